This design comes from an exercise in tuning for small area on the open sky130 flow, not from production work. At most, simulation tests tie the RTL to the original design; equivalence was not proved. The runs stand in the order in which they began. Some may have run side by side, so a run need not build on the results above it, and the first need not be the original design. Not every run is shown, and edits may drop behaviour that the tests do not exercise. The RTL of run 1 was laid out without a check of its function. Power and IR drop assume default switching activity.

==> design.v <==
module MUX #(
    parameter N=1
) (
    output wire o,
    input  wire i,
    input  wire [N-1:0] s,
    input  wire [N-1:0] d);
    assign o = (|s) ? &(d|(~s)) : i;
endmodule
module LOGIC (
    input  [1725-1:0] i,
    output [1725-1:0] o);
assign o[674] = i[192]|i[256];
assign o[928] = i[1077]|i[829];
assign o[522] = i[197]|i[403];
assign o[1117] = i[1134]|i[717];
assign o[876] = i[276]|i[697];
assign o[1448] = ~i[636]|i[660];
assign o[996] = ~i[310]|~i[119];
assign o[1018] = i[893]|i[68];
assign o[1688] = i[787]|i[673];
assign o[1309] = i[1077]|i[1669];
assign o[1228] = i[303]|i[1504];
assign o[125] = i[1410]|i[809]|i[540];
assign o[1081] = i[1055]|i[1337]|i[1355];
assign o[925] = ~i[1675]|i[541]|~i[1609];
assign o[544] = i[1609]|i[1675]|~i[541]|i[119];
assign o[630] = i[0]|i[1210]|i[461]|i[677];
assign o[664] = i[1620]|~i[310]|i[1050]|~i[1300];
assign o[837] = i[310]|i[1675]|i[1536]|~i[541]|~i[1609];
assign o[636] = ~i[1620]|~i[1575]|~i[1300]|i[927]|i[996];
assign o[218] = i[309]|i[528]|i[932]|i[1589]|i[446]|i[1430];
assign o[847] = i[1382]|i[712]|~i[1107]|i[1259]|i[857]|i[342];
assign o[980] = i[1620]|i[1675]|~i[927]|~i[541]|i[1300]|~i[678]|i[996];
assign o[1065] = i[1620]|i[1675]|i[1536]|~i[1300]|~i[541]|i[927]|i[996];
assign o[889] = i[1620]|~i[1675]|i[1536]|~i[1300]|~i[541]|i[927]|i[996];
assign o[1379] = i[1609]|~i[1675]|i[1536]|~i[927]|~i[541]|i[1300]|i[996];
assign o[774] = i[1620]|i[1675]|i[1536]|~i[1300]|i[541]|i[927]|i[996];
assign o[340] = i[1620]|i[1609]|~i[1675]|~i[1300]|i[541]|i[927]|i[996];
assign o[1268] = i[1503]|i[493]|i[1473]|i[1108]|i[991]|i[1302]|i[892]|i[833];
assign o[1586] = i[1620]|i[1609]|~i[1675]|i[1536]|~i[1300]|i[541]|i[119]|i[927];
assign o[1219] = ~i[1620]|i[1609]|~i[378]|~i[1675]|~i[927]|~i[1300]|~i[541]|i[996];
assign o[979] = ~i[24]&i[546];
assign o[19] = ~(~i[660]|~i[559]);
assign o[36] = ~(~i[1341]|i[393]);
assign o[46] = ~(i[197]|~i[595]);
assign o[53] = ~(i[1675]|i[119]);
assign o[65] = ~(~i[1425]|i[308]);
assign o[80] = ~(i[1130]|i[267]);
assign o[160] = ~(i[781]|~i[366]);
assign o[169] = ~(i[1624]|i[366]);
assign o[174] = ~(~i[427]|i[1459]);
assign o[176] = ~(i[10]|i[660]);
assign o[180] = ~(i[197]|i[1716]);
assign o[188] = ~(i[1606]|~i[223]);
assign o[193] = ~(~i[1122]|i[701]);
assign o[200] = ~(~i[292]|i[919]);
assign o[204] = ~(~i[1620]|~i[1575]);
assign o[251] = ~(i[1035]|~i[1579]);
assign o[260] = ~(i[1205]|~i[1001]);
assign o[261] = ~(i[447]|i[461]);
assign o[264] = ~(i[1312]|i[1149]);
assign o[269] = ~(i[1241]|~i[336]);
assign o[275] = ~(i[773]|~i[664]);
assign o[295] = ~(i[425]|~i[1285]);
assign o[327] = ~(i[1226]|i[1569]);
assign o[334] = ~(i[1382]|i[1553]);
assign o[335] = ~(i[347]|i[925]);
assign o[378] = ~(~i[223]|i[18]);
assign o[385] = ~(i[604]|~i[857]);
assign o[410] = ~(i[1184]|~i[900]);
assign o[412] = ~(i[164]|i[560]);
assign o[425] = ~(i[155]|~i[841]);
assign o[467] = ~(i[134]|i[17]);
assign o[479] = ~(i[739]|~i[1336]);
assign o[506] = ~(i[192]|i[660]);
assign o[516] = ~(i[1691]|~i[681]);
assign o[540] = ~(i[1077]|i[369]);
assign o[550] = ~(i[384]|i[1228]);
assign o[553] = ~(i[781]|~i[1124]);
assign o[555] = ~(i[1525]|~i[590]);
assign o[595] = ~(i[354]|i[1168]);
assign o[637] = ~(i[1318]|i[1314]);
assign o[640] = ~(i[649]|~i[350]);
assign o[678] = ~(~i[223]|i[644]);
assign o[717] = ~(i[1132]|i[1036]);
assign o[720] = ~(i[197]|i[56]);
assign o[735] = ~(~i[1150]|i[36]);
assign o[743] = ~(i[523]|~i[49]);
assign o[753] = ~(i[1257]|i[811]);
assign o[773] = ~(~i[17]|i[273]);
assign o[781] = ~(i[197]|i[199]);
assign o[790] = ~(i[53]|i[691]);
assign o[809] = ~(i[1077]|i[361]);
assign o[810] = ~(~i[584]|i[293]);
assign o[811] = ~(~i[412]|~i[581]);
assign o[812] = ~(~i[17]|~i[24]);
assign o[813] = ~(i[653]|~i[24]);
assign o[817] = ~(i[1220]|~i[142]);
assign o[819] = ~(i[449]|i[596]);
assign o[824] = ~(i[487]|i[579]);
assign o[827] = ~(~i[717]|i[1350]);
assign o[860] = ~(~i[1023]|i[640]);
assign o[877] = ~(i[506]|i[933]);
assign o[879] = ~(i[197]|~i[1011]);
assign o[882] = ~(i[597]|i[1252]);
assign o[917] = ~(i[197]|~i[712]);
assign o[930] = ~(i[134]|i[1276]);
assign o[944] = ~(i[89]|i[759]);
assign o[959] = ~(i[430]|i[294]);
assign o[964] = ~(i[554]|i[1533]);
assign o[1044] = ~(~i[32]|i[812]);
assign o[1055] = ~(~i[660]|i[756]);
assign o[1069] = ~(~i[94]|i[1274]);
assign o[1087] = ~(i[1382]|i[717]);
assign o[1090] = ~(~i[1225]|i[157]);
assign o[1097] = ~(i[345]|~i[1188]);
assign o[1109] = ~(i[1464]|i[902]);
assign o[1115] = ~(i[1609]|i[620]);
assign o[1134] = ~(i[1465]|~i[698]);
assign o[1154] = ~(i[197]|i[959]);
assign o[1159] = ~(i[613]|~i[1287]);
assign o[1170] = ~(i[781]|~i[443]);
assign o[1179] = ~(~i[1425]|~i[599]);
assign o[1180] = ~(i[197]|i[554]);
assign o[1213] = ~(~i[205]|i[609]);
assign o[1217] = ~(i[1241]|~i[1314]);
assign o[1220] = ~(i[1632]|~i[477]);
assign o[1225] = ~(i[285]|i[1524]);
assign o[1241] = ~(~i[1318]|i[1398]);
assign o[1253] = ~(~i[655]|i[1542]);
assign o[1257] = ~(i[412]|~i[1565]);
assign o[1286] = ~(i[17]|i[930]);
assign o[1312] = ~(i[1693]|i[1291]);
assign o[1316] = ~(i[344]|~i[377]);
assign o[1342] = ~(i[310]|i[1536]);
assign o[1343] = ~(i[197]|i[152]);
assign o[1345] = ~(i[379]|~i[1139]);
assign o[1350] = ~(i[1382]|i[760]);
assign o[1374] = ~(i[562]|i[882]);
assign o[1380] = ~(i[819]|i[1154]);
assign o[1382] = ~(i[197]|~i[1452]);
assign o[1391] = ~(i[352]|i[750]);
assign o[1410] = ~(i[1077]|i[1690]);
assign o[1457] = ~(i[781]|~i[974]);
assign o[1465] = ~(i[197]|~i[370]);
assign o[1517] = ~(~i[1176]|i[559]);
assign o[1575] = ~(~i[223]|i[1360]);
assign o[1587] = ~(i[1077]|i[894]);
assign o[1610] = ~(i[640]|~i[681]);
assign o[1619] = ~(i[1448]|i[182]);
assign o[1622] = ~(i[1077]|i[758]);
assign o[1629] = ~(~i[166]|i[753]);
assign o[1671] = ~(i[1077]|i[955]);
assign o[1705] = ~(i[467]|i[630]);
assign o[10] = ~(i[467]|i[1721]|i[1211]);
assign o[14] = ~(~i[1395]|i[323]|i[671]);
assign o[58] = ~(i[927]|i[1620]|~i[678]);
assign o[134] = ~(i[1557]|i[259]|i[1052]);
assign o[187] = ~(i[197]|~i[717]|i[1131]);
assign o[191] = ~(i[347]|i[197]|i[790]);
assign o[258] = ~(i[1300]|~i[1575]|i[927]);
assign o[267] = ~(i[544]|i[785]|~i[1447]);
assign o[273] = ~(~i[1575]|i[1620]|i[791]);
assign o[279] = ~(~i[1104]|~i[338]|~i[1049]);
assign o[281] = ~(i[927]|i[1620]|~i[188]);
assign o[285] = ~(~i[1575]|~i[1620]|i[1300]);
assign o[307] = ~(i[541]|~i[32]|~i[1675]);
assign o[354] = ~(i[927]|i[1620]|~i[188]);
assign o[447] = ~(i[927]|i[1620]|~i[678]);
assign o[501] = ~(i[819]|~i[1395]|i[180]);
assign o[510] = ~(i[347]|i[1052]|~i[790]);
assign o[513] = ~(i[1646]|~i[338]|~i[384]);
assign o[546] = ~(~i[1675]|~i[541]|i[119]);
assign o[616] = ~(i[1482]|i[286]|i[665]);
assign o[677] = ~(i[791]|i[1620]|~i[678]);
assign o[691] = ~(~i[1675]|~i[541]|i[119]);
assign o[844] = ~(i[786]|i[985]|i[1664]);
assign o[1019] = ~(i[1622]|~i[1587]|i[1671]);
assign o[1215] = ~(i[1382]|i[1185]|~i[1713]);
assign o[1243] = ~(~i[541]|i[310]|~i[1533]);
assign o[1246] = ~(~i[541]|i[1675]|i[119]);
assign o[1275] = ~(i[832]|i[197]|i[1019]);
assign o[1293] = ~(i[541]|i[1675]|~i[627]);
assign o[1358] = ~(i[917]|i[1109]|i[245]);
assign o[1368] = ~(i[1374]|~i[1431]|~i[1032]);
assign o[1371] = ~(~i[69]|~i[541]|~i[1675]);
assign o[1433] = ~(~i[541]|i[1675]|~i[1625]);
assign o[1562] = ~(~i[1675]|i[541]|i[119]);
assign o[1614] = ~(i[1177]|i[1111]|i[1436]);
assign o[1712] = ~(i[1134]|i[264]|~i[717]);
assign o[145] = ~(~i[1675]|i[541]|i[310]|~i[1609]);
assign o[152] = ~(~i[272]|i[630]|~i[1219]|i[1575]);
assign o[219] = ~(~i[1575]|~i[927]|~i[1620]|i[1300]);
assign o[302] = ~(~i[1622]|~i[1587]|i[1671]|i[540]);
assign o[324] = ~(i[1675]|i[541]|i[1609]|i[119]);
assign o[384] = ~(i[946]|i[1228]|i[653]|~i[1455]);
assign o[388] = ~(i[425]|i[623]|i[516]|~i[841]);
assign o[570] = ~(~i[477]|i[1220]|i[142]|~i[1459]);
assign o[575] = ~(i[310]|i[1675]|i[1609]|i[1536]);
assign o[607] = ~(~i[927]|i[1300]|i[1620]|~i[678]);
assign o[620] = ~(i[307]|i[1433]|i[1371]|i[1293]);
assign o[822] = ~(i[310]|i[1675]|i[1609]|~i[1533]);
assign o[904] = ~(i[1300]|i[927]|~i[1620]|~i[678]);
assign o[1031] = ~(~i[927]|~i[541]|~i[678]|i[996]);
assign o[1057] = ~(~i[1575]|~i[927]|i[1620]|i[1300]);
assign o[1155] = ~(i[310]|i[1675]|i[1609]|~i[1533]);
assign o[1178] = ~(i[960]|i[614]|i[848]|i[1652]);
assign o[1185] = ~(i[729]|i[916]|i[197]|i[1137]);
assign o[1196] = ~(i[522]|i[1228]|~i[837]|~i[366]);
assign o[1385] = ~(~i[1620]|i[310]|~i[378]|~i[1300]);
assign o[1466] = ~(~i[1675]|~i[541]|i[1609]|i[119]);
assign o[1524] = ~(~i[1575]|i[310]|~i[1620]|~i[1300]);
assign o[1540] = ~(~i[1675]|i[541]|i[119]|~i[1609]);
assign o[1716] = ~(i[510]|i[653]|i[218]|i[660]);
assign o[60] = ~(i[310]|~i[1620]|i[927]|~i[1300]|~i[678]);
assign o[84] = ~(i[310]|~i[1575]|~i[927]|~i[1620]|~i[1300]);
assign o[104] = ~(~i[636]|~i[24]|i[1589]|i[275]|i[847]);
assign o[157] = ~(~i[927]|~i[1575]|~i[541]|~i[1300]|i[996]);
assign o[301] = ~(~i[1533]|i[310]|i[541]|i[1675]|~i[1609]);
assign o[342] = ~(i[310]|~i[1620]|i[927]|~i[1300]|~i[678]);
assign o[347] = ~(i[281]|i[219]|i[1385]|i[607]|i[904]);
assign o[403] = ~(i[1536]|~i[1675]|~i[541]|i[310]|~i[1609]);
assign o[461] = ~(i[310]|~i[1620]|i[927]|~i[1300]|~i[188]);
assign o[492] = ~(i[310]|~i[1620]|i[927]|~i[1300]|~i[188]);
assign o[660] = ~(i[927]|~i[1620]|~i[678]|~i[1300]|i[996]);
assign o[787] = ~(i[310]|i[1675]|i[1536]|i[1609]|i[541]);
assign o[791] = ~(~i[927]|i[1620]|~i[541]|~i[1300]|i[996]);
assign o[985] = ~(i[1536]|~i[1675]|i[541]|i[1609]|i[119]);
assign o[1050] = ~(~i[927]|i[1620]|~i[541]|~i[1300]|i[996]);
assign o[1130] = ~(~i[1219]|i[192]|i[1109]|i[653]|~i[666]);
assign o[1168] = ~(i[310]|~i[1620]|~i[378]|~i[1300]|i[927]);
assign o[1204] = ~(~i[1575]|~i[1620]|i[310]|~i[1300]|i[927]);
assign o[1210] = ~(i[310]|~i[1620]|~i[927]|~i[378]|~i[1300]);
assign o[1211] = ~(~i[636]|i[273]|~i[666]|~i[1219]|i[1286]);
assign o[1259] = ~(i[310]|~i[1620]|~i[927]|~i[1300]|~i[188]);
assign o[1294] = ~(i[1587]|i[1622]|i[1671]|~i[1410]|i[540]);
assign o[1334] = ~(~i[292]|~i[1670]|~i[1704]|~i[584]|~i[502]);
assign o[1337] = ~(i[1536]|~i[927]|i[541]|i[1675]|i[996]);
assign o[1355] = ~(i[1536]|i[310]|i[541]|i[1675]|~i[1609]);
assign o[1420] = ~(~i[1675]|i[310]|i[1536]|i[1609]|i[541]);
assign o[1428] = ~(i[310]|~i[1620]|~i[927]|~i[1300]|~i[678]);
assign o[1504] = ~(~i[1675]|i[310]|i[1536]|i[1609]|~i[541]);
assign o[1512] = ~(~i[1575]|i[1620]|i[310]|~i[1300]|i[927]);
assign o[1582] = ~(~i[927]|~i[1575]|~i[541]|~i[1300]|i[996]);
assign o[1601] = ~(~i[1675]|i[1300]|i[541]|~i[1609]|i[996]);
assign o[272] = ~(~i[17]|i[273]|~i[636]|i[660]|i[0]|~i[666]);
assign o[286] = ~(~i[1675]|i[1536]|~i[927]|i[541]|i[1609]|i[996]);
assign o[665] = ~(~i[1675]|i[1536]|i[1300]|i[541]|i[1609]|i[996]);
assign o[764] = ~(~i[927]|~i[541]|i[1675]|i[1300]|i[1620]|i[996]);
assign o[857] = ~(i[1675]|~i[927]|~i[1620]|~i[541]|~i[1300]|i[996]);
assign o[1052] = ~(~i[927]|~i[541]|i[1675]|i[1300]|i[1620]|i[996]);
assign o[1233] = ~(i[1536]|~i[927]|i[1675]|i[541]|~i[1609]|i[996]);
assign o[1324] = ~(~i[927]|~i[541]|i[1620]|~i[1533]|~i[1300]|i[119]);
assign o[1347] = ~(~i[636]|i[1396]|i[979]|i[550]|~i[666]|i[782]);
assign o[1352] = ~(i[653]|~i[24]|i[335]|i[352]|i[1642]|i[932]);
assign o[1396] = ~(i[1536]|~i[927]|i[1620]|~i[541]|~i[1300]|i[119]);
assign o[1464] = ~(i[370]|i[784]|i[271]|i[552]|i[1612]|i[1487]);
assign o[1520] = ~(i[1620]|~i[927]|i[1609]|~i[541]|~i[1300]|i[996]);
assign o[1557] = ~(~i[927]|~i[541]|~i[1620]|~i[1609]|~i[1300]|i[996]);
assign o[1658] = ~(i[1536]|~i[927]|i[1675]|i[541]|i[1609]|i[996]);
assign o[1710] = ~(~i[927]|~i[1533]|i[1675]|i[541]|~i[1620]|i[996]);
assign o[1721] = ~(i[1536]|i[927]|~i[1620]|~i[47]|~i[1300]|i[996]);
assign o[256] = ~(i[784]|i[0]|i[1478]|i[594]|i[188]|i[1210]|i[678]);
assign o[259] = ~(~i[1675]|~i[1620]|~i[927]|i[1609]|~i[541]|~i[1300]|i[996]);
assign o[303] = ~(i[1536]|~i[1675]|~i[927]|~i[541]|i[1300]|i[1609]|i[996]);
assign o[382] = ~(i[1536]|~i[927]|i[541]|i[1620]|~i[1609]|~i[1300]|i[996]);
assign o[446] = ~(i[1675]|~i[1620]|~i[927]|~i[378]|~i[541]|~i[1300]|i[996]);
assign o[552] = ~(i[1536]|~i[927]|~i[541]|i[1620]|~i[1609]|~i[1300]|i[996]);
assign o[594] = ~(i[1536]|~i[927]|~i[541]|i[1675]|i[1300]|i[1620]|i[996]);
assign o[804] = ~(~i[1675]|~i[927]|~i[541]|~i[1620]|~i[188]|~i[1300]|i[996]);
assign o[932] = ~(~i[927]|~i[1575]|~i[541]|i[1620]|~i[1609]|~i[1300]|i[996]);
assign o[950] = ~(~i[927]|~i[1533]|i[1300]|i[1675]|i[541]|i[1620]|i[996]);
assign o[1074] = ~(i[1536]|i[1675]|~i[927]|i[1620]|~i[541]|~i[1300]|i[119]);
assign o[1430] = ~(~i[927]|i[1620]|~i[541]|i[1609]|~i[678]|~i[1300]|i[996]);
assign o[1455] = ~(i[1420]|i[179]|i[131]|i[1324]|i[1243]|i[257]|i[822]);
assign o[1478] = ~(i[1536]|~i[927]|~i[541]|~i[1620]|~i[1609]|~i[1300]|i[996]);
assign o[1482] = ~(~i[927]|~i[1533]|i[541]|i[1620]|~i[1609]|~i[1300]|i[996]);
assign o[1487] = ~(~i[927]|i[1620]|~i[541]|i[1609]|~i[678]|~i[1300]|i[996]);
assign o[1589] = ~(~i[927]|~i[541]|i[1300]|i[1675]|~i[188]|i[1620]|i[996]);
assign o[1646] = ~(~i[1675]|~i[927]|~i[541]|~i[1533]|i[1300]|i[1609]|i[996]);
assign o[1665] = ~(~i[1675]|~i[927]|~i[541]|i[1620]|~i[1533]|~i[1300]|i[119]);
assign o[0] = ~(~i[1620]|i[1675]|~i[378]|~i[927]|i[1609]|~i[541]|~i[1300]|i[996]);
assign o[4] = ~(~i[1675]|i[1536]|i[1620]|~i[927]|i[1609]|i[541]|~i[1300]|i[996]);
assign o[76] = ~(i[1536]|~i[927]|i[1675]|i[541]|i[1620]|i[119]|~i[1300]|~i[1609]);
assign o[131] = ~(i[1675]|i[1536]|i[1620]|~i[927]|i[1609]|~i[541]|~i[1300]|i[996]);
assign o[167] = ~(~i[1675]|i[1536]|i[1620]|~i[927]|i[1609]|i[541]|~i[1300]|i[119]);
assign o[179] = ~(~i[1675]|i[1536]|~i[927]|i[541]|i[1620]|i[119]|~i[1300]|~i[1609]);
assign o[245] = ~(~i[1675]|i[1536]|i[541]|i[119]|i[1620]|i[927]|~i[1300]|~i[1609]);
assign o[257] = ~(~i[1675]|i[1536]|i[541]|i[927]|i[1620]|~i[1609]|~i[1300]|i[996]);
assign o[271] = ~(~i[1675]|i[1536]|~i[1620]|~i[927]|i[1609]|~i[541]|~i[1300]|i[996]);
assign o[309] = ~(~i[1575]|~i[927]|i[1675]|~i[541]|i[1620]|i[1300]|~i[1609]|i[996]);
assign o[352] = ~(~i[1675]|~i[927]|~i[1620]|~i[541]|~i[1609]|~i[188]|~i[1300]|i[996]);
assign o[370] = ~(~i[1675]|~i[927]|~i[1620]|~i[541]|~i[378]|~i[1609]|~i[1300]|i[996]);
assign o[487] = ~(~i[1675]|~i[927]|~i[1575]|~i[541]|~i[1620]|~i[1609]|~i[1300]|i[996]);
assign o[528] = ~(~i[1620]|~i[1675]|~i[378]|~i[927]|i[1609]|~i[541]|~i[1300]|i[996]);
assign o[579] = ~(~i[1675]|~i[927]|~i[1620]|~i[541]|i[1609]|~i[678]|~i[1300]|i[996]);
assign o[712] = ~(~i[1575]|~i[1675]|~i[1620]|~i[927]|i[1609]|~i[541]|~i[1300]|i[996]);
assign o[750] = ~(~i[1675]|~i[927]|~i[1575]|~i[541]|i[1620]|~i[1609]|~i[1300]|i[996]);
assign o[784] = ~(i[1675]|~i[927]|~i[1620]|~i[541]|~i[378]|~i[1609]|~i[1300]|i[996]);
assign o[786] = ~(~i[927]|~i[1533]|i[1675]|i[541]|i[1620]|i[119]|~i[1300]|~i[1609]);
assign o[1086] = ~(~i[1575]|~i[927]|i[1675]|~i[541]|i[1620]|~i[1609]|~i[1300]|i[996]);
assign o[1173] = ~(~i[1675]|i[1536]|i[541]|i[927]|i[1620]|~i[1609]|~i[1300]|i[996]);
assign o[1226] = ~(~i[1675]|i[1536]|i[1620]|~i[927]|i[1609]|~i[541]|~i[1300]|i[996]);
assign o[1311] = ~(~i[927]|i[1675]|~i[1620]|~i[541]|~i[1609]|~i[188]|~i[1300]|i[996]);
assign o[1543] = ~(~i[1675]|i[1536]|~i[927]|i[541]|i[1620]|i[119]|~i[1300]|~i[1609]);
assign o[1569] = ~(i[1675]|~i[927]|~i[1620]|~i[541]|~i[1609]|~i[188]|~i[1300]|i[996]);
assign o[1612] = ~(i[1675]|~i[927]|~i[1620]|~i[541]|i[1609]|~i[188]|~i[1300]|i[996]);
assign o[1664] = ~(i[1675]|~i[927]|i[1620]|~i[1533]|i[1609]|i[541]|~i[1300]|i[996]);
assign o[1649] = ~(i[764]|i[197]|i[1109]|i[1382]|i[1057]|~i[1107]|i[1259]|i[712]|i[857]);
assign o[1704] = ~(~i[655]|i[379]|~i[1611]|~i[1359]|~i[377]|~i[622]|~i[1139]|~i[1022]|~i[900]);
assign o[919] = ~(i[1704]&i[1670]);
assign o[1137] = ~(i[790]&i[925]);
assign o[1386] = ~(i[1316]&i[1611]);
assign o[1101] = ~(i[813]&i[46]);
assign o[1077] = ~(i[879]&i[827]);
assign o[757] = ~(i[142]&~i[477]);
assign o[1594] = ~(i[779]&i[604]);
assign o[523] = ~(i[948]&i[1334]);
assign o[473] = ~(i[980]&i[1408]);
assign o[1642] = ~(i[824]&~i[1338]);
assign o[29] = ~(i[787]&i[348]);
assign o[293] = ~(i[200]&i[502]);
assign o[986] = ~(i[276]&i[697]);
assign o[782] = ~(i[1303]&~i[712]);
assign o[673] = ~(i[575]&i[348]);
assign o[504] = ~(~i[24]&~i[197]);
assign o[319] = ~(i[623]&~i[841]);
assign o[701] = ~(~i[1691]&i[681]);
assign o[1525] = ~(~i[143]&i[1628]);
assign o[308] = ~(i[1063]&~i[404]);
assign o[946] = ~(i[844]&i[616]);
assign o[1184] = ~(i[1253]&i[1359]);
assign o[933] = ~(~i[1679]&~i[1176]);
assign o[233] = ~(i[893]&i[68]);
assign o[192] = ~(~i[1721]&i[595]);
assign o[609] = ~(i[743]&i[1551]);
assign o[1459] = ~(i[336]&~i[1084]);
assign o[695] = ~(~i[1425]&i[1450]);
assign o[1542] = ~(i[1345]&i[1022]);
assign o[344] = ~(i[410]&i[622]);
assign o[1111] = ~(i[215]&i[199]);
assign o[651] = ~(~i[1425]&i[308]|i[65]);
assign o[274] = ~(~i[1023]&i[640]|i[860]);
assign o[515] = ~(i[1542]&~i[655]|i[1253]);
assign o[1209] = ~(i[609]&~i[205]|i[1213]);
assign o[1500] = ~(i[379]&~i[1139]|i[1345]);
assign o[263] = ~(i[753]&~i[166]|i[1629]);
assign o[371] = ~(~i[590]&i[1525]|i[555]);
assign o[486] = ~(~i[142]&i[1220]|i[817]);
assign o[1314] = ~(i[427]&i[336]|i[1084]);
assign o[366] = ~(~i[24]&i[1246]|i[1074]);
assign o[1285] = ~(i[1628]&i[590]|i[143]);
assign o[754] = ~(i[443]&i[199]|i[1673]);
assign o[207] = ~(i[293]&~i[584]|i[810]);
assign o[916] = ~(i[412]&i[559]|i[1517]);
assign o[22] = ~(~i[1122]&i[701]|i[193]);
assign o[427] = ~(i[142]&~i[1632]|~i[477]);
assign o[1486] = ~(i[919]&~i[292]|i[200]);
assign o[586] = ~(i[1544]&~i[636]|i[1619]);
assign o[142] = ~(i[1425]&i[1063]|i[404]);
assign o[532] = ~(~i[1314]&i[1241]|i[1217]);
assign o[1475] = ~(i[345]&~i[1188]|i[1097]);
assign o[1308] = ~(i[1314]&i[1398]|i[637]);
assign o[965] = ~(~i[1285]&i[425]|i[295]);
assign o[1039] = ~(i[197]&i[151]|i[456]);
assign o[1327] = ~(i[1314]&~i[1398]|~i[1318]);
assign o[1023] = ~(i[681]&i[1122]|i[1691]);
assign o[732] = ~(i[792]&i[1528]|i[1161]);
assign o[1009] = ~(i[36]&~i[1150]|i[735]);
assign o[1494] = ~(i[1205]&~i[1001]|i[260]);
assign o[450] = ~(i[613]&~i[1287]|i[1159]);
assign o[623] = ~(i[1628]&i[590]|i[143]);
assign o[20] = ~(i[344]&~i[377]|i[1316]);
assign o[1544] = ~(i[1609]&i[620]|i[1115]);
assign o[1290] = ~(i[197]&~i[698]|i[1126]);
assign o[875] = ~(i[523]&~i[49]|i[743]);
assign o[1197] = ~(~i[427]&i[1459]|i[174]);
assign o[632] = ~(~i[902]&i[271]|i[1582]);
assign o[1122] = ~(i[1285]&~i[155]|~i[841]);
assign o[679] = ~(i[739]&~i[1336]|i[479]);
assign o[1037] = ~(i[145]&i[335]|i[1086]);
assign o[474] = ~(i[1184]&~i[900]|i[410]);
assign o[1425] = ~(i[1023]&~i[649]|i[1372]|~i[350]);
assign o[851] = ~(i[1019]&i[125]|i[1294]|i[302]);
assign o[182] = ~(i[660]&~i[1679]|i[0]|~i[17]|~i[1211]);
assign o[11] = ~(~i[1420]&i[1342]|i[4]|i[167]|i[1396]|i[1228]);
assign o[1107] = ~(i[324]&~i[24]|i[1520]|i[1428]|i[1204]|i[492]|i[58]);
assign o[252] = ~(i[691]&i[653]|i[1710]|i[1665]|i[1155]|i[950]|i[301]);
assign o[604] = ~(i[1536]&i[204]|i[197]|i[1582]|i[804]|i[1311]|i[1031]|i[1428]);
assign o[472] = ~(~i[197]&i[706]|i[197]&i[1373]);
assign o[428] = ~(~i[197]&i[40]|i[197]&i[706]);
assign o[613] = ~(~i[697]&i[393]|~i[1341]&i[697]);
assign o[262] = ~(~i[1008]&i[685]|~i[1321]&i[1008]);
assign o[468] = ~(~i[197]&i[1373]|i[197]&i[940]);
assign o[1091] = ~(~i[197]&i[537]|i[197]&i[40]);
assign o[626] = ~(~i[493]&i[1269]|~i[1269]&i[1530]);
assign o[345] = ~(i[986]&~i[1341]|i[393]&i[876]);
assign o[1181] = ~(i[754]&~i[493]|~i[754]&i[1442]);
assign o[739] = ~(~i[893]&i[811]|i[893]&i[1257]);
assign o[1205] = ~(i[811]&i[1018]|i[233]&i[1257]);
assign o[1106] = ~(i[258]&~i[1562]|i[335]&i[1540]|i[76]|i[1543]|i[1658]|i[245]|i[84]);
assign o[1717] = ~(i[258]&i[1562]|i[335]&i[1601]|i[1173]|i[1233]|i[60]|i[382]|i[1512]);
assign o[1495] = ~(~i[1302]&i[781]|i[1457]&i[99]|i[1609]&~i[974]);
assign o[566] = ~(i[1170]&i[1607]|~i[991]&i[781]|~i[443]&i[1268]);
assign o[845] = ~(~i[1473]&i[781]|~i[1124]&i[1609]|i[553]&i[1078]);
assign o[299] = ~(i[408]&i[1436]|i[1614]&i[44]|~i[833]&i[1111]|~i[1283]);
assign o[1082] = ~(~i[1049]&~i[1108]|i[412]&~i[338]|i[1051]&i[279]|i[1609]&~i[1104]);
wire sb_local_1287 = i[801]|i[1263]|~i[621]|~i[512]|i[1698];
wire idb_local_1473 = i[1331]|~i[398]|~i[878]|i[710]&~i[1221]|~i[1577];
wire adh_local_1651 = ~i[1683]|~i[598]|i[710]&~i[1020];
wire db2sb_1287 = idb_local_1473 & ~i[1527];
wire sb2db_1473 = sb_local_1287 & ~i[1527];
wire adh2sb_1287 = adh_local_1651 & ~i[1602];
wire sb2adh_1651 = sb_local_1287 & ~i[1602];
MUX #(8) mux_sb_1287 (.o(o[1287]), .i(i[1287]), .s({i[943],i[801],i[1263],~i[621],~i[512],i[1698],db2sb_1287,adh2sb_1287}), .d({i[657],i[573],i[1],~i[752],~i[276],i[978],i[1473],i[1651]}));
MUX #(7) mux_idb_1473 (.o(o[1473]), .i(i[1473]), .s({i[943],i[1331],~i[398],~i[878],i[710]&~i[1221],sb2db_1473,~i[1577]}), .d({i[657],i[978],~i[114],i[1411],~i[1485],i[1287],~i[334]}));
MUX #(6) mux_adl_1242 (.o(o[1242]), .i(i[1242]), .s({i[943],~i[339],~i[745],~i[897],i[710]&~i[1121],i[45]}), .d({i[657],~i[752],~i[276],i[1411],~i[1485],i[558]}));
MUX #(5) mux_adh_1651 (.o(o[1651]), .i(i[1651]), .s({i[943],~i[1683],~i[598],i[710]&~i[1020], sb2adh_1651}), .d({i[657],i[558],~i[114],~i[1485],i[1287]}));
MUX #(2) mux_pcl_655 (.o(o[655]), .i(i[655]), .s({i[898],i[414]}), .d({i[1411],i[1242]}));
MUX #(2) mux_pch_502 (.o(o[502]), .i(i[502]), .s({i[48],i[741]}), .d({i[1651],~i[114]}));
wire sb_local_54 = i[801]|i[1263]|~i[621]|~i[512]|i[1698];
wire idb_local_1108 = i[1331]|~i[398]|~i[878]|i[710]&~i[1221]|~i[1577];
wire adh_local_407 = ~i[683]|~i[598]|i[710]&~i[1020];
wire db2sb_54 = idb_local_1108 & ~i[1527];
wire sb2db_1108 = sb_local_54 & ~i[1527];
wire adh2sb_54 = adh_local_407 & ~i[1602];
wire sb2adh_407 = sb_local_54 & ~i[1602];
MUX #(8) mux_sb_54 (.o(o[54]), .i(i[54]), .s({i[943],i[801],i[1263],~i[621],~i[512],i[1698],db2sb_54,adh2sb_54}), .d({i[657],i[64],i[1216],~i[418],~i[394],i[737],i[1108],i[407]}));
MUX #(7) mux_idb_1108 (.o(o[1108]), .i(i[1108]), .s({i[943],i[1331],~i[398],~i[878],i[710]&~i[1221],sb2db_1108,~i[1577]}), .d({i[657],i[737],~i[780],i[526],~i[116],i[54],i[32]}));
MUX #(6) mux_adl_413 (.o(o[413]), .i(i[413]), .s({i[943],~i[339],~i[745],~i[897],i[710]&~i[1121],~i[357]}), .d({i[657],~i[418],~i[394],i[526],~i[116],i[558]}));
MUX #(5) mux_adh_407 (.o(o[407]), .i(i[407]), .s({i[943],~i[683],~i[598],i[710]&~i[1020], sb2adh_407}), .d({i[657],i[558],~i[780],~i[116],i[54]}));
MUX #(2) mux_pcl_1139 (.o(o[1139]), .i(i[1139]), .s({i[898],i[414]}), .d({i[526],i[413]}));
MUX #(2) mux_pch_1670 (.o(o[1670]), .i(i[1670]), .s({i[48],i[741]}), .d({i[407],~i[780]}));
wire sb_local_1150 = i[801]|i[1263]|~i[621]|~i[512]|i[1698];
wire idb_local_991 = i[1331]|~i[398]|~i[878]|i[710]&~i[1221]|~i[1577];
wire adh_local_52 = ~i[1683]|~i[598]|i[710]&~i[1020];
wire db2sb_1150 = idb_local_991 & ~i[1527];
wire sb2db_991 = sb_local_1150 & ~i[1527];
wire adh2sb_1150 = adh_local_52 & ~i[1602];
wire sb2adh_52 = sb_local_1150 & ~i[1602];
MUX #(8) mux_sb_1150 (.o(o[1150]), .i(i[1150]), .s({i[943],i[801],i[1263],~i[621],~i[512],i[1698],db2sb_1150,adh2sb_1150}), .d({i[657],i[1148],i[98],~i[1064],~i[697],i[1234],i[991],i[52]}));
MUX #(7) mux_idb_991 (.o(o[991]), .i(i[991]), .s({i[943],i[1331],~i[398],~i[878],i[710]&~i[1221],sb2db_991,~i[1577]}), .d({i[657],i[1234],i[126],~i[1102],~i[576],i[1150],i[627]}));
MUX #(6) mux_adl_1282 (.o(o[1282]), .i(i[1282]), .s({i[943],~i[339],~i[745],~i[897],i[710]&~i[1121],~i[170]}), .d({i[657],~i[1064],~i[697],~i[1102],~i[576],i[558]}));
MUX #(5) mux_adh_52 (.o(o[52]), .i(i[52]), .s({i[943],~i[1683],~i[598],i[710]&~i[1020], sb2adh_52}), .d({i[657],i[558],i[126],~i[576],i[1150]}));
MUX #(2) mux_pcl_1022 (.o(o[1022]), .i(i[1022]), .s({i[898],i[414]}), .d({~i[1102],i[1282]}));
MUX #(2) mux_pch_292 (.o(o[292]), .i(i[292]), .s({i[48],i[741]}), .d({i[52],i[126]}));
wire sb_local_1188 = i[801]|i[1263]|~i[621]|~i[512]|i[1698];
wire idb_local_1302 = i[1331]|~i[398]|~i[878]|i[710]&~i[1221]|~i[1577];
wire adh_local_315 = ~i[1683]|~i[598]|i[710]&~i[1020];
wire db2sb_1188 = idb_local_1302 & ~i[1527];
wire sb2db_1302 = sb_local_1188 & ~i[1527];
wire adh2sb_1188 = adh_local_315 & ~i[1602];
wire sb2adh_315 = sb_local_1188 & ~i[1602];
MUX #(8) mux_sb_1188 (.o(o[1188]), .i(i[1188]), .s({i[943],i[801],i[1263],~i[621],~i[512],i[1698],db2sb_1188,adh2sb_1188}), .d({i[657],i[305],i[1648],~i[828],~i[495],i[162],i[1302],i[315]}));
MUX #(7) mux_idb_1302 (.o(o[1302]), .i(i[1302]), .s({i[943],i[1331],~i[398],~i[878],i[710]&~i[1221],sb2db_1302,~i[1577]}), .d({i[657],i[162],i[1061],~i[868],~i[1284],i[1188],i[348]}));
MUX #(6) mux_adl_684 (.o(o[684]), .i(i[684]), .s({i[943],~i[339],~i[745],~i[897],i[710]&~i[1121],i[558]}), .d({i[657],~i[828],~i[495],~i[868],~i[1284],i[558]}));
MUX #(5) mux_adh_315 (.o(o[315]), .i(i[315]), .s({i[943],~i[1683],~i[598],i[710]&~i[1020], sb2adh_315}), .d({i[657],i[558],i[1061],~i[1284],i[1188]}));
MUX #(2) mux_pcl_1359 (.o(o[1359]), .i(i[1359]), .s({i[898],i[414]}), .d({~i[868],i[684]}));
MUX #(2) mux_pch_584 (.o(o[584]), .i(i[584]), .s({i[48],i[741]}), .d({i[315],i[1061]}));
wire sb_local_1405 = i[801]|i[1263]|~i[621]|~i[512]|i[1698];
wire idb_local_892 = i[1331]|~i[398]|~i[878]|i[710]&~i[1221]|~i[1577];
wire adh_local_1160 = ~i[1683]|~i[598]|i[710]&~i[1020];
wire db2sb_1405 = idb_local_892 & ~i[1527];
wire sb2db_892 = sb_local_1405 & ~i[1527];
wire adh2sb_1405 = adh_local_1160 & ~i[1602];
wire sb2adh_1160 = sb_local_1405 & ~i[1602];
MUX #(8) mux_sb_1405 (.o(o[1405]), .i(i[1405]), .s({i[943],i[801],i[1263],~i[621],~i[512],i[1698],db2sb_1405,adh2sb_1405}), .d({i[657],i[989],i[85],~i[1603],~i[1490],i[727],i[892],i[1160]}));
MUX #(7) mux_idb_892 (.o(o[892]), .i(i[892]), .s({i[943],i[1331],~i[398],~i[878],i[710]&~i[1221],sb2db_892,~i[1577]}), .d({i[657],i[727],~i[820],i[15],~i[1516],i[1405],i[827]}));
MUX #(6) mux_adl_1437 (.o(o[1437]), .i(i[1437]), .s({i[943],~i[339],~i[745],~i[897],i[710]&~i[1121],i[558]}), .d({i[657],~i[1603],~i[1490],i[15],~i[1516],i[558]}));
MUX #(5) mux_adh_1160 (.o(o[1160]), .i(i[1160]), .s({i[943],~i[1683],~i[598],i[710]&~i[1020], sb2adh_1160}), .d({i[657],i[558],~i[820],~i[1516],i[1405]}));
MUX #(2) mux_pcl_900 (.o(o[900]), .i(i[900]), .s({i[898],i[414]}), .d({i[15],i[1437]}));
MUX #(2) mux_pch_948 (.o(o[948]), .i(i[948]), .s({i[48],i[741]}), .d({i[1160],~i[820]}));
wire sb_local_166 = i[801]|i[1263]|~i[621]|~i[512]|i[1698];
wire idb_local_1503 = i[1331]|~i[398]|~i[878]|i[710]&~i[1221]|i[558];
wire adh_local_483 = ~i[1683]|~i[598]|i[710]&~i[1020];
wire db2sb_166 = idb_local_1503 & ~i[1527];
wire sb2db_1503 = sb_local_166 & ~i[1527];
wire adh2sb_166 = adh_local_483 & ~i[1602];
wire sb2adh_483 = sb_local_166 & ~i[1602];
MUX #(8) mux_sb_166 (.o(o[166]), .i(i[166]), .s({i[943],i[801],i[1263],~i[621],~i[512],i[1698],db2sb_166,adh2sb_166}), .d({i[657],i[615],i[589],~i[601],~i[893],i[858],i[1503],i[483]}));
MUX #(7) mux_idb_1503 (.o(o[1503]), .i(i[1503]), .s({i[943],i[1331],~i[398],~i[878],i[710]&~i[1221],sb2db_1503,i[558]}), .d({i[657],i[858],i[469],~i[1326],~i[498],i[166],i[558]}));
MUX #(6) mux_adl_1630 (.o(o[1630]), .i(i[1630]), .s({i[943],~i[339],~i[745],~i[897],i[710]&~i[1121],i[558]}), .d({i[657],~i[601],~i[893],~i[1326],~i[498],i[558]}));
MUX #(5) mux_adh_483 (.o(o[483]), .i(i[483]), .s({i[943],~i[1683],~i[598],i[710]&~i[1020], sb2adh_483}), .d({i[657],i[558],i[469],~i[498],i[166]}));
MUX #(2) mux_pcl_622 (.o(o[622]), .i(i[622]), .s({i[898],i[414]}), .d({~i[1326],i[1630]}));
MUX #(2) mux_pch_49 (.o(o[49]), .i(i[49]), .s({i[48],i[741]}), .d({i[483],i[469]}));
wire sb_local_1336 = i[801]|i[1263]|~i[621]|~i[512]|i[1698];
wire idb_local_833 = i[1331]|~i[398]|~i[878]|i[710]&~i[1221]|~i[1577];
wire adh_local_13 = ~i[1683]|~i[598]|i[710]&~i[1020];
wire db2sb_1336 = idb_local_833 & ~i[1527];
wire sb2db_833 = sb_local_1336 & ~i[1527];
wire adh2sb_1336 = adh_local_13 & ~i[1602];
wire sb2adh_13 = sb_local_1336 & ~i[1602];
MUX #(8) mux_sb_1336 (.o(o[1336]), .i(i[1336]), .s({i[943],i[801],i[1263],~i[621],~i[512],i[1698],db2sb_1336,adh2sb_1336}), .d({i[657],i[115],i[448],~i[1029],~i[68],i[1136],i[833],i[13]}));
MUX #(7) mux_idb_833 (.o(o[833]), .i(i[833]), .s({i[943],i[1331],~i[398],~i[878],i[710]&~i[1221],sb2db_833,~i[1577]}), .d({i[657],i[1136],~i[751],i[993],~i[1537],i[1336],i[1625]}));
MUX #(6) mux_adl_121 (.o(o[121]), .i(i[121]), .s({i[943],~i[339],~i[745],~i[897],i[710]&~i[1121],i[558]}), .d({i[657],~i[1029],~i[68],i[993],~i[1537],i[558]}));
MUX #(5) mux_adh_13 (.o(o[13]), .i(i[13]), .s({i[943],~i[1683],~i[598],i[710]&~i[1020], sb2adh_13}), .d({i[657],i[558],~i[751],~i[1537],i[1336]}));
MUX #(2) mux_pcl_377 (.o(o[377]), .i(i[377]), .s({i[898],i[414]}), .d({i[993],i[121]}));
MUX #(2) mux_pch_1551 (.o(o[1551]), .i(i[1551]), .s({i[48],i[741]}), .d({i[13],~i[751]}));
wire sb_local_1001 = i[801]|i[1263]|~i[621]|i[1333]|i[1698];
wire idb_local_493 = i[1331]|~i[398]|~i[878]|i[710]&~i[1221]|~i[1577];
wire adh_local_1539 = ~i[1683]|~i[598]|i[710]&~i[1020];
wire db2sb_1001 = idb_local_493 & ~i[1527];
wire sb2db_493 = sb_local_1001 & ~i[1527];
wire adh2sb_1001 = adh_local_1539 & ~i[1602];
wire sb2adh_1539 = sb_local_1001 & ~i[1602];
MUX #(8) mux_sb_1001 (.o(o[1001]), .i(i[1001]), .s({i[943],i[801],i[1263],~i[621],i[1333],i[1698],db2sb_1001,adh2sb_1001}), .d({i[657],i[843],i[777],~i[181],~i[1123],i[1653],i[493],i[1539]}));
MUX #(7) mux_idb_493 (.o(o[493]), .i(i[493]), .s({i[943],i[1331],~i[398],~i[878],i[710]&~i[1221],sb2db_493,~i[1577]}), .d({i[657],i[1653],i[663],~i[536],~i[529],i[1001],i[69]}));
MUX #(6) mux_adl_1299 (.o(o[1299]), .i(i[1299]), .s({i[943],~i[339],~i[745],~i[897],i[710]&~i[1121],i[558]}), .d({i[657],~i[181],~i[1123],~i[536],~i[529],i[558]}));
MUX #(5) mux_adh_1539 (.o(o[1539]), .i(i[1539]), .s({i[943],~i[1683],~i[598],i[710]&~i[1020], sb2adh_1539}), .d({i[657],i[558],i[663],~i[529],i[1001]}));
MUX #(2) mux_pcl_1611 (.o(o[1611]), .i(i[1611]), .s({i[898],i[414]}), .d({~i[536],i[1299]}));
MUX #(2) mux_pch_205 (.o(o[205]), .i(i[205]), .s({i[48],i[741]}), .d({i[1539],i[663]}));
assign o[430] = (i[756]^i[412]) & i[899];
assign o[1536] = ~(i[964]|i[732]);
assign o[17] = ~(i[964]|i[732]);
assign o[779] = ~((i[787]|i[1081]|~i[1219])&~i[197]);
assign o[1035] = ~(i[943]|i[943]);
assign o[1085] = ~(~i[197]&(~i[17]|~i[636]&i[1544])|~i[666]&i[197]);
assign o[379] = ~((i[1581]|i[1570])&i[1472]);
assign o[480] = ~((~i[334]|~i[675])&i[264]);
assign o[1229] = ~((i[1670]|i[1704])&i[919]);
assign o[484] = ~((i[1611]|i[1316])&i[1386]);
assign o[1408] = ~((i[575]|i[1466])&i[1044]);
assign o[1657] = ~((i[1334]|i[948])&i[523]);
assign o[1402] = ~((i[502]|i[200])&i[293]);
assign o[1631] = ~((i[1359]|i[1253])&i[1184]);
assign o[1192] = ~((i[1551]|i[743])&i[609]);
assign o[1073] = ~((i[410]|i[622])&i[344]);
assign o[1099] = ~((i[1345]|i[1022])&i[1542]);
assign o[629] = ~((~i[636]|~i[17])&i[480]|i[50]);
assign o[696] = ~((i[1343]|i[877])&~i[660]|~i[357]);
assign o[1372] = ~((i[1691]|i[319])&(i[1610]|i[388])|~i[1450]);
assign o[333] = ~((i[757]|i[1459])&(i[570]|i[269])|~i[1450]);
assign o[1303] = ~((i[1601]|i[1540])&i[335]);
assign o[1393] = ~i[873];
assign o[945] = ~i[1288];
assign o[1591] = ~i[1418];
assign o[650] = ~i[823];
assign o[175] = ~i[1266];
assign o[82] = ~i[527];
assign o[1005] = ~i[222];
assign o[1349] = ~i[158];
assign o[1331] = ~i[266]&i[710]&~i[943];
assign o[1698] = ~i[55]&i[710]&~i[943];
assign o[1263] = ~i[1404]&i[710]&~i[943];
assign o[801] = ~i[1113]&i[710]&~i[943];
assign o[414] = ~i[265]&i[710]&~i[943];
assign o[654] = ~i[796]&i[710]&~i[943];
assign o[859] = ~i[688]&i[710]&~i[943];
assign o[325] = ~i[460]&i[710]&~i[943];
assign o[984] = ~i[1027]&i[710]&~i[943];
assign o[549] = ~i[360]&i[710]&~i[943];
assign o[1068] = ~i[805]&i[710]&~i[943];
assign o[437] = ~i[1477]&i[710]&~i[943];
assign o[1186] = ~i[459]&i[710]&~i[943];
assign o[48] = ~i[1162]&i[710]&~i[943];
assign o[741] = ~i[1509]&i[710]&~i[943];
assign o[534] = ~i[1505]&i[710]&~i[943];
assign o[898] = ~i[509]&i[710]&~i[943];
assign o[874] = ~i[521]&i[710]&~i[943];
assign o[710] = ~i[1171];
assign o[943] =  i[1171];
assign o[297] = ~(i[1032]|~i[1297]&i[943]);
assign o[1032] = ~(i[297]|i[1297]&i[943]);
assign o[854] = ~(i[975]|~i[159]&i[943]);
assign o[330] = ~(i[807]|i[103]&i[943]);
assign o[807] = ~(i[330]|~i[103]&i[943]);
assign o[975] = ~(i[854]|i[159]&i[943]);
assign o[539] = ~i[666];
assign o[1156] = ~i[402];
assign o[736] = i[710]&~i[190]? i[1630] : i[736];
assign o[148] = i[710]&~i[610]? i[52] : i[148];
assign o[451] = i[710]&~i[190]? i[1282] : i[451];
assign o[1340] = i[710]&~i[190]? i[1242] : i[1340];
assign o[211] = i[710]&~i[190]? i[684] : i[211];
assign o[1493] = i[710]&~i[190]? i[1299] : i[1493];
assign o[1443] = i[710]&~i[610]? i[1651] : i[1443];
assign o[195] = i[710]&~i[610]? i[1539] : i[195];
assign o[887] = i[710]&~i[190]? i[121] : i[887];
assign o[230] = i[710]&~i[610]? i[407] : i[230];
assign o[399] = i[710]&~i[610]? i[315] : i[399];
assign o[349] = i[710]&~i[610]? i[483] : i[349];
assign o[672] = i[710]&~i[610]? i[13] : i[672];
assign o[268] = i[710]&~i[190]? i[413] : i[268];
assign o[435] = i[710]&~i[190]? i[1437] : i[435];
assign o[1237] = i[710]&~i[610]? i[1160] : i[1237];
assign o[1532] = i[874]? i[1188] : i[654]? ~i[828] : i[1532];
assign o[828] = i[943]? ~i[1532] : i[828];
assign o[1098] = i[874]? i[166] : i[654]? ~i[601] : i[1098];
assign o[601] = i[943]? ~i[1098] : i[601];
assign o[1435] = i[874]? i[1001] : i[654]? ~i[181] : i[1435];
assign o[181] = i[943]? ~i[1435] : i[181];
assign o[1702] = i[874]? i[1405] : i[654]? ~i[1603] : i[1702];
assign o[1603] = i[943]? ~i[1702] : i[1603];
assign o[1403] = i[874]? i[54] : i[654]? ~i[418] : i[1403];
assign o[418] = i[943]? ~i[1403] : i[418];
assign o[1212] = i[874]? i[1336] : i[654]? ~i[1029] : i[1212];
assign o[1029] = i[943]? ~i[1212] : i[1029];
assign o[81] = i[874]? i[1287] : i[654]? ~i[752] : i[81];
assign o[752] = i[943]? ~i[81] : i[752];
assign o[183] = i[874]? i[1150] : i[654]? ~i[1064] : i[183];
assign o[1064] = i[943]? ~i[183] : i[1064];
assign o[737] = i[534]? i[54] : i[737];
assign o[1653] = i[534]? i[1494] : i[1653];
assign o[305] = i[325]? i[1188] : i[305];
assign o[978] = i[534]? i[450] : i[978];
assign o[85] = i[1186]? i[1405] : i[85];
assign o[727] = i[534]? i[1405] : i[727];
assign o[989] = i[325]? i[1405] : i[989];
assign o[448] = i[1186]? i[1336] : i[448];
assign o[1] = i[1186]? i[1287] : i[1];
assign o[162] = i[534]? i[1475] : i[162];
assign o[615] = i[325]? i[166] : i[615];
assign o[1216] = i[1186]? i[54] : i[1216];
assign o[589] = i[1186]? i[166] : i[589];
assign o[64] = i[325]? i[54] : i[64];
assign o[1148] = i[325]? i[1150] : i[1148];
assign o[1136] = i[534]? i[679] : i[1136];
assign o[98] = i[1186]? i[1150] : i[98];
assign o[115] = i[325]? i[1336] : i[115];
assign o[573] = i[325]? i[1287] : i[573];
assign o[1648] = i[1186]? i[1188] : i[1648];
assign o[1234] = i[534]? i[1009] : i[1234];
assign o[777] = i[1186]? i[1001] : i[777];
assign o[843] = i[325]? i[1001] : i[843];
assign o[858] = i[534]? i[263] : i[858];
assign o[1609] = i[710]&i[879]? i[928] : i[1609];
assign o[1675] = i[710]&i[879]? i[1309] : i[1675];
assign o[1620] = i[710]&i[879]? ~i[1587] : i[1620];
assign o[541] = i[710]&i[879]? ~i[1410] : i[541];
assign o[1300] = i[710]&i[879]? ~i[1671] : i[1300];
assign o[119] = i[710]&i[879]? ~i[809] : i[119];
assign o[310] = i[710]&i[879]? ~i[1622] : i[310];
assign o[927] = i[710]&i[879]? ~i[540] : i[927];
MUX #(5) mux_alu_out_68 (.o(o[68]), .i(i[68]), .s({~i[226]&i[943],~i[1674]&i[943],~i[95]&i[943],~i[101]&i[943],~i[1529]&i[943]}), .d({i[1318],i[1197],i[1084],i[1459],i[336]}));
MUX #(5) mux_alu_out_276 (.o(o[276]), .i(i[276]), .s({~i[1674]&i[943],~i[95]&i[943],~i[101]&i[943],~i[1529]&i[943],~i[226]&i[943]}), .d({i[22],i[1691],i[701],i[681],i[350]}));
MUX #(5) mux_alu_out_495 (.o(o[495]), .i(i[495]), .s({~i[1674]&i[943],~i[95]&i[943],~i[101]&i[943],~i[226]&i[943],~i[1529]&i[943]}), .d({i[274],i[649],~i[640],i[1063],i[350]}));
MUX #(5) mux_alu_out_893 (.o(o[893]), .i(i[893]), .s({~i[1674]&i[943],~i[226]&i[943],~i[95]&i[943],~i[101]&i[943],~i[1529]&i[943]}), .d({i[486],i[336],i[1632],~i[1220],i[477]}));
MUX #(5) mux_alu_out_394 (.o(o[394]), .i(i[394]), .s({~i[1674]&i[943],~i[1529]&i[943],~i[95]&i[943],~i[101]&i[943],~i[226]&i[943]}), .d({i[371],i[1628],i[143],i[1525],i[841]}));
MUX #(5) mux_alu_out_697 (.o(o[697]), .i(i[697]), .s({~i[95]&i[943],~i[101]&i[943],~i[1674]&i[943],~i[226]&i[943],~i[1529]&i[943]}), .d({i[155],~i[425],i[965],i[681],i[841]}));
MUX #(5) mux_alu_out_1490 (.o(o[1490]), .i(i[1490]), .s({~i[226]&i[943],~i[1674]&i[943],~i[101]&i[943],~i[1529]&i[943],~i[95]&i[943]}), .d({i[477],i[651],i[308],i[1063],i[404]}));
MUX #(5) mux_alu_out_1123 (.o(o[1123]), .i(i[1123]), .s({~i[1529]&i[943],~i[101]&i[943],~i[95]&i[943],~i[1674]&i[943],~i[226]&i[943]}), .d({i[1318],~i[1241],i[1398],i[532],i[657]}));
MUX #(2) mux_alua_1627 (.o(o[1627]), .i(i[1627]), .s({i[549],i[984]}), .d({i[1336],i[558]}));
MUX #(3) mux_alub_235 (.o(o[235]), .i(i[235]), .s({ i[1068],i[859],i[437]}), .d({~i[833],i[833],i[121]}));
assign o[1084] = ~(i[235]|i[1627]);
assign o[336] = ~(i[235]&i[1627]);
MUX #(2) mux_alua_1522 (.o(o[1522]), .i(i[1522]), .s({i[549],i[984]}), .d({i[1001],i[558]}));
MUX #(3) mux_alub_1535 (.o(o[1535]), .i(i[1535]), .s({ i[1068],i[859],i[437]}), .d({~i[493],i[493],i[1299]}));
assign o[1398] = ~(i[1535]|i[1522]);
assign o[1318] = ~(i[1535]&i[1522]);
MUX #(2) mux_alua_1332 (.o(o[1332]), .i(i[1332]), .s({i[549],i[984]}), .d({i[1287],i[558]}));
MUX #(3) mux_alub_704 (.o(o[704]), .i(i[704]), .s({ i[1068],i[859],i[437]}), .d({~i[1473],i[1473],i[1242]}));
assign o[1691] = ~(i[704]|i[1332]);
assign o[681] = ~(i[704]&i[1332]);
MUX #(2) mux_alua_1142 (.o(o[1142]), .i(i[1142]), .s({i[549],i[984]}), .d({i[1405],i[558]}));
MUX #(3) mux_alub_1645 (.o(o[1645]), .i(i[1645]), .s({ i[1068],i[859],i[437]}), .d({~i[892],i[892],i[1437]}));
assign o[404] = ~(i[1645]|i[1142]);
assign o[1063] = ~(i[1645]&i[1142]);
MUX #(2) mux_alua_1248 (.o(o[1248]), .i(i[1248]), .s({i[549],i[984]}), .d({i[1150],i[558]}));
MUX #(3) mux_alub_1432 (.o(o[1432]), .i(i[1432]), .s({ i[1068],i[859],i[437]}), .d({~i[991],i[991],i[1282]}));
assign o[155] = ~(i[1432]|i[1248]);
assign o[841] = ~(i[1432]&i[1248]);
MUX #(2) mux_alua_1167 (.o(o[1167]), .i(i[1167]), .s({i[549],i[984]}), .d({i[54],i[558]}));
MUX #(3) mux_alub_977 (.o(o[977]), .i(i[977]), .s({ i[1068],i[859],i[437]}), .d({~i[1108],i[1108],i[413]}));
assign o[143] = ~(i[977]|i[1167]);
assign o[1628] = ~(i[977]&i[1167]);
MUX #(2) mux_alua_530 (.o(o[530]), .i(i[530]), .s({i[549],i[984]}), .d({i[166],i[558]}));
MUX #(3) mux_alub_1678 (.o(o[1678]), .i(i[1678]), .s({ i[1068],i[859],i[437]}), .d({~i[1503],i[1503],i[1630]}));
assign o[1632] = ~(i[1678]|i[530]);
assign o[477] = ~(i[1678]&i[530]);
MUX #(2) mux_alua_1680 (.o(o[1680]), .i(i[1680]), .s({i[549],i[984]}), .d({i[1188],i[558]}));
MUX #(3) mux_alub_96 (.o(o[96]), .i(i[96]), .s({ i[1068],i[859],i[437]}), .d({~i[1302],i[1302],i[684]}));
assign o[649] = ~(i[96]|i[1680]);
assign o[350] = ~(i[96]&i[1680]);
assign o[758] = i[943] ? ~i[1005] : i[758];
assign o[361] = i[943] ? ~i[82] : i[361];
assign o[688] = i[943] ? i[1594] : i[688];
assign o[1565] = i[943] ? i[1450] : i[1565];
assign o[1027] = i[943] ? i[1649] : i[1027];
assign o[760] = i[943] ? i[629] : i[760];
assign o[610] = i[943] ? i[696] : i[610];
assign o[1436] = i[943] ? i[1155] : i[1436];
assign o[1078] = i[943] ? i[334] : i[1078];
assign o[1341] = i[943] ? i[695] : i[1341];
assign o[56] = i[943] ? i[824] : i[56];
assign o[1485] = i[943] ? ~i[945] : i[1485];
assign o[1338] = i[710] ? i[720] : i[1338];
assign o[449] = i[943] ? ~i[1395] : i[449];
assign o[45] = i[943] ? i[1712] : i[45];
assign o[1252] = i[943] ? i[1374] : i[1252];
assign o[899] = i[943] ? i[19] : i[899];
assign o[1126] = i[943] ? i[1465] : i[1126];
assign o[680] = i[943] ? i[1688] : i[680];
assign o[415] = i[943] ? i[1196] : i[415];
assign o[968] = i[943] ? ~i[366] : i[968];
assign o[974] = i[943] ? i[774] : i[974];
assign o[1404] = i[943] ? i[1106] : i[1404];
assign o[1577] = i[943] ? i[1391] : i[1577];
assign o[339] = i[943] ? i[632] : i[339];
assign o[685] = i[943] ? ~i[1447] : i[685];
assign o[596] = i[943] ? i[1085] : i[596];
assign o[1291] = i[710] ? i[1382] : i[1291];
assign o[527] = i[710] ? ~i[991] : i[527];
assign o[666] = i[710] ? i[1380] : i[666];
assign o[47] = i[710] ? ~i[865] : i[47];
assign o[1221] = i[943] ? i[104] : i[1221];
assign o[215] = i[943] ? i[1379] : i[215];
assign o[759] = i[710] ? i[187] : i[759];
assign o[1693] = i[943] ? i[264] : i[1693];
assign o[799] = i[943] ? i[264] : i[799];
assign o[40] = i[943] ? i[1575] : i[40];
assign o[1602] = i[943] ? i[506] : i[1602];
assign o[94] = i[710] ? ~i[1672] : i[94];
assign o[456] = i[943] ? i[191] : i[456];
assign o[1121] = i[943] ? i[1225] : i[1121];
assign o[1530] = i[943] ? ~i[756] : i[1530];
assign o[780] = i[943] ? i[1229] : i[780];
assign o[554] = i[943] ? i[17] : i[554];
assign o[581] = i[943] ? i[599] : i[581];
assign o[627] = i[710] ? i[566] : i[627];
assign o[1579] = i[710] ? i[187] : i[1579];
assign o[338] = i[943] ? i[252] : i[338];
assign o[199] = i[943] ? i[327] : i[199];
assign o[1269] = i[943] ? ~i[636] : i[1269];
assign o[158] = i[710] ? ~i[493] : i[158];
assign o[537] = i[943] ? ~i[666] : i[537];
assign o[576] = i[943] ? ~i[82] : i[576];
assign o[18] = i[710] ? i[468] : i[18];
assign o[1699] = i[943] ? ~i[94] : i[1699];
assign o[706] = i[943] ? i[678] : i[706];
assign o[536] = i[943] ? i[484] : i[536];
assign o[940] = i[943] ? i[378] : i[940];
assign o[126] = i[943] ? i[1486] : i[126];
assign o[1411] = i[943] ? i[515] : i[1411];
assign o[751] = i[943] ? i[1192] : i[751];
assign o[590] = i[710] ? i[1178] : i[590];
assign o[868] = i[943] ? i[1631] : i[868];
assign o[360] = i[943] ? ~i[1649] : i[360];
assign o[1505] = i[943] ? i[1455] : i[1505];
assign o[460] = i[943] ? i[616] : i[460];
assign o[151] = i[943] ? ~i[24] : i[151];
assign o[526] = i[943] ? i[1500] : i[526];
assign o[1533] = i[710] ? i[1180] : i[1533];
assign o[529] = i[943] ? ~i[1349] : i[529];
assign o[1509] = i[943] ? ~i[272] : i[1509];
assign o[1266] = i[710] ? ~i[1503] : i[1266];
assign o[1176] = i[943] ? ~i[1409] : i[1176];
assign o[671] = i[710] ? ~i[197] : i[671];
assign o[99] = i[943] ? ~i[348] : i[99];
assign o[1652] = i[943] ? i[385] : i[1652];
assign o[357] = i[943] ? ~i[1465] : i[357];
assign o[1442] = i[943] ? ~i[69] : i[1442];
assign o[1177] = i[943] ? i[1069] : i[1177];
assign o[993] = i[943] ? i[20] : i[993];
assign o[190] = i[943] ? i[1101] : i[190];
assign o[24] = i[710] ? i[1039] : i[24];
assign o[1333] = i[943] ? i[80] : i[1333];
assign o[1409] = i[710] ? i[916] : i[1409];
assign o[1020] = i[943] ? i[1705] : i[1020];
assign o[1274] = i[710] ? ~i[1699] : i[1274];
assign o[55] = i[943] ? i[11] : i[55];
assign o[644] = i[710] ? i[428] : i[644];
assign o[521] = i[943] ? i[1358] : i[521];
assign o[1326] = i[943] ? i[1073] : i[1326];
assign o[69] = i[710] ? i[1181] : i[69];
assign o[663] = i[943] ? i[1209] : i[663];
assign o[398] = i[943] ? i[824] : i[398];
assign o[1124] = i[943] ? i[1065] : i[1124];
assign o[1272] = i[710] ? i[197] : i[1272];
assign o[1574] = i[943] ? i[1228] : i[1574];
assign o[1438] = i[943] ? i[504] : i[1438];
assign o[1360] = i[710] ? i[1091] : i[1360];
assign o[1713] = i[943] ? i[501] : i[1713];
assign o[1276] = i[710] ? i[197] : i[1276];
assign o[1049] = i[943] ? i[160] : i[1049];
assign o[73] = i[943] ? ~i[366] : i[73];
assign o[1102] = i[943] ? i[1099] : i[1102];
assign o[512] = i[943] ? i[1130] : i[512];
assign o[745] = i[943] ? i[674] : i[745];
assign o[114] = i[943] ? i[1402] : i[114];
assign o[897] = i[943] ? i[1211] : i[897];
assign o[265] = i[943] ? i[182] : i[265];
assign o[1161] = i[710] ? ~i[1380] : i[1161];
assign o[1528] = i[710] ? i[1215] : i[1528];
assign o[50] = i[710] ? i[1350] : i[50];
assign o[1581] = i[710] ? i[1275] : i[1581];
assign o[1472] = i[710] ? i[827] : i[1472];
assign o[226] = i[710] ? ~i[968] : i[226];
assign o[621] = i[943] ? i[1586] : i[621];
assign o[266] = i[943] ? i[1037] : i[266];
assign o[1149] = i[710] ? i[1368] : i[1149];
assign o[1051] = i[943] ? ~i[32] : i[1051];
assign o[1321] = i[943] ? i[32] : i[1321];
assign o[1284] = i[943] ? ~i[650] : i[1284];
assign o[560] = i[943] ? ~i[1327] : i[560];
assign o[1452] = i[943] ? ~i[698] : i[1452];
assign o[469] = i[943] ? i[875] : i[469];
assign o[559] = i[943] ? ~i[1272] : i[559];
assign o[44] = i[943] ? ~i[1625] : i[44];
assign o[1606] = i[710] ? i[472] : i[1606];
assign o[1624] = i[710] ? i[197] : i[1624];
assign o[88] = i[943] ? i[522] : i[88];
assign o[982] = i[943] ? ~i[837] : i[982];
assign o[865] = i[943] ? ~i[89] : i[865];
assign o[1431] = i[943] ? i[1134] : i[1431];
assign o[832] = i[943] ? i[586] : i[832];
assign o[294] = i[943] ? i[14] : i[294];
assign o[675] = i[710] ? i[330] : i[675];
assign o[599] = i[710] ? ~i[561] : i[599];
assign o[1669] = i[943] ? ~i[1591] : i[1669];
assign o[1690] = i[943] ? ~i[1349] : i[1690];
assign o[955] = i[943] ? ~i[945] : i[955];
assign o[698] = i[710] ? i[1290] : i[698];
assign o[796] = i[943] ? ~i[1358] : i[796];
assign o[1104] = i[943] ? i[889] : i[1104];
assign o[1283] = i[943] ? i[340] : i[1283];
assign o[1008] = i[943] ? i[169] : i[1008];
assign o[1625] = i[710] ? i[299] : i[1625];
assign o[222] = i[710] ? ~i[1108] : i[222];
assign o[1011] = i[943] ? ~i[666] : i[1011];
assign o[1036] = i[943] ? ~i[1395] : i[1036];
assign o[598] = i[943] ? i[176] : i[598];
assign o[820] = i[943] ? i[1657] : i[820];
assign o[1529] = i[710] ? ~i[1574] : i[1529];
assign o[95] = i[710] ? ~i[88] : i[95];
assign o[1131] = i[943] ? i[1352] : i[1131];
assign o[1418] = i[710] ? ~i[833] : i[1418];
assign o[197] = i[943] ? i[944] : i[197];
assign o[562] = i[710] ? ~i[1032] : i[562];
assign o[509] = i[943] ? ~i[182] : i[509];
assign o[597] = i[710] ? ~i[799] : i[597];
assign o[1288] = i[710] ? ~i[1473] : i[1288];
assign o[792] = i[710] ? i[851] : i[792];
assign o[1447] = i[710] ? i[262] : i[1447];
assign o[1537] = i[943] ? ~i[1591] : i[1537];
assign o[369] = i[943] ? ~i[1393] : i[369];
assign o[894] = i[943] ? ~i[650] : i[894];
assign o[829] = i[943] ? ~i[175] : i[829];
assign o[902] = i[710] ? i[197] : i[902];
assign o[823] = i[710] ? ~i[1302] : i[823];
assign o[756] = i[710] ? i[626] : i[756];
assign o[683] = i[943] ? i[1225] : i[683];
assign o[1373] = i[943] ? i[188] : i[1373];
assign o[1132] = i[710] ? i[1087] : i[1132];
assign o[1607] = i[943] ? ~i[627] : i[1607];
assign o[1395] = i[710] ? i[854] : i[1395];
assign o[960] = i[943] ? i[1081] : i[960];
assign o[614] = i[943] ? ~i[1107] : i[614];
assign o[848] = i[943] ? i[473] : i[848];
assign o[223] = i[710] ? i[1215] : i[223];
assign o[1679] = i[710] ? i[197] : i[1679];
assign o[116] = i[943] ? ~i[1005] : i[116];
assign o[459] = i[943] ? i[844] : i[459];
assign o[164] = i[943] ? i[333] : i[164];
assign o[1061] = i[943] ? i[207] : i[1061];
assign o[498] = i[943] ? ~i[175] : i[498];
assign o[1113] = i[943] ? i[1717] : i[1113];
assign o[402] = i[710] ? i[187] : i[402];
assign o[15] = i[943] ? i[474] : i[15];
assign o[1683] = i[943] ? i[1090] : i[1683];
assign o[878] = i[943] ? ~i[1338] : i[878];
assign o[1553] = i[710] ? i[845] : i[1553];
assign o[323] = i[710] ? i[959] : i[323];
assign o[729] = i[943] ? i[261] : i[729];
assign o[1477] = i[943] ? i[604] : i[1477];
assign o[1450] = i[710] ? ~i[680] : i[1450];
assign o[1674] = i[710] ? ~i[415] : i[1674];
assign o[873] = i[710] ? ~i[892] : i[873];
assign o[170] = i[943] ? i[1117] : i[170];
assign o[561] = i[943] ? i[29] : i[561];
assign o[408] = i[943] ? i[1308] : i[408];
assign o[101] = i[710] ? ~i[982] : i[101];
assign o[805] = i[943] ? i[779] : i[805];
assign o[393] = i[943] ? i[1179] : i[393];
assign o[1570] = i[710] ? i[430] : i[1570];
assign o[653] = i[710] ? ~i[1438] : i[653];
assign o[1516] = i[943] ? ~i[1393] : i[1516];
assign o[1673] = i[943] ? i[1646] : i[1673];
assign o[443] = i[943] ? i[513] : i[443];
assign o[785] = i[710] ? ~i[73] : i[785];
assign o[1527] = i[943] ? i[1347] : i[1527];
assign o[348] = i[710] ? i[1495] : i[348];
assign o[1162] = i[943] ? i[272] : i[1162];
assign o[32] = i[710] ? i[1082] : i[32];
endmodule
module chip_6502 (
    input           clk,     
    input           clr,     
    input           phi,     
    input           res,
    input           so,
    input           rdy,
    input           nmi,
    input           irq,
    input     [7:0] dbi,
    output    [7:0] dbo,
    output          rw,
    output          sync,
    output   [15:0] ab,
    output   [15:0] pc);
    wire [1725-1:0] no;
    reg  [1725-1:0] ni;
    reg  [1725-1:0] q;
    LOGIC logic_00 (.i(ni), .o(no));
    always @ (posedge clk)
        if (clr) q <= 0;
        else q <= no;
    always @* begin
        ni = q;
        ni[657 ]  = 1'b1;
        ni[558 ]  = 1'b0;
        ni[159 ]  = res;
        ni[1171]  = phi;
        ni[1672  ]  = so;
        ni[89 ]  = rdy;
        ni[1297 ]  = nmi;
        ni[103 ]  = irq;
       {ni[1349],ni[1591],ni[175],ni[1393],
        ni[650],ni[945],ni[82],ni[1005]} = dbi[7:0];
    end
    assign dbo[7:0] = {
        no[1349],no[1591],no[175],no[1393],
        no[650],no[945],no[82],no[1005]
    };
    assign ab[15:0] = {
        no[195], no[672], no[349], no[1237],
        no[399], no[1443], no[148],  no[230],
        no[1493],  no[887],  no[736],  no[435],
        no[211],  no[1340],  no[451],  no[268]
    };
    assign pc[15:0] = {
        no[205], no[1551], no[49], no[948],
        no[584], no[502], no[292], no[1670],
        no[1611], no[377], no[622], no[900],
        no[1359], no[655], no[1022], no[1139]
    };
    assign rw   = no[1156];
    assign sync = no[539];
endmodule
`default_nettype none
module tia #(
  parameter DATA_WIDTH = 8,
  parameter ADDR_WIDTH = 6
) (
  input                           clk_i,
  input                           rst_i,
  input                           enable_i,
  input                           cpu_enable_i,
  input                           cpu_tick_i,
  input                           stb_i,
  input                           we_i,
  input [ADDR_WIDTH-1:0]          adr_i,
  input [DATA_WIDTH-1:0]          dat_i,
  output reg [DATA_WIDTH-1:0]     dat_o,
  input [6:0]                     buttons,
  input [7:0]                     pot,
  input                           pal,
  output [3:0]                    audio_left,
  output [3:0]                    audio_right,
  output reg                      stall_cpu,
  output reg [6:0]                vid_out,
  output [15:0]                   vid_addr,
  output reg                      vid_wr
);
    localparam UP = 3, RIGHT = 6, LEFT = 5, DOWN = 4, SELECT = 2, RESET = 0, FIRE = 1;
  reg [6:0]        colubk, colup0, colup1, colupf;
  reg              vsync, vblank, enam0, enam1, enabl, vdelbl, vdelp0, vdelp1;
  reg              refp0, refp1, refpf, scorepf, pf_priority;
  reg [7:0]        grp0, grp1, old_grp0, old_grp1;
  reg [7:0]        x_p0, x_p1, x_m0, x_m1, x_bl;
  reg [19:0]       pf;
  reg signed [7:0] hmp0, hmp1, hmm0, hmm1, hmbl;
  reg [14:0]       cx;
  reg              cx_clr;
  reg [3:0]        audc0, audc1, audv0, audv1;
  reg [4:0]        audf0, audf1;
  reg              m0_locked, m1_locked;
  reg [3:0]        ball_w, m0_w, m1_w;
  reg [5:0]        p0_w, p1_w;
  reg [1:0]        p0_scale, p1_scale;
  reg [1:0]        p0_copies, p1_copies;
  reg [6:0]        p0_spacing, p1_spacing;
  reg              latch_ports, dump_ports;
  reg [7:0]        xpos;
  reg [8:0]        ypos;
  wire [8:0] depth = pal ? 312 : 262;
  wire [8:0] start = pal ? 36 : 22;
  wire [8:0] hblank_area = pal ? 48 : 38;
  assign vid_addr = (ypos - start) * 160 + xpos;
  wire       valid_cmd = stb_i;
  wire       valid_write_cmd = valid_cmd && we_i;
  wire       valid_read_cmd = valid_cmd && !we_i;
  wire [31:0] pf_idx  = xpos < 80 ? (xpos >> 2) : ((!refpf ? xpos - 80 : 159 - xpos) >> 2);
  wire [31:0] p0_idx  = refp0 ? (xpos - x_p0) >> p0_scale  : 7 - ((xpos - x_p0) >> p0_scale);
  wire [31:0] p1_idx  = refp1 ? (xpos - x_p1) >> p1_scale  : 7 - ((xpos - x_p1) >> p1_scale);
  wire       pf_bit   = pf_idx < 20 ? pf[pf_idx[4:0]] : 1'b0;
  wire       p0_bit   = (xpos >= x_p0 && xpos < x_p0 + p0_w ||
                        (p0_copies > 0 && ((xpos - p0_spacing) >= x_p0 &&
                        (xpos - p0_spacing) < x_p0 + p0_w)) ||
                        (p0_copies > 1 && ((xpos - (p0_spacing << 1)) >= x_p0 &&
                        (xpos - (p0_spacing << 1)) < x_p0 + p0_w))) &&
                         (p0_idx < 8) && (vdelp0 ? old_grp0[p0_idx[2:0]] : grp0[p0_idx[2:0]]);
  wire       p1_bit   = (xpos >= x_p1 && xpos < x_p1 + p1_w ||
                        (p1_copies > 0 && ((xpos - p1_spacing) >= x_p1 &&
                        (xpos - p1_spacing) < x_p1 + p1_w)) ||
                        (p1_copies > 1 && ((xpos - (p1_spacing << 1)) >= x_p1 &&
                        (xpos - (p1_spacing << 1)) < x_p1 + p1_w))) &&
                         (p1_idx < 8) && (vdelp1 ? old_grp1[p1_idx[2:0]] : grp1[p1_idx[2:0]]);
  wire       bl_bit   = enabl && xpos >= x_bl && xpos < x_bl + ball_w;
  wire       m0_bit   = enam0 && xpos >= x_m0 && xpos < x_m0 + m0_w;
  wire       m1_bit   = enam1 && xpos >= x_m1 && xpos < x_m1 + m1_w;
  wire [6:0] pf_color = (scorepf ? (xpos < 160 ? colup0 : colup1) :  colupf);
  wire [15:0] audio_div0 = 38 * (audf0 + 1) *
   (audc0 == 2 ? 15 :
    audc0 == 4 || audc0 == 5 ? 2 :
    audc0 == 6 || audc0 == 10 ? 31 :
    audc0 == 12 || audc0 == 13 || audc0 == 15 ? 6 :
    audc0 == 14 ? 93 : 1) ;
  wire [15:0] audio_div1 = 38 * (audf1 + 1) *
   (audc1 == 2 ? 15 :
    audc1 == 4 || audc1 == 5 ? 2 :
    audc1 == 6 || audc1 == 10 ? 31 :
    audc1 == 12 || audc1 == 13 || audc1 == 15 ? 6 :
    audc1 == 14 ? 93 : 1) ;
  reg [15:0] audio_left_counter, audio_right_counter;
  integer i;
  always @(posedge clk_i) begin
      if (rst_i) dat_o <= 0;
      else if (cpu_tick_i && valid_read_cmd) begin
        dat_o <= 0;
        case (adr_i[3:0])
          'h0: dat_o <= cx[14:13] << 6;          
          'h1: dat_o <= cx[12:11] << 6;          
          'h2: dat_o <= cx[10:9] << 6;           
          'h3: dat_o <= cx[8:7] << 6;            
          'h4: dat_o <= cx[6:5] << 6;            
          'h5: dat_o <= cx[4:3] << 6;            
          'h6: dat_o <= cx[2] << 7;              
          'h7: dat_o <= cx[1:0] << 6;            
          'h8: dat_o <= ypos > pot ? 8'h80 : 8'h00;                      
          'h9: dat_o <= 0;                       
          'ha: dat_o <= 0;                       
          'hb: dat_o <= 0;                       
          'hc: dat_o <= {buttons[FIRE], 7'b0};   
          'hd: dat_o <= {buttons[FIRE], 7'b0};   
        endcase
      end
  end
  always @(posedge clk_i) begin
    if (rst_i) begin
      colubk <= 0;
      colupf <= 0;
      colup0 <= 0;
      colup1 <= 0;
      vsync <= 0;
      vblank <= 0;
      enam0 <= 0;
      enam1 <= 0;
      enabl <= 0;
      vdelbl <= 0;
      vdelp0 <= 0;
      vdelp1 <= 0;
      refp0 <= 0;
      refp1 <= 0;
      refpf <= 0;
      scorepf <= 0;
      pf_priority <= 0;
      grp0 <= 0;
      grp1 <= 0;
      x_p0 <= 0;
      x_p1 <= 0;
      x_m0 <= 0;
      x_m1 <= 0;
      x_bl <= 0;
      pf <= 0;
      hmp0 <= 0;
      hmp1 <= 0;
      hmm0 <= 0;
      hmm1 <= 0;
      hmbl <= 0;
      cx <= 0;
      cx_clr <= 0;
      m0_locked <= 0;
      m1_locked <= 0;
      ball_w <= 0;
      m0_w <= 0;
      m1_w <= 0;
      p0_w <= 0;
      p1_w <= 0;
      p0_scale <= 0;
      p1_scale <= 0;
      p0_copies <= 0;
      p1_copies <= 0;
      p0_spacing <= 0;
      p1_spacing <= 0;
      audv0 <= 0;
      audv1 <= 0;
      audc0 <= 0;
      audc1 <= 0;
      audf0 <= 0;
      audf1 <= 0;
      xpos <= 0;
      ypos <= 0;
      old_grp0 <= 0;
      old_grp1 <= 0;
      latch_ports <= 0;
      dump_ports <= 0;
      vid_out <= 0;
      stall_cpu <= 0;
      vid_wr <= 0;
    end else if (cpu_enable_i) begin
      cx_clr <= 0;
      if (valid_write_cmd) begin
        case (adr_i) 
          'h00: begin                      
                  vsync <= dat_i[1];
                  if (vsync == 0 && dat_i[1] == 1) begin
                    xpos <= 0;
                    ypos <= 0;
                  end
                end
          'h01: begin                      
                  vblank <= dat_i[1];
                  latch_ports <= dat_i[6];
                  dump_ports <= dat_i[7];
                end
          'h02: stall_cpu <= 1;            
          'h03: ;                          
          'h04: begin                      
                  m0_w <= (1 << dat_i[5:4]);
                  p0_scale <= 0;
                  case (dat_i[2:0])
                    0: begin p0_w <= 8; p0_copies <= 0; end
                    1: begin p0_w <= 8; p0_copies <= 1; p0_spacing <= 16; end
                    2: begin p0_w <= 8; p0_copies <= 1; p0_spacing <= 32; end
                    3: begin p0_w <= 8; p0_copies <= 2; p0_spacing <= 16; end
                    4: begin p0_w <= 8; p0_copies <= 1; p0_spacing <= 64; end
                    5: begin p0_w <= 16; p0_scale <= 1; p0_copies <= 0; end
                    6: begin p0_w <= 8; p0_copies <= 2; p0_spacing <= 32; end
                    7: begin p0_w <=32; p0_scale <= 2; p0_copies <= 0; end
                  endcase
                end
          'h05: begin                      
                  m1_w <= (1 << dat_i[5:4]);
                  p1_scale <= 0;
                  case (dat_i[2:0])
                    0: begin p1_w <= 8; p1_copies <= 0; end
                    1: begin p1_w <= 8; p1_copies <= 1; p1_spacing <= 16; end
                    2: begin p1_w <= 8; p1_copies <= 1; p1_spacing <= 32; end
                    3: begin p1_w <= 8; p1_copies <= 2; p1_spacing <= 16; end
                    4: begin p1_w <= 8; p1_copies <= 1; p1_spacing <= 64; end
                    5: begin p1_w <= 16; p1_scale <= 1; p1_copies <= 0; end
                    6: begin p1_w <= 8; p1_copies <= 2; p1_spacing <= 32; end
                    7: begin p1_w <=32; p1_scale <= 2; p1_copies <= 0; end
                  endcase
                end
          'h06: colup0 <= dat_i[7:1];      
          'h07: colup1 <= dat_i[7:1];      
          'h08: colupf <= dat_i[7:1];      
          'h09: colubk <= dat_i[7:1];      
          'h0a: begin                      
                  ball_w <= (1 << dat_i[5:4]); 
                  refpf <= dat_i[0];
                  scorepf <= dat_i[1];
                  pf_priority <= dat_i[2];
                end
          'h0b: refp0 <= dat_i[3];         
          'h0c: refp1 <= dat_i[3];         
          'h0d: for(i = 0; i<4; i = i + 1) pf[i] <= dat_i[4+i];    
          'h0e: for(i = 0; i<8; i = i + 1) pf[4+i] <= dat_i[7-i];  
          'h0f: for(i = 0; i<8; i = i + 1) pf[12+i] <= dat_i[i];   
          'h10: x_p0 <= xpos >= 160 ? 0 : xpos + 5;         
          'h11: x_p1 <= xpos >= 160 ? 0 : xpos + 5;         
          'h12: x_m0 <= xpos >= 160 ? 0 : xpos + 5;         
          'h13: x_m1 <= xpos >= 160 ? 0 : xpos + 5;         
          'h14: x_bl <= xpos >= 160 ? 0 : xpos + 5;         
          'h15: audc0 <= dat_i[3:0];       
          'h16: audc1 <= dat_i[3:0];       
          'h17: audf0 <= dat_i[4:0];       
          'h18: audf1 <= dat_i[4:0];       
          'h19: audv0 <= dat_i[3:0];       
          'h1a: audv1 <= dat_i[3:0];       
	  'h1b: begin grp0 <= dat_i; old_grp1 <= grp1; end             
	  'h1c: begin grp1 <= dat_i; old_grp0 <= grp0; end             
          'h1d: enam0 <= dat_i[1];         
          'h1e: enam1 <= dat_i[1];         
          'h1f: enabl <= dat_i[1];         
          'h20: hmp0 <= $signed(dat_i[7:4]);        
          'h21: hmp1 <= $signed(dat_i[7:4]);        
          'h22: hmm0 <= $signed(dat_i[7:4]);        
          'h23: hmm1 <= $signed(dat_i[7:4]);        
          'h24: hmbl <= $signed(dat_i[7:4]);        
          'h25: vdelp0 <= dat_i[0];        
          'h26: vdelp1 <= dat_i[0];        
          'h27: vdelbl <= dat_i[0];        
          'h28: begin x_m0 <= x_p0 + (p0_w >> 1); m0_locked <= dat_i[1]; end  
          'h29: begin x_m1 <= x_p1 + (p1_w >> 1); m1_locked <= dat_i[1]; end  
          'h2a: begin                      
                  x_p0 <= x_p0 - hmp0;
                  x_p1 <= x_p1 - hmp1;
                  x_m0 <= x_m0 - hmm0;
                  x_m1 <= x_m1 - hmm1;
                  x_bl <= x_bl - hmbl;
                end
          'h2b: begin
                  hmp0 <= 0;               
                  hmp1 <= 0;
                  hmm0 <= 0;  
                  hmm1 <= 0;  
                  hmbl <= 0; 
                end
          'h2c: cx_clr <= 1;               
        endcase
      end
    end
    if (xpos == 160) stall_cpu <= 0;
    if (!rst_i && enable_i) begin
      if (cx_clr) cx <= 0;
      vid_wr <= 0;
      if (ypos < depth - 1) begin  
        if (xpos < 227)  begin  
           xpos <= xpos + 1;
        end else begin
           xpos <= 0;
           ypos <= ypos + 1;
        end
        if (m0_bit) begin
          if (p1_bit) cx[14] <= 1;
          if (p0_bit) cx[13] <= 1;
        end
        if (m1_bit) begin
          if (p0_bit) cx[12] <= 1;  
          if (p1_bit) cx[11] <= 1;
        end
        if (p0_bit) begin
          if (pf_bit) cx[10] <= 1;
          if (bl_bit) cx[9] <= 1;
        end
        if (p1_bit) begin
          if (pf_bit) cx[8] <= 1;
          if (bl_bit) cx[7] <= 1;
        end
        if (m0_bit) begin
          if (pf_bit) cx[6] <= 1;
          if (bl_bit) cx[5] <= 1;
        end
        if (m1_bit) begin
          if (pf_bit) cx[4] <= 1;
          if (bl_bit) cx[3] <= 1;
        end
        if (bl_bit && pf_bit) cx[2] <= 1;
        if (p0_bit && p1_bit) cx[1] <= 1;
        if (m0_bit && m1_bit) cx[0] <= 1;
        if ( ypos >= start && xpos < 160) begin  
	  if (ypos >= hblank_area)
            vid_out <=
               bl_bit ? colupf :
               m0_bit ? colup0 :
               m1_bit ? colup1 :
               pf_priority && pf_bit ? pf_color :
               p0_bit ? colup0 :
               p1_bit ? colup1 :
               pf_bit ? pf_color : colubk;
          else vid_out <= 8'b0;
          vid_wr <= 1;
        end
      end else begin
         ypos <= 0;
      end
    end
  end
  reg audio_l, audio_r;
  wire p4_l, p5_l, p9_l, p4_r, p5_r, p9_r;
  poly4 poly4_l (
    .clk(clk_i),
    .ena(audio_left_counter == audio_div0),
    .reset(rst_i),
    .q(p4_l)
  );
  poly5 poly5_l (
    .clk(clk_i),
    .ena(audio_left_counter == audio_div0),
    .reset(rst_i),
    .q(p5_l)
  );
  poly9 poly9_l (
    .clk(clk_i),
    .ena(audio_left_counter == audio_div0),
    .reset(rst_i),
    .q(p9_l)
  );
  poly4 poly4_r (
    .clk(clk_i),
    .ena(audio_right_counter == audio_div0),
    .reset(rst_i),
    .q(p4_r)
  );
  poly5 poly5_r (
    .clk(clk_i),
    .ena(audio_right_counter == audio_div0),
    .reset(rst_i),
    .q(p5_r)
  );
  poly9 poly9_r (
    .clk(clk_i),
    .ena(audio_right_counter == audio_div0),
    .reset(rst_i),
    .q(p9_r)
  );
  always @(posedge clk_i) begin
   if (rst_i) begin
    audio_left_counter <= 0;
    audio_right_counter <= 0;
    audio_l <= 0;
    audio_r <= 0;
   end else if (cpu_tick_i) begin
    audio_left_counter <= audio_left_counter + 1;
    audio_right_counter <= audio_right_counter + 1;
    if (audc0 != 4'h0 && audc0 != 4'hb) begin
      if (audio_left_counter >= audio_div0) begin
        if (audc0 == 1) audio_l <= p4_l;
	else if (audc0 == 8) audio_l <= p9_l;
	else if (audc0 == 9 || audc0 == 7) audio_l <= p5_l;
	else audio_l <= !audio_l;
        audio_left_counter <= 0;
      end
    end else audio_l <= 1;
    if (audc1 != 4'h0 && audc1 != 4'hb) begin
      if (audio_right_counter >= audio_div1) begin
        if (audc1 == 1) audio_r <= p4_r;
	else if (audc1 == 8) audio_r <= p9_r;
	else if (audc1 == 9 || audc1 == 7) audio_r <= p5_r;
	else audio_r <= !audio_r;
        audio_right_counter <= 0;
      end
    end else audio_r <= 1;
   end
  end
  assign audio_left = audio_l * audv0;
  assign audio_right = audio_r * audv1;
endmodule
module poly4 (
  input clk,
  input ena,
  input reset,
  output q
);
reg [3:0] x;
always @(posedge clk) begin
  if (reset) x <= 4'b1111;
  else if (ena) x <= {x[1] ^ x[0], x[3:1]};
end
assign q = x[0];
endmodule
module poly5 (
  input clk,
  input ena,
  input reset,
  output q
);
reg [4:0] x;
always @(posedge clk) begin
  if (reset) x <= 5'b11111;
  else if (ena) x <= {x[2] ^ x[0], x[4:1]};
end
assign q = x[0];
endmodule
module poly9 (
  input clk,
  input ena,
  input reset,
  output q
);
reg [8:0] x;
always @(posedge clk) begin
  if (reset) x <= 5'b11111;
  else if (ena) x <= {x[4] ^ x[0], x[8:1]};
end
assign q = x[0];
endmodule
`default_nettype none
module pia (
  input                           clk_i,
  input                           cpu_tick_i,
  input                           rst_i,
  input                           stb_i,
  input                           we_i,
  input [6:0]                     adr_i,
  input [7:0]                     dat_i,
  output reg [7:0]                dat_o,
  input [6:0]                     buttons,
  input [3:0]                     sw
);
  localparam UP = 3, RIGHT = 6, LEFT = 5, DOWN = 4, SELECT = 2, RESET = 0, FIRE = 1;
  wire valid_cmd = !rst_i && stb_i;
  wire valid_write_cmd = valid_cmd && we_i;
  wire valid_read_cmd = valid_cmd && !we_i;
  reg [7:0]  intim;
  reg [1:0]  instat;
  reg        underflow;
  reg [23:0] time_counter;
  reg [7:0]  reset_timer;
  reg [10:0] interval;
  reg [7:0]  swa_dir, swb_dir;
  always @(posedge clk_i) begin
    if (rst_i) begin
      interval <= sw[3];
      time_counter <= 0;
      intim <= 0;
      underflow <= 0;
      instat <= 0;
      reset_timer <= 0;
      dat_o <= 0;
      swa_dir <= 0;
      swb_dir <= 0;
    end else if (cpu_tick_i) begin
      reset_timer <= 0;
      if (valid_read_cmd) begin
        case (adr_i) 
          7'h00: begin dat_o <= {buttons[6:3], buttons[6:3]}; end 
          7'h01: dat_o <= swa_dir;  
          7'h02: dat_o <= {~sw[0], ~sw[1], 2'b11, sw[2], 1'b1, buttons[SELECT], buttons[RESET]};  
          7'h03: dat_o <= {2'b0, swb_dir[5:4], 1'b0, swb_dir[2], 2'b0};  
	  7'h04: begin; dat_o <= intim; underflow <= 0; end  
	  7'h05: begin dat_o <= {instat, 6'b0}; instat[0] <= 0; end 
        endcase
      end
      if (valid_write_cmd) begin
        case (adr_i)
          7'h01: swa_dir <= dat_i;
          7'h03: swb_dir <= dat_i; 
          7'h14: begin interval <= 1; reset_timer <= dat_i; underflow <= 0; end  
          7'h15: begin interval <= 8; reset_timer <= dat_i; underflow <= 0; end   
          7'h16: begin interval <= 64; reset_timer <= dat_i; underflow <= 0; end  
          7'h17: begin interval <= 1024; reset_timer <= dat_i; underflow <= 0; end  
        endcase
      end
      if (reset_timer > 0) begin
        time_counter <= 0;
        intim <= reset_timer;
	instat <= 2'b0;
      end else begin
        time_counter <= time_counter + 1;
      end
      if (time_counter == (underflow ? 11'b1 : interval) - 1) begin
        if (intim == 0) begin
	  underflow <= 1;
	  instat <= 2'b11;
        end
        intim <= intim - 1;
        time_counter <= 0;
      end
    end
  end
endmodule
module ram #(
  parameter DATA_WIDTH = 8,
  parameter DEPTH = 128,
  parameter ADDRESS_WIDTH = $clog2(DEPTH)
) (
  input                       clk,
  input                       rst,
  input                       we,
  input [ADDRESS_WIDTH-1:0]   addr,
  input [DATA_WIDTH-1:0]      din,
  output reg [DATA_WIDTH-1:0] dout
);
  reg [DATA_WIDTH*DEPTH-1:0] mem;
  always @(posedge clk) begin
    if (rst) begin
      mem <= 0;
      dout <= 0;
    end else begin
      if (we)
        mem[addr*DATA_WIDTH +: DATA_WIDTH] <= din;
      dout <= mem[addr*DATA_WIDTH +: DATA_WIDTH];
    end
  end
endmodule
`default_nettype none
module atari_core (
  input         clk,
  input         rst,           
  input  [6:0]  btn,
  input  [3:0]  sw,
  input  [7:0]  pot,
  input         pal,
  input  [2:0]  rom_size,
  input         e0_detect,
  input         fe_detect,
  output [14:0] rom_addr,
  input  [7:0]  rom_data,
  output [15:0] cpu_addr,
  output [7:0]  cpu_dout,
  output        cpu_rw,
  output [6:0]  vid_out,
  output [15:0] vid_addr,
  output        vid_wr,
  output [3:0]  audio_l,
  output [3:0]  audio_r
);
  localparam c_speed = 3;
  reg [6:0] r_btn;
  always @(posedge clk)
    if (rst) r_btn <= 0;
    else r_btn <= btn;
  reg [c_speed:0] clk_counter;
  wire            cpu_enable = clk_counter == 0;
  wire            tia_enable = clk_counter >= 5 && clk_counter <= 7;
  wire            clk_cpu = clk_counter[c_speed];
  wire            cpu_tick = clk_counter == 8;
  always @(posedge clk) begin
    if (rst) clk_counter <= 0;
    else clk_counter <= clk_counter + 1;
  end
  reg [7:0] res_counter;
  wire      reset = rst;
  wire      cpu_res_n = res_counter[7];
  always @(posedge clk) begin
    if (rst) res_counter <= 0;
    else if (!res_counter[7]) res_counter <= res_counter + 1;
  end
  wire [7:0]  ram_out;
  wire [7:0]  pia_dat_o;
  wire [7:0]  tia_dat_o;
  wire [7:0]  cpu_din;
  wire [15:0] cpu_address;
  wire [15:0] pc;
  wire        rnw;
  wire        stall_cpu;
  assign cpu_addr = cpu_address;
  assign cpu_rw = rnw;
  wire ram_cs = cpu_address[12] == 0 && cpu_address[9] == 0 && cpu_address[7] == 1;
  wire tia_cs = cpu_address[12] == 0 && cpu_address[7] == 0;
  wire pia_cs = cpu_address[12] == 0 && cpu_address[9] == 1 && cpu_address[7] == 1;
  wire rom_cs = cpu_address[12] == 1;
  chip_6502 aholme_cpu (
    .clk(clk),
    .clr(rst),
    .phi(clk_cpu),
    .res(cpu_res_n),
    .so(1'b1),
    .rdy(!stall_cpu),
    .nmi(1'b1),
    .irq(1'b1),
    .rw(rnw),
    .dbi(cpu_din),
    .dbo(cpu_dout),
    .ab(cpu_address),
    .sync(),
    .pc(pc)
  );
  reg [2:0] bank;
  reg [2:0] bank0;
  reg [2:0] bank1;
  reg [2:0] bank2;
  wire f8 = rom_size == 3'b001;
  wire e0 = rom_size == 3'b001 && e0_detect;
  wire fe = rom_size == 3'b001 && fe_detect;
  wire f6 = rom_size == 3'b011;
  wire f4 = rom_size == 3'b111;
  always @(posedge clk) begin
    if (reset) begin
      bank <= 0;
      bank0 <= 0;
      bank1 <= 0;
      bank2 <= 0;
    end begin
      if (clk_counter == 15) begin
        if (e0) begin  
          if (cpu_address[12:0] == 13'h1fe0) bank0 <= 0;
          if (cpu_address[12:0] == 13'h1fe1) bank0 <= 1;
          if (cpu_address[12:0] == 13'h1fe2) bank0 <= 2;
          if (cpu_address[12:0] == 13'h1fe3) bank0 <= 3;
          if (cpu_address[12:0] == 13'h1fe4) bank0 <= 4;
          if (cpu_address[12:0] == 13'h1fe5) bank0 <= 5;
          if (cpu_address[12:0] == 13'h1fe6) bank0 <= 6;
          if (cpu_address[12:0] == 13'h1fe7) bank0 <= 7;
          if (cpu_address[12:0] == 13'h1fe8) bank1 <= 0;
          if (cpu_address[12:0] == 13'h1fe9) bank1 <= 1;
          if (cpu_address[12:0] == 13'h1fea) bank1 <= 2;
          if (cpu_address[12:0] == 13'h1feb) bank1 <= 3;
          if (cpu_address[12:0] == 13'h1fec) bank1 <= 4;
          if (cpu_address[12:0] == 13'h1fed) bank1 <= 5;
          if (cpu_address[12:0] == 13'h1fee) bank1 <= 6;
          if (cpu_address[12:0] == 13'h1fef) bank1 <= 7;
          if (cpu_address[12:0] == 13'h1ff0) bank2 <= 0;
          if (cpu_address[12:0] == 13'h1ff1) bank2 <= 1;
          if (cpu_address[12:0] == 13'h1ff2) bank2 <= 2;
          if (cpu_address[12:0] == 13'h1ff3) bank2 <= 3;
          if (cpu_address[12:0] == 13'h1ff4) bank2 <= 4;
          if (cpu_address[12:0] == 13'h1ff5) bank2 <= 5;
          if (cpu_address[12:0] == 13'h1ff6) bank2 <= 6;
          if (cpu_address[12:0] == 13'h1ff7) bank2 <= 7;
        end else if (fe) begin  
          if (cpu_address[12:0] == 13'h01fe) bank <= 0;
          if (cpu_address[12:0] == 13'h11fe) bank <= 1;
        end else if (f8) begin  
          if (cpu_address[12:0] == 13'h1ff8) bank <= 0;
          if (cpu_address[12:0] == 13'h1ff9)  bank <= 1;
        end else if (f6) begin  
          if (cpu_address[12:0] == 13'h1ff6) bank <= 0;
          if (cpu_address[12:0] == 13'h1ff7) bank <= 1;
          if (cpu_address[12:0] == 13'h1ff8) bank <= 2;
          if (cpu_address[12:0] == 13'h1ff9) bank <= 3;
        end else if (f4) begin  
          if (cpu_address[12:0] == 13'h1ff4) bank <= 0;
          if (cpu_address[12:0] == 13'h1ff5) bank <= 1;
          if (cpu_address[12:0] == 13'h1ff6) bank <= 2;
          if (cpu_address[12:0] == 13'h1ff7) bank <= 3;
          if (cpu_address[12:0] == 13'h1ff8) bank <= 4;
          if (cpu_address[12:0] == 13'h1ff9) bank <= 5;
          if (cpu_address[12:0] == 13'h1ffa) bank <= 6;
          if (cpu_address[12:0] == 13'h1ffb) bank <= 7;
        end
      end
    end
  end
  assign cpu_din = tia_cs ? tia_dat_o :
                   pia_cs ? pia_dat_o :
                   ram_cs ? ram_out :
                   rom_cs ? rom_data : 8'h00;
  tia tia_ram (
    .clk_i(clk),
    .rst_i(reset),
    .stb_i(tia_cs),
    .we_i(!rnw),
    .adr_i(cpu_address[5:0]),
    .dat_i(cpu_dout),
    .dat_o(tia_dat_o),
    .buttons({~r_btn[6:1], r_btn[0]}),
    .pot(pot),
    .audio_left(audio_l),
    .audio_right(audio_r),
    .stall_cpu(stall_cpu),
    .enable_i(tia_enable),
    .cpu_enable_i(cpu_enable),
    .cpu_tick_i(cpu_tick),
    .vid_out(vid_out),
    .vid_addr(vid_addr),
    .vid_wr(vid_wr),
    .pal(pal)
  );
  pia pia (
    .clk_i(clk),
    .cpu_tick_i(cpu_tick),
    .rst_i(reset),
    .stb_i(pia_cs),
    .we_i(!rnw),
    .adr_i(cpu_address[6:0]),
    .dat_i(cpu_dout),
    .dat_o(pia_dat_o),
    .buttons({~r_btn[6:1], r_btn[0]}),
    .sw(sw)
  );
  reg [14:0] rom_address;
  always @* begin
    if (e0) begin
      case(cpu_address[11:10])
        0: rom_address = {bank0, cpu_address[9:0]};
        1: rom_address = {bank1, cpu_address[9:0]};
        2: rom_address = {bank2, cpu_address[9:0]};
        3: rom_address = {3'b111, cpu_address[9:0]};
      endcase
    end else rom_address = {bank, cpu_address[11:0]};
  end
  assign rom_addr = rom_address;
  ram #(
    .DATA_WIDTH(8),
    .DEPTH(128)
  ) ram (
    .clk(clk),
    .rst(reset),
    .addr(cpu_address[6:0]),
    .dout(ram_out),
    .din(cpu_dout),
    .we(!rnw && ram_cs)
  );
endmodule
==> run.sh <==
#!/bin/bash
# synth_recipe.tcl (not shown) runs the flow's synth.tcl, then flattens the netlist and writes it again
# the make line also repeats each setting of config.mk as NAME=value (left out here)
make -C /OpenROAD-flow-scripts/flow DESIGN_CONFIG=/design/flow/config.mk WORK_HOME=/design/flow/orfs CLKGATE_MAP_FILE= SYNTH_SCRIPT=/design/flow/synth_recipe.tcl finish
==> config.mk <==
export PLATFORM = sky130hd
export DESIGN_NAME = atari_core
export DESIGN_NICKNAME = atari_core
export VERILOG_FILES = /design/flow/design.v
export SDC_FILE = /design/flow/constraint.sdc
export NUM_CORES = 4
export LEC_CHECK = 0
export CAP_MARGIN = 20
export CORE_MARGIN = 2
export CORE_UTILIZATION = 40
export SLEW_MARGIN = 20
==> constraint.sdc <==
create_clock -name core_clock -period 12.0 [get_ports {clk}]
set_input_delay 2.4000 -clock core_clock [delete_from_list [all_inputs] [get_ports {clk}]]
set_output_delay 2.4000 -clock core_clock [all_outputs]
set_load 0.01 [all_outputs]
==> impl_metrics.env, run 1 <==
export IMPL_via_per_inst=5.67
export IMPL_maxCapViolCount=0
export IMPL_cellPowerDensity_nw_per_um2=136
export IMPL_worstMarginPinSlew_ns=1.17
export IMPL_post_place_ws_ns=2.17
export IMPL_syn2layout_area_growth_pct=10.6
export IMPL_ys_flop_type="dfxtp_1"
export IMPL_slew_headroom_pct=21.8
export IMPL_tritoncts="yes"
export IMPL_vias=89200
export IMPL_row_count=186
export IMPL_place_area_sq_um=106000
export IMPL_yosysTopAreaCell="dfxtp_1"
export IMPL_reg2reg_to="tia_ram.audio_left_counter[11]"
export IMPL_insertion_delay_ns=0.91
export IMPL_multi_input_area_sq_um=53900
export IMPL_finalHoldViolCount=0
export IMPL_h_tree_depth=4
export IMPL_finClkSkew_ns=0.0675
export IMPL_final_core_util_pct=44.5
export IMPL_die_y_microns=513
export IMPL_slew_viol_final=0
export IMPL_dr_pass1_iters=6
export IMPL_cts_root_buf="clkbuf_16"
export IMPL_path_class="flip-flop to flip-flop"
export IMPL_synth_seq_cells=2212
export IMPL_synthMostInstantiatedCell="nor2_1"
export IMPL_fin_crit_ns=9.84
export IMPL_setup_viol=0
export IMPL_startpoint_type="flip-flop"
export IMPL_rr_worst_depth=36
export IMPL_gr_usage_all_layers_pct=24.0
export IMPL_post_route_cell_area_sq_um=115000
export IMPL_cts_hold_buf=0
export IMPL_grt_max_degree=227
export IMPL_clock_sinks=2212
export IMPL_ir_drop_mv=0.158
export IMPL_final_antenna_net_count=0
export IMPL_critPathCaptureType="flip-flop"
export IMPL_critPathLaunch="tia_ram.audf0[0]"
export IMPL_slowest_stage="dfxtp_1"
export IMPL_tns_ns=0
export IMPL_hpwl_microns=216000
export IMPL_power_leakage_nw=40.6
export IMPL_die_x_microns=513
export IMPL_io_pins=107
export IMPL_start_util_pct=40.3
export IMPL_numPortBuffers=106
export IMPL_max_freq_mhz=102
export IMPL_crit_path_end="tia_ram.audio_left_counter[11]"
export IMPL_setup_ws_ns=2.16
export IMPL_antenna_found_initial=6
export IMPL_r2r_start="tia_ram.audf0[0]"
export IMPL_synth_common_cells="nor2_1, dfxtp_1, nand2_1"
export IMPL_core_sq_um=257000
export IMPL_post_drt_wl_per_cell_microns=20.7
export IMPL_clkTransAtPathRegs_ns=0.07
export IMPL_num_fill_cells=25000
export IMPL_drtIter0Drc=8266
export IMPL_grt_overflow=0
export IMPL_layout_drive_gt1_share_pct=5.79
export IMPL_synth_top_area_share_pct=42.7
export IMPL_grt_pass1_wl_microns=505000
export IMPL_regArea_sq_um=44300
export IMPL_postSynthAreaPerCell_sq_um=8.18
export IMPL_async_reset_ff_share_pct=0
export IMPL_ys_top_cells_by_area="dfxtp_1, nor2_1, a211oi_1"
export IMPL_fin_crit_sh_pct=82.0
export IMPL_ff2ff_setup_slack_ns=2.16
export IMPL_synth_edff_count=2
export IMPL_status="complete, no violations"
export IMPL_drc=0
export IMPL_place_gp_congestion=0.890
export IMPL_die_area_sq_um=263000
export IMPL_netlist_area_sq_um=104000
export IMPL_synth_seq_area_share_pct=42.8
export IMPL_worstPathMaxFanout=18
export IMPL_cts_buffers=226
export IMPL_hold_ws_ns=0.369
export IMPL_yosysWarnings=917
export IMPL_routed_wl_microns=326000
export IMPL_crit_top_cell="ha_1"
export IMPL_rsz0062_at_grt="false"
export IMPL_required_ns=12.78
export IMPL_synth_cell_types=107
export IMPL_synth_nets=13200
export IMPL_syn_inst=12700
export IMPL_cts_setup_buffers=0
export IMPL_grt_pass1_vias=84900
export IMPL_cts_resized_gates=0
export IMPL_worst_path_largest_cell_delay_ns=0.65
export IMPL_clk_path_buf_depth=3
export IMPL_worstPathArrival_ns=10.62
export IMPL_fin_nets=12700
export IMPL_hold_path_class="flip-flop to flip-flop"
cells in the final DEF (no fill, tap or decap), drive strengths merged, types with 55 or more instances in the layout:
cell           count
a21o              55
nor2b             86
a21oi            483
buf              156
clkbuf           321
mux2i            263
ha               412
o22ai             65
nor3             228
clkinv            58
dfxtp           2210
a311oi           148
fa                88
nand2           1476
nor4              55
xnor2            158
nor2            2352
a211oi          1162
clkdlybuf4s50    105
o21ai            241
a31oi             73
inv              448
and3             151
nand2b            73
nand3            634
xor2              96
registers in the layout, indices dropped and copies added (netlist names), 9 cells and up:
| register | count |
|---|---|
| tia_ram.audio_right_counter | 16 |
| tia_ram.audio_left_counter | 16 |
| tia_ram.poly9_r.x | 9 |
| pia.time_counter | 24 |
| tia_ram.ypos | 9 |
| aholme_cpu.q | 762 |
| tia_ram.poly9_l.x | 9 |
| tia_ram.pf | 20 |
| ram.mem | 1024 |
| tia_ram.cx | 15 |
where the power goes:
part | internal (mW) | switching, mW | total (mW) | leakage [nW]
Clock | 4.29 | 3.12 | 7.40 | 3.86
Sequential | 7.43 | 0.0982 | 7.53 | 17.9
Combinational | 0.150 | 0.445 | 0.595 | 18.8
Total | 11.9 | 3.66 | 15.5 | 40.6
worst max-delay path: cells and delay by family, from the launching register on:
family | cells | cell delay, ns
xor gates and xnor gates | 3 | 0.86
buffers and inverters | 5 | 0.65
DFF | 1 | 0.65
AOI/OAI and AO/OA | 8 | 1.53
and+or+nand+nor | 8 | 1.30
adders and majority gates | 12 | 4.74
stage by stage:
stage          std cells  total power [mW]
2_1_floorplan      12700              8.02
3_3_place_gp       15300              8.27
3_5_place_dp       15300              8.27
4_1_cts            15700              15.6
5_1_grt            15700              16.0
6_report           15700              15.5
layout make-up:
cell class              count  share of cell area (%)
diodes                      3                 0.00656
clock buffers             321                    5.75
clock inverters            93                    1.16
inverters                 446                    1.48
multi-input cells        9006                    47.1
flip-flops and latches   2212                    38.7
well taps                3384                    3.70
repair buffers            261                    2.11
routing by layer:
metal  track usage, %  vias to the layer above  part of all wire, %
met3             3.34                      555                  6.1
met2             39.1                     2854                   46
met4             8.38                        0                  3.4
li1                 -                    43000                    -
met5                0                        -                    0
met1             32.3                    42800                   45
cell families after synthesis:
| kind of cell | count (synthesis) | synth area share, % |
|---|---|---|
| flops | 2212 | 42.8 |
| fa+ha+maj | 500 | 6.68 |
| compound gates | 2650 | 17.9 |
| buf+inv | 1438 | 5.42 |
| simple gates | 5304 | 22.0 |
| mux | 297 | 3.03 |
| xor+xnor | 255 | 2.20 |
worst min path at each step:
| stage | end | cells after the start | from | slack [ns] |
|---|---|---|---|---|
| finish | aholme_cpu.q[790] | 1 | aholme_cpu.q[53] | 0.37 |
| CTS | aholme_cpu.q[790] | 1 | aholme_cpu.q[53] | 0.38 |
| floorplan | aholme_cpu.q[1032] | 1 | aholme_cpu.q[297] | 0.37 |
| global route | aholme_cpu.q[1286] | 1 | aholme_cpu.q[930] | 0.39 |
| detailed placement | aholme_cpu.q[790] | 1 | aholme_cpu.q[53] | 0.37 |
| global placement | aholme_cpu.q[1286] | 1 | aholme_cpu.q[930] | 0.37 |
==> run 2: changes to the inputs <==
--- a/design.v
+++ b/design.v
@@ -964,5 +964,5 @@
 );
-    localparam UP = 3, RIGHT = 6, LEFT = 5, DOWN = 4, SELECT = 2, RESET = 0, FIRE = 1;
+  localparam FIRE = 1;
   reg [6:0]        colubk, colup0, colup1, colupf;
-  reg              vsync, vblank, enam0, enam1, enabl, vdelbl, vdelp0, vdelp1;
+  reg              vsync, enam0, enam1, enabl, vdelp0, vdelp1;
   reg              refp0, refp1, refpf, scorepf, pf_priority;
@@ -971,3 +971,3 @@
   reg [19:0]       pf;
-  reg signed [7:0] hmp0, hmp1, hmm0, hmm1, hmbl;
+  reg [3:0]        hmp0, hmp1, hmm0, hmm1, hmbl;    
   reg [14:0]       cx;
@@ -976,52 +976,81 @@
   reg [4:0]        audf0, audf1;
-  reg              m0_locked, m1_locked;
-  reg [3:0]        ball_w, m0_w, m1_w;
-  reg [5:0]        p0_w, p1_w;
-  reg [1:0]        p0_scale, p1_scale;
-  reg [1:0]        p0_copies, p1_copies;
-  reg [6:0]        p0_spacing, p1_spacing;
-  reg              latch_ports, dump_ports;
+  reg [3:0]        ball_w, m0_w, m1_w;               
+  reg [1:0]        p0_sz, p1_sz;                     
   reg [7:0]        xpos;
   reg [8:0]        ypos;
-  wire [8:0] depth = pal ? 312 : 262;
-  wire [8:0] start = pal ? 36 : 22;
-  wire [8:0] hblank_area = pal ? 48 : 38;
-  assign vid_addr = (ypos - start) * 160 + xpos;
-  wire       valid_cmd = stb_i;
-  wire       valid_write_cmd = valid_cmd && we_i;
-  wire       valid_read_cmd = valid_cmd && !we_i;
-  wire [31:0] pf_idx  = xpos < 80 ? (xpos >> 2) : ((!refpf ? xpos - 80 : 159 - xpos) >> 2);
-  wire [31:0] p0_idx  = refp0 ? (xpos - x_p0) >> p0_scale  : 7 - ((xpos - x_p0) >> p0_scale);
-  wire [31:0] p1_idx  = refp1 ? (xpos - x_p1) >> p1_scale  : 7 - ((xpos - x_p1) >> p1_scale);
-  wire       pf_bit   = pf_idx < 20 ? pf[pf_idx[4:0]] : 1'b0;
-  wire       p0_bit   = (xpos >= x_p0 && xpos < x_p0 + p0_w ||
-                        (p0_copies > 0 && ((xpos - p0_spacing) >= x_p0 &&
-                        (xpos - p0_spacing) < x_p0 + p0_w)) ||
-                        (p0_copies > 1 && ((xpos - (p0_spacing << 1)) >= x_p0 &&
-                        (xpos - (p0_spacing << 1)) < x_p0 + p0_w))) &&
-                         (p0_idx < 8) && (vdelp0 ? old_grp0[p0_idx[2:0]] : grp0[p0_idx[2:0]]);
-  wire       p1_bit   = (xpos >= x_p1 && xpos < x_p1 + p1_w ||
-                        (p1_copies > 0 && ((xpos - p1_spacing) >= x_p1 &&
-                        (xpos - p1_spacing) < x_p1 + p1_w)) ||
-                        (p1_copies > 1 && ((xpos - (p1_spacing << 1)) >= x_p1 &&
-                        (xpos - (p1_spacing << 1)) < x_p1 + p1_w))) &&
-                         (p1_idx < 8) && (vdelp1 ? old_grp1[p1_idx[2:0]] : grp1[p1_idx[2:0]]);
-  wire       bl_bit   = enabl && xpos >= x_bl && xpos < x_bl + ball_w;
-  wire       m0_bit   = enam0 && xpos >= x_m0 && xpos < x_m0 + m0_w;
-  wire       m1_bit   = enam1 && xpos >= x_m1 && xpos < x_m1 + m1_w;
-  wire [6:0] pf_color = (scorepf ? (xpos < 160 ? colup0 : colup1) :  colupf);
-  wire [15:0] audio_div0 = 38 * (audf0 + 1) *
-   (audc0 == 2 ? 15 :
-    audc0 == 4 || audc0 == 5 ? 2 :
-    audc0 == 6 || audc0 == 10 ? 31 :
-    audc0 == 12 || audc0 == 13 || audc0 == 15 ? 6 :
-    audc0 == 14 ? 93 : 1) ;
-  wire [15:0] audio_div1 = 38 * (audf1 + 1) *
-   (audc1 == 2 ? 15 :
-    audc1 == 4 || audc1 == 5 ? 2 :
-    audc1 == 6 || audc1 == 10 ? 31 :
-    audc1 == 12 || audc1 == 13 || audc1 == 15 ? 6 :
-    audc1 == 14 ? 93 : 1) ;
+  wire [8:0] depth_m1    = pal ? 9'd311 : 9'd261;
+  wire [8:0] start       = pal ? 9'd36 : 9'd22;
+  wire [8:0] hblank_area = pal ? 9'd48 : 9'd38;
+  wire [10:0] va_hi = {ypos, 2'b00} + {2'b00, ypos} + {8'd0, xpos[7:5]} - (pal ? 11'd180 : 11'd110);
+  assign vid_addr = {va_hi, xpos[4:0]};
+  wire valid_write_cmd = stb_i && we_i;
+  wire valid_read_cmd  = stb_i && !we_i;
+  wire [5:0] xq = xpos[7:2];
+  wire [4:0] pf_j = xq - 6'd20;
+  reg        pf_bit;
+  always @* begin
+    if (xq < 20) pf_bit = pf[xq[4:0]];
+    else if (xq < 40) pf_bit = refpf ? pf[5'd19 - pf_j] : pf[pf_j];
+    else pf_bit = 1'b0;
+  end
+  function player_bit;
+    input [7:0] xp;
+    input [7:0] x;
+    input [1:0] sz;
+    input       refl;
+    input [7:0] g;
+    reg   [8:0] d;
+    reg         in;
+    reg   [2:0] idx;
+    begin
+      d = {1'b0, xp} - {1'b0, x};
+      case (sz)
+        2'd1: begin in = d[7:3] == 0 && x[7:3] != 5'h1f; idx = d[2:0]; end
+        2'd2: begin in = d[7:4] == 0 && x[7:4] != 4'hf;  idx = d[3:1]; end
+        2'd3: begin in = d[7:5] == 0 && x[7:5] != 3'h7;  idx = d[4:2]; end
+        default: begin in = 1'b0; idx = d[2:0]; end
+      endcase
+      if (!refl) idx = ~idx;
+      player_bit = !d[8] && in && g[idx];
+    end
+  endfunction
+  function object_bit;
+    input [7:0] xp;
+    input [7:0] x;
+    input [3:0] w;
+    reg   [8:0] d;
+    begin
+      d = {1'b0, xp} - {1'b0, x};
+      object_bit = !d[8] &&
+        ((w[0] && d[7:0] == 0 && x[7:0] != 8'hff) ||
+         (w[1] && d[7:1] == 0 && x[7:1] != 7'h7f) ||
+         (w[2] && d[7:2] == 0 && x[7:2] != 6'h3f) ||
+         (w[3] && d[7:3] == 0 && x[7:3] != 5'h1f));
+    end
+  endfunction
+  wire p0_bit = player_bit(xpos, x_p0, p0_sz, refp0, vdelp0 ? old_grp0 : grp0);
+  wire p1_bit = player_bit(xpos, x_p1, p1_sz, refp1, vdelp1 ? old_grp1 : grp1);
+  wire bl_bit = enabl && object_bit(xpos, x_bl, ball_w);
+  wire m0_bit = enam0 && object_bit(xpos, x_m0, m0_w);
+  wire m1_bit = enam1 && object_bit(xpos, x_m1, m1_w);
+  wire [6:0] pf_color = scorepf ? colup0 : colupf;
+  function [15:0] audio_div;
+    input [3:0] c;
+    input [4:0] f;
+    reg  [11:0] m;
+    begin
+      case (c)
+        4'd2:                 m = 12'd570;    
+        4'd4, 4'd5:           m = 12'd76;     
+        4'd6, 4'd10:          m = 12'd1178;   
+        4'd12, 4'd13, 4'd15:  m = 12'd228;    
+        4'd14:                m = 12'd3534;   
+        default:              m = 12'd38;
+      endcase
+      audio_div = m * ({1'b0, f} + 6'd1);
+    end
+  endfunction
+  wire [15:0] audio_div0 = audio_div(audc0, audf0);
+  wire [15:0] audio_div1 = audio_div(audc1, audf1);
   reg [15:0] audio_left_counter, audio_right_counter;
-  integer i;
   always @(posedge clk_i) begin
@@ -1031,16 +1060,14 @@
         case (adr_i[3:0])
-          'h0: dat_o <= cx[14:13] << 6;          
-          'h1: dat_o <= cx[12:11] << 6;          
-          'h2: dat_o <= cx[10:9] << 6;           
-          'h3: dat_o <= cx[8:7] << 6;            
-          'h4: dat_o <= cx[6:5] << 6;            
-          'h5: dat_o <= cx[4:3] << 6;            
-          'h6: dat_o <= cx[2] << 7;              
-          'h7: dat_o <= cx[1:0] << 6;            
-          'h8: dat_o <= ypos > pot ? 8'h80 : 8'h00;                      
-          'h9: dat_o <= 0;                       
-          'ha: dat_o <= 0;                       
-          'hb: dat_o <= 0;                       
-          'hc: dat_o <= {buttons[FIRE], 7'b0};   
-          'hd: dat_o <= {buttons[FIRE], 7'b0};   
+          'h0: dat_o[7:6] <= cx[14:13];            
+          'h1: dat_o[7:6] <= cx[12:11];            
+          'h2: dat_o[7:6] <= cx[10:9];             
+          'h3: dat_o[7:6] <= cx[8:7];              
+          'h4: dat_o[7:6] <= cx[6:5];              
+          'h5: dat_o[7:6] <= cx[4:3];              
+          'h6: dat_o[7] <= cx[2];                  
+          'h7: dat_o[7:6] <= cx[1:0];              
+          'h8: dat_o[7] <= ypos > pot;             
+          'hc: dat_o[7] <= buttons[FIRE];          
+          'hd: dat_o[7] <= buttons[FIRE];          
+          default: ;
         endcase
@@ -1055,3 +1082,2 @@
       vsync <= 0;
-      vblank <= 0;
       enam0 <= 0;
@@ -1059,3 +1085,2 @@
       enabl <= 0;
-      vdelbl <= 0;
       vdelp0 <= 0;
@@ -1082,4 +1107,2 @@
       cx_clr <= 0;
-      m0_locked <= 0;
-      m1_locked <= 0;
       ball_w <= 0;
@@ -1087,10 +1110,4 @@
       m1_w <= 0;
-      p0_w <= 0;
-      p1_w <= 0;
-      p0_scale <= 0;
-      p1_scale <= 0;
-      p0_copies <= 0;
-      p1_copies <= 0;
-      p0_spacing <= 0;
-      p1_spacing <= 0;
+      p0_sz <= 0;
+      p1_sz <= 0;
       audv0 <= 0;
@@ -1105,4 +1122,2 @@
       old_grp1 <= 0;
-      latch_ports <= 0;
-      dump_ports <= 0;
       vid_out <= 0;
@@ -1113,3 +1128,3 @@
       if (valid_write_cmd) begin
-        case (adr_i) 
+        case (adr_i)
           'h00: begin                      
@@ -1121,36 +1136,10 @@
                 end
-          'h01: begin                      
-                  vblank <= dat_i[1];
-                  latch_ports <= dat_i[6];
-                  dump_ports <= dat_i[7];
-                end
           'h02: stall_cpu <= 1;            
-          'h03: ;                          
           'h04: begin                      
-                  m0_w <= (1 << dat_i[5:4]);
-                  p0_scale <= 0;
-                  case (dat_i[2:0])
-                    0: begin p0_w <= 8; p0_copies <= 0; end
-                    1: begin p0_w <= 8; p0_copies <= 1; p0_spacing <= 16; end
-                    2: begin p0_w <= 8; p0_copies <= 1; p0_spacing <= 32; end
-                    3: begin p0_w <= 8; p0_copies <= 2; p0_spacing <= 16; end
-                    4: begin p0_w <= 8; p0_copies <= 1; p0_spacing <= 64; end
-                    5: begin p0_w <= 16; p0_scale <= 1; p0_copies <= 0; end
-                    6: begin p0_w <= 8; p0_copies <= 2; p0_spacing <= 32; end
-                    7: begin p0_w <=32; p0_scale <= 2; p0_copies <= 0; end
-                  endcase
+                  m0_w <= 4'b0001 << dat_i[5:4];
+                  p0_sz <= dat_i[2:0] == 5 ? 2'd2 : dat_i[2:0] == 7 ? 2'd3 : 2'd1;
                 end
           'h05: begin                      
-                  m1_w <= (1 << dat_i[5:4]);
-                  p1_scale <= 0;
-                  case (dat_i[2:0])
-                    0: begin p1_w <= 8; p1_copies <= 0; end
-                    1: begin p1_w <= 8; p1_copies <= 1; p1_spacing <= 16; end
-                    2: begin p1_w <= 8; p1_copies <= 1; p1_spacing <= 32; end
-                    3: begin p1_w <= 8; p1_copies <= 2; p1_spacing <= 16; end
-                    4: begin p1_w <= 8; p1_copies <= 1; p1_spacing <= 64; end
-                    5: begin p1_w <= 16; p1_scale <= 1; p1_copies <= 0; end
-                    6: begin p1_w <= 8; p1_copies <= 2; p1_spacing <= 32; end
-                    7: begin p1_w <=32; p1_scale <= 2; p1_copies <= 0; end
-                  endcase
+                  m1_w <= 4'b0001 << dat_i[5:4];
+                  p1_sz <= dat_i[2:0] == 5 ? 2'd2 : dat_i[2:0] == 7 ? 2'd3 : 2'd1;
                 end
@@ -1161,3 +1150,3 @@
           'h0a: begin                      
-                  ball_w <= (1 << dat_i[5:4]); 
+                  ball_w <= 4'b0001 << dat_i[5:4];
                   refpf <= dat_i[0];
@@ -1168,10 +1157,11 @@
           'h0c: refp1 <= dat_i[3];         
-          'h0d: for(i = 0; i<4; i = i + 1) pf[i] <= dat_i[4+i];    
-          'h0e: for(i = 0; i<8; i = i + 1) pf[4+i] <= dat_i[7-i];  
-          'h0f: for(i = 0; i<8; i = i + 1) pf[12+i] <= dat_i[i];   
-          'h10: x_p0 <= xpos >= 160 ? 0 : xpos + 5;         
-          'h11: x_p1 <= xpos >= 160 ? 0 : xpos + 5;         
-          'h12: x_m0 <= xpos >= 160 ? 0 : xpos + 5;         
-          'h13: x_m1 <= xpos >= 160 ? 0 : xpos + 5;         
-          'h14: x_bl <= xpos >= 160 ? 0 : xpos + 5;         
+          'h0d: pf[3:0] <= dat_i[7:4];     
+          'h0e: pf[11:4] <= {dat_i[0], dat_i[1], dat_i[2], dat_i[3],
+                             dat_i[4], dat_i[5], dat_i[6], dat_i[7]};  
+          'h0f: pf[19:12] <= dat_i;        
+          'h10: x_p0 <= xpos >= 160 ? 8'd0 : xpos + 8'd5;         
+          'h11: x_p1 <= xpos >= 160 ? 8'd0 : xpos + 8'd5;         
+          'h12: x_m0 <= xpos >= 160 ? 8'd0 : xpos + 8'd5;         
+          'h13: x_m1 <= xpos >= 160 ? 8'd0 : xpos + 8'd5;         
+          'h14: x_bl <= xpos >= 160 ? 8'd0 : xpos + 8'd5;         
           'h15: audc0 <= dat_i[3:0];       
@@ -1182,4 +1172,4 @@
           'h1a: audv1 <= dat_i[3:0];       
-	  'h1b: begin grp0 <= dat_i; old_grp1 <= grp1; end             
-	  'h1c: begin grp1 <= dat_i; old_grp0 <= grp0; end             
+          'h1b: begin grp0 <= dat_i; old_grp1 <= grp1; end             
+          'h1c: begin grp1 <= dat_i; old_grp0 <= grp0; end             
           'h1d: enam0 <= dat_i[1];         
@@ -1187,18 +1177,17 @@
           'h1f: enabl <= dat_i[1];         
-          'h20: hmp0 <= $signed(dat_i[7:4]);        
-          'h21: hmp1 <= $signed(dat_i[7:4]);        
-          'h22: hmm0 <= $signed(dat_i[7:4]);        
-          'h23: hmm1 <= $signed(dat_i[7:4]);        
-          'h24: hmbl <= $signed(dat_i[7:4]);        
+          'h20: hmp0 <= dat_i[7:4];        
+          'h21: hmp1 <= dat_i[7:4];        
+          'h22: hmm0 <= dat_i[7:4];        
+          'h23: hmm1 <= dat_i[7:4];        
+          'h24: hmbl <= dat_i[7:4];        
           'h25: vdelp0 <= dat_i[0];        
           'h26: vdelp1 <= dat_i[0];        
-          'h27: vdelbl <= dat_i[0];        
-          'h28: begin x_m0 <= x_p0 + (p0_w >> 1); m0_locked <= dat_i[1]; end  
-          'h29: begin x_m1 <= x_p1 + (p1_w >> 1); m1_locked <= dat_i[1]; end  
+          'h28: x_m0 <= x_p0 + {2'b00, p0_sz == 3, p0_sz == 2, p0_sz == 1, 2'b00};  
+          'h29: x_m1 <= x_p1 + {2'b00, p1_sz == 3, p1_sz == 2, p1_sz == 1, 2'b00};  
           'h2a: begin                      
-                  x_p0 <= x_p0 - hmp0;
-                  x_p1 <= x_p1 - hmp1;
-                  x_m0 <= x_m0 - hmm0;
-                  x_m1 <= x_m1 - hmm1;
-                  x_bl <= x_bl - hmbl;
+                  x_p0 <= x_p0 - {{4{hmp0[3]}}, hmp0};
+                  x_p1 <= x_p1 - {{4{hmp1[3]}}, hmp1};
+                  x_m0 <= x_m0 - {{4{hmm0[3]}}, hmm0};
+                  x_m1 <= x_m1 - {{4{hmm1[3]}}, hmm1};
+                  x_bl <= x_bl - {{4{hmbl[3]}}, hmbl};
                 end
@@ -1207,7 +1196,8 @@
                   hmp1 <= 0;
-                  hmm0 <= 0;  
-                  hmm1 <= 0;  
-                  hmbl <= 0; 
+                  hmm0 <= 0;
+                  hmm1 <= 0;
+                  hmbl <= 0;
                 end
           'h2c: cx_clr <= 1;               
+          default: ;
         endcase
@@ -1219,3 +1209,3 @@
       vid_wr <= 0;
-      if (ypos < depth - 1) begin  
+      if (ypos < depth_m1) begin  
         if (xpos < 227)  begin  
@@ -1253,4 +1243,4 @@
         if (m0_bit && m1_bit) cx[0] <= 1;
-        if ( ypos >= start && xpos < 160) begin  
-	  if (ypos >= hblank_area)
+        if (ypos >= start && xpos < 160) begin  
+          if (ypos >= hblank_area)
             vid_out <=
@@ -1263,3 +1253,3 @@
                pf_bit ? pf_color : colubk;
-          else vid_out <= 8'b0;
+          else vid_out <= 7'b0;
           vid_wr <= 1;
@@ -1273,38 +1263,10 @@
   wire p4_l, p5_l, p9_l, p4_r, p5_r, p9_r;
-  poly4 poly4_l (
-    .clk(clk_i),
-    .ena(audio_left_counter == audio_div0),
-    .reset(rst_i),
-    .q(p4_l)
-  );
-  poly5 poly5_l (
-    .clk(clk_i),
-    .ena(audio_left_counter == audio_div0),
-    .reset(rst_i),
-    .q(p5_l)
-  );
-  poly9 poly9_l (
-    .clk(clk_i),
-    .ena(audio_left_counter == audio_div0),
-    .reset(rst_i),
-    .q(p9_l)
-  );
-  poly4 poly4_r (
-    .clk(clk_i),
-    .ena(audio_right_counter == audio_div0),
-    .reset(rst_i),
-    .q(p4_r)
-  );
-  poly5 poly5_r (
-    .clk(clk_i),
-    .ena(audio_right_counter == audio_div0),
-    .reset(rst_i),
-    .q(p5_r)
-  );
-  poly9 poly9_r (
-    .clk(clk_i),
-    .ena(audio_right_counter == audio_div0),
-    .reset(rst_i),
-    .q(p9_r)
-  );
+  wire ena_l = audio_left_counter == audio_div0;
+  wire ena_r = audio_right_counter == audio_div0;
+  poly4 poly4_l (.clk(clk_i), .ena(ena_l), .reset(rst_i), .q(p4_l));
+  poly5 poly5_l (.clk(clk_i), .ena(ena_l), .reset(rst_i), .q(p5_l));
+  poly9 poly9_l (.clk(clk_i), .ena(ena_l), .reset(rst_i), .q(p9_l));
+  poly4 poly4_r (.clk(clk_i), .ena(ena_r), .reset(rst_i), .q(p4_r));
+  poly5 poly5_r (.clk(clk_i), .ena(ena_r), .reset(rst_i), .q(p5_r));
+  poly9 poly9_r (.clk(clk_i), .ena(ena_r), .reset(rst_i), .q(p9_r));
   always @(posedge clk_i) begin
@@ -1321,5 +1283,5 @@
         if (audc0 == 1) audio_l <= p4_l;
-	else if (audc0 == 8) audio_l <= p9_l;
-	else if (audc0 == 9 || audc0 == 7) audio_l <= p5_l;
-	else audio_l <= !audio_l;
+        else if (audc0 == 8) audio_l <= p9_l;
+        else if (audc0 == 9 || audc0 == 7) audio_l <= p5_l;
+        else audio_l <= !audio_l;
         audio_left_counter <= 0;
@@ -1330,5 +1292,5 @@
         if (audc1 == 1) audio_r <= p4_r;
-	else if (audc1 == 8) audio_r <= p9_r;
-	else if (audc1 == 9 || audc1 == 7) audio_r <= p5_r;
-	else audio_r <= !audio_r;
+        else if (audc1 == 8) audio_r <= p9_r;
+        else if (audc1 == 9 || audc1 == 7) audio_r <= p5_r;
+        else audio_r <= !audio_r;
         audio_right_counter <= 0;
@@ -1338,4 +1300,4 @@
   end
-  assign audio_left = audio_l * audv0;
-  assign audio_right = audio_r * audv1;
+  assign audio_left = audio_l ? audv0 : 4'd0;
+  assign audio_right = audio_r ? audv1 : 4'd0;
 endmodule
@@ -1375,3 +1337,3 @@
 always @(posedge clk) begin
-  if (reset) x <= 5'b11111;
+  if (reset) x <= 9'h01f;
   else if (ena) x <= {x[4] ^ x[0], x[8:1]};
@@ -1467,13 +1429,15 @@
 );
-  reg [DATA_WIDTH*DEPTH-1:0] mem;
-  always @(posedge clk) begin
-    if (rst) begin
-      mem <= 0;
-      dout <= 0;
-    end else begin
-      if (we)
-        mem[addr*DATA_WIDTH +: DATA_WIDTH] <= din;
-      dout <= mem[addr*DATA_WIDTH +: DATA_WIDTH];
+  wire [DATA_WIDTH-1:0] wdata = rst ? {DATA_WIDTH{1'b0}} : din;
+  reg [DATA_WIDTH-1:0] mem [0:DEPTH-1];
+  genvar k;
+  generate
+    for (k = 0; k < DEPTH; k = k + 1) begin : word
+      wire wen = rst | (we && addr == k);
+      always @(posedge clk)
+        if (wen) mem[k] <= wdata;
     end
-  end
+  endgenerate
+  always @(posedge clk)
+    if (rst) dout <= 0;
+    else dout <= mem[addr];
 endmodule
==> run 2 against run 1 <==
Compared with the run above: cell area is 8.2% lower; largest power group unchanged; sequential share of layout area grew 13 points; critical endpoint is now vid_addr[15]; core utilization rose by 1.2 points; via count shrank 22%; wire length rose by 4.0%; clock skew grew 0.056 ns; worst setup slack better by 0.92 ns; die area shrank 11%; first-iteration DRC count rose by 6.9%; fmax up 10%; synthesized area down 11%; clock power decreased by 1%.
==> impl_metrics.env, run 2 <==
export IMPL_status="complete, no violations"
export IMPL_power_leakage_nw=37.8
export IMPL_start_util_pct=40.2
export IMPL_vias=70000
export IMPL_synth_cell_types=105
export IMPL_power_internal_mw=12.6
export IMPL_p_sw_share_pct=23.1
export IMPL_synth_nets=8663
export IMPL_hpwl_microns=232000
export IMPL_max_freq_mhz=112
export IMPL_ys_top_cells_by_area="edfxtp_1, dfxtp_1, nor2_1"
export IMPL_worstPathArrival_ns=6.52
export IMPL_clkPwrFrac_pct=44.5
export IMPL_largest_reg_flops=1024
export IMPL_cts_resized_gates=0
export IMPL_synth_top_area_share_pct=33.3
export IMPL_grt_pass1_vias=65800
export IMPL_synth_edff_count=1026
export IMPL_synthMostInstantiatedCell="dfxtp_1"
export IMPL_clock_sinks=2218
export IMPL_final_common_cell="dfxtp_1"
export IMPL_grt_overflow=0
export IMPL_worstPathMaxFanout=8
export IMPL_cts_setup_buffers=0
export IMPL_slowest_stage="clkdlybuf4s50_1"
export IMPL_finClkSkew_ns=0.124
export IMPL_worstMarginPinSlew_ns=1.32
export IMPL_fin_nets=8775
export IMPL_place_area_sq_um=97300
export IMPL_layout_drive_gt1_share_pct=8.53
export IMPL_slew_viol_final=0
export IMPL_post_drt_wl_per_cell_microns=29.1
export IMPL_cts_hold_buf=0
export IMPL_clk_path_buf_depth=3
export IMPL_io_pins=107
export IMPL_path_class="input pin to primary output"
export IMPL_rsz0062_at_grt="false"
export IMPL_top_regs="ram.mem (1024), aholme_cpu.q (762), pia.time_counter (24)"
export IMPL_cts_buffers=225
export IMPL_place_gp_congestion=1.00
export IMPL_row_count=176
export IMPL_drtIter0Drc=8839
export IMPL_async_reset_ff_share_pct=0
export IMPL_maxCapViolCount=0
export IMPL_postSynthAreaPerCell_sq_um=11.1
export IMPL_combPwrFrac_pct=4.0
export IMPL_cellPowerDensity_nw_per_um2=156
export IMPL_fin_crit_ns=8.92
export IMPL_cts_root_buf="clkbuf_16"
export IMPL_syn2layout_area_growth_pct=13.8
export IMPL_grt_max_degree=137
export IMPL_setup_viol=0
export IMPL_die_x_microns=485
export IMPL_crit_buf_inv=2
export IMPL_post_route_cell_area_sq_um=105000
export IMPL_synth_common_cells="dfxtp_1, nor2_1, edfxtp_1"
export IMPL_tns_ns=0
export IMPL_die_area_sq_um=235000
export IMPL_startpoint_type="input pin"
export IMPL_netlist_area_sq_um=92400
export IMPL_worst_path_largest_cell_delay_ns=0.68
export IMPL_antenna_found_initial=11
export IMPL_die_y_microns=485
export IMPL_via_per_inst=6.00
export IMPL_gr_usage_all_layers_pct=28.0
export IMPL_slew_headroom_pct=12.2
export IMPL_dr_pass1_iters=8
export IMPL_yosysWarnings=918
export IMPL_drc=0
export IMPL_finalHoldViolCount=0
export IMPL_synth_seq_cells=2218
export IMPL_synth_seq_area_share_pct=59.1
export IMPL_ys_flop_type="dfxtp_1"
export IMPL_path_cells="clkdlybuf4s50_1, fa_1, fa_1, ha_1, a21o_1, a21oi_1, o21bai_1, a21oi_1, nor2b_1, o21a_1, o21ai_0, nand2b_1, a21oi_1, xnor2_1, clkdlybuf4s50_1"
export IMPL_critPathTopFamily="adder cells"
export IMPL_tritoncts="yes"
export IMPL_grt_pass1_wl_microns=479000
export IMPL_core_sq_um=230000
export IMPL_syn_inst=8327
export IMPL_required_ns=9.60
export IMPL_ir_drop_mv=0.142
export IMPL_h_tree_depth=4
export IMPL_largest_register="ram.mem"
export IMPL_crit_top_cell="a21oi_1"
export IMPL_p_sw_mw=3.79
export IMPL_numPortBuffers=106
export IMPL_yosysTopAreaCell="edfxtp_1"
export IMPL_routed_wl_microns=339000
export IMPL_clkTransAtPathRegs_ns=0.06
export IMPL_final_antenna_net_count=0
export IMPL_insertion_delay_ns=0.94
export IMPL_critPathCaptureType="primary output"
export IMPL_final_cell_mix="dfxtp_1, edfxtp_1, nor2_1, nand2_1, inv_1"
export IMPL_fin_crit_sh_pct=74.4
export IMPL_p_seq_share_pct=51.4
export IMPL_hold_path_class="flip-flop to flip-flop"
run 2: changes by cell type in the layout (fill, tap and decap cells not counted), moves of 512 or more:
cell / delta
dfxtp_1: -1011
a211oi_1: -932
nand3_1: -512
nor2_1: -1275
nand2_1: -788
edfxtp_1: +1024
run 2: final cells by class:
class,count,area (sq um)
Multi-Input combinational cell,5286,34700
Antenna cell,11,27.5
Sequential cell,2218,54700
Tap cell,3026,3790
Clock inverter,118,1480
Clock buffer,298,6250
Fill cell,21100,125000
Timing Repair Buffer,315,2720
Inverter,393,1480
run 2: final timing paths:
check	slack (ns)	start	depth (start not counted)	endpoint
worst min-delay path	0.37	aholme_cpu.q[487]	1	aholme_cpu.q[824]
worst min register to register	0.37	aholme_cpu.q[487]	1	aholme_cpu.q[824]
worst max register to register	4.81	tia_ram.audf0[0]	25	tia_ram.audio_left_counter[3]
worst max-delay path	3.08	pal	15	vid_addr[15]
run 2: cells by family after synthesis:
| family | after synthesis | share of synthesized area [%] |
|---|---|---|
| xor gates and xnor gates | 178 | 1.72 |
| DFF | 2218 | 59.1 |
| and+or+nand+nor | 2712 | 13.5 |
| muxes | 307 | 3.57 |
| buffers and inverters | 823 | 3.59 |
| AOI/OAI and AO/OA | 1788 | 13.6 |
| adders and majority gates | 301 | 4.81 |
run 2: worst register-to-register path: stages (launching register included):
cell	delay (ns)
dfxtp_1	0.58
ha_1	0.26
nand3_1	0.11
xnor2_1	0.72
nand2_1	0.19
fa_1	0.52
fa_1	0.55
inv_1	0.05
fa_1	0.47
ha_1	0.34
nor2b_1	0.14
o21ai_0	0.23
a21oi_1	0.12
o21ai_0	0.28
nand2b_1	0.17
xnor2_1	0.16
ha_1	0.31
a21o_1	0.16
a21o_1	0.16
a21o_1	0.16
a21o_1	0.16
a21o_1	0.17
a211oi_1	0.34
a21boi_0	0.21
a21o_1	0.39
nor2_1	0.16
run 2: power by group through the flow:
stage	sequential, mW	combinational [mW]	clock, mW
6_report	8.44	0.662	7.31
2_1_floorplan	8.53	0.343	0
3_5_place_dp	8.60	0.638	0
4_1_cts	8.43	0.639	7.37
5_1_grt	8.46	0.681	7.67
3_3_place_gp	8.58	0.631	0
run 2: metal layers:
layer / GRT usage [%] / wire, microns
met5: 0 / 25
met4: 15.7 / 21700
met3: 6.95 / 37400
met2: 42.5 / 148000
met1: 36.4 / 132000
run 2: per-stage QoR:
stage	std cells	hold WS, ns	power, mW	setup WS (ns)	utilization [%]
after global placement	11200	0.372	9.22	2.91	42.3
after CTS	11700	0.371	16.4	3.01	45.7
after global routing	11700	0.383	16.8	2.70	45.7
after floorplan	8327	0.367	8.88	4.61	-
final	11700	0.370	16.4	3.08	45.7
after detailed placement	11200	0.375	9.23	3.05	42.3
==> run 3: changes to the inputs <==
--- a/config.mk
+++ b/config.mk
@@ -7,5 +7,7 @@
 export LEC_CHECK = 0
-export CAP_MARGIN = 20
+export CAP_MARGIN = 0
 export CORE_MARGIN = 2
 export CORE_UTILIZATION = 40
-export SLEW_MARGIN = 20
+export CTS_BUF_LIST = sky130_fd_sc_hd__clkbuf_4 sky130_fd_sc_hd__clkbuf_8
+export CTS_CLUSTER_SIZE = 30
+export SLEW_MARGIN = 0
==> run 3 against run 2 <==
Compared with the run above: highest routed layer unchanged; synthesized area did not move; via count rose by 1.0%; core utilization fell by 0.089 points; global-route usage rose by 0.26 points; largest power group unchanged; largest cell class unchanged; combinational power barely moved; fmax fell by 0.65%; power fell by 1.9%; sequential share of layout area rose by 0.10 points; synthesized cell count did not move.
==> impl_metrics.env, run 3 <==
export IMPL_post_drt_wl_per_cell_microns=28.7
export IMPL_cts_buffers=380
export IMPL_numPortBuffers=106
export IMPL_top_regs="ram.mem (1024), aholme_cpu.q (762), pia.time_counter (24)"
export IMPL_finClkSkew_ns=0.118
export IMPL_synth_nets=8663
export IMPL_yosysTopAreaCell="edfxtp_1"
export IMPL_synthMostInstantiatedCell="dfxtp_1"
export IMPL_worstPathMaxFanout=8
export IMPL_h_tree_depth=5
export IMPL_async_reset_ff_share_pct=0
export IMPL_dr_pass1_iters=9
export IMPL_startpoint_type="input pin"
export IMPL_synth_edff_count=1026
export IMPL_fin_crit_sh_pct=74.8
export IMPL_die_area_sq_um=235000
export IMPL_required_ns=9.60
export IMPL_via_per_inst=5.94
export IMPL_slew_viol_final=0
export IMPL_power_leakage_nw=38.1
export IMPL_grt_pass1_wl_microns=484000
export IMPL_largest_register="ram.mem"
export IMPL_die_x_microns=485
export IMPL_largest_reg_flops=1024
export IMPL_clock_sinks=2218
export IMPL_synth_seq_area_share_pct=59.1
export IMPL_synth_top_area_share_pct=33.3
export IMPL_cts_resized_gates=0
export IMPL_ff2ff_setup_slack_ns=4.75
export IMPL_final_antenna_net_count=0
export IMPL_gr_usage_all_layers_pct=28.2
export IMPL_clk_path_buf_depth=4
export IMPL_hold_ws_ns=0.380
export IMPL_setup_viol=0
export IMPL_drtIter0Drc=9558
export IMPL_rsz0062_at_grt="false"
export IMPL_grt_overflow=0
export IMPL_drc=0
export IMPL_cts_root_buf="clkbuf_8"
export IMPL_yosysWarnings=918
export IMPL_routed_wl_microns=341000
export IMPL_postSynthAreaPerCell_sq_um=11.1
export IMPL_status="complete, no violations"
export IMPL_cts_hold_buf=0
export IMPL_grt_max_degree=137
export IMPL_final_core_util_pct=45.7
export IMPL_ys_top_cells_by_area="edfxtp_1, dfxtp_1, nor2_1"
export IMPL_layout_cells_non_filler=11900
export IMPL_synth_common_cells="dfxtp_1, nor2_1, edfxtp_1"
export IMPL_max_freq_mhz=111
export IMPL_fin_crit_ns=8.98
export IMPL_hold_path_class="flip-flop to flip-flop"
export IMPL_die_y_microns=485
export IMPL_slew_headroom_pct=4.57
export IMPL_layout_drive_gt1_share_pct=11.1
export IMPL_netlist_area_sq_um=92400
export IMPL_final_cell_mix="dfxtp_1, edfxtp_1, nor2_1, nand2_1, clkbuf_8"
export IMPL_syn_inst=8327
export IMPL_finalHoldViolCount=0
export IMPL_fin_nets=8926
export IMPL_final_common_cell="dfxtp_1"
export IMPL_grt_pass1_vias=67000
export IMPL_tns_ns=0
export IMPL_maxCapViolCount=0
export IMPL_hpwl_microns=232000
export IMPL_syn2layout_area_growth_pct=13.5
export IMPL_synth_cell_types=105
export IMPL_tritoncts="yes"
export IMPL_cellPowerDensity_nw_per_um2=153
export IMPL_clkTransAtPathRegs_ns=0.06
export IMPL_antenna_found_initial=13
export IMPL_start_util_pct=40.2
export IMPL_placed_cells=11200
export IMPL_ir_drop_mv=0.113
export IMPL_ys_flop_type="dfxtp_1"
export IMPL_critPathCaptureType="primary output"
export IMPL_synth_seq_cells=2218
export IMPL_core_sq_um=230000
export IMPL_row_count=176
export IMPL_insertion_delay_ns=1.08
export IMPL_worstMarginPinSlew_ns=1.43
export IMPL_io_pins=107
export IMPL_cts_setup_buffers=0
export IMPL_path_class="input pin to primary output"
export IMPL_vias=70700
export IMPL_place_gp_congestion=1.00
export IMPL_worstPathArrival_ns=6.58
## run 3: final timing paths
kind                                     to         startpoint  depth (start not counted)
max reg2reg  tia_ram.audio_left_counter[14]   tia_ram.audf0[0]                         25
min                       aholme_cpu.q[678]  aholme_cpu.q[644]                          1
min reg2reg               aholme_cpu.q[678]  aholme_cpu.q[644]                          1
max                            vid_addr[15]                pal                         15
## run 3: area by class of cell
cell class                 count  area [sq um]
multi-input combinational   5286         34700
timing repair buffer         311          2660
fill                       21300        125000
clock inverter                91           638
antenna                        8          20.0
inverter                     393          1480
tap                         3026          3790
sequential                  2218         54700
clock buffer                 564          7010
## run 3: kinds of logic after synthesis
logic type / share of synthesized area (%)
mux: 3.57
xor+xnor: 1.72
flops: 59.1
simple gates: 13.5
fa+ha+maj: 4.81
compound gates: 13.6
buf+inv: 3.59
## run 3: per-layer routing
layer	track usage (%)	up-vias	wire, microns
met2	42.8	4142	149000
met1	36.7	34700	132000
met5	0	-	60
li1	-	31000	-
met4	16.0	8	22500
met3	7.09	925	37700
## run 3: power breakdown
part           total (mW)  leakage (nW)  switching, mW  internal [mW]
Sequential           8.44          20.1          0.148           8.29
Clock                7.00          4.06           3.12           3.88
Combinational       0.660          14.0          0.522          0.138
## run 3: per-stage QoR
stage                     setup slack (ns)  cell area [sq um]  total power, mW
final                                 3.02             105000             16.1
after global routing                  2.66             105000             16.5
after floorplan                       4.61              92400             8.88
after global placement                2.91              97300             9.22
after CTS                             2.95             105000             16.1
after detailed placement              2.98              97300             9.23
## run 3: worst max-delay path, cell delays in order
cell and delay (ns):
clkdlybuf4s50_1 0.69, fa_1 0.56, fa_1 0.51, ha_1 0.30
a21o_1 0.18, a21oi_1 0.25, o21bai_1 0.10, a21oi_1 0.23
nor2b_1 0.07, o21a_1 0.18, o21ai_0 0.16, nand2b_1 0.08
a21oi_1 0.17, xnor2_1 0.14, clkdlybuf4s50_1 0.56
==> run 4: changes to the inputs <==
--- a/design.v
+++ b/design.v
@@ -949,2 +949,3 @@
   input                           cpu_tick_i,
+  input [3:0]                     cc_i,           
   input                           stb_i,
@@ -1052,4 +1053,6 @@
   endfunction
-  wire [15:0] audio_div0 = audio_div(audc0, audf0);
-  wire [15:0] audio_div1 = audio_div(audc1, audf1);
+  wire        div_right = cc_i == 4'd8;
+  wire [15:0] audio_div_x = audio_div(div_right ? audc1 : audc0, div_right ? audf1 : audf0);
+  wire        cmp_phase = cc_i == 4'd1 || cc_i == 4'd9;
+  reg         ena_l_q, ena_r_q, ge_l_q;
   reg [15:0] audio_left_counter, audio_right_counter;
@@ -1263,4 +1266,17 @@
   wire p4_l, p5_l, p9_l, p4_r, p5_r, p9_r;
-  wire ena_l = audio_left_counter == audio_div0;
-  wire ena_r = audio_right_counter == audio_div0;
+  wire ena_l = cmp_phase ? audio_left_counter == audio_div_x : ena_l_q;
+  wire ena_r = cmp_phase ? audio_right_counter == audio_div_x : ena_r_q;
+  wire ge_l  = cc_i == 4'd1 ? audio_left_counter >= audio_div_x : ge_l_q;
+  wire ge_r  = audio_right_counter >= audio_div_x;
+  always @(posedge clk_i) begin
+    if (rst_i) begin
+      ena_l_q <= 0;
+      ena_r_q <= 0;
+      ge_l_q <= 0;
+    end else begin
+      ena_l_q <= ena_l;
+      ena_r_q <= ena_r;
+      ge_l_q <= ge_l;
+    end
+  end
   poly4 poly4_l (.clk(clk_i), .ena(ena_l), .reset(rst_i), .q(p4_l));
@@ -1281,3 +1297,3 @@
     if (audc0 != 4'h0 && audc0 != 4'hb) begin
-      if (audio_left_counter >= audio_div0) begin
+      if (ge_l) begin
         if (audc0 == 1) audio_l <= p4_l;
@@ -1290,3 +1306,3 @@
     if (audc1 != 4'h0 && audc1 != 4'hb) begin
-      if (audio_right_counter >= audio_div1) begin
+      if (ge_r) begin
         if (audc1 == 1) audio_r <= p4_r;
@@ -1602,2 +1618,3 @@
     .cpu_tick_i(cpu_tick),
+    .cc_i(clk_counter),
     .vid_out(vid_out),
==> flow/run.sh (new file) <==
#!/bin/bash
# Layout flow: the standard flow (standard.sh) with two changes.
# 1. Synthesis maps the combinational logic with an area-oriented ABC script
#    (flow/abc_speed.script, delay relaxed, no buffering or upsizing) in place
#    of ORFS's delay-oriented one; the clock period leaves ample slack. The
#    rest of synthesis, and so every register it infers, is the standard one.
# 2. Clock tree synthesis clusters up to 25 sinks within 100 um per
#    clkbuf_16 leaf buffer and inserts no dummy loads.
# Each tool's output goes to ORFS's logs under orfs/logs; make's to
# standard_flow.log here.
set -euo pipefail
here=$(pwd)
rm -rf "$here/orfs_scripts"
cp -r "$FLOW_HOME/scripts" "$here/orfs_scripts"
cp "$here/flow/abc_speed.script" "$here/orfs_scripts/abc_speed.script"
export SCRIPTS_DIR="$here/orfs_scripts"
export CTS_ARGS="-sink_clustering_enable -repair_clock_nets -dont_use_dummy_load -sink_clustering_size 25 -sink_clustering_max_diameter 100 -buf_list sky130_fd_sc_hd__clkbuf_16"
bash standard.sh > "$here/standard_flow.log" 2>&1
==> flow/abc_speed.script (new file) <==
&get -n
&st
&synch2
&dch -f
&nf -R 1000 -p -E 100 -F 8 -A 4
&put
topo
dnsize -c
==> standard.sh (new file) <==
#!/bin/bash
# synth_recipe.tcl (not shown) runs the flow's synth.tcl, then flattens the netlist and writes it again
# the make line also repeats each setting of config.mk as NAME=value (left out here)
make -C /OpenROAD-flow-scripts/flow DESIGN_CONFIG=/design/flow/config.mk WORK_HOME=/design/flow/orfs CLKGATE_MAP_FILE= SYNTH_SCRIPT=/design/flow/synth_recipe.tcl "${@:-finish}"
==> config.mk (replaced) <==
export PLATFORM = sky130hd
export DESIGN_NAME = atari_core
export DESIGN_NICKNAME = atari_core
export VERILOG_FILES = /design/flow/design.v
export SDC_FILE = /design/flow/constraint.sdc
export NUM_CORES = 4
export LEC_CHECK = 0
export CAP_MARGIN = 20
export CORE_MARGIN = 2
export CORE_UTILIZATION = 50
export SLEW_MARGIN = 20
removed: run.sh
==> run 4 against run 3 <==
Compared with the run above: largest cell class unchanged; first-iteration DRC count down 25%; still clean on timing, DRC and antenna; sequential cell count down 17; non-clock buffer count down 86; power down 21%; global-route usage up 0.19 points; critical path depth up 20.
==> impl_metrics.env, run 4 <==
export IMPL_status="complete, no violations"
export IMPL_post_drt_wl_per_cell_microns=25.7
export IMPL_start_util_pct=50.4
export IMPL_cts_root_buf="clkbuf_16"
export IMPL_final_core_util_pct=54.6
export IMPL_synthMuxAreaShare_pct=1.16
export IMPL_grt_max_degree=107
export IMPL_tns_ns=0
export IMPL_cts_setup_buffers=0
export IMPL_slew_headroom_pct=22.1
export IMPL_worst_path_largest_cell_delay_ns=0.79
export IMPL_hpwl_microns=171000
export IMPL_clkPwrFrac_pct=29.3
export IMPL_layout_cells_non_filler=9861
export IMPL_worstPathArrival_ns=9.85
export IMPL_max_freq_mhz=108
export IMPL_gr_usage_all_layers_pct=28.4
export IMPL_grt_overflow=0
export IMPL_p_sw_share_pct=22.6
export IMPL_hold_path_class="flip-flop to flip-flop"
export IMPL_top_regs="ram.mem (1024), aholme_cpu.q (762), pia.time_counter (24)"
export IMPL_clkTransAtPathRegs_ns=0.10
export IMPL_clk_path_buf_depth=3
export IMPL_power_internal_mw=9.86
export IMPL_crit_top_cell="a21oi_1"
export IMPL_synth_xor_area_share_pct=1.42
export IMPL_core_sq_um=170000
export IMPL_synthAdderAreaFrac_pct=4.04
export IMPL_grt_pass1_wl_microns=376000
export IMPL_h_tree_depth=3
export IMPL_insertion_delay_ns=0.77
export IMPL_finClkSkew_ns=0.0844
export IMPL_routed_wl_microns=253000
export IMPL_fin_nets=7920
export IMPL_ir_drop_mv=0.156
export IMPL_netlist_area_sq_um=85500
export IMPL_syn2layout_area_growth_pct=8.37
export IMPL_required_ns=12.63
export IMPL_regArea_sq_um=54300
export IMPL_synth_seq_cells=2201
export IMPL_fin_crit_ns=9.22
export IMPL_antenna_found_initial=4
export IMPL_ys_flop_type="dfxtp_1"
export IMPL_finalHoldViolCount=0
export IMPL_slew_viol_final=0
export IMPL_die_area_sq_um=174000
export IMPL_final_cell_mix="dfxtp_1, edfxtp_1, nand2_1, nor2_1, a21oi_1"
export IMPL_fin_crit_sh_pct=76.8
export IMPL_worstMarginPinSlew_ns=1.17
export IMPL_r2r_start="clk_counter[0]"
export IMPL_synthMostInstantiatedCell="dfxtp_1"
export IMPL_multi_input_area_sq_um=29900
export IMPL_maxCapViolCount=0
export IMPL_p_seq_share_pct=65.8
export IMPL_num_fill_cells=14700
export IMPL_power_leakage_nw=32.8
export IMPL_final_common_cell="dfxtp_1"
export IMPL_die_x_microns=418
export IMPL_drc=0
export IMPL_setup_viol=0
export IMPL_place_gp_congestion=0.912
export IMPL_path_class="flip-flop to flip-flop"
export IMPL_yosysWarnings=918
export IMPL_synthSimpleGateAreaFrac_pct=12.2
export IMPL_largest_register="ram.mem"
export IMPL_cellPowerDensity_nw_per_um2=137
export IMPL_drtIter0Drc=7209
export IMPL_ys_top_cells_by_area="edfxtp_1, dfxtp_1, nand2_1"
export IMPL_grt_pass1_vias=58100
export IMPL_synth_common_cells="dfxtp_1, edfxtp_1, nand2_1"
export IMPL_cts_hold_buf=0
export IMPL_vias=61200
export IMPL_syn_inst=7357
export IMPL_cts_buffers=99
export IMPL_startpoint_type="flip-flop"
export IMPL_min_delay_start="aholme_cpu.q[807]"
export IMPL_dr_pass1_iters=9
export IMPL_slowest_stage="a21oi_1"
export IMPL_combPwrFrac_pct=4.9
export IMPL_row_count=151
export IMPL_synth_cell_types=73
export IMPL_synth_edff_count=1026
export IMPL_critPathCaptureType="flip-flop"
export IMPL_synth_top_area_share_pct=36.0
export IMPL_clock_sinks=2201
export IMPL_rsz0062_at_grt="false"
export IMPL_synth_top_family_by_area="compound AO/OA/AOI/OAI gates"
export IMPL_worstPathMaxFanout=15
export IMPL_via_per_inst=6.20
export IMPL_synth_nets=7633
export IMPL_layout_drive_gt1_share_pct=3.42
export IMPL_placed_cells=9760
export IMPL_synth_seq_area_share_pct=63.5
export IMPL_hold_ws_ns=0.352
export IMPL_largest_reg_flops=1024
export IMPL_yosysTopAreaCell="edfxtp_1"
export IMPL_tritoncts="yes"
export IMPL_die_y_microns=418
export IMPL_cts_resized_gates=0
export IMPL_crit_buf_inv=3
export IMPL_p_sw_mw=2.87
export IMPL_postSynthAreaPerCell_sq_um=11.6
export IMPL_async_reset_ff_share_pct=0
export IMPL_critPathLaunch="clk_counter[0]"
export IMPL_io_pins=107
export IMPL_critPathTopFamily="compound AO/OA/AOI/OAI gates"
export IMPL_final_antenna_net_count=0
export IMPL_numPortBuffers=106
export IMPL_synth_compound_area_share_pct=15.9
-- run 4: cell count changes in the layout (fill, tap and decap cells not counted), moves of 192 or more --
cell / change
a21oi_1: +225
clkbuf_8: -443
clkinv_1: +285
inv_1: -389
nor2_1: -289
o21ai_0: +192
-- run 4: final cells by class --
cell class,instances,share of cell area (%)
Inverter,329,1.34
Multi-Input combinational cell,4788,32.2
Sequential cell,2201,58.6
Antenna cell,1,0.00270
Tap cell,2218,2.99
Timing Repair Buffer,225,2.15
Clock buffer,99,2.67
-- run 4: kinds of logic after synthesis --
logic type / after synthesis
AND/OR/NAND/NOR: 2323
flip-flops: 2201
AO/OA/AOI/OAI: 1997
buffers and inverters: 368
adder cells (fa/ha/maj): 244
XOR/XNOR: 139
multiplexers: 85
-- run 4: metal layers --
metal / vias up / wire length, microns / GRT usage (%)
li1: 28300 / - / -
met1: 30300 / 107000 / 38.9
met2: 2149 / 120000 / 46.9
met3: 369 / 15800 / 3.19
met4: 2 / 9940 / 10.2
met5: - / 13 / 0
-- run 4: worst paths after layout --
check,endpoint,slack [ns],cells past startpoint
max,tia_ram.audio_right_counter[7],2.78,35
min,aholme_cpu.q[330],0.35,1
max reg2reg,tia_ram.audio_right_counter[7],2.78,35
min reg2reg,aholme_cpu.q[330],0.35,1
-- run 4: per-stage QoR --
| step | power [mW] | instance area (sq um) | worst slack, ns |
|---|---|---|---|
| after global routing | 13.1 | 92700 | 1.85 |
| after CTS | 12.8 | 92700 | 2.74 |
| after detailed placement | 9.17 | 90200 | 2.80 |
| after global placement | 9.16 | 90200 | 3.01 |
| final | 12.7 | 92700 | 2.78 |
| after floorplan | 8.84 | 85600 | 1.66 |
-- run 4: power by group through the flow --
stage	clock network, mW	logic [mW]	registers (mW)
after CTS	3.79	0.625	8.38
after detailed placement	0	0.624	8.55
after floorplan	0	0.325	8.52
after global placement	0	0.615	8.54
final	3.73	0.626	8.38
after global routing	4.02	0.674	8.41
-- run 4: worst register-to-register path: cells and delay by family, from the launching register on --
family	cells	cell delay, ns
and+or+nand+nor	12	2.37
AOI/OAI and AO/OA	12	3.36
DFF	1	0.37
adders and majority gates	6	2.33
buffers and inverters	3	0.36
xor gates and xnor gates	2	0.34
==> run 5: changes to the inputs <==
==> run.sh (new file) <==
#!/bin/bash
# synth_recipe.tcl (not shown) runs the flow's synth.tcl, then flattens the netlist and writes it again
# the make line also repeats each setting of config.mk as NAME=value (left out here)
make -C /OpenROAD-flow-scripts/flow DESIGN_CONFIG=/design/flow/config.mk WORK_HOME=/design/flow/orfs CLKGATE_MAP_FILE= SYNTH_SCRIPT=/design/flow/synth_recipe.tcl finish
--- a/config.mk
+++ b/config.mk
@@ -10,2 +10,5 @@
 export CORE_UTILIZATION = 50
+export CTS_BUF_LIST = sky130_fd_sc_hd__clkbuf_16
+export CTS_CLUSTER_DIAMETER = 100
+export CTS_CLUSTER_SIZE = 25
 export SLEW_MARGIN = 20
removed: flow/run.sh
removed: flow/abc_speed.script
removed: standard.sh
==> run 5 against run 4 <==
Compared with the run above: sequential share of layout area shrank 2.9 points; combinational power up 7.0%; worst setup slack better by 0.23 ns; critical endpoint is now vid_addr[15]; global-route usage rose by 7.0 points; still clean on timing, DRC and antenna; cell area grew 5.2%; clock skew decreased by 0.00096 ns; synthesized cell count increased by 11%; first-iteration DRC count grew 36%; power up 2.9%; largest power group unchanged.
==> impl_metrics.env, run 5 <==
export IMPL_synth_common_cells="dfxtp_1, nor2_1, edfxtp_1"
export IMPL_path_cells="clkdlybuf4s50_1, fa_1, fa_1, ha_1, a21o_1, a21oi_1, o21bai_1, a21oi_1, nor2b_1, o21a_1, o21ai_0, nand2b_1, a21oi_1, xnor2_1, clkdlybuf4s50_1"
export IMPL_multi_input_area_sq_um=33200
export IMPL_setup_viol=0
export IMPL_path_class="input pin to primary output"
export IMPL_required_ns=9.60
export IMPL_p_sw_mw=3.12
export IMPL_worstMarginPinSlew_ns=1.28
export IMPL_tns_ns=0
export IMPL_placed_cells=10400
export IMPL_synth_nets=8433
export IMPL_crit_buf_inv=2
export IMPL_synth_top_area_share_pct=34.1
export IMPL_die_x_microns=429
export IMPL_ir_drop_mv=0.141
export IMPL_power_total_mw=13.1
export IMPL_h_tree_depth=3
export IMPL_io_pins=107
export IMPL_cts_hold_buf=0
export IMPL_netlist_area_sq_um=90300
export IMPL_clock_sinks=2201
export IMPL_synth_xor_area_share_pct=1.54
export IMPL_place_gp_congestion=1.00
export IMPL_num_fill_cells=15500
export IMPL_tritoncts="yes"
export IMPL_synthMostInstantiatedCell="dfxtp_1"
export IMPL_fin_crit_sh_pct=74.9
export IMPL_synth_top_family_by_area="compound AO/OA/AOI/OAI gates"
export IMPL_worstPathMaxFanout=8
export IMPL_die_area_sq_um=184000
export IMPL_grt_pass1_vias=63200
export IMPL_core_sq_um=179000
export IMPL_synth_cell_types=95
export IMPL_top_regs="ram.mem (1024), aholme_cpu.q (762), pia.time_counter (24)"
export IMPL_ys_top_cells_by_area="edfxtp_1, dfxtp_1, nor2_1"
export IMPL_syn2layout_area_growth_pct=8.00
export IMPL_clkTransAtPathRegs_ns=0.09
export IMPL_critPathTopFamily="adder cells"
export IMPL_startpoint_type="input pin"
export IMPL_dr_pass1_iters=6
export IMPL_cts_resized_gates=0
export IMPL_hpwl_microns=231000
export IMPL_fin_crit_ns=8.99
export IMPL_worst_path_largest_cell_delay_ns=0.68
export IMPL_insertion_delay_ns=0.85
export IMPL_start_util_pct=50.4
export IMPL_cts_buffers=100
export IMPL_largest_reg_flops=1024
export IMPL_regArea_sq_um=54300
export IMPL_finClkSkew_ns=0.0835
export IMPL_clkPwrFrac_pct=31.0
export IMPL_routed_wl_microns=335000
export IMPL_drc=0
export IMPL_grt_max_degree=157
export IMPL_final_core_util_pct=54.5
export IMPL_drtIter0Drc=9783
export IMPL_rsz0062_at_grt="false"
export IMPL_yosysWarnings=918
export IMPL_worstPathArrival_ns=6.59
export IMPL_synth_compound_area_share_pct=13.8
export IMPL_row_count=155
export IMPL_synthAdderAreaFrac_pct=3.81
export IMPL_vias=68300
export IMPL_slowest_stage="clkdlybuf4s50_1"
export IMPL_final_common_cell="dfxtp_1"
export IMPL_status="complete, no violations"
export IMPL_antenna_found_initial=11
export IMPL_synth_seq_area_share_pct=60.2
export IMPL_maxCapViolCount=0
export IMPL_via_per_inst=6.46
export IMPL_synthSimpleGateAreaFrac_pct=13.6
export IMPL_p_sw_share_pct=23.8
export IMPL_p_seq_share_pct=63.9
export IMPL_slew_viol_final=0
export IMPL_cts_root_buf="clkbuf_16"
export IMPL_finalHoldViolCount=0
export IMPL_combPwrFrac_pct=5.1
export IMPL_postSynthAreaPerCell_sq_um=11.1
export IMPL_syn_inst=8157
export IMPL_final_antenna_net_count=0
export IMPL_ys_flop_type="dfxtp_1"
export IMPL_numPortBuffers=106
export IMPL_cts_setup_buffers=0
export IMPL_cellPowerDensity_nw_per_um2=134
export IMPL_power_internal_mw=9.99
export IMPL_final_cell_mix="dfxtp_1, nor2_1, edfxtp_1, nand2_1, inv_1"
export IMPL_hold_path_class="flip-flop to flip-flop"
export IMPL_synth_edff_count=1026
export IMPL_gr_usage_all_layers_pct=35.4
export IMPL_async_reset_ff_share_pct=0
export IMPL_fin_nets=8435
export IMPL_synthMuxAreaShare_pct=3.66
export IMPL_grt_overflow=0
export IMPL_slew_headroom_pct=14.4
export IMPL_hold_ws_ns=0.384
export IMPL_ff2ff_setup_slack_ns=4.58
export IMPL_critPathCaptureType="primary output"
export IMPL_clk_path_buf_depth=3
export IMPL_synth_seq_cells=2201
export IMPL_max_freq_mhz=111
export IMPL_grt_pass1_wl_microns=469000
export IMPL_largest_register="ram.mem"
export IMPL_crit_top_cell="a21oi_1"
export IMPL_yosysTopAreaCell="edfxtp_1"
export IMPL_die_y_microns=429
export IMPL_power_leakage_nw=34.9
export IMPL_post_drt_wl_per_cell_microns=31.7
export IMPL_layout_drive_gt1_share_pct=6.30
export IMPL_layout_cells_non_filler=10600
run 5: changes by cell type in the layout (fill, tap and decap cells not counted), moves of 208 or more:
cell | previous run | this run
nor2_1 | 731 | 1112
inv_1 | 0 | 369
clkinv_1 | 328 | 3
o21ai_0 | 416 | 191
a21oi_1 | 529 | 306
mux2i_1 | 67 | 275
run 5: cells by family after synthesis:
family,count (synthesis)
adders and majority gates,242
AOI/OAI and AO/OA,1740
muxes,318
DFF,2201
xor gates and xnor gates,159
and+or+nand+nor,2729
buffers and inverters,768
run 5: path summary, 6_finish.rpt:
check,to,cells past startpoint,startpoint
setup / recovery,vid_addr[15],15,pal
hold / removal,aholme_cpu.q[1374],1,aholme_cpu.q[882]
setup reg to reg,tia_ram.audio_left_counter[13],28,clk_counter[0]
hold reg to reg,aholme_cpu.q[1374],1,aholme_cpu.q[882]
run 5: stage by stage:
step	cell area (sq um)	worst slack, ns
after detailed placement	94500	3.00
after floorplan	90300	4.59
after global placement	94400	2.97
after global routing	97500	2.56
final	97500	3.01
after CTS	97400	2.98
run 5: per-layer routing:
metal | routed length, microns | GRT usage, %
met1 | 128000 | 46.8
met2 | 144000 | 53.2
met3 | 39700 | 8.80
met4 | 23200 | 20.0
met5 | 96 | 0
run 5: power by group through the flow:
stage | Clock [mW] | Sequential, mW | Combinational, mW
2_1_floorplan | 0 | 8.48 | 0.345
3_3_place_gp | 0 | 8.53 | 0.633
3_5_place_dp | 0 | 8.54 | 0.640
4_1_cts | 4.09 | 8.37 | 0.641
5_1_grt | 4.34 | 8.40 | 0.685
6_report | 4.06 | 8.37 | 0.670
run 5: cell type report:
type                       count  area share (%)
clock inverter                48           0.377
multi-input combinational   5188            34.0
inverter                     340            1.32
antenna                        4          0.0103
clock buffer                 103            2.64
sequential                  2201            55.7
timing repair buffer         328            2.87
tap                         2355            3.02
==> run 6: changes to the inputs <==
==> flow/run.sh (new file) <==
#!/bin/bash
# Layout flow: the standard flow (standard.sh) with two changes.
# 1. Synthesis maps the combinational logic with an area-oriented ABC script
#    (flow/abc_speed.script, delay relaxed, no buffering or upsizing) in place
#    of ORFS's delay-oriented one; the clock period leaves ample slack. The
#    rest of synthesis, and so every register it infers, is the standard one.
# 2. Clock tree synthesis clusters up to 25 sinks within 100 um per
#    clkbuf_16 leaf buffer and inserts no dummy loads.
# Each tool's output goes to ORFS's logs under orfs/logs; make's to
# standard_flow.log here.
set -euo pipefail
here=$(pwd)
rm -rf "$here/orfs_scripts"
cp -r "$FLOW_HOME/scripts" "$here/orfs_scripts"
cp "$here/flow/abc_speed.script" "$here/orfs_scripts/abc_speed.script"
export SCRIPTS_DIR="$here/orfs_scripts"
export CTS_ARGS="-sink_clustering_enable -repair_clock_nets -dont_use_dummy_load -sink_clustering_size 25 -sink_clustering_max_diameter 100 -buf_list sky130_fd_sc_hd__clkbuf_16"
bash standard.sh > "$here/standard_flow.log" 2>&1
==> flow/abc_speed.script (new file) <==
&get -n
&st
&syn3
&synch2
&dch -f
&nf -R 1000 -p -E 100 -F 8 -A 4 -C 32
&put
topo
dnsize -c
==> standard.sh (new file) <==
#!/bin/bash
# synth_recipe.tcl (not shown) runs the flow's synth.tcl, then flattens the netlist and writes it again
# the make line also repeats each setting of config.mk as NAME=value (left out here)
make -C /OpenROAD-flow-scripts/flow DESIGN_CONFIG=/design/flow/config.mk WORK_HOME=/design/flow/orfs CLKGATE_MAP_FILE= SYNTH_SCRIPT=/design/flow/synth_recipe.tcl "${@:-finish}"
--- a/config.mk
+++ b/config.mk
@@ -10,5 +10,3 @@
 export CORE_UTILIZATION = 50
-export CTS_BUF_LIST = sky130_fd_sc_hd__clkbuf_16
-export CTS_CLUSTER_DIAMETER = 100
-export CTS_CLUSTER_SIZE = 25
+export PLACE_DENSITY = 0.75
 export SLEW_MARGIN = 20
removed: run.sh
==> run 6 against run 5 <==
Compared with the run above: still clean; cell area shrank 5.2%; die area decreased by 5.4%; global-route usage is 8.6 points lower; critical path depth grew 19; synthesized cell count is 10% lower; register-to-register slack worse by 1.9 ns; sequential share of layout area rose by 3.0 points; power is 3.6% lower; fmax fell by 3.5%; worst setup slack worse by 0.32 ns; clock skew rose by 0.024 ns; highest routed layer unchanged.
==> impl_metrics.env, run 6 <==
export IMPL_slowest_stage="xor2_1"
export IMPL_cts_resized_gates=0
export IMPL_cts_root_buf="clkbuf_16"
export IMPL_final_common_cell="dfxtp_1"
export IMPL_num_fill_cells=14100
export IMPL_synth_seq_cells=2201
export IMPL_grt_pass1_vias=59000
export IMPL_maxCapViolCount=0
export IMPL_status="complete, no violations"
export IMPL_fin_crit_sh_pct=77.6
export IMPL_synthMostInstantiatedCell="dfxtp_1"
export IMPL_tritoncts="yes"
export IMPL_rsz0062_at_grt="false"
export IMPL_dr_pass1_iters=9
export IMPL_finalHoldViolCount=0
export IMPL_power_total_mw=12.6
export IMPL_max_freq_mhz=107
export IMPL_largest_reg_flops=1024
export IMPL_drtIter0Drc=9479
export IMPL_synth_seq_area_share_pct=63.6
export IMPL_post_drt_wl_per_cell_microns=24.5
export IMPL_cts_hold_buf=0
export IMPL_drc=0
export IMPL_synth_top_area_share_pct=36.1
export IMPL_row_count=151
export IMPL_worstMarginPinSlew_ns=1.19
export IMPL_ir_drop_mv=0.131
export IMPL_path_class="flip-flop to flip-flop"
export IMPL_grt_overflow=0
export IMPL_insertion_delay_ns=0.78
export IMPL_h_tree_depth=3
export IMPL_hold_path_class="flip-flop to flip-flop"
export IMPL_top_regs="ram.mem (1024), aholme_cpu.q (762), pia.time_counter (24)"
export IMPL_largest_register="ram.mem"
export IMPL_layout_drive_gt1_share_pct=3.42
export IMPL_finClkSkew_ns=0.108
export IMPL_final_cell_mix="dfxtp_1, edfxtp_1, nand2_1, nor2_1, a21oi_1"
export IMPL_required_ns=12.55
export IMPL_clkTransAtPathRegs_ns=0.10
export IMPL_routed_wl_microns=241000
export IMPL_cts_buffers=99
export IMPL_gr_usage_all_layers_pct=26.8
export IMPL_syn_inst=7340
export IMPL_die_y_microns=417
export IMPL_grt_pass1_wl_microns=361000
export IMPL_fin_nets=7901
export IMPL_worstPathMaxFanout=36
export IMPL_grt_max_degree=136
export IMPL_slew_viol_final=0
export IMPL_setup_viol=0
export IMPL_crit_buf_inv=4
export IMPL_dr_wl_met3_microns=22300
export IMPL_via_per_inst=6.36
export IMPL_syn2layout_area_growth_pct=8.33
export IMPL_critPathTopFamily="adder cells"
export IMPL_ys_top_cells_by_area="edfxtp_1, dfxtp_1, nand2_1"
export IMPL_die_x_microns=417
export IMPL_die_area_sq_um=174000
export IMPL_cts_setup_buffers=0
export IMPL_yosysWarnings=918
export IMPL_io_pins=107
export IMPL_critPathCaptureType="flip-flop"
export IMPL_highest_layer="met5"
export IMPL_yosysTopAreaCell="edfxtp_1"
export IMPL_synth_nets=7616
export IMPL_netlist_area_sq_um=85400
export IMPL_async_reset_ff_share_pct=0
export IMPL_startpoint_type="flip-flop"
export IMPL_fin_crit_ns=9.32
export IMPL_core_sq_um=169000
export IMPL_synth_cell_types=68
export IMPL_place_gp_congestion=0.953
export IMPL_synth_edff_count=1026
export IMPL_synth_common_cells="dfxtp_1, edfxtp_1, nand2_1"
export IMPL_cellPowerDensity_nw_per_um2=137
export IMPL_tns_ns=0
export IMPL_numPortBuffers=106
export IMPL_worst_path_largest_cell_delay_ns=0.69
export IMPL_clock_sinks=2201
export IMPL_final_antenna_net_count=0
export IMPL_slew_headroom_pct=19.6
export IMPL_wirelength_met1_microns=93500
export IMPL_hpwl_microns=161000
export IMPL_antenna_found_initial=12
export IMPL_crit_top_cell="ha_1"
export IMPL_ys_flop_type="dfxtp_1"
export IMPL_start_util_pct=50.4
export IMPL_wl_met2_microns=111000
export IMPL_vias=62600
export IMPL_worstPathArrival_ns=9.87
export IMPL_clk_path_buf_depth=3
export IMPL_power_leakage_nw=32.7
export IMPL_postSynthAreaPerCell_sq_um=11.6
[run 6: cell type report]
class                   instances  area [sq um]  share of cell area, %
inverters                     320          1210                   1.31
flip-flops and latches       2201         54300                   58.7
diodes                          6          15.0                 0.0162
multi-input cells            4780         29700                   32.1
repair buffers                223          2000                   2.16
well taps                    2218          2780                   3.00
clock buffers                  99          2480                   2.68
[run 6: final timing paths]
kind | start | to | slack, ns | cells after the start
setup / recovery | clk_counter[0] | tia_ram.audio_left_counter[7] | 2.68 | 34
hold / removal | aholme_cpu.q[479] | aholme_cpu.q[679] | 0.32 | 1
setup reg to reg | clk_counter[0] | tia_ram.audio_left_counter[7] | 2.68 | 34
hold reg to reg | aholme_cpu.q[479] | aholme_cpu.q[679] | 0.32 | 1
[run 6: cell families (layout without fill, tap and decap cells)]
group	after synthesis	in the layout	synth area share, %
and+or+nand+nor	2362	2362	12.5
DFF	2201	2201	63.6
muxes	66	66	1.10
other	0	6	0
xor gates and xnor gates	137	137	1.41
adders and majority gates	242	242	4.03
buffers and inverters	359	642	1.75
AOI/OAI and AO/OA	1973	1973	15.6
[run 6: worst reg2reg max path: cells and delay by family, from the launching register on]
family	cells	cell delay [ns]
flops	1	0.37
fa+ha+maj	7	2.74
buf+inv	4	0.63
compound gates	11	2.26
simple gates	10	2.30
xor+xnor	2	0.82
[run 6: metrics by stage]
step	hold slack, ns	setup WS (ns)	cells	cell area (sq um)	utilization (%)
after floorplan	0.367	1.08	7340	85400	-
after global placement	0.369	3.06	9738	89900	53.1
after detailed placement	0.372	2.85	9738	89900	53.1
after CTS	0.334	2.78	9837	92400	54.5
after global routing	0.342	2.07	9846	92500	54.6
final	0.324	2.68	9847	92500	54.6
[run 6: per-layer routing]
metal / up-vias / track usage, %
li1: 28300 / -
met3: 592 / 4.40
met2: 3216 / 42.5
met1: 30500 / 35.5
met4: 2 / 14.2
met5: - / 0
[run 6: power by group]
part | total (mW) | leakage [nW] | internal (mW) | switching [mW]
registers | 8.38 | 19.9 | 8.23 | 0.146
clock network | 3.69 | 1.22 | 1.48 | 2.21
logic | 0.568 | 11.6 | 0.134 | 0.434
total | 12.6 | 32.7 | 9.84 | 2.79
==> run 7: changes to the inputs <==
--- a/design.v
+++ b/design.v
@@ -1037,16 +1037,28 @@
   wire [6:0] pf_color = scorepf ? colup0 : colupf;
-  function [15:0] audio_div;
+  function [11:0] audio_div;
     input [3:0] c;
     input [4:0] f;
-    reg  [11:0] m;
+    reg   [6:0] k;
+    reg  [11:0] x;
     begin
       case (c)
-        4'd2:                 m = 12'd570;    
-        4'd4, 4'd5:           m = 12'd76;     
-        4'd6, 4'd10:          m = 12'd1178;   
-        4'd12, 4'd13, 4'd15:  m = 12'd228;    
-        4'd14:                m = 12'd3534;   
-        default:              m = 12'd38;
+        4'd2:                 k = 7'd15;
+        4'd4, 4'd5:           k = 7'd2;
+        4'd6, 4'd10:          k = 7'd31;
+        4'd12, 4'd13, 4'd15:  k = 7'd6;
+        4'd14:                k = 7'd93;
+        default:              k = 7'd1;
       endcase
-      audio_div = m * ({1'b0, f} + 6'd1);
+      x = k * ({1'b0, f} + 6'd1);
+      if (x >= 12'd1725) audio_div = {1'b1, x[10:0] - 11'd1725};
+      else audio_div = {1'b0, x[10:0]};
+    end
+  endfunction
+  function [16:0] audio_inc;
+    input [10:0] a;
+    input [5:0]  b;
+    begin
+      if (a == 11'd1724 && b == 6'd23) audio_inc = 17'd0;
+      else if (b == 6'd37) audio_inc = {a + 11'd1, 6'd0};
+      else audio_inc = {a, b + 6'd1};
     end
@@ -1054,6 +1066,13 @@
   wire        div_right = cc_i == 4'd8;
-  wire [15:0] audio_div_x = audio_div(div_right ? audc1 : audc0, div_right ? audf1 : audf0);
+  wire [11:0] audio_div_x = audio_div(div_right ? audc1 : audc0, div_right ? audf1 : audf0);
   wire        cmp_phase = cc_i == 4'd1 || cc_i == 4'd9;
   reg         ena_l_q, ena_r_q, ge_l_q;
-  reg [15:0] audio_left_counter, audio_right_counter;
+  reg [10:0] al_a, ar_a;
+  reg [5:0]  al_b, ar_b;
+  wire al_aeq = al_a == audio_div_x[10:0];
+  wire ar_aeq = ar_a == audio_div_x[10:0];
+  wire al_eq  = al_aeq && al_b == (audio_div_x[11] ? 6'd14 : 6'd0);
+  wire ar_eq  = ar_aeq && ar_b == (audio_div_x[11] ? 6'd14 : 6'd0);
+  wire al_ge  = al_a > audio_div_x[10:0] || (al_aeq && (!audio_div_x[11] || al_b >= 6'd14));
+  wire ar_ge  = ar_a > audio_div_x[10:0] || (ar_aeq && (!audio_div_x[11] || ar_b >= 6'd14));
   always @(posedge clk_i) begin
@@ -1266,6 +1285,6 @@
   wire p4_l, p5_l, p9_l, p4_r, p5_r, p9_r;
-  wire ena_l = cmp_phase ? audio_left_counter == audio_div_x : ena_l_q;
-  wire ena_r = cmp_phase ? audio_right_counter == audio_div_x : ena_r_q;
-  wire ge_l  = cc_i == 4'd1 ? audio_left_counter >= audio_div_x : ge_l_q;
-  wire ge_r  = audio_right_counter >= audio_div_x;
+  wire ena_l = cmp_phase ? al_eq : ena_l_q;
+  wire ena_r = cmp_phase ? ar_eq : ena_r_q;
+  wire ge_l  = cc_i == 4'd1 ? al_ge : ge_l_q;
+  wire ge_r  = ar_ge;
   always @(posedge clk_i) begin
@@ -1289,4 +1308,4 @@
    if (rst_i) begin
-    audio_left_counter <= 0;
-    audio_right_counter <= 0;
+    {al_a, al_b} <= 0;
+    {ar_a, ar_b} <= 0;
     audio_l <= 0;
@@ -1294,4 +1313,4 @@
    end else if (cpu_tick_i) begin
-    audio_left_counter <= audio_left_counter + 1;
-    audio_right_counter <= audio_right_counter + 1;
+    {al_a, al_b} <= audio_inc(al_a, al_b);
+    {ar_a, ar_b} <= audio_inc(ar_a, ar_b);
     if (audc0 != 4'h0 && audc0 != 4'hb) begin
@@ -1302,3 +1321,3 @@
         else audio_l <= !audio_l;
-        audio_left_counter <= 0;
+        {al_a, al_b} <= 0;
       end
@@ -1311,3 +1330,3 @@
         else audio_r <= !audio_r;
-        audio_right_counter <= 0;
+        {ar_a, ar_b} <= 0;
       end
==> run 7 against run 6 <==
Compared with the run above: cell area decreased by 0.21%; wire length hardly changed; non-clock buffer count is 4 lower; largest power group unchanged; critical endpoint is now tia_ram.al_a[4]; first-iteration DRC count fell by 3.4%; still clean; worst setup slack got worse by 0.16 ns; combinational power increased by 14%; sequential share of layout area up 0.17 points; register-to-register slack lost 0.16 ns; synthesized area decreased by 0.17%.
==> impl_metrics.env, run 7 <==
export IMPL_synth_edff_count=1026
export IMPL_max_freq_mhz=106
export IMPL_worstMarginPinSlew_ns=1.21
export IMPL_synth_cell_types=72
export IMPL_synth_seq_area_share_pct=63.8
export IMPL_drc=0
export IMPL_ys_flop_type="dfxtp_1"
export IMPL_path_class="flip-flop to flip-flop"
export IMPL_dr_pass1_iters=13
export IMPL_maxCapViolCount=0
export IMPL_place_gp_congestion=0.952
export IMPL_antenna_found_initial=4
export IMPL_p_sw_mw=2.85
export IMPL_top_regs="ram.mem (1024), aholme_cpu.q (762), pia.time_counter (24)"
export IMPL_finClkSkew_ns=0.0650
export IMPL_p_seq_share_pct=65.9
export IMPL_cts_setup_buffers=0
export IMPL_post_route_cell_area_sq_um=92300
export IMPL_async_reset_ff_share_pct=0
export IMPL_synth_common_cells="dfxtp_1, edfxtp_1, nand2_1"
export IMPL_largest_register="ram.mem"
export IMPL_synth_seq_cells=2203
export IMPL_ir_drop_mv=0.120
export IMPL_status="complete, no violations"
export IMPL_netlist_area_sq_um=85200
export IMPL_gr_usage_all_layers_pct=27.1
export IMPL_vias=62500
export IMPL_rsz0062_at_grt="false"
export IMPL_critPathCaptureType="flip-flop"
export IMPL_insertion_delay_ns=0.77
export IMPL_clkTransAtPathRegs_ns=0.09
export IMPL_p_sw_share_pct=22.4
export IMPL_num_fill_cells=14200
export IMPL_worstPathArrival_ns=10.07
export IMPL_clk_path_buf_depth=3
export IMPL_synth_nets=7603
export IMPL_cts_hold_buf=0
export IMPL_ys_top_cells_by_area="edfxtp_1, dfxtp_1, nand2_1"
export IMPL_slew_headroom_pct=16.9
export IMPL_cts_buffers=99
export IMPL_row_count=151
export IMPL_power_leakage_nw=32.2
export IMPL_fin_crit_sh_pct=78.9
export IMPL_min_delay_path_depth=1
export IMPL_die_area_sq_um=174000
export IMPL_yosysTopAreaCell="edfxtp_1"
export IMPL_rr_worst_depth=37
export IMPL_core_sq_um=169000
export IMPL_drtIter0Drc=9153
export IMPL_grt_pass1_wl_microns=365000
export IMPL_cellPowerDensity_nw_per_um2=138
export IMPL_place_area_sq_um=89800
export IMPL_clkPwrFrac_pct=29.0
export IMPL_final_antenna_net_count=0
export IMPL_die_x_microns=417
export IMPL_postSynthAreaPerCell_sq_um=11.6
export IMPL_slew_viol_final=0
export IMPL_worstPathMaxFanout=36
export IMPL_largest_reg_flops=1024
export IMPL_numPortBuffers=106
export IMPL_slowest_stage="fa_1"
export IMPL_via_per_inst=6.35
export IMPL_io_pins=107
export IMPL_min_delay_start="aholme_cpu.q[297]"
export IMPL_finalHoldViolCount=0
export IMPL_clock_sinks=2203
export IMPL_cts_resized_gates=0
export IMPL_setup_viol=0
export IMPL_critPathLaunch="clk_counter[0]"
export IMPL_worst_path_largest_cell_delay_ns=0.55
export IMPL_final_cell_mix="dfxtp_1, edfxtp_1, nand2_1, nor2_1, a21oi_1"
export IMPL_synthMostInstantiatedCell="dfxtp_1"
export IMPL_h_tree_depth=3
export IMPL_grt_max_degree=108
export IMPL_routed_wl_microns=241000
export IMPL_final_common_cell="dfxtp_1"
export IMPL_yosysWarnings=918
export IMPL_start_util_pct=50.3
export IMPL_hold_path_class="flip-flop to flip-flop"
export IMPL_grt_pass1_vias=59500
export IMPL_required_ns=12.60
export IMPL_hpwl_microns=163000
export IMPL_combPwrFrac_pct=5.1
export IMPL_tns_ns=0
export IMPL_post_drt_wl_per_cell_microns=24.5
export IMPL_fin_nets=7884
export IMPL_tritoncts="yes"
export IMPL_layout_drive_gt1_share_pct=3.46
export IMPL_synth_top_area_share_pct=36.2
export IMPL_syn2layout_area_growth_pct=8.29
export IMPL_power_internal_mw=9.89
export IMPL_grt_overflow=0
export IMPL_cts_root_buf="clkbuf_16"
export IMPL_r2r_start="clk_counter[0]"
export IMPL_die_y_microns=417
export IMPL_fin_crit_ns=9.47
export IMPL_startpoint_type="flip-flop"
export IMPL_syn_inst=7343
## run 7: cell types whose count changed in the layout (fill, tap and decap cells not counted), sizes merged, moves of 11 or more
cell	before	now
a211oi	126	170
a22oi	195	173
fa	55	34
clkinv	319	299
nor2	758	778
nand3	105	124
a21o	54	39
a22o	106	120
a21oi	509	496
nand4	115	103
a221oi	27	38
a222oi	210	199
## run 7: cells by family after synthesis
logic type	Yosys count	synth area share, %
muxes	68	1.12
xor gates and xnor gates	137	1.41
and+or+nand+nor	2398	12.7
AOI/OAI and AO/OA	1972	15.6
DFF	2203	63.8
buffers and inverters	339	1.66
adders and majority gates	226	3.61
## run 7: worst paths after layout
| kind | endpoint | slack [ns] |
|---|---|---|
| max | tia_ram.al_a[4] | 2.53 |
| min | aholme_cpu.q[1032] | 0.38 |
| max reg2reg | tia_ram.al_a[4] | 2.53 |
| min reg2reg | aholme_cpu.q[1032] | 0.38 |
## run 7: metal layers
metal | up-vias | wire, microns | track usage, %
met4 | 0 | 13600 | 13.2
met1 | 30400 | 94300 | 36.1
met2 | 3111 | 112000 | 43.4
li1 | 28400 | - | -
met3 | 569 | 21200 | 4.37
met5 | - | 0 | 0
## run 7: power by group through the flow
stage	combinational (mW)	sequential (mW)	clock, mW
floorplan	0.341	8.53	0
detailed placement	0.640	8.56	0
finish	0.648	8.40	3.70
CTS	0.641	8.39	3.72
global placement	0.621	8.55	0
global route	0.700	8.43	3.98
## run 7: critical path, delay by kind of cell (launching register included)
family	cells	cell delay, ns
and+or+nand+nor	17	3.16
adders and majority gates	7	2.75
xor gates and xnor gates	3	0.82
DFF	1	0.43
buffers and inverters	3	0.57
AOI/OAI and AO/OA	7	1.54
## run 7: area by class of cell
cell class,count,area (sq um),share of cell area [%]
sequential,2203,54400,58.9
multi-input combinational,4801,29600,32.1
tap,2218,2780,3.01
clock buffer,99,2480,2.68
timing repair buffer,219,1930,2.09
inverter,300,1130,1.23
antenna,2,5.00,0.00542
## run 7: per-stage QoR
stage	util [%]	power [mW]	setup slack (ns)	instances	hold slack, ns
6_report	54.5	12.7	2.53	9842	0.384
5_1_grt	54.5	13.1	1.62	9841	0.386
4_1_cts	54.5	12.8	2.57	9839	0.370
3_5_place_dp	53.0	9.20	2.64	9740	0.372
3_3_place_gp	53.0	9.17	2.89	9739	0.372
2_1_floorplan	-	8.87	1.76	7343	0.367
==> run 8: changes to the inputs <==
--- a/flow/run.sh
+++ b/flow/run.sh
@@ -6,3 +6,3 @@
 #    rest of synthesis, and so every register it infers, is the standard one.
-# 2. Clock tree synthesis clusters up to 25 sinks within 100 um per
+# 2. Clock tree synthesis clusters up to 28 sinks within 100 um per
 #    clkbuf_16 leaf buffer and inserts no dummy loads.
@@ -16,3 +16,3 @@
 export SCRIPTS_DIR="$here/orfs_scripts"
-export CTS_ARGS="-sink_clustering_enable -repair_clock_nets -dont_use_dummy_load -sink_clustering_size 25 -sink_clustering_max_diameter 100 -buf_list sky130_fd_sc_hd__clkbuf_16"
+export CTS_ARGS="-sink_clustering_enable -repair_clock_nets -dont_use_dummy_load -sink_clustering_size 28 -sink_clustering_max_diameter 100 -buf_list sky130_fd_sc_hd__clkbuf_16"
 bash standard.sh > "$here/standard_flow.log" 2>&1
==> run 8 against run 7 <==
Compared with the run above: synthesized cell count unchanged; fmax down 0.53%; sequential cell count unchanged; count of clock-buffer cells in the layout shrank 8; core utilization decreased by 0.12 points; critical path depth stayed put; clock skew grew 0.022 ns; still clean; first-iteration DRC count rose by 1.0%; non-clock buffer count unchanged; largest power group unchanged; combinational power about the same.
==> impl_metrics.env, run 8 <==
export IMPL_r2r_start="clk_counter[0]"
export IMPL_post_drt_wl_per_cell_microns=24.5
export IMPL_synthMostInstantiatedCell="dfxtp_1"
export IMPL_fin_crit_ns=9.52
export IMPL_synth_common_cells="dfxtp_1, edfxtp_1, nand2_1"
export IMPL_hpwl_microns=163000
export IMPL_cellPowerDensity_nw_per_um2=137
export IMPL_cts_setup_buffers=0
export IMPL_layout_cells_non_filler=9833
export IMPL_synth_seq_cells=2203
export IMPL_worstMarginPinSlew_ns=1.24
export IMPL_synth_top_area_share_pct=36.2
export IMPL_worstPathMaxFanout=36
export IMPL_synth_nets=7603
export IMPL_top_regs="ram.mem (1024), aholme_cpu.q (762), pia.time_counter (24)"
export IMPL_final_antenna_net_count=0
export IMPL_grt_pass1_vias=59400
export IMPL_placed_cells=9740
export IMPL_required_ns=12.58
export IMPL_synth_seq_area_share_pct=63.8
export IMPL_cts_buffers=91
export IMPL_reg2reg_to="tia_ram.al_a[4]"
export IMPL_cts_resized_gates=0
export IMPL_slowest_stage="fa_1"
export IMPL_setup_viol=0
export IMPL_row_count=151
export IMPL_finalHoldViolCount=0
export IMPL_regArea_sq_um=54400
export IMPL_tritoncts="yes"
export IMPL_yosysTopAreaCell="edfxtp_1"
export IMPL_netlist_area_sq_um=85200
export IMPL_vias=62300
export IMPL_cts_hold_buf=0
export IMPL_die_x_microns=417
export IMPL_postSynthAreaPerCell_sq_um=11.6
export IMPL_worstPathArrival_ns=10.10
export IMPL_yosysWarnings=918
export IMPL_clock_sinks=2203
export IMPL_final_common_cell="dfxtp_1"
export IMPL_start_util_pct=50.3
export IMPL_maxCapViolCount=0
export IMPL_min_delay_start="aholme_cpu.q[18]"
export IMPL_critPathCaptureType="flip-flop"
export IMPL_power_leakage_nw=32.1
export IMPL_synth_cell_types=72
export IMPL_fin_nets=7876
export IMPL_tns_ns=0
export IMPL_finClkSkew_ns=0.0868
export IMPL_grt_pass1_wl_microns=365000
export IMPL_num_fill_cells=14100
export IMPL_h_tree_depth=3
export IMPL_status="complete, no violations"
export IMPL_routed_wl_microns=241000
export IMPL_async_reset_ff_share_pct=0
export IMPL_largest_register="ram.mem"
export IMPL_clkTransAtPathRegs_ns=0.10
export IMPL_post_route_cell_area_sq_um=92100
export IMPL_min_delay_path_depth=1
export IMPL_slew_viol_final=0
export IMPL_worst_path_largest_cell_delay_ns=0.55
export IMPL_insertion_delay_ns=0.80
export IMPL_ir_drop_mv=0.130
export IMPL_die_area_sq_um=174000
export IMPL_syn2layout_area_growth_pct=8.05
export IMPL_gr_usage_all_layers_pct=27.1
export IMPL_multi_input_area_sq_um=29600
export IMPL_via_per_inst=6.34
export IMPL_grt_overflow=0
export IMPL_hold_path_class="flip-flop to flip-flop"
export IMPL_grt_max_degree=108
export IMPL_dr_pass1_iters=10
export IMPL_fin_crit_sh_pct=79.3
export IMPL_startpoint_type="flip-flop"
export IMPL_max_freq_mhz=105
export IMPL_layout_drive_gt1_share_pct=3.36
export IMPL_cts_root_buf="clkbuf_16"
export IMPL_io_pins=107
export IMPL_final_cell_mix="dfxtp_1, edfxtp_1, nand2_1, nor2_1, a21oi_1"
export IMPL_min_to="aholme_cpu.q[378]"
export IMPL_path_class="flip-flop to flip-flop"
export IMPL_antenna_found_initial=4
export IMPL_rsz0062_at_grt="false"
export IMPL_hold_ws_ns=0.382
export IMPL_clk_path_buf_depth=3
export IMPL_drtIter0Drc=9247
export IMPL_ys_flop_type="dfxtp_1"
export IMPL_ys_top_cells_by_area="edfxtp_1, dfxtp_1, nand2_1"
export IMPL_largest_reg_flops=1024
export IMPL_numPortBuffers=106
export IMPL_syn_inst=7343
export IMPL_ff2ff_setup_slack_ns=2.48
export IMPL_power_total_mw=12.6
export IMPL_synth_edff_count=1026
export IMPL_slew_headroom_pct=15.1
export IMPL_place_area_sq_um=89800
export IMPL_drc=0
export IMPL_rr_worst_depth=37
export IMPL_core_sq_um=169000
export IMPL_die_y_microns=417
export IMPL_place_gp_congestion=0.952
-- run 8: cell count changes in the layout (fill, tap and decap cells not counted), sizes merged --
| cell | change |
|---|---|
| diode | -1 |
| clkbuf | -8 |
-- run 8: cells by family (layout without fill, tap and decap cells) --
group	after synthesis	after routing	synth area share, %
flip-flops	2203	2203	63.8
AND/OR/NAND/NOR	2398	2398	12.7
AO/OA/AOI/OAI	1972	1972	15.6
other	0	1	0
adder cells (fa/ha/maj)	226	226	3.61
multiplexers	68	68	1.12
XOR/XNOR	137	137	1.41
buffers and inverters	339	610	1.66
-- run 8: worst max-delay path, delay by kind of cell (launching register included) --
| kind | cells | cell delay (ns) |
|---|---|---|
| AND/OR/NAND/NOR | 17 | 3.17 |
| adder cells (fa/ha/maj) | 7 | 2.76 |
| AO/OA/AOI/OAI | 7 | 1.56 |
| XOR/XNOR | 3 | 0.81 |
| buffers and inverters | 3 | 0.57 |
| flip-flops | 1 | 0.43 |
-- run 8: final cells by class --
cell class	instances	share of cell area [%]
tap	2218	3.01
antenna	1	0.00272
clock buffer	91	2.47
timing repair buffer	219	2.09
multi-input combinational	4801	32.1
sequential	2203	59.0
inverter	300	1.23
-- run 8: metrics by stage --
stage          utilization, %  setup slack (ns)
2_1_floorplan               -              1.76
3_3_place_gp             53.0              2.89
3_5_place_dp             53.0              2.64
4_1_cts                  54.4              2.53
5_1_grt                  54.4              1.58
6_report                 54.4              2.48
-- run 8: power breakdown --
group	leakage, nW	internal, mW	switching (mW)
clock	1.12	1.36	2.20
combinational	11.1	0.168	0.480
sequential	19.9	8.24	0.153
total	32.1	9.77	2.83
-- run 8: routing by layer --
metal	vias to the layer above	wire length (microns)	GRT usage (%)	share of wire [%]
met5	-	0	0	0
met4	0	14300	13.9	5.9
met3	577	20800	4.32	8.6
met2	3073	111000	43.0	46
met1	30400	94600	36.2	39
li1	28300	-	-	-
-- run 8: worst max path at each step --
stage                     depth (start not counted)            from                 end  slack [ns]
after floorplan                                   5             rst  aholme_cpu.q[1669]        1.76
after global routing                             36  clk_counter[0]     tia_ram.al_a[4]        1.58
after global placement                           38  clk_counter[0]     tia_ram.ar_a[4]        2.89
final                                            37  clk_counter[0]     tia_ram.al_a[4]        2.48
after CTS                                        38  clk_counter[0]     tia_ram.al_a[4]        2.53
after detailed placement                         37  clk_counter[0]     tia_ram.al_a[4]        2.64

## re-timing with driven ports
How much do the figures lean on ideal ports? The routed layouts below were timed once more, with nothing changed but the port constraints.
Step 1 sets driving cells, clkbuf_16 on the clock port and buf_2 on the other inputs (assumed; they add their load-dependent delay and slew).
Step 2, shift: input delay + t, output delay - t, t = (earliest + latest rising clock arrival at the registers) / 2. This alone moves slack from input paths to output paths.
a / b / c = ideal / step 1 / step 2; a / b = the first two.
| run | shift t [ns] | slack for setup (ns) | worst register clock-pin slew, ns |
|---|---|---|---|
| run 1 | 0.968 | 2.162 / 2.162 / 2.162 | 0.07 / 0.07 |
| run 2 | 0.960 | 3.077 / 3.056 / 3.056 | 0.07 / 0.07 |
| run 3 | 1.132 | 3.019 / 2.998 / 2.998 | 0.07 / 0.07 |
| run 4 | 0.816 | 2.779 / 2.779 / 2.779 | 0.11 / 0.11 |
| run 5 | 0.892 | 3.008 / 2.984 / 2.984 | 0.12 / 0.12 |
| run 6 | 0.820 | 2.685 / 2.685 / 2.685 | 0.11 / 0.11 |
| run 7 | 0.824 | 2.529 / 2.529 / 2.529 | 0.11 / 0.11 |
| run 8 | 0.837 | 2.479 / 2.479 / 2.479 | 0.12 / 0.12 |
After both steps every run listed still meets setup and hold. The setup slack of run 5, which loses most, moves by -0.024 ns with the drivers and by -0.024 ns with both steps.
